From an optimization exercise on the open Yosys and OpenROAD flow, aimed at small area; shortcuts taken in it are not production practice. Where RTL was checked, it was by simulation tests only, not by an equivalence proof against the original. The runs stand in the order in which they began. Some may have run side by side, so a run need not build on the results above it, and the first need not be the original design. Some runs may be left out. An edit can pass the tests and still lose a function that they never use. Function not checked in runs 3 to 5 and 8: the RTL went through the layout flow alone. The clock cells of runs 5 to 16 come from the design's own scripts or RTL, not from TritonCTS. The clock port is modelled as an ideal driver, which makes a skipped or thinned clock tree look cheaper than it is; a real chip needs a root buffer or a tree. Power figures rest on the tool's default switching activity, not on a simulated workload.

**run.sh**
```bash
#!/bin/bash
# synth_recipe.tcl (not shown) runs the flow's synth.tcl, then flattens the netlist and writes it again
# the make line also repeats each setting of config.mk as NAME=value (left out here)
make -C /OpenROAD-flow-scripts/flow DESIGN_CONFIG=/design/flow/config.mk WORK_HOME=/design/flow/orfs CLKGATE_MAP_FILE= SYNTH_SCRIPT=/design/flow/synth_recipe.tcl finish
```
**config.mk**
```make
export PLATFORM = sky130hd
export DESIGN_NAME = TopModule
export DESIGN_NICKNAME = TopModule
export VERILOG_FILES = /design/flow/design.v
export SDC_FILE = /design/flow/constraint.sdc
export NUM_CORES = 4
export LEC_CHECK = 0
export CAP_MARGIN = 20
export CORE_MARGIN = 2
export CORE_UTILIZATION = 40
export SLEW_MARGIN = 20
```
**constraint.sdc**
```tcl
create_clock -name core_clock -period 10.0 [get_ports {clk}]
set_input_delay 2.0000 -clock core_clock [delete_from_list [all_inputs] [get_ports {clk}]]
set_output_delay 2.0000 -clock core_clock [all_outputs]
set_load 0.01 [all_outputs]
```
**design.v**
```verilog
`timescale 1ns / 1ps
module debouncer(clk, rst, trigger, PB_down);
    input clk, rst, trigger;
    output PB_down;
     reg PB_state;
    reg PB_sync_0;  always @(posedge clk) PB_sync_0 <= rst ? 1'b0 : ~trigger;   
    reg PB_sync_1;  always @(posedge clk) PB_sync_1 <= rst ? 1'b0 : PB_sync_0;
    reg [15:0] PB_cnt;
    wire PB_idle = (PB_state==PB_sync_1);
    wire PB_cnt_max = &PB_cnt;   
    always @(posedge clk)
    if(rst) begin
         PB_cnt <= 0;
         PB_state <= 1'b0;
    end
    else if(PB_idle)
         PB_cnt <= 0;   
    else
    begin
         PB_cnt <= PB_cnt + 16'd1;   
         if(PB_cnt_max) PB_state <= ~PB_state;   
    end
    assign PB_down = ~PB_idle & PB_cnt_max & ~PB_state;
endmodule
`timescale 1ns / 1ps
module clkdiv(clk_100MHz,rst,clk_1kHz,tick_1kHz,clk_1Hz);
	input clk_100MHz;
	input rst;
	output reg clk_1kHz;
	output tick_1kHz;  
   output reg clk_1Hz;
reg [25:0]counter1;  
reg [25:0]counter2;  
assign tick_1kHz = (counter1==49999) & ~clk_1kHz;
always @(posedge clk_100MHz)
if (rst) begin
	counter1 <= 0;
	counter2 <= 0;
	clk_1kHz <= 1'b0;
	clk_1Hz <= 1'b0;
end
else begin
		counter1 <= counter1 + 1'd1;
	  counter2 <= counter2 + 1'd1;
if (counter1==49999)  
		begin
		counter1 <=0;
		clk_1kHz <= ~clk_1kHz;
		end
if(counter2 == 49999999) begin
			counter2 <=0;
			clk_1Hz <= ~clk_1Hz;
			end		
end
endmodule
`timescale 1ns / 1ps
module fsm(
	input [5:0] in,   
	input rst,
	input clk,  
	output reg [1:0] floor,  
	output reg [1:0] dir, output reg busy
    );
	 parameter F1 = 1, F2=2, F3=3,up=1,down=2,hold=3;
	 reg [1:0] dest_floor;
	 reg [1:0] next_floor;
	 reg [31:0]counter;
	reg reset;  
	 always @ (posedge clk) begin  
		if(rst) begin  
		dest_floor <= F1;
		next_floor <= F1;
		reset <= 1'b1;
		floor <= F1;
		dir <= hold;
		busy <= 1'b0;
		counter <= 0;
		end
		else if (reset) begin
			counter <= counter + 1'd1;
			dir <= down;
			if(counter ==  50000) begin  
				floor <= next_floor;  
				counter <= 0;
				reset<=0;
				dir <= hold;
			end
		end
		else begin
			if(floor == dest_floor) begin
				busy <= 1'b0;
			end
			if(busy==1'b0) begin
			case(in)
				1 : begin dest_floor <= F1; busy <= 1'b1; end  
				2 : begin dest_floor <= F2; busy <= 1'b1; end  
				4 : begin dest_floor <= F3; busy <= 1'b1; end  
				8 : begin dest_floor <= F1; busy <= 1'b1; end  
				16 : begin dest_floor <= F2; busy <= 1'b1; end  
				32 : begin dest_floor <= F3; busy <= 1'b1; end  
			endcase
			end
			else begin  
			case(dest_floor)  
			F1 : next_floor <= (floor==F3) ?  (F2) : (F1);  
			F2 : next_floor <= F2;
			F3 : next_floor <= (floor==F1) ? (F2) : (F3);  
			endcase
			case(next_floor)  
			F1 : dir <= (floor > F1) ? (down) : hold;
			F2 : dir <= (floor > F2) ? (down) : (floor < F2) ? (up) : hold;
			F3 : dir <= (floor < F3) ? (up) : hold;
			default : dir <= hold;
			endcase
			counter <= counter + 1'd1;
			if(counter ==  50000) begin  
				floor <= next_floor;  
				counter <= 0;
			end
			end
		end
	end
endmodule
module binary_to_segment(bin,seven);
input [3:0] bin;  
output reg [6:0] seven;  
always @ (*)
	case(bin)	 
		1:	 seven = 7'b1001111;	
		2:	 seven = 7'b0010010;
		3:	 seven = 7'b0000110;
		8:	 seven = 7'b0001001;  
		4:	 seven = 7'b1000001;  
		12:	 seven = 7'b1111110;  
		default: seven = 7'b0000000;	
	endcase
endmodule			
module seven_alternate (floor, dir, small_bin, AN, clk, rst, en);   
    input[1:0] floor;         
	 input[1:0] dir;				 
    output reg [3:0] small_bin;  
    output reg [3:0] AN;         
    input clk;                   
    input rst;
    input en;                    
    reg  count;             
	always @ (posedge clk) if (rst) begin
		AN = 0;
		small_bin = 0;
		count = 0;
	end
	else if (en) begin	
		count= count+ 1'b1;
		case (count)	
			0: begin  
				AN = 4'b1110;	
				small_bin = {2'b00, floor};
			end	
			1: begin  
				AN = 4'b0111;	
				small_bin = {dir, 2'b00};
			end	
			default:begin
				AN = 4'b1110;	
				small_bin = 4'b0000;
			end  
		endcase
	end
endmodule
`timescale 1ns / 1ps
module LED_display(floor,dir, hex, AN, clk, rst, en);
	input[1:0] dir;  
	input[1:0] floor;
	output[6:0] hex;  
	output[3:0] AN;  
	input clk;
	input rst;
	input en;  
	wire [3:0] small_bin;
	seven_alternate s1 (floor, dir, small_bin, AN, clk, rst, en);
	binary_to_segment b1 (small_bin, hex);
endmodule
`timescale 1ns / 1ps
module TopModule(
    input [5:0] in,
    input clk,
	 input reset,
    output [6:0] NUM,
    output [3:0] AN, output busy, output wire [5:0] in2
    );
	 wire clk_1kHz;
	 wire tick_1kHz;  
	 wire clk_1Hz;
	 wire [1:0] floor;
	 wire [1:0] dir;
	debouncer d1(.clk(clk),.rst(reset),.trigger(in[0]),.PB_down(in2[0]));  
	debouncer d2(.clk(clk),.rst(reset),.trigger(in[1]),.PB_down(in2[1])); 
	debouncer d3(.clk(clk),.rst(reset),.trigger(in[2]),.PB_down(in2[2])); 
	debouncer d4(.clk(clk),.rst(reset),.trigger(in[3]),.PB_down(in2[3])); 
	debouncer d5(.clk(clk),.rst(reset),.trigger(in[4]),.PB_down(in2[4])); 
	debouncer d6(.clk(clk),.rst(reset),.trigger(in[5]),.PB_down(in2[5])); 
	 clkdiv clgfat(.clk_100MHz(clk),.rst(reset),.clk_1kHz(clk_1kHz),.tick_1kHz(tick_1kHz),.clk_1Hz(clk_1Hz));
	 fsm f1(.in(in2),.rst(reset),.clk(clk),.floor(floor),.dir(dir),.busy(busy));  
	 LED_display randall(.dir(dir),.floor(floor),.hex(NUM),.AN(AN),.clk(clk),.rst(reset),.en(tick_1kHz));  
endmodule
```
==> summary.txt, run 1 <==
Status: no timing/DRC/antenna violations
Hold Fails Final Rpt: 0
Drt wl/cell: 11.4 um
Worst hold path class: reg2reg
Area added between synthesis and finish: 11.6%
CTS Hold Bufs: 0
Syn Area/Cell: 8.72 sq um
Worst Reg2Reg Path Length in Cells: 6
Port Buf Inserts: 25
CTS Buf Count: 17
CTS root buffer: clkbuf_16
Synth area leader: dfxtp_1
Via Count: 5847
Ports: 26
F_max: 216 MHz
Post-Syn Area: 8260 sq um
HPWL Detailed: 9.58 mm
Least-Margin Pin Slew: 0.806 ns
Initial Utilization: 0.408
WHS Endpoint: d1.PB_sync_1
Aggregate routed wire length: 14.1 mm
Routed vias/inst: 4.73
Post-CTS resize count: 0
Post-CTS Setup Inserts: 0
Critical path class: reg2out
Clk_skew: 0.0117 ns
Peak VDD IR: 0.000121 V
Count of different cell masters after synthesis: 54
WP data arrival: 2.62 ns
Synth warn: 5
Power Dens Cells: 157 nW/um^2
Nets: 970
Post-layout util: 0.455
Count of flip-flops with a built-in enable after synthesis: 0
H-tree lvl count: 4
Tcrit/Tclk final: 0.462
Clk latency of the worst-skew pair: 0.44 ns
Number of synthesized register bits: 190
Hold Crit Depth: 1
Reg-to-Reg Start: clgfat.counter1[5]
Worst r2r dst: randall.s1.small_bin[3]
Core Footprint: 20200 sq um
Pleak: 3.14 nW
CP max FO: 5
Final min period: 4.62 ns
Yosys top cell area share: 0.461
Startpoint Class: register
R2r setup slk: 7.44 ns
Total grt overflow: 0
Hold_sp: d1.PB_sync_0
Max_cap viols: 0
Asr flop ratio synth: 0
Setup Total Neg Slack: 0 ns
Syn Inst Count: 947
Final setup viols: 0
Die width: 148 um
Drt pass-1 iters: 4
Synth Flop Type: dfxtp_1
Number of global-route vias before repair: 5532
Max Slew Vio Count: 0
Syn_nets: 964
Initial antenna violation count: 0
Post-synthesis sequential area ratio: 0.461
Die ar.: 21800 sq um
Share of layout cells above drive strength 1: 0.0590
Post-detailed-route count of antenna-violating nets: 0
CTS Sinks: 190
# rows: 52
GPL Wtd Cong: 0.737
Gr usage total: 0.137
CP required: 8.00 ns
Slew Limit Headroom: 0.458
Clock Tree Buf Depth: 2
Drt initial violations: 256
CTS tree: built
Die height: 148 um
DRC violations left: 0
CP Capture Type: primary output
RSZ-0062 raised after global routing: false
Largest net degree at the start of global routing: 46
Top post-synthesis cells by area: dfxtp_1 46%, nor2_1 9.4%, xor2_1 8.6%
Clock-pin slew on the worst setup and hold paths: 0.07 ns
First-pass GRT wire length: 24.6 mm
ANT cells: 0
final cells by class:
| type | count | area, sq um |
|---|---|---|
| clock buffer | 17 | 425 |
| clock inverter | 15 | 153 |
| fill | 1950 | 11000 |
| inverter | 27 | 101 |
| multi-input combinational | 692 | 4150 |
| sequential | 190 | 3800 |
| tap | 270 | 338 |
| timing repair buffer | 25 | 245 |
layer usage:
layer | global-route usage | share of wire | up-vias
met5 | 0 | 0 | -
met4 | 0.0462 | 0.0096 | 0
met3 | 0.0355 | 0.023 | 13
met2 | 0.220 | 0.44 | 33
met1 | 0.179 | 0.53 | 2651
li1 | - | - | 3150
worst max-delay path by stage:
stage | from | to | depth (start not counted) | slack [ns]
5_1_grt | d1.PB_cnt[0] | in2[0] | 6 | 5.16
6_report | d2.PB_cnt[0] | in2[1] | 6 | 5.38
3_5_place_dp | d2.PB_cnt[0] | in2[1] | 6 | 5.83
2_1_floorplan | d2.PB_cnt[0] | in2[1] | 6 | 6.37
3_3_place_gp | d2.PB_cnt[0] | in2[1] | 6 | 5.84
4_1_cts | d2.PB_cnt[0] | in2[1] | 6 | 5.33
state kept, by name, summed over array words and instances, names as in the netlist, 2 cells and up:
signal / flops
randall.s1.AN: 3
f1.dir: 2
d4.PB_cnt: 16
f1.floor: 2
randall.s1.small_bin: 4
d6.PB_cnt: 16
clgfat.counter1: 26
f1.counter: 32
f1.next_floor: 2
d3.PB_cnt: 16
d2.PB_cnt: 16
d5.PB_cnt: 16
d1.PB_cnt: 16
f1.dest_floor: 2
cell families (layout without fill, tap and decap cells):
group	after synthesis	after routing	share of synthesized area
simple gates	481	481	0.287
flops	190	190	0.461
xor+xnor	147	147	0.156
buf+inv	65	84	0.0370
compound gates	46	46	0.0344
fa+ha+maj	9	9	0.0136
mux	9	9	0.0115
power breakdown:
group | internal [W] | switching [W] | total (W)
logic | 0.00000766 | 0.0000133 | 0.0000210
registers | 0.000761 | 0.00000398 | 0.000765
clock network | 0.000352 | 0.000310 | 0.000662
synthesized netlist by cell type (2+ instances only):
| master | count |
|---|---|
| buf_6 | 3 |
| xnor2_1 | 66 |
| nor4b_1 | 3 |
| or4_1 | 4 |
| a21oi_1 | 17 |
| and2_1 | 2 |
| nand2_1 | 66 |
| and3_2 | 3 |
| or3b_2 | 2 |
| dfxtp_1 | 190 |
| and4_4 | 2 |
| mux2i_1 | 8 |
| nor3_1 | 14 |
| clkbuf_1 | 22 |
| nand4_1 | 34 |
| buf_4 | 9 |
| or3_1 | 5 |
| nor3b_1 | 5 |
| a211oi_1 | 2 |
| ha_1 | 9 |
| or2_2 | 4 |
| nand2b_1 | 13 |
| buf_2 | 4 |
| and4_1 | 8 |
| a211o_1 | 3 |
| nor2b_1 | 13 |
| o211ai_1 | 2 |
| o21ai_0 | 13 |
| nor4_4 | 2 |
| nor2_1 | 207 |
| inv_1 | 27 |
| a31oi_1 | 2 |
| o2111ai_1 | 2 |
| nand3_1 | 55 |
| xor2_1 | 81 |
| nor4_1 | 10 |
| and3_1 | 18 |
layout by cell type, fill, tap and decap left out, drive strengths merged, types with 4 or more instances in the layout:
cell	count
nor3b	5
nor4	13
ha	9
a21oi	17
inv	34
or3	6
xor2	81
nand3	56
and4	10
nor3	14
clkbuf	17
nand2b	13
or2	4
xnor2	66
nor2b	13
nand4	35
o21ai	13
clkinv	6
and3	21
dfxtp	190
clkdlybuf4s50	24
nor2	208
or4	5
mux2i	8
nand2	66
worst max-delay path, cell delays in order (launching register included):
cell             delay (ns)
dfxtp_1                0.35
ha_1                   0.25
and3_1                 0.24
nand3_4                0.11
or4_4                  0.54
inv_1                  0.15
clkdlybuf4s50_1        0.56
stage by stage:
step,instances,worst slack [ns],hold slack (ns),cell area (sq um),total power [W]
6_report,1236,5.38,0.431,9220,0.00145
5_1_grt,1236,5.16,0.456,9220,0.00150
4_1_cts,1236,5.33,0.436,9220,0.00147
3_5_place_dp,1204,5.83,0.423,8640,0.000805
3_3_place_gp,1204,5.84,0.418,8640,0.000805
2_1_floorplan,947,6.37,0.413,8260,0.000799
==> run 2: changes to the inputs <==
==> design.v (replaced) <==
module debouncer(clk, rst, trigger, PB_down);
    input clk, rst, trigger;
    output PB_down;
    reg PB_sync_0, PB_sync_1, PB_state;
    reg [15:0] PB_cnt;
    wire PB_idle = (PB_state == PB_sync_1);
    wire low_zero = ~|PB_cnt[14:0];
    wire PB_cnt_max = PB_cnt[15] & low_zero;
    wire fb = PB_cnt[15] ^ PB_cnt[14] ^ PB_cnt[12] ^ PB_cnt[3] ^ low_zero;
    always @(posedge clk) begin
        PB_sync_0 <= ~rst & ~trigger;
        PB_sync_1 <= ~rst & PB_sync_0;
        if (rst | PB_idle) PB_cnt <= 16'd0;
        else PB_cnt <= {PB_cnt[14:0], fb};
        if (rst) PB_state <= 1'b0;
        else if (~PB_idle & PB_cnt_max) PB_state <= ~PB_state;
    end
    assign PB_down = ~PB_idle & PB_cnt_max & ~PB_state;
endmodule
module clkdiv(clk_100MHz, rst, tick_1kHz);
    input clk_100MHz;
    input rst;
    output tick_1kHz;
    reg [15:0] counter1;
    reg clk_1kHz;
    wire wrap = (counter1 == 16'h9487);
    wire fb = ~(counter1[15] ^ counter1[14] ^ counter1[12] ^ counter1[3]);
    assign tick_1kHz = wrap & ~clk_1kHz;
    always @(posedge clk_100MHz) begin
        if (rst | wrap) counter1 <= 16'd0;
        else counter1 <= {counter1[14:0], fb};
        clk_1kHz <= ~rst & (clk_1kHz ^ wrap);
    end
endmodule
module fsm(
    input [5:0] in,
    input rst,
    input clk,
    output reg [1:0] floor,
    output reg [1:0] dir,
    output reg busy
    );
    localparam F1 = 2'd1, F2 = 2'd2, F3 = 2'd3, up = 2'd1, down = 2'd2, hold = 2'd3;
    reg [1:0] dest_floor;
    reg [1:0] next_floor;
    reg [15:0] counter;
    reg reset;
    wire run = reset | busy;
    wire hit = (counter == 16'h290f);
    wire fb = ~(counter[15] ^ counter[14] ^ counter[12] ^ counter[3]);
    wire [2:0] lo = in[2:0], hi = in[5:3];
    wire lo_one = (lo == 3'b001) | (lo == 3'b010) | (lo == 3'b100);
    wire hi_one = (hi == 3'b001) | (hi == 3'b010) | (hi == 3'b100);
    wire lo_zero = ~|lo, hi_zero = ~|hi;
    wire req = (lo_one & hi_zero) | (hi_one & lo_zero);
    wire [2:0] sel = lo | hi;
    wire [1:0] req_floor = sel[0] ? F1 : sel[1] ? F2 : F3;
    reg [1:0] nf;
    reg [1:0] nd;
    always @(*) begin
        case (dest_floor)
            F1: nf = (floor == F3) ? F2 : F1;
            F2: nf = F2;
            default: nf = (floor == F1) ? F2 : F3;
        endcase
        case (next_floor)
            F1: nd = (floor > F1) ? down : hold;
            F2: nd = (floor > F2) ? down : (floor < F2) ? up : hold;
            F3: nd = (floor < F3) ? up : hold;
            default: nd = hold;
        endcase
    end
    always @(posedge clk) begin
        if (rst | (run & hit)) counter <= 16'd0;
        else if (run) counter <= {counter[14:0], fb};
        if (rst) begin
            next_floor <= F1;
            reset <= 1'b1;
            floor <= F1;
            dir <= hold;
            busy <= 1'b0;
        end else if (reset) begin
            dir <= hit ? hold : down;
            if (hit) reset <= 1'b0;
        end else if (!busy) begin
            if (req) begin
                dest_floor <= req_floor;
                busy <= 1'b1;
            end
        end else begin
            if (floor == dest_floor) busy <= 1'b0;
            next_floor <= nf;
            dir <= nd;
            if (hit) floor <= next_floor;
        end
    end
endmodule
module binary_to_segment(show_dir, show_floor, code, seven);
    input show_dir, show_floor;
    input [1:0] code;
    output reg [6:0] seven;
    always @(*)
        if (show_floor)
            case (code)
                2'd1: seven = 7'b1001111;
                2'd2: seven = 7'b0010010;
                2'd3: seven = 7'b0000110;
                default: seven = 7'b0000000;
            endcase
        else if (show_dir)
            case (code)
                2'd1: seven = 7'b1000001;  
                2'd2: seven = 7'b0001001;  
                2'd3: seven = 7'b1111110;  
                default: seven = 7'b0000000;
            endcase
        else
            seven = 7'b0000000;
endmodule
module seven_alternate (floor, dir, show_dir, show_floor, code, clk, rst, en);
    input [1:0] floor;
    input [1:0] dir;
    output reg show_dir;
    output reg show_floor;
    output reg [1:0] code;
    input clk;
    input rst;
    input en;
    always @(posedge clk)
        if (rst) begin
            show_dir <= 1'b0;
            show_floor <= 1'b0;
            code <= 2'd0;
        end else if (en) begin
            show_dir <= ~show_dir;
            show_floor <= show_dir;
            code <= show_dir ? floor : dir;
        end
endmodule
module LED_display(floor, dir, hex, AN, clk, rst, en);
    input [1:0] dir;
    input [1:0] floor;
    output [6:0] hex;
    output [3:0] AN;
    input clk;
    input rst;
    input en;
    wire show_dir, show_floor;
    wire [1:0] code;
    seven_alternate s1 (floor, dir, show_dir, show_floor, code, clk, rst, en);
    binary_to_segment b1 (show_dir, show_floor, code, hex);
    assign AN = {show_floor, show_dir | show_floor, show_dir | show_floor, show_dir};
endmodule
module TopModule(
    input [5:0] in,
    input clk,
    input reset,
    output [6:0] NUM,
    output [3:0] AN,
    output busy,
    output wire [5:0] in2
    );
    wire tick_1kHz;
    wire [1:0] floor;
    wire [1:0] dir;
    debouncer d1(.clk(clk), .rst(reset), .trigger(in[0]), .PB_down(in2[0]));
    debouncer d2(.clk(clk), .rst(reset), .trigger(in[1]), .PB_down(in2[1]));
    debouncer d3(.clk(clk), .rst(reset), .trigger(in[2]), .PB_down(in2[2]));
    debouncer d4(.clk(clk), .rst(reset), .trigger(in[3]), .PB_down(in2[3]));
    debouncer d5(.clk(clk), .rst(reset), .trigger(in[4]), .PB_down(in2[4]));
    debouncer d6(.clk(clk), .rst(reset), .trigger(in[5]), .PB_down(in2[5]));
    clkdiv clgfat(.clk_100MHz(clk), .rst(reset), .tick_1kHz(tick_1kHz));
    fsm f1(.in(in2), .rst(reset), .clk(clk), .floor(floor), .dir(dir), .busy(busy));
    LED_display randall(.dir(dir), .floor(floor), .hex(NUM), .AN(AN), .clk(clk), .rst(reset), .en(tick_1kHz));
endmodule
==> run 2 against run 1 <==
Net effect:
- first-iteration DRC count fell by 42%
- sequential cell count fell by 29
- critical path type unchanged
- register-to-register slack improved by 0.44 ns
==> summary.txt, run 2 <==
Status: no timing/DRC/antenna violations
CP required: 8.00 ns (about the same)
Worst hold path class: reg2reg
WHS: 0.438 ns (+0.00702 ns)
Clock-pin slew on the worst setup and hold paths: 0.06 ns (about the same)
Routed vias/inst: 4.74 (+0.12%)
Die width: 125 um (-16%)
Ports: 26 (unchanged)
Post-synthesis sequential area ratio: 0.558 (+0.0973)
Synth warn: 5 (unchanged)
CTS root buffer: clkbuf_16
Drt wl/cell: 11.8 um (+3.5%)
CP max stage delay: 0.62 ns (+0.06 ns)
Commonest non-fill, non-tap cell in the layout: dfxtp_1
H-tree lvl count: 4 (unchanged)
Share of layout cells above drive strength 1: 0.0801 (+0.0211)
CP Capture Type: primary output
Top delay family on crit path: simple AND/OR/NAND/NOR gates
CP max FO: 4 (-1)
Post-CTS resize count: 0 (unchanged)
CTS tree: built
HPWL Detailed: 6.44 mm (-33%)
GPL Wtd Cong: 0.743 (+0.79%)
Top post-synthesis cells by area: dfxtp_1 55%, and2_1 11%, xnor2_1 4.7%
Clk_skew: 0.00638 ns (-0.00536 ns)
Most frequent cell after synthesis: dfxtp_1
Peak VDD IR: 0.000143 V (+18%)
Aggregate routed wire length: 9.43 mm (-33%)
Least-Margin Pin Slew: 0.773 ns (-0.0335 ns)
Max_cap viols: 0 (unchanged)
Critical path class: reg2out
Core Footprint: 14400 sq um (-29%)
Post-Syn Area: 5810 sq um (-30%)
First-pass GRT wire length: 16.7 mm (-32%)
CTS Hold Bufs: 0 (unchanged)
Syn_nets: 598 (-38%)
Crit path buf inv count: 1 (-1)
Asr flop ratio synth: 0 (unchanged)
Initial Utilization: 0.405 (-0.00355)
Port Buf Inserts: 25 (unchanged)
Syn Inst Count: 581 (-39%)
Hold_sp: d5.PB_sync_0
Clock Tree Buf Depth: 2 (unchanged)
Via Count: 3770 (-36%)
Pleak: 2.57 nW (-18%)
Number of synthesized register bits: 161 (-15%)
Final min period: 4.37 ns (-0.251 ns)
Slew Limit Headroom: 0.484 (+0.0268)
Crit-path slowest cell: clkdlybuf4s50_1
DRC violations left: 0 (unchanged)
Hold Fails Final Rpt: 0 (unchanged)
Synth Flop Type: dfxtp_1
Yosys top cell area share: 0.548 (+0.0870)
Total grt overflow: 0 (unchanged)
Most frequent cells in the layout: 159 x dfxtp_1, 99 x and2_1, 52 x nand2_1
Startpoint Class: register
Tcrit/Tclk final: 0.437 (-0.0251)
Drt pass-1 iters: 4 (unchanged)
CTS Buf Count: 17 (unchanged)
Drt initial violations: 148 (-42%)
Synth area leader: dfxtp_1
Final setup viols: 0 (unchanged)
Critical path origin: d5.PB_cnt[5]
Nets: 616 (-36%)
Gr usage total: 0.131 (-0.00527)
Clk latency of the worst-skew pair: 0.41 ns (-0.03 ns)
Die ar.: 15500 sq um (-29%)
Number of global-route vias before repair: 3751 (-32%)
Cell chain of the critical path: nor4_1 -> nand4_1 -> nor3_1 -> clkdlybuf4s50_1
Count of flip-flops with a built-in enable after synthesis: 2 (+2)
Setup Total Neg Slack: 0 ns (unchanged)
# rows: 44 (-15%)
CTS Sinks: 161 (-15%)
F_max: 229 MHz (+5.7%)
Area added between synthesis and finish: 16.1%
Reg-to-Reg Start: d2.PB_cnt[8]
Max Slew Vio Count: 0 (unchanged)
Post-detailed-route count of antenna-violating nets: 0 (unchanged)
ANT cells: 0 (unchanged)
Post-CTS Setup Inserts: 0 (unchanged)
Count of different cell masters after synthesis: 51 (-5.6%)
WP data arrival: 2.37 ns (-0.25 ns)
RSZ-0062 raised after global routing: false
Top cells by count, synth: 159 x dfxtp_1, 99 x and2_1, 52 x nand2_1, 40 x nor2_1, 31 x xnor2_1
Power Dens Cells: 194 nW/um^2 (+23%)
Syn Area/Cell: 10.0 sq um (+15%)
Initial antenna violation count: 0 (unchanged)
Die height: 125 um (-16%)
Largest net degree at the start of global routing: 51 (+11%)
## run 2: cell types whose count changed in the layout (fill, tap and decap cells not counted), moves of 30 or more
cell / delta
nor2_1: -167
and2_1: +97
xor2_1: -77
nand3_1: -53
xnor2_1: -35
dfxtp_1: -31
nand4_1: -30
## run 2: per-stage QoR
| stage | total power, W | utilization | setup slack, ns | instances | instance area (sq um) |
|---|---|---|---|---|---|
| after floorplan | 0.000676 | - | 6.82 | 581 | 5810 |
| after global placement | 0.000682 | 0.429 | 6.12 | 764 | 6160 |
| after detailed placement | 0.000682 | 0.429 | 6.08 | 764 | 6160 |
| after CTS | 0.00133 | 0.470 | 5.60 | 796 | 6750 |
| after global routing | 0.00136 | 0.470 | 5.42 | 796 | 6750 |
| final | 0.00131 | 0.470 | 5.63 | 796 | 6750 |
## run 2: cells by family after synthesis
family / synth area share
mux: 0.0103
fa+ha+maj: 0.0194
simple gates: 0.265
xor+xnor: 0.0527
compound gates: 0.0618
buf+inv: 0.0331
flops: 0.558
## run 2: path summary, 6_finish.rpt
check             cells after the start               end  slack [ns]
hold / removal                        1      d5.PB_sync_1        0.44
setup reg to reg                      6  f1.dest_floor[1]        7.88
hold reg to reg                       1      d5.PB_sync_1        0.44
setup / recovery                      4            in2[4]        5.63
## run 2: layout make-up
cell class,count,area (sq um)
Sequential cell,161,3240
Fill cell,1337,7620
Multi-Input combinational cell,378,2380
Clock inverter,14,153
Clock buffer,18,439
Timing Repair Buffer,26,253
Inverter,15,56.3
Tap cell,184,230
## run 2: where the power goes
group          switching (W)  internal (W)
Sequential        0.00000278      0.000647
Clock               0.000263      0.000379
Combinational      0.0000101    0.00000702
## run 2: worst reg2reg max path, stage by stage, from the launching register on
cell and delay, ns:
dfxtp_1 0.32, nor4_2 0.34, nand4_2 0.24, nor3_4 0.35
and2b_1 0.19, o21ai_1 0.09, a211oi_2 0.28
## run 2: routing by layer
metal,global-route usage,share of wire
met1,0.164,0.49
met2,0.208,0.46
met3,0.0434,0.036
met4,0.0555,0.011
met5,0,0
==> run 3: changes to the inputs <==
--- a/design.v
+++ b/design.v
@@ -1,34 +1,36 @@
 module debouncer(clk, rst, trigger, PB_down);
     input clk, rst, trigger;
     output PB_down;
-    reg PB_sync_0, PB_sync_1, PB_state;
-    reg [15:0] PB_cnt;
+    localparam [15:0] INV = 16'hAAAA;
+    reg PB_sync_0, PB_sync_1_n, PB_state;
+    reg [15:0] PB_cnt_q;
+    wire [15:0] PB_cnt = PB_cnt_q ^ INV;
+    wire PB_sync_1 = ~PB_sync_1_n;
     wire PB_idle = (PB_state == PB_sync_1);
     wire low_zero = ~|PB_cnt[14:0];
     wire PB_cnt_max = PB_cnt[15] & low_zero;
     wire fb = PB_cnt[15] ^ PB_cnt[14] ^ PB_cnt[12] ^ PB_cnt[3] ^ low_zero;
     always @(posedge clk) begin
         PB_sync_0 <= ~rst & ~trigger;
-        PB_sync_1 <= ~rst & PB_sync_0;
-        if (rst | PB_idle) PB_cnt <= 16'd0;
-        else PB_cnt <= {PB_cnt[14:0], fb};
-        if (rst) PB_state <= 1'b0;
-        else if (~PB_idle & PB_cnt_max) PB_state <= ~PB_state;
+        PB_sync_1_n <= rst | ~PB_sync_0;
+        PB_cnt_q <= PB_idle ? INV : ({PB_cnt[14:0], fb} ^ INV);
+        PB_state <= ~rst & (PB_cnt_max ? PB_sync_1 : PB_state);
     end
-    assign PB_down = ~PB_idle & PB_cnt_max & ~PB_state;
+    assign PB_down = PB_cnt_max & PB_sync_1 & ~PB_state;
 endmodule
 module clkdiv(clk_100MHz, rst, tick_1kHz);
     input clk_100MHz;
     input rst;
     output tick_1kHz;
-    reg [15:0] counter1;
+    localparam [15:0] INV = 16'hAAAA;
+    reg [15:0] counter1_q;
+    wire [15:0] counter1 = counter1_q ^ INV;
     reg clk_1kHz;
     wire wrap = (counter1 == 16'h9487);
     wire fb = ~(counter1[15] ^ counter1[14] ^ counter1[12] ^ counter1[3]);
     assign tick_1kHz = wrap & ~clk_1kHz;
     always @(posedge clk_100MHz) begin
-        if (rst | wrap) counter1 <= 16'd0;
-        else counter1 <= {counter1[14:0], fb};
+        counter1_q <= (rst | wrap) ? INV : ({counter1[14:0], fb} ^ INV);
         clk_1kHz <= ~rst & (clk_1kHz ^ wrap);
     end
 endmodule
@@ -130,12 +132,12 @@
         if (rst) begin
             show_dir <= 1'b0;
             show_floor <= 1'b0;
-            code <= 2'd0;
         end else if (en) begin
             show_dir <= ~show_dir;
             show_floor <= show_dir;
-            code <= show_dir ? floor : dir;
         end
+    always @(posedge clk)
+        if (en) code <= show_dir ? floor : dir;
 endmodule
 module LED_display(floor, dir, hex, AN, clk, rst, en);
     input [1:0] dir;
--- a/config.mk
+++ b/config.mk
@@ -7,5 +7,8 @@
 export LEC_CHECK = 0
 export CAP_MARGIN = 20
 export CORE_MARGIN = 2
-export CORE_UTILIZATION = 40
+export CORE_UTILIZATION = 60
+export CTS_BUF_LIST = sky130_fd_sc_hd__clkbuf_8
+export CTS_CLUSTER_DIAMETER = 100
+export CTS_CLUSTER_SIZE = 40
 export SLEW_MARGIN = 20
==> run 3 against run 2 <==
Net effect:
- still clean
- synthesized cell count shrank 2.4%
- setup slack lost 0.12 ns
- fmax shrank 2.6%
- sequential power is essentially flat
- combinational power grew 32%
- clock skew grew 0.0042 ns
- clock power shrank 27%
- first-iteration DRC count shrank 26%
- area after synthesis shrank 3.2%
- critical path type unchanged
- largest power group unchanged
- highest routed layer unchanged
==> summary.txt, run 3 <==
Ports: 26 (unchanged)
Cell chain of the critical path: or4b_4 -> nor4_4 -> and2_2 -> clkdlybuf4s50_1
Syn_nets: 584 (-2.3%)
Die height: 101 um (-19%)
Post-CTS resize count: 0 (unchanged)
Worst hold path class: reg2reg
Pleak: 2.32 nW (-10%)
Status: no timing/DRC/antenna violations
Synth Flop Type: dfxtp_1
CP Capture Type: primary output
Post-CTS Setup Inserts: 0 (unchanged)
Initial antenna violation count: 0 (unchanged)
Most frequent cell after synthesis: dfxtp_1
Core Footprint: 9150 sq um (-36%)
Port Buf Inserts: 25 (unchanged)
H-tree lvl count: 4 (unchanged)
Post-synthesis sequential area ratio: 0.580 (+0.0222)
Syn Area/Cell: 9.92 sq um (-0.84%)
Final setup viols: 0 (unchanged)
Post-layout util: 0.690 (+0.220)
Syn Inst Count: 567 (-2.4%)
Routed vias/inst: 5.19 (+9.6%)
CP max stage delay: 0.56 ns (-0.06 ns)
Die width: 101 um (-19%)
Commonest non-fill, non-tap cell in the layout: dfxtp_1
RSZ-0062 raised after global routing: false
Max Slew Vio Count: 0 (unchanged)
Drt pass-1 iters: 4 (unchanged)
Largest net degree at the start of global routing: 39 (-24%)
WP data arrival: 2.49 ns (+0.12 ns)
Die ar.: 10200 sq um (-34%)
Count of different cell masters after synthesis: 56 (+9.8%)
# rows: 35 (-20%)
Most frequent cells in the layout: 157 x dfxtp_1, 99 x nand2_1, 81 x nor2_1
Peak VDD IR: 0.000135 V (-5.7%)
Drt wl/cell: 13.1 um (+11%)
Initial Utilization: 0.615 (+0.210)
Critical path class: reg2out
Tcrit/Tclk final: 0.449 (+0.0116)
CTS root buffer: clkbuf_8
Least-Margin Pin Slew: 0.661 ns (-0.112 ns)
Total grt overflow: 0 (unchanged)
HPWL Detailed: 6.62 mm (+2.8%)
Number of global-route vias before repair: 3573 (-4.7%)
Gr usage total: 0.200 (+0.0685)
Area added between synthesis and finish: 12.2%
Startpoint Class: register
Power Dens Cells: 181 nW/um^2 (-6.6%)
Clk_skew: 0.0105 ns (+0.00415 ns)
Clk latency of the worst-skew pair: 0.43 ns (+0.02 ns)
GPL Wtd Cong: 0.784 (+5.6%)
Drt initial violations: 109 (-26%)
Share of layout cells above drive strength 1: 0.0908 (+0.0107)
Yosys top cell area share: 0.559 (+0.0112)
Aggregate routed wire length: 9.40 mm (-0.27%)
Setup Total Neg Slack: 0 ns (unchanged)
CTS Hold Bufs: 0 (unchanged)
Hold Fails Final Rpt: 0 (unchanged)
Top post-synthesis cells by area: dfxtp_1 56%, nand2_1 6.6%, nor2_1 5.4%
Asr flop ratio synth: 0 (unchanged)
CTS Sinks: 161 (unchanged)
Via Count: 3721 (-1.3%)
CP required: 8.00 ns (about the same)
First-pass GRT wire length: 15.9 mm (-5.0%)
Crit-path slowest cell: clkdlybuf4s50_1
Nets: 610 (-0.97%)
ANT cells: 0 (unchanged)
Clock-pin slew on the worst setup and hold paths: 0.08 ns (+0.02 ns)
Max_cap viols: 0 (unchanged)
Synth area leader: dfxtp_1
Post-detailed-route count of antenna-violating nets: 0 (unchanged)
F_max: 223 MHz (-2.6%)
Clock Tree Buf Depth: 2 (unchanged)
Slew Limit Headroom: 0.556 (+0.0718)
CP max FO: 6 (+2)
CTS Buf Count: 17 (unchanged)
Number of synthesized register bits: 161 (unchanged)
Synth warn: 5 (unchanged)
Top cells by count, synth: 157 x dfxtp_1, 99 x nand2_1, 81 x nor2_1, 29 x xnor2_1, 24 x a21oi_1
Count of flip-flops with a built-in enable after synthesis: 4 (+2)
CTS tree: built
DRC violations left: 0 (unchanged)
Post-Syn Area: 5630 sq um (-3.2%)
Final min period: 4.49 ns (+0.116 ns)
==> run 3: changes by cell type in the layout (fill, tap and decap cells not counted), moves of 9 or more <==
cell | previous run | this run
and2_1 | 99 | 0
nand2_1 | 52 | 99
nor2_1 | 40 | 81
clkbuf_8 | 1 | 20
clkbuf_16 | 17 | 0
nor2b_1 | 15 | 3
nor4_1 | 13 | 2
nand2b_1 | 2 | 11
==> run 3: area by class of cell <==
class,count,area (sq um)
inverters,15,56.3
flip-flops and latches,161,3260
well taps,111,139
clock inverters,12,130
fillers,738,2840
repair buffers,27,265
clock buffers,20,275
multi-input cells,371,2180
==> run 3: report_power, final <==
part           switching (W)  internal [W]
sequential        0.00000373      0.000648
clock               0.000226      0.000242
combinational      0.0000135    0.00000912
==> run 3: critical path, delay by kind of cell (launching register included) <==
family / cells / cell delay, ns
AND/OR/NAND/NOR: 3 / 1.17
flip-flops: 1 / 0.32
buffers and inverters: 1 / 0.56
==> run 3: path summary, 6_finish.rpt <==
path             startpoint          endpoint  slack, ns  depth (start not counted)
max          d5.PB_cnt_q[4]            in2[4]       5.51                          4
min            d1.PB_sync_0    d1.PB_sync_1_n       0.38                          1
max reg2reg  d5.PB_cnt_q[4]  f1.dest_floor[1]       7.76                          6
min reg2reg    d1.PB_sync_0    d1.PB_sync_1_n       0.38                          1
==> run 3: logic make-up after synthesis <==
logic type | count (synthesis) | share of synthesized area
multiplexers | 3 | 0.00578
flip-flops | 161 | 0.580
XOR/XNOR | 40 | 0.0623
adder cells (fa/ha/maj) | 9 | 0.0200
buffers and inverters | 35 | 0.0327
AO/OA/AOI/OAI | 59 | 0.0650
AND/OR/NAND/NOR | 260 | 0.234
==> run 3: layer usage <==
layer	track usage	wire length [um]
met1	0.261	4730
met2	0.312	4260
met3	0.0749	361
met4	0.0537	52
met5	0	0
==> run 3: per-stage QoR <==
stage | power, W | cells | hold slack, ns | worst slack [ns] | instance area, sq um
floorplan | 0.000683 | 567 | 0.352 | 6.50 | 5630
global placement | 0.000690 | 685 | 0.362 | 6.01 | 5900
detailed placement | 0.000690 | 685 | 0.361 | 5.97 | 5900
CTS | 0.00116 | 717 | 0.382 | 5.48 | 6310
global route | 0.00119 | 717 | 0.392 | 5.42 | 6310
finish | 0.00114 | 717 | 0.379 | 5.51 | 6310
==> run 4: changes to the inputs <==
--- a/design.v
+++ b/design.v
@@ -42,7 +42,6 @@
     output reg [1:0] dir,
     output reg busy
     );
-    localparam F1 = 2'd1, F2 = 2'd2, F3 = 2'd3, up = 2'd1, down = 2'd2, hold = 2'd3;
     reg [1:0] dest_floor;
     reg [1:0] next_floor;
     reg [15:0] counter;
@@ -53,36 +52,23 @@
     wire [2:0] lo = in[2:0], hi = in[5:3];
     wire lo_one = (lo == 3'b001) | (lo == 3'b010) | (lo == 3'b100);
     wire hi_one = (hi == 3'b001) | (hi == 3'b010) | (hi == 3'b100);
-    wire lo_zero = ~|lo, hi_zero = ~|hi;
-    wire req = (lo_one & hi_zero) | (hi_one & lo_zero);
+    wire req = (lo_one & ~|hi) | (hi_one & ~|lo);
     wire [2:0] sel = lo | hi;
-    wire [1:0] req_floor = sel[0] ? F1 : sel[1] ? F2 : F3;
-    reg [1:0] nf;
-    reg [1:0] nd;
-    always @(*) begin
-        case (dest_floor)
-            F1: nf = (floor == F3) ? F2 : F1;
-            F2: nf = F2;
-            default: nf = (floor == F1) ? F2 : F3;
-        endcase
-        case (next_floor)
-            F1: nd = (floor > F1) ? down : hold;
-            F2: nd = (floor > F2) ? down : (floor < F2) ? up : hold;
-            F3: nd = (floor < F3) ? up : hold;
-            default: nd = hold;
-        endcase
-    end
+    wire [1:0] req_floor = {sel[1] | sel[2], sel[2]};
+    wire [1:0] nf = {floor[0] | dest_floor[1], floor[1] & dest_floor[0]};
+    wire nd_up = (next_floor[1] & ~floor[1]) | (next_floor[0] & ~floor[0]);
+    wire nd_down = (~next_floor[1] & floor[1]) | (~next_floor[0] & floor[0]);
     always @(posedge clk) begin
         if (rst | (run & hit)) counter <= 16'd0;
         else if (run) counter <= {counter[14:0], fb};
         if (rst) begin
-            next_floor <= F1;
+            next_floor <= 2'b00;
             reset <= 1'b1;
-            floor <= F1;
-            dir <= hold;
+            floor <= 2'b00;
+            dir <= 2'b00;
             busy <= 1'b0;
         end else if (reset) begin
-            dir <= hit ? hold : down;
+            dir <= {1'b0, ~hit};
             if (hit) reset <= 1'b0;
         end else if (!busy) begin
             if (req) begin
@@ -92,7 +78,7 @@
         end else begin
             if (floor == dest_floor) busy <= 1'b0;
             next_floor <= nf;
-            dir <= nd;
+            dir <= {nd_up, nd_down};
             if (hit) floor <= next_floor;
         end
     end
@@ -100,24 +86,16 @@
 module binary_to_segment(show_dir, show_floor, code, seven);
     input show_dir, show_floor;
     input [1:0] code;
-    output reg [6:0] seven;
-    always @(*)
-        if (show_floor)
-            case (code)
-                2'd1: seven = 7'b1001111;
-                2'd2: seven = 7'b0010010;
-                2'd3: seven = 7'b0000110;
-                default: seven = 7'b0000000;
-            endcase
-        else if (show_dir)
-            case (code)
-                2'd1: seven = 7'b1000001;  
-                2'd2: seven = 7'b0001001;  
-                2'd3: seven = 7'b1111110;  
-                default: seven = 7'b0000000;
-            endcase
-        else
-            seven = 7'b0000000;
+    output [6:0] seven;
+    wire a = code[1], b = code[0];
+    wire idle_dir = show_dir & ~a & ~b;
+    assign seven[6] = (show_floor & ~a) | (show_dir & ~b);
+    assign seven[5] = idle_dir;
+    assign seven[4] = (show_floor & a & ~b) | idle_dir;
+    assign seven[3] = (show_floor | show_dir) & ~a;
+    assign seven[2] = (show_floor & (~a | b)) | idle_dir;
+    assign seven[1] = show_floor | idle_dir;
+    assign seven[0] = (show_floor & ~a) | (show_dir & (a | b));
 endmodule
 module seven_alternate (floor, dir, show_dir, show_floor, code, clk, rst, en);
     input [1:0] floor;
==> flow/run.sh (new file) <==
#!/bin/bash
set -euo pipefail
bash standard.sh \
  "BUFFER_PORTS_ARGS=-buffer_cell sky130_fd_sc_hd__buf_1" \
  "CTS_ARGS=-sink_clustering_enable -repair_clock_nets -dont_use_dummy_load -buf_list sky130_fd_sc_hd__clkbuf_8" \
  finish > standard_make.log 2>&1
==> standard.sh (new file) <==
#!/bin/bash
# synth_recipe.tcl (not shown) runs the flow's synth.tcl, then flattens the netlist and writes it again
# the make line also repeats each setting of config.mk as NAME=value (left out here)
make -C /OpenROAD-flow-scripts/flow DESIGN_CONFIG=/design/flow/config.mk WORK_HOME=/design/flow/orfs CLKGATE_MAP_FILE= SYNTH_SCRIPT=/design/flow/synth_recipe.tcl "${@:-finish}"
--- a/config.mk
+++ b/config.mk
@@ -8,7 +8,4 @@
 export CAP_MARGIN = 20
 export CORE_MARGIN = 2
 export CORE_UTILIZATION = 60
-export CTS_BUF_LIST = sky130_fd_sc_hd__clkbuf_8
-export CTS_CLUSTER_DIAMETER = 100
-export CTS_CLUSTER_SIZE = 40
 export SLEW_MARGIN = 20
removed: run.sh
==> run 4 against run 3 <==
Net effect:
- via count shrank 0.56%
- area after synthesis fell by 2.9%
- combinational power shrank 12%
- largest cell class unchanged
- critical endpoint is now in2[5]
- global-route usage increased by 0.16 points
==> summary.txt, run 4 <==
Hold Fails Final Rpt: 0 (unchanged)
WHS Endpoint: d4.PB_cnt_q[5]
CTS Sinks: 161 (unchanged)
Initial antenna violation count: 0 (unchanged)
Fill count: 750 (+1.6%)
HPWL Detailed: 6.36 mm (-3.8%)
CP Capture Type: primary output
Routed wl met2: 4.25 mm (-0.16%)
Final setup viols: 0 (unchanged)
Clock Tree Buf Depth: 2 (unchanged)
Startpoint Class: register
Commonest non-fill, non-tap cell in the layout: dfxtp_1
Worst r2r dst: f1.dest_floor[1]
Hold_sp: d4.PB_cnt_q[4]
CTS Hold Bufs: 0 (unchanged)
Worst hold path class: reg2reg
# rows: 34 (-2.9%)
Status: no timing/DRC/antenna violations
Nets: 594 (-2.6%)
Gr usage total: 0.201 (+0.00164)
Reg-to-Reg Start: d6.PB_cnt_q[0]
Peak VDD IR: 0.0000958 V (-29%)
Post-detailed-route count of antenna-violating nets: 0 (unchanged)
Via Count: 3700 (-0.56%)
R2r setup slk: 7.57 ns (-0.19 ns)
Most frequent cell after synthesis: dfxtp_1
Cell count after placement: 672 (-1.9%)
Drt initial violations: 71 (-35%)
Most frequent cells in the layout: 157 x dfxtp_1, 95 x nand2_1, 83 x nor2_1
DRC violations left: 0 (unchanged)
Synth warn: 4 (-1)
Clk latency of the worst-skew pair: 0.44 ns (about the same)
Register area: 3260 sq um (unchanged)
Share of layout cells above drive strength 1: 0.0482 (-0.0426)
Post-Syn Area: 5460 sq um (-2.9%)
Aggregate routed wire length: 9.10 mm (-3.2%)
Met3 wire length: 318 um (-12%)
Slew Limit Headroom: 0.320 (-0.236)
Synth area leader: dfxtp_1
Post-CTS Setup Inserts: 0 (unchanged)
ANT cells: 0 (unchanged)
Highest routing layer actually used: met4
Least-Margin Pin Slew: 1.02 ns (+0.355 ns)
Tcrit/Tclk final: 0.408 (-0.0412)
GPL Wtd Cong: 0.832 (+6.0%)
Syn Inst Count: 560 (-1.2%)
Worst Reg2Reg Path Length in Cells: 6 (unchanged)
Initial Utilization: 0.623 (+0.00873)
Syn Area/Cell: 9.75 sq um (-1.7%)
Power Dens Cells: 174 nW/um^2 (-3.9%)
Area added between synthesis and finish: 6.44%
Fin cells: 689 (-3.9%)
CP max FO: 9 (+3)
CTS root buffer: clkbuf_8
Drt pass-1 iters: 4 (unchanged)
CTS tree: built
H-tree lvl count: 4 (unchanged)
Pleak: 2.07 nW (-11%)
Syn_nets: 571 (-2.2%)
Post-synthesis sequential area ratio: 0.597 (+0.0173)
Multi-input gate area: 2050 sq um (-5.9%)
First-pass GRT wire length: 16.2 mm (+2.1%)
Drt wl/cell: 13.2 um (+0.74%)
Max Slew Vio Count: 0 (unchanged)
Routed vias/inst: 5.37 (+3.5%)
Post-CTS resize count: 0 (unchanged)
Max_cap viols: 0 (unchanged)
Core Footprint: 8760 sq um (-4.3%)
Die width: 99.4 um (-1.4%)
Clock-pin slew on the worst setup and hold paths: 0.07 ns (about the same)
Largest net degree at the start of global routing: 39 (unchanged)
Final min period: 4.08 ns (-0.412 ns)
F_max: 245 MHz (+10%)
Ports: 26 (unchanged)
Die ar.: 9880 sq um (-2.8%)
Hold Crit Depth: 1 (unchanged)
RSZ-0062 raised after global routing: false
Total grt overflow: 0 (unchanged)
CP required: 8.00 ns (about the same)
WP data arrival: 2.08 ns (-0.41 ns)
Top cells by count, synth: 157 x dfxtp_1, 95 x nand2_1, 83 x nor2_1, 26 x xnor2_1, 24 x a21oi_1
Clk_skew: 0.0457 ns (+0.0352 ns)
Metal-1 WL: 4.43 mm (-6.3%)
Setup Total Neg Slack: 0 ns (unchanged)
Count of flip-flops with a built-in enable after synthesis: 4 (unchanged)
Critical path class: reg2out
Count of different cell masters after synthesis: 43 (-23%)
Yosys top cell area share: 0.575 (+0.0166)
Synth Flop Type: dfxtp_1
Port Buf Inserts: 25 (unchanged)
Number of global-route vias before repair: 3650 (+2.2%)
Top post-synthesis cells by area: dfxtp_1 58%, nand2_1 6.5%, nor2_1 5.7%
Number of synthesized register bits: 161 (unchanged)
Die height: 99.4 um (-1.4%)
Asr flop ratio synth: 0 (unchanged)
CTS Buf Count: 17 (unchanged)
[run 4: how the worst max path moves through the flow]
stage	cells past startpoint	start	to	slack, ns
floorplan	4	d6.PB_cnt_q[0]	in2[5]	6.64
global placement	4	d6.PB_cnt_q[0]	in2[5]	6.41
detailed placement	4	d6.PB_cnt_q[0]	in2[5]	6.38
CTS	4	d6.PB_cnt_q[0]	in2[5]	5.92
global route	4	d6.PB_cnt_q[0]	in2[5]	5.76
finish	4	d6.PB_cnt_q[0]	in2[5]	5.92
[run 4: metrics by stage]
stage,utilization,worst slack [ns],power [W],area [sq um],hold slack [ns]
2_1_floorplan,-,6.64,0.000681,5460,0.354
3_3_place_gp,0.636,6.41,0.000687,5580,0.358
3_5_place_dp,0.636,6.38,0.000687,5580,0.364
4_1_cts,0.663,5.92,0.00102,5810,0.376
5_1_grt,0.663,5.76,0.00105,5810,0.385
6_report,0.663,5.92,0.00101,5810,0.369
[run 4: report_power, final]
group | total [W] | internal [W] | switching [W]
registers | 0.000653 | 0.000649 | 0.00000372
clock network | 0.000340 | 0.000150 | 0.000190
logic | 0.0000198 | 0.00000705 | 0.0000128
total | 0.00101 | 0.000806 | 0.000206
[run 4: area by class of cell]
class                           instances  area share
Sequential cell                       161       0.561
Multi-Input combinational cell        369       0.353
Clock buffer                           17      0.0402
Tap cell                              108      0.0232
Timing Repair Buffer                   25      0.0164
Inverter                                9     0.00581
[run 4: cells by family after synthesis]
group / synth area share
mux: 0.00779
xor+xnor: 0.0609
simple gates: 0.240
fa+ha+maj: 0.00687
buf+inv: 0.0275
compound gates: 0.0596
flops: 0.597
[run 4: worst max-delay path: stages, from the launching register on]
cell	delay (ns)
dfxtp_1	0.33
nor4_1	0.28
nand3_1	0.12
nor4_2	0.70
buf_1	0.24
[run 4: layer usage]
metal | track usage | vias to the layer above
li1 | - | 1896
met1 | 0.260 | 1742
met2 | 0.330 | 52
met3 | 0.0611 | 10
met4 | 0.0569 | 0
met5 | 0 | -
==> run 5: changes to the inputs <==
==> flow/run.sh (replaced) <==
#!/bin/bash
# Own flow: the standard layout (standard.sh) with two changes: port
# buffers use the smallest buffer cell, and the clock tree is built by
# flow/cts_pre.tcl (a few large clock buffers) instead of TritonCTS.
set -euo pipefail
here=$(pwd)
bash standard.sh \
  "BUFFER_PORTS_ARGS=-buffer_cell sky130_fd_sc_hd__buf_1" \
  "PRE_CTS_TCL=$here/flow/cts_pre.tcl" \
  CTS_LEAVES=8 CTS_LEAF_CELL=sky130_fd_sc_hd__clkbuf_8 CTS_ROOT_CELL=sky130_fd_sc_hd__clkbuf_16 \
  finish > standard_make.log 2>&1
==> flow/cts_pre.tcl (new file) <==
set leaves $::env(CTS_LEAVES)
set leaf_cell $::env(CTS_LEAF_CELL)
set block [ord::get_db_block]
set db [ord::get_db]
set clk [$block findNet clk]

set pts {}
foreach it [$clk getITerms] {
  lassign [$it getAvgXY] ok x y
  lappend pts [list $it $x $y]
}

proc bisect {pts n} {
  if {$n <= 1} { return [list $pts] }
  set xs [lsort -integer [lmap p $pts {lindex $p 1}]]
  set ys [lsort -integer [lmap p $pts {lindex $p 2}]]
  set axis [expr {([lindex $xs end] - [lindex $xs 0]) >= ([lindex $ys end] - [lindex $ys 0]) ? 1 : 2}]
  set sorted [lsort -integer -index $axis $pts]
  set n1 [expr {$n / 2}]
  set k [expr {int(round([llength $sorted] * double($n1) / $n))}]
  set a [lrange $sorted 0 [expr {$k - 1}]]
  set b [lrange $sorted $k end]
  return [concat [bisect $a $n1] [bisect $b [expr {$n - $n1}]]]
}

proc centre {pts} {
  set sx 0; set sy 0
  foreach p $pts { set sx [expr {$sx + [lindex $p 1]}]; set sy [expr {$sy + [lindex $p 2]}] }
  set n [llength $pts]
  return [list [expr {$sx / $n}] [expr {$sy / $n}]]
}

proc add_buf {block db cell name in_net x y} {
  set master [$db findMaster $cell]
  set inst [odb::dbInst_create $block $master $name]
  set out [odb::dbNet_create $block "${name}_net"]
  $out setSigType CLOCK
  [$inst findITerm A] connect $in_net
  [$inst findITerm X] connect $out
  $inst setLocation [expr {int($x)}] [expr {int($y)}]
  $inst setPlacementStatus PLACED
  return $out
}

set groups [bisect $pts $leaves]
set drive $clk
if {$leaves > 4} {
  lassign [centre $pts] cx cy
  set drive [add_buf $block $db $::env(CTS_ROOT_CELL) clkroot $clk $cx $cy]
}
set i 0
foreach g $groups {
  lassign [centre $g] cx cy
  set out [add_buf $block $db $leaf_cell clkleaf_$i $drive $cx $cy]
  foreach p $g {
    set it [lindex $p 0]
    $it disconnect
    $it connect $out
  }
  puts "clock leaf $i: [llength $g] flip-flops"
  incr i
}

rename clock_tree_synthesis orfs_clock_tree_synthesis
proc clock_tree_synthesis {args} {
  puts "clock tree built by cts_pre.tcl"
  set_propagated_clock [all_clocks]
}
==> run 5 against run 4 <==
Net effect:
- highest routed layer unchanged
- routed wire length decreased by 2.3%
- worst hold slack improved by 0.015 ns
- cell count decreased by 1.0%
- via count fell by 1.1%
- fmax up 2.1%
- register-to-register slack better by 0.06 ns
- combinational power barely moved
- area after synthesis unchanged
==> summary.txt, run 5 <==
Port Buf Inserts: 25 (unchanged)
RSZ-0062 raised after global routing: false
Synth area leader: dfxtp_1
Count of different cell masters after synthesis: 43 (unchanged)
First-pass GRT wire length: 15.9 mm (-1.7%)
Die ar.: 9880 sq um (unchanged)
Synth Flop Type: dfxtp_1
Hold Crit Depth: 1 (unchanged)
CTS Hold Bufs: 0 (unchanged)
WHS Endpoint: d3.PB_sync_1_n
Final setup viols: 0 (unchanged)
Total grt overflow: 0 (unchanged)
Largest net degree at the start of global routing: 39 (unchanged)
Post-detailed-route count of antenna-violating nets: 0 (unchanged)
Hold_sp: d3.PB_sync_0
Aggregate routed wire length: 8.89 mm (-2.3%)
Post-CTS resize count: 0 (unchanged)
F_max: 250 MHz (+2.1%)
Critical path class: reg2out
Startpoint Class: register
Number of synthesized register bits: 161 (unchanged)
CP max FO: 9 (unchanged)
Slew Limit Headroom: 0.493 (+0.173)
Number of global-route vias before repair: 3599 (-1.4%)
Worst r2r dst: f1.dest_floor[0]
Crit-path slowest cell: nor4_2
Max_cap viols: 0 (unchanged)
Die width: 99.4 um (unchanged)
Share of layout cells above drive strength 1: 0.0366 (-0.0116)
Post-synthesis sequential area ratio: 0.597 (unchanged)
GPL Wtd Cong: 0.832 (unchanged)
Syn_nets: 571 (unchanged)
DRC violations left: 0 (unchanged)
Ports: 26 (unchanged)
Clk latency of the worst-skew pair: 0.35 ns (-0.09 ns)
Post-CTS Setup Inserts: 0 (unchanged)
HPWL Detailed: 6.36 mm (unchanged)
Worst Reg2Reg Path Length in Cells: 6 (unchanged)
Drt wl/cell: 13.0 um (-1.3%)
Final min period: 3.99 ns (-0.0827 ns)
Syn Area/Cell: 9.75 sq um (unchanged)
Pleak: 2.02 nW (-2.3%)
Via Count: 3658 (-1.1%)
PnR worst setup slack: 6.01 ns (+0.0827 ns)
CP max stage delay: 0.68 ns (-0.02 ns)
WP data arrival: 1.99 ns (-0.09 ns)
# rows: 34 (unchanged)
Max Slew Vio Count: 0 (unchanged)
Multi-input gate area: 2050 sq um (unchanged)
Post-Syn Area: 5460 sq um (unchanged)
ANT cells: 0 (unchanged)
Most frequent cell after synthesis: dfxtp_1
Worst hold path class: reg2reg
Setup Total Neg Slack: 0 ns (unchanged)
Power Dens Cells: 164 nW/um^2 (-6.0%)
Hold Fails Final Rpt: 0 (unchanged)
Drt pass-1 iters: 4 (unchanged)
Count of flip-flops with a built-in enable after synthesis: 4 (unchanged)
Least-Margin Pin Slew: 0.754 ns (-0.262 ns)
Asr flop ratio synth: 0 (unchanged)
Area added between synthesis and finish: 4.76%
Gr usage total: 0.185 (-0.0169)
Cell chain of the critical path: nor4_1 -> nand3_1 -> nor4_2 -> buf_1
Fill count: 756 (+0.80%)
Drt initial violations: 98 (+38%)
Most frequent cells in the layout: 157 x dfxtp_1, 95 x nand2_1, 83 x nor2_1
Commonest non-fill, non-tap cell in the layout: dfxtp_1
Die height: 99.4 um (unchanged)
Initial Utilization: 0.623 (unchanged)
Syn Inst Count: 560 (unchanged)
Register area: 3260 sq um (unchanged)
Top cells by count, synth: 157 x dfxtp_1, 95 x nand2_1, 83 x nor2_1, 26 x xnor2_1, 24 x a21oi_1
WHS: 0.384 ns (+0.0148 ns)
CP Capture Type: primary output
Yosys top cell area share: 0.575 (unchanged)
Clock-pin slew on the worst setup and hold paths: 0.11 ns (+0.04 ns)
Routed vias/inst: 5.36 (-0.12%)
Clk_skew: 0.00845 ns (-0.0372 ns)
Post-layout util: 0.653 (-0.0104)
Status: no timing/DRC/antenna violations
Peak VDD IR: 0.000112 V (+17%)
Core Footprint: 8760 sq um (unchanged)
Tcrit/Tclk final: 0.399 (-0.00827)
R2r setup slk: 7.63 ns (+0.06 ns)
Synth warn: 4 (unchanged)
Pre-CTS WS: 6.38 ns (unchanged)
Nets: 587 (-1.2%)
Reg-to-Reg Start: d6.PB_cnt_q[0]
Initial antenna violation count: 0 (unchanged)
CP required: 8.00 ns (about the same)
Top post-synthesis cells by area: dfxtp_1 58%, nand2_1 6.5%, nor2_1 5.7%
==> run 5: cell type report <==
| type | instances | share of cell area |
|---|---|---|
| inverter | 9 | 0.00590 |
| timing repair buffer | 26 | 0.0179 |
| buffer | 9 | 0.0236 |
| multi-input combinational | 369 | 0.359 |
| sequential | 161 | 0.570 |
| tap | 108 | 0.0236 |
==> run 5: stage by stage <==
step	power, W	cells	area, sq um
6_report	0.000937	682	5720
3_5_place_dp	0.000687	672	5580
5_1_grt	0.000975	682	5720
3_3_place_gp	0.000687	672	5580
2_1_floorplan	0.000681	560	5460
4_1_cts	0.000948	681	5710
==> run 5: routing by layer <==
layer / vias to the layer above / routed length [um] / track usage
li1: 1888 / - / -
met1: 1727 / 4370 / 0.257
met2: 32 / 4160 / 0.325
met3: 11 / 221 / 0.0148
met4: 0 / 138 / 0.0232
met5: - / 0 / 0
==> run 5: how the worst max path moves through the flow <==
stage	start	slack, ns	cells past startpoint	endpoint
2_1_floorplan	d6.PB_cnt_q[0]	6.64	4	in2[5]
3_3_place_gp	d6.PB_cnt_q[0]	6.41	4	in2[5]
3_5_place_dp	d6.PB_cnt_q[0]	6.38	4	in2[5]
4_1_cts	d6.PB_cnt_q[0]	5.97	4	in2[5]
5_1_grt	d6.PB_cnt_q[0]	5.82	4	in2[5]
6_report	d6.PB_cnt_q[0]	6.01	4	in2[5]
==> run 5: cells by family after synthesis <==
| family | synth area share |
|---|---|
| and+or+nand+nor | 0.240 |
| DFF | 0.597 |
| AOI/OAI and AO/OA | 0.0596 |
| xor gates and xnor gates | 0.0609 |
| buffers and inverters | 0.0275 |
| muxes | 0.00779 |
| adders and majority gates | 0.00687 |
==> run 5: critical path: cells and delay by family (launching register included) <==
family                 cells  cell delay [ns]
DFF                        1             0.34
buffers and inverters      1             0.23
and+or+nand+nor            3             1.07
==> run 5: power breakdown <==
group          switching [W]   total, W  leakage (nW)  internal [W]
registers         0.00000371   0.000653          1.31      0.000649
clock network       0.000173   0.000265        0.0698     0.0000917
logic              0.0000127  0.0000197         0.641    0.00000705
total               0.000189   0.000937          2.02      0.000748
==> run 6: changes to the inputs <==
--- a/design.v
+++ b/design.v
@@ -49,6 +49,8 @@
     wire run = reset | busy;
     wire hit = (counter == 16'h290f);
     wire fb = ~(counter[15] ^ counter[14] ^ counter[12] ^ counter[3]);
+    wire step = ~rst & run & ~hit;
+    wire keep = ~rst & ~run;
     wire [2:0] lo = in[2:0], hi = in[5:3];
     wire lo_one = (lo == 3'b001) | (lo == 3'b010) | (lo == 3'b100);
     wire hi_one = (hi == 3'b001) | (hi == 3'b010) | (hi == 3'b100);
@@ -59,8 +61,7 @@
     wire nd_up = (next_floor[1] & ~floor[1]) | (next_floor[0] & ~floor[0]);
     wire nd_down = (~next_floor[1] & floor[1]) | (~next_floor[0] & floor[0]);
     always @(posedge clk) begin
-        if (rst | (run & hit)) counter <= 16'd0;
-        else if (run) counter <= {counter[14:0], fb};
+        counter <= ({16{step}} & {counter[14:0], fb}) | ({16{keep}} & counter);
         if (rst) begin
             next_floor <= 2'b00;
             reset <= 1'b1;
==> run 6 against run 5 <==
Net effect:
- synthesized cell count decreased by 7.7%
- first-iteration DRC count up 23%
- clock power barely moved
- register-to-register slack improved by 0.04 ns
- critical path depth is the same
- setup slack lost 0.12 ns
- clock skew increased by 0.0012 ns
- sequential share of layout area up 0.44 points
- critical endpoint is now in2[1]
==> summary.txt, run 6 <==
Post-CTS Setup Inserts: 0 (unchanged)
Most frequent cell after synthesis: dfxtp_1
Top cells by count, synth: 157 x dfxtp_1, 77 x nor2_1, 73 x nand2_1, 24 x xnor2_1
Synth Flop Type: dfxtp_1
Final setup viols: 0 (unchanged)
Number of global-route vias before repair: 3185 (-12%)
ANT cells: 0 (unchanged)
Number of synthesized register bits: 161 (unchanged)
Die height: 99.2 um (-0.20%)
Core Footprint: 8760 sq um (unchanged)
HPWL Detailed: 6.34 mm (-0.41%)
Finished Cell Area: 5680 sq um (-0.77%)
Port Buf Inserts: 25 (unchanged)
Synth area leader: dfxtp_1
Post-CTS resize count: 0 (unchanged)
Commonest non-fill, non-tap cell in the layout: dfxtp_1
Pleak: 2.02 nW (+0.15%)
Tcrit/Tclk final: 0.412 (+0.0121)
Top post-synthesis cells by area: dfxtp_1 58%, nor2_1 5.3%, nand2_1 5.0%
Yosys top cell area share: 0.578 (+0.00238)
Routed vias/inst: 5.43 (+1.3%)
Crit-path slowest cell: or4b_4
Combinational share of power: 0.022 (about the same)
CP required: 8.00 ns (about the same)
Ports: 26 (unchanged)
Final min period: 4.12 ns (+0.121 ns)
Max Slew Vio Count: 0 (unchanged)
Slew Limit Headroom: 0.552 (+0.0588)
Startpoint Class: register
Post-detailed-route count of antenna-violating nets: 0 (unchanged)
Syn Inst Count: 517 (-7.7%)
CTS Hold Bufs: 0 (unchanged)
Largest net degree at the start of global routing: 29 (-26%)
CP max stage delay: 0.54 ns (-0.14 ns)
F_max: 243 MHz (-2.9%)
Clock-pin slew on the worst setup and hold paths: 0.11 ns (about the same)
Peak VDD IR: 0.000169 V (+51%)
Clock power share: 0.282 (about the same)
Via Count: 3476 (-5.0%)
# rows: 34 (unchanged)
Clk_skew: 0.00962 ns (+0.00117 ns)
Synth warn: 4 (unchanged)
First-pass GRT wire length: 15.1 mm (-5.1%)
Drt pass-1 iters: 4 (unchanged)
CP max FO: 6 (-3)
Sequential share of power: 0.696 (about the same)
CP Capture Type: primary output
Setup Total Neg Slack: 0 ns (unchanged)
Placed cell areas: 5540 sq um (-0.58%)
Count of flip-flops with a built-in enable after synthesis: 4 (unchanged)
DRC violations left: 0 (unchanged)
Asr flop ratio synth: 0 (unchanged)
Most frequent cells in the layout: 157 x dfxtp_1, 77 x nor2_1, 73 x nand2_1
Clk latency of the worst-skew pair: 0.35 ns (about the same)
Area added between synthesis and finish: 4.39%
Post-synthesis sequential area ratio: 0.600 (+0.00247)
Hold Fails Final Rpt: 0 (unchanged)
Worst hold path class: reg2reg
RSZ-0062 raised after global routing: false
Power Dens Cells: 165 nW/um^2 (+0.81%)
Sw Pwr: 0.000190 W (+0.16%)
Aggregate routed wire length: 8.86 mm (-0.30%)
Total grt overflow: 0 (unchanged)
Gr usage total: 0.179 (-0.00561)
Drt initial violations: 121 (+23%)
WP data arrival: 2.12 ns (+0.13 ns)
Initial antenna violation count: 0 (unchanged)
Share of layout cells above drive strength 1: 0.0602 (+0.0236)
Syn Area/Cell: 10.5 sq um (+7.9%)
Syn_nets: 528 (-7.5%)
Nets: 545 (-7.2%)
Status: no timing/DRC/antenna violations
Max_cap viols: 0 (unchanged)
Critical path class: reg2out
Post-Syn Area: 5440 sq um (-0.41%)
Switching share of power: 0.202 (+0.000245)
GPL Wtd Cong: 0.799 (-3.9%)
Die ar.: 9840 sq um (-0.39%)
Least-Margin Pin Slew: 0.667 ns (-0.0867 ns)
Initial Utilization: 0.621 (-0.00257)
Drt wl/cell: 13.8 um (+6.2%)
Count of different cell masters after synthesis: 58 (+35%)
Cell chain of the critical path: or4b_4 -> nor4_4 -> and2_1 -> buf_1
P_int: 0.000748 W (about the same)
Die width: 99.2 um (-0.20%)
-- run 6: changes by cell type after synthesis, moves of 4 or more --
| cell | previous run | this run |
|---|---|---|
| a211oi_1 | 8 | 4 |
| a21oi_1 | 24 | 9 |
| a22o_1 | 0 | 14 |
| and4_1 | 5 | 1 |
| clkbuf_1 | 10 | 4 |
| inv_1 | 9 | 13 |
| nand2_1 | 95 | 73 |
| nand2b_1 | 14 | 2 |
| nor2_1 | 83 | 77 |
| o21ai_0 | 12 | 8 |
| or2_2 | 5 | 1 |
-- run 6: power by group through the flow --
stage	Clock, W	Sequential [W]	Combinational (W)
2_1_floorplan	0	0.000666	0.0000156
3_3_place_gp	0	0.000667	0.0000205
3_5_place_dp	0	0.000667	0.0000207
4_1_cts	0.000275	0.000653	0.0000209
5_1_grt	0.000294	0.000654	0.0000231
6_report	0.000264	0.000653	0.0000206
-- run 6: cell type report --
type	instances	area [sq um]
buffer	9	135
timing repair buffer	27	109
tap	108	135
inverter	13	48.8
multi-input combinational	322	1990
fill	749	3080
sequential	161	3260
-- run 6: cell families after synthesis --
family	share of synthesized area
AO/OA/AOI/OAI	0.0672
XOR/XNOR	0.0612
adder cells (fa/ha/maj)	0.00690
buffers and inverters	0.0347
flip-flops	0.600
multiplexers	0.00782
AND/OR/NAND/NOR	0.222
-- run 6: routing by layer --
layer / share of wire / track usage
met5: 0 / 0
met1: 0.51 / 0.274
met2: 0.44 / 0.286
met3: 0.030 / 0.0155
met4: 0.017 / 0.0242
-- run 6: per-stage QoR --
stage / hold slack (ns) / worst slack (ns) / util / power [W] / cells
4_1_cts: 0.384 / 5.86 / 0.648 / 0.000948 / 640
3_3_place_gp: 0.359 / 6.30 / 0.633 / 0.000688 / 631
3_5_place_dp: 0.358 / 6.27 / 0.633 / 0.000688 / 631
6_report: 0.381 / 5.88 / 0.648 / 0.000937 / 640
2_1_floorplan: 0.352 / 6.45 / - / 0.000682 / 517
5_1_grt: 0.400 / 5.78 / 0.648 / 0.000971 / 640
-- run 6: final timing paths --
path                                startpoint          endpoint  slack, ns  cells past startpoint
worst max register to register  d1.PB_cnt_q[4]  f1.dest_floor[0]       7.67                      6
worst max-delay path            d2.PB_cnt_q[4]            in2[1]       5.88                      4
worst min-delay path              d3.PB_sync_0    d3.PB_sync_1_n       0.38                      1
worst min register to register    d3.PB_sync_0    d3.PB_sync_1_n       0.38                      1
-- run 6: worst max-delay path: cells and delay by family, from the launching register on --
kind	cells	cell delay, ns
and+or+nand+nor	3	1.24
buffers and inverters	1	0.20
DFF	1	0.33
==> run 7: changes to the inputs <==
==> flow/run.sh (replaced) <==
#!/bin/bash
# Own flow: the standard layout (standard.sh) with three changes:
#  - synthesis maps logic with flow/abc_area.script (area-oriented ABC mapping)
#    in place of ORFS's speed script; everything else in synthesis is ORFS's
#    own scripts, copied unchanged into scripts/ here;
#  - port buffers use the smallest buffer cell;
#  - the clock tree is built by flow/cts_pre.tcl (a few large clock buffers)
#    instead of TritonCTS.
# All tool output goes to standard_make.log and ORFS's own logs.
set -euo pipefail
here=$(pwd)
rm -rf "$here/scripts"
cp -r "$FLOW_HOME/scripts" "$here/scripts"
cp "$here/flow/abc_area.script" "$here/scripts/abc_speed.script"
bash standard.sh \
  "SCRIPTS_DIR=$here/scripts" \
  "BUFFER_PORTS_ARGS=-buffer_cell sky130_fd_sc_hd__buf_1" \
  "PRE_CTS_TCL=$here/flow/cts_pre.tcl" \
  CTS_LEAVES=8 CTS_LEAF_CELL=sky130_fd_sc_hd__clkbuf_8 CTS_ROOT_CELL=sky130_fd_sc_hd__clkbuf_16 \
  finish > standard_make.log 2>&1
==> flow/abc_area.script (new file) <==
&get -n
&st
&dch
&nf -a
&st
&dch
&nf -a
&st
&dch
&nf -a
&put
topo
stime -c
dnsize -c
==> run 7 against run 6 <==
Net effect:
- still clean
- combinational power shrank 13%
- global-route usage shrank 0.068 points
- sequential share of layout area grew 2.7 points
- core utilization grew 0.92 points
- fmax shrank 1.2%
- die area shrank 5.7%
- synthesized cell count shrank 5.8%
- sequential cell count is the same
- critical path depth is the same
- cell count shrank 3.3%
- clock skew shrank 0.0041 ns
==> summary.txt, run 7 <==
Pleak: 1.92 nW (-5.3%)
Port Buf Inserts: 25 (unchanged)
CP max stage delay: 0.82 ns (+0.28 ns)
Setup Total Neg Slack: 0 ns (unchanged)
Post-CTS Setup Inserts: 0 (unchanged)
Peak VDD IR: 0.000165 V (-2.9%)
Synth area leader: dfxtp_1
Aggregate routed wire length: 8.07 mm (-8.9%)
Placed cell areas: 5290 sq um (-4.5%)
Top post-synthesis cells by area: dfxtp_1 61%, nor2_1 6.0%, nand2_1 4.6%
Largest net degree at the start of global routing: 34 (+17%)
Critical path class: reg2out
Initial antenna violation count: 0 (unchanged)
Global-route met1 utilization: 0.245 (-0.0286)
Core Footprint: 8260 sq um (-5.8%)
CP max FO: 4 (-2)
Area added between synthesis and finish: 6.01%
F_max: 240 MHz (-1.2%)
Top delay family on crit path: simple AND/OR/NAND/NOR gates
P_int: 0.000747 W (-0.12%)
Max_cap viols: 0 (unchanged)
Count of different cell masters after synthesis: 35 (-40%)
Power Dens Cells: 171 nW/um^2 (+3.8%)
Post-Syn Area: 5120 sq um (-5.9%)
Clk latency of the worst-skew pair: 0.34 ns (about the same)
Clk_skew: 0.00557 ns (-0.00405 ns)
Yosys top cell area share: 0.614 (+0.0361)
HPWL Detailed: 5.68 mm (-10%)
# rows: 33 (-2.9%)
Most frequent cells in the layout: 157 x dfxtp_1, 82 x nor2_1, 63 x nand2_1
Die ar.: 9290 sq um (-5.7%)
Routed vias/inst: 5.36 (-1.3%)
Top cells by count, synth: 157 x dfxtp_1, 82 x nor2_1, 63 x nand2_1, 19 x xnor2_1, 16 x a22o_1
CP most frequent cell: nor4_1
Synth Flop Type: dfxtp_1
Final setup viols: 0 (unchanged)
Count of flip-flops with a built-in enable after synthesis: 4 (unchanged)
Post-layout util: 0.657 (+0.00921)
Most frequent cell after synthesis: dfxtp_1
Synth warn: 4 (unchanged)
Crit. path cell count: 4 (unchanged)
CTS Hold Bufs: 0 (unchanged)
Nets: 527 (-3.3%)
RSZ-0062 raised after global routing: false
GPL Wtd Cong: 0.779 (-2.5%)
Total grt overflow: 0 (unchanged)
Drt wl/cell: 13.0 um (-5.8%)
Crit path buf inv count: 1 (unchanged)
Clock-pin slew on the worst setup and hold paths: 0.11 ns (about the same)
Post-CTS resize count: 0 (unchanged)
Final min period: 4.16 ns (+0.0490 ns)
Number of synthesized register bits: 161 (unchanged)
Die width: 96.4 um (-2.9%)
CP Capture Type: primary output
Drt initial violations: 114 (-5.8%)
Slew Limit Headroom: 0.301 (-0.251)
Hold Crit Depth: 1 (unchanged)
Syn Area/Cell: 10.5 sq um (about the same)
Finished Cell Area: 5430 sq um (-4.4%)
Cell chain of the critical path: nor4_1 -> nand4_1 -> nor4_1 -> buf_1
Sequential share of power: 0.702 (+0.006)
Die height: 96.4 um (-2.9%)
Met2 Use GR: 0.316 (+0.0301)
Syn_nets: 498 (-5.7%)
Worst Reg2Reg Path Length in Cells: 7 (+1)
DRC violations left: 0 (unchanged)
Least-Margin Pin Slew: 1.04 ns (+0.371 ns)
Number of global-route vias before repair: 3085 (-3.1%)
Commonest non-fill, non-tap cell in the layout: dfxtp_1
Combinational share of power: 0.019 (-0.003)
Worst hold path class: reg2reg
Via Count: 3317 (-4.6%)
Ports: 26 (unchanged)
Tcrit/Tclk final: 0.416 (+0.00490)
First-pass GRT wire length: 13.7 mm (-9.1%)
Post-synthesis sequential area ratio: 0.637 (+0.0375)
Hold Fails Final Rpt: 0 (unchanged)
Drt pass-1 iters: 5 (+1)
Sw Pwr: 0.000183 W (-3.6%)
Max Slew Vio Count: 0 (unchanged)
Syn Inst Count: 487 (-5.8%)
GRT met3 Usage: 0.0194 (+0.00393)
Busiest grt layer: met2
ANT cells: 0 (unchanged)
Crit-path slowest cell: nor4_1
Switching share of power: 0.197 (-0.00571)
Post-detailed-route count of antenna-violating nets: 0 (unchanged)
Startpoint Class: register
Asr flop ratio synth: 0 (unchanged)
Status: no timing/DRC/antenna violations
Gr usage total: 0.178 (-0.000678)
CP required: 8.00 ns (about the same)
WP data arrival: 2.16 ns (+0.04 ns)
Share of layout cells above drive strength 1: 0.0233 (-0.0368)
Initial Utilization: 0.620 (-0.000788)
Clock power share: 0.279 (-0.003)
run 7: path summary, 6_finish.rpt:
path                                startpoint             end  slack (ns)
worst max-delay path            d5.PB_cnt_q[4]          in2[4]        5.84
worst min-delay path              d2.PB_sync_0  d2.PB_sync_1_n        0.38
worst max register to register  d5.PB_cnt_q[4]         f1.busy        7.49
worst min register to register    d2.PB_sync_0  d2.PB_sync_1_n        0.38
run 7: layout make-up:
cell class / instances / area (sq um)
Buffer: 9 / 135
Inverter: 8 / 30.0
Sequential cell: 161 / 3260
Multi-Input combinational cell: 308 / 1750
Timing Repair Buffer: 28 / 116
Tap cell: 105 / 131
Fill cell: 683 / 2830
run 7: layer usage:
layer / vias up / wire length, um
li1: 1698 / -
met1: 1592 / 3880
met2: 20 / 3900
met3: 7 / 217
met4: 0 / 75
met5: - / 0
run 7: power by group through the flow:
stage	clock network (W)	logic, W	registers, W
after CTS	0.000273	0.0000184	0.000653
after detailed placement	0	0.0000183	0.000667
after global routing	0.000297	0.0000203	0.000653
after floorplan	0	0.0000117	0.000666
after global placement	0	0.0000181	0.000667
final	0.000259	0.0000180	0.000652
run 7: metrics by stage:
step	std cells	total power (W)	hold slack, ns	setup WS, ns
detailed placement	610	0.000685	0.362	6.24
floorplan	487	0.000678	0.353	6.52
global placement	610	0.000685	0.358	6.32
CTS	619	0.000944	0.389	5.82
finish	619	0.000930	0.385	5.84
global route	619	0.000971	0.395	5.71
run 7: cell families (layout without fill, tap and decap cells):
family	count (synthesis)	in the layout	share of synthesized area
buffers and inverters	18	45	0.0205
XOR/XNOR	33	33	0.0565
AO/OA/AOI/OAI	50	50	0.0706
AND/OR/NAND/NOR	219	219	0.202
adder cells (fa/ha/maj)	5	5	0.0112
multiplexers	1	1	0.00196
flip-flops	161	161	0.637
run 7: worst reg2reg max path, stage by stage (launching register included):
cell and delay (ns):
dfxtp_1 0.33, nor4_1 0.27, nand4_1 0.19, nor4_1 0.82, maj3_1 0.36, nor3b_1 0.06
o21a_1 0.23, o21bai_1 0.16
==> run 8: changes to the inputs <==
--- a/design.v
+++ b/design.v
@@ -43,7 +43,7 @@
     output reg busy
     );
     reg [1:0] dest_floor;
-    reg [1:0] next_floor;
+    reg fresh;
     reg [15:0] counter;
     reg reset;
     wire run = reset | busy;
@@ -58,30 +58,18 @@
     wire [2:0] sel = lo | hi;
     wire [1:0] req_floor = {sel[1] | sel[2], sel[2]};
     wire [1:0] nf = {floor[0] | dest_floor[1], floor[1] & dest_floor[0]};
-    wire nd_up = (next_floor[1] & ~floor[1]) | (next_floor[0] & ~floor[0]);
-    wire nd_down = (~next_floor[1] & floor[1]) | (~next_floor[0] & floor[0]);
+    wire go_up = (dest_floor[1] & ~floor[1]) | (dest_floor[0] & ~floor[0]);
+    wire go_down = (~dest_floor[1] & floor[1]) | (~dest_floor[0] & floor[0]);
+    wire moving = busy & ~fresh;
     always @(posedge clk) begin
         counter <= ({16{step}} & {counter[14:0], fb}) | ({16{keep}} & counter);
-        if (rst) begin
-            next_floor <= 2'b00;
-            reset <= 1'b1;
-            floor <= 2'b00;
-            dir <= 2'b00;
-            busy <= 1'b0;
-        end else if (reset) begin
-            dir <= {1'b0, ~hit};
-            if (hit) reset <= 1'b0;
-        end else if (!busy) begin
-            if (req) begin
-                dest_floor <= req_floor;
-                busy <= 1'b1;
-            end
-        end else begin
-            if (floor == dest_floor) busy <= 1'b0;
-            next_floor <= nf;
-            dir <= {nd_up, nd_down};
-            if (hit) floor <= next_floor;
-        end
+        reset <= rst | (reset & ~hit);
+        busy <= ~rst & (busy ? (floor != dest_floor) : (req & ~reset));
+        fresh <= rst | ~busy | (hit & ~fresh);
+        dir <= {~rst & moving & go_up, ~rst & ((reset & ~hit) | (moving & go_down))};
+        if (rst) floor <= 2'b00;
+        else if (moving & hit) floor <= nf;
+        if (!busy) dest_floor <= req_floor;
     end
 endmodule
 module binary_to_segment(show_dir, show_floor, code, seven);
--- a/flow/run.sh
+++ b/flow/run.sh
@@ -16,5 +16,5 @@
   "SCRIPTS_DIR=$here/scripts" \
   "BUFFER_PORTS_ARGS=-buffer_cell sky130_fd_sc_hd__buf_1" \
   "PRE_CTS_TCL=$here/flow/cts_pre.tcl" \
-  CTS_LEAVES=8 CTS_LEAF_CELL=sky130_fd_sc_hd__clkbuf_8 CTS_ROOT_CELL=sky130_fd_sc_hd__clkbuf_16 \
+  CTS_LEAVES=8 CTS_LEAF_CELL=sky130_fd_sc_hd__clkbuf_8 CTS_ROOT_CELL=sky130_fd_sc_hd__clkbuf_8 \
   finish > standard_make.log 2>&1
--- a/config.mk
+++ b/config.mk
@@ -5,7 +5,7 @@
 export SDC_FILE = /design/flow/constraint.sdc
 export NUM_CORES = 4
 export LEC_CHECK = 0
-export CAP_MARGIN = 20
+export CAP_MARGIN = 0
 export CORE_MARGIN = 2
 export CORE_UTILIZATION = 60
-export SLEW_MARGIN = 20
+export SLEW_MARGIN = 0
==> run 8 against run 7 <==
Net effect:
- still clean on timing, DRC and antenna
- clock power is 3% lower
- clock skew is 0.0042 ns higher
- core utilization is 0.087 points higher
- sequential share of layout area is 0.15 points lower
- register-to-register slack better by 0.04 ns
- combinational power is 2% lower
- setup slack worse by 0.23 ns
- sequential cell count is 1 lower
- critical path depth is 1 higher
- first-iteration DRC count is 32% lower
- critical endpoint is now in2[2]
==> summary.txt, run 8 <==
Drt pass-1 iters: 4 (-1)
F_max: 228 MHz (-5.1%)
Peak VDD IR: 0.000157 V (-4.5%)
Share of layout cells above drive strength 1: 0.0233 (unchanged)
Fill count: 688 (+0.73%)
Crit path buf inv count: 1 (unchanged)
Reg-to-Reg Start: d3.PB_cnt_q[4]
CP most frequent cell: nor4_1
ANT cells: 0 (unchanged)
Gr usage total: 0.174 (-0.00441)
First-pass GRT wire length: 13.3 mm (-3.2%)
Clock power share: 0.274 (-0.005)
Aggregate routed wire length: 8.07 mm (about the same)
CTS Hold Bufs: 0 (unchanged)
Startpoint Class: register
Total grt overflow: 0 (unchanged)
Post-synthesis sequential area ratio: 0.635 (-0.00282)
Tcrit/Tclk final: 0.439 (+0.0225)
Commonest non-fill, non-tap cell in the layout: dfxtp_1
Setup Total Neg Slack: 0 ns (unchanged)
Largest net degree at the start of global routing: 31 (-8.8%)
Routed vias/inst: 5.28 (-1.4%)
Post-Syn Area: 5110 sq um (-0.17%)
Port Buf Inserts: 25 (unchanged)
Yosys top cell area share: 0.611 (-0.00286)
Crit-path slowest cell: nor3b_1
RSZ-0062 raised after global routing: false
Post-CTS resize count: 0 (unchanged)
Hold Fails Final Rpt: 0 (unchanged)
Die width: 96.3 um (about the same)
Pleak: 1.97 nW (+2.6%)
Synth area leader: dfxtp_1
Top post-synthesis cells by area: dfxtp_1 61%, nor2_1 6.2%, nand2_1 4.6%
Clk_skew: 0.00977 ns (+0.00420 ns)
Syn_nets: 502 (+0.80%)
Clock-pin slew on the worst setup and hold paths: 0.11 ns (about the same)
Most frequent cell after synthesis: dfxtp_1
Asr flop ratio synth: 0 (unchanged)
Count of different cell masters after synthesis: 36 (+2.9%)
CP max FO: 5 (+1)
Status: no timing/DRC/antenna violations
Syn Area/Cell: 10.5 sq um (-0.17%)
Post-layout util: 0.658 (+0.000866)
Die height: 96.3 um (about the same)
Die ar.: 9270 sq um (-0.17%)
Sw Pwr: 0.000184 W (+0.88%)
Initial antenna violation count: 0 (unchanged)
Via Count: 3269 (-1.4%)
Least-Margin Pin Slew: 0.823 ns (-0.215 ns)
Worst hold path class: reg2reg
DRC violations left: 0 (unchanged)
Post-detailed-route count of antenna-violating nets: 0 (unchanged)
Power Dens Cells: 170 nW/um^2 (-0.89%)
Worst r2r dst: f1.busy
Slew Limit Headroom: 0.446 (+0.144)
Critical path class: reg2out
Final min period: 4.39 ns (+0.225 ns)
Number of synthesized register bits: 160 (-0.62%)
Count of flip-flops with a built-in enable after synthesis: 4 (unchanged)
Synth warn: 4 (unchanged)
Crit. path cell count: 5 (+1)
GPL Wtd Cong: 0.776 (-0.37%)
Number of global-route vias before repair: 2944 (-4.6%)
Worst setup path endpoint: in2[2]
R2r setup slk: 7.53 ns (+0.04 ns)
Combinational share of power: 0.019 (about the same)
Max Slew Vio Count: 0 (unchanged)
HPWL Detailed: 5.76 mm (+1.4%)
P_int: 0.000734 W (-1.8%)
Drt initial violations: 77 (-32%)
Switching share of power: 0.201 (+0.00425)
Final setup viols: 0 (unchanged)
Top cells by count, synth: 156 x dfxtp_1, 85 x nor2_1, 63 x nand2_1, 17 x xnor2_1, 17 x xor2_1
CP max stage delay: 0.63 ns (-0.19 ns)
CP required: 8.00 ns (about the same)
Core Footprint: 8220 sq um (-0.50%)
Clk latency of the worst-skew pair: 0.38 ns (+0.04 ns)
Register area: 3240 sq um (-0.61%)
# rows: 33 (unchanged)
Synth Flop Type: dfxtp_1
CP Capture Type: primary output
Nets: 531 (+0.76%)
Area added between synthesis and finish: 5.80%
Max_cap viols: 0 (unchanged)
Initial Utilization: 0.622 (+0.00205)
WP data arrival: 2.39 ns (+0.23 ns)
Ports: 26 (unchanged)
Multi-input gate area: 1750 sq um (unchanged)
Most frequent cells in the layout: 156 x dfxtp_1, 85 x nor2_1, 63 x nand2_1
Top delay family on crit path: simple AND/OR/NAND/NOR gates
Post-CTS Setup Inserts: 0 (unchanged)
Syn Inst Count: 487 (unchanged)
Drt wl/cell: 13.0 um (about the same)
Sequential share of power: 0.706 (+0.004)
Critical path origin: d3.PB_cnt_q[4]
Worst Reg2Reg Path Length in Cells: 7 (unchanged)
Cell chain of the critical path: nor4_1 -> nand2_1 -> nor4_1 -> nor3b_1 -> buf_1
-- run 8: cell types whose count changed after synthesis, sizes merged, moves of 3 or more --
cell | before | now
nand4b | 1 | 5
and4 | 6 | 3
xor2 | 14 | 17
clkinv | 8 | 11
a21oi | 9 | 5
nor2 | 82 | 85
ha | 3 | 7
and4b | 6 | 2
-- run 8: worst min-delay path by stage --
stage / from / endpoint / slack (ns) / cells after the start
after floorplan: d1.PB_cnt_q[0] / d1.PB_cnt_q[1] / 0.35 / 1
after global placement: d4.PB_sync_0 / d4.PB_sync_1_n / 0.36 / 1
after detailed placement: d3.PB_sync_0 / d3.PB_sync_1_n / 0.36 / 1
after CTS: d1.PB_sync_0 / d1.PB_sync_1_n / 0.38 / 1
after global routing: d2.PB_sync_0 / d2.PB_sync_1_n / 0.40 / 1
final: d1.PB_sync_0 / d1.PB_sync_1_n / 0.38 / 1
-- run 8: layout make-up --
cell class,count,share of cell area
tap,105,0.0243
inverter,11,0.00764
sequential,160,0.600
timing repair buffer,28,0.0215
multi-input combinational,306,0.324
buffer,9,0.0229
-- run 8: kinds of logic after synthesis --
kind of cell	count (synthesis)	synth area share
AO/OA/AOI/OAI	42	0.0632
multiplexers	1	0.00196
AND/OR/NAND/NOR	221	0.200
buffers and inverters	21	0.0228
adder cells (fa/ha/maj)	8	0.0191
XOR/XNOR	34	0.0583
flip-flops	160	0.635
-- run 8: metal layers --
metal  track usage  part of all wire  wire length [um]
met1         0.244              0.50              4060
met2         0.299              0.45              3650
met3        0.0188             0.031               249
met4        0.0235             0.014               110
met5             0                 0                 0
-- run 8: per-stage QoR --
| stage | power, W | std cells | area, sq um | setup slack, ns | hold slack (ns) |
|---|---|---|---|---|---|
| final | 0.000918 | 619 | 5410 | 5.61 | 0.380 |
| after global routing | 0.000951 | 619 | 5410 | 5.34 | 0.401 |
| after CTS | 0.000927 | 619 | 5410 | 5.61 | 0.383 |
| after detailed placement | 0.000681 | 610 | 5280 | 6.06 | 0.361 |
| after global placement | 0.000680 | 610 | 5280 | 6.15 | 0.359 |
| after floorplan | 0.000674 | 487 | 5110 | 6.45 | 0.353 |
-- run 8: power by group through the flow --
stage / combinational [W] / sequential, W / clock [W]
3_5_place_dp: 0.0000177 / 0.000663 / 0
3_3_place_gp: 0.0000176 / 0.000663 / 0
2_1_floorplan: 0.0000116 / 0.000662 / 0
6_report: 0.0000176 / 0.000648 / 0.000252
5_1_grt: 0.0000200 / 0.000649 / 0.000282
4_1_cts: 0.0000178 / 0.000648 / 0.000261
==> run 9: changes to the inputs <==
--- a/design.v
+++ b/design.v
@@ -43,10 +43,11 @@
     output reg busy
     );
     reg [1:0] dest_floor;
-    reg fresh;
+    reg mode;
     reg [15:0] counter;
-    reg reset;
-    wire run = reset | busy;
+    wire reset = mode & ~busy;
+    wire moving = mode & busy;
+    wire run = mode | busy;
     wire hit = (counter == 16'h290f);
     wire fb = ~(counter[15] ^ counter[14] ^ counter[12] ^ counter[3]);
     wire step = ~rst & run & ~hit;
@@ -60,12 +61,10 @@
     wire [1:0] nf = {floor[0] | dest_floor[1], floor[1] & dest_floor[0]};
     wire go_up = (dest_floor[1] & ~floor[1]) | (dest_floor[0] & ~floor[0]);
     wire go_down = (~dest_floor[1] & floor[1]) | (~dest_floor[0] & floor[0]);
-    wire moving = busy & ~fresh;
     always @(posedge clk) begin
         counter <= ({16{step}} & {counter[14:0], fb}) | ({16{keep}} & counter);
-        reset <= rst | (reset & ~hit);
-        busy <= ~rst & (busy ? (floor != dest_floor) : (req & ~reset));
-        fresh <= rst | ~busy | (hit & ~fresh);
+        mode <= rst | (reset & ~hit) | (busy & (floor != dest_floor) & (~mode | ~hit));
+        busy <= ~rst & (busy ? (floor != dest_floor) : (req & ~mode));
         dir <= {~rst & moving & go_up, ~rst & ((reset & ~hit) | (moving & go_down))};
         if (rst) floor <= 2'b00;
         else if (moving & hit) floor <= nf;
==> flow/abc_area.script (replaced) <==
&get -n
&st
&dch
&nf -a -A 6 -F 8 -R 1000 -C 32 -p
&st
&dch
&nf -a -A 6 -F 8 -R 1000 -C 32 -p
&st
&dch
&nf -a -A 6 -F 8 -R 1000 -C 32 -p
&put
topo
stime -c
dnsize -c
==> run 9 against run 8 <==
Net effect:
- still clean
- routed wire length down 2.0%
- cell count unchanged
- critical path depth unchanged
- global-route usage down 0.10 points
- clock skew down 0.0034 ns
- critical endpoint is now in2[5]
==> summary.txt, run 9 <==
Status: no timing/DRC/antenna violations
CTS Hold Bufs: 0 (unchanged)
Drt initial violations: 84 (+9.1%)
Asr flop ratio synth: 0 (unchanged)
Synth warn: 4 (unchanged)
Sequential share of power: 0.707 (about the same)
Synth Flop Type: dfxtp_1
Least-Margin Pin Slew: 1.02 ns (+0.199 ns)
Port Buf Inserts: 25 (unchanged)
Clk latency of the worst-skew pair: 0.39 ns (about the same)
WP data arrival: 2.33 ns (-0.06 ns)
Cell count after placement: 610 (unchanged)
Switching share of power: 0.200 (-0.000435)
Worst setup path endpoint: in2[5]
F_max: 231 MHz (+1.3%)
Die height: 96.1 um (-0.21%)
Most frequent cells in the layout: 155 x dfxtp_1, 82 x nor2_1, 66 x nand2_1
Syn Area/Cell: 10.4 sq um (-0.85%)
DRC violations left: 0 (unchanged)
P_int: 0.000729 W (-0.62%)
Critical path origin: d6.PB_cnt_q[4]
Cell chain of the critical path: nor4_1 -> nand2_1 -> nor4_1 -> nor3b_1 -> buf_1
Syn_nets: 504 (+0.40%)
CP most frequent cell: nor4_1
Clk_skew: 0.00637 ns (-0.00340 ns)
Startpoint Class: register
Clock-pin slew on the worst setup and hold paths: 0.11 ns (about the same)
Worst r2r dst: f1.busy
Post-detailed-route count of antenna-violating nets: 0 (unchanged)
Max Slew Vio Count: 0 (unchanged)
Critical path class: reg2out
Top delay family on crit path: simple AND/OR/NAND/NOR gates
ANT cells: 0 (unchanged)
Initial antenna violation count: 0 (unchanged)
Count of different cell masters after synthesis: 36 (unchanged)
Met3 wire length: 229 um (-8.0%)
Reg-to-Reg Start: d6.PB_cnt_q[4]
Count of flip-flops with a built-in enable after synthesis: 4 (unchanged)
Drt wl/cell: 12.8 um (-2.0%)
CP max FO: 4 (-1)
Number of synthesized register bits: 159 (-0.63%)
Synth area leader: dfxtp_1
Total grt overflow: 0 (unchanged)
Pleak: 1.96 nW (-0.33%)
Crit-path slowest cell: nor3b_1
Drt pass-1 iters: 4 (unchanged)
GPL Wtd Cong: 0.771 (-0.68%)
Peak VDD IR: 0.000114 V (-27%)
Post-CTS resize count: 0 (unchanged)
Nets: 531 (unchanged)
Routed wl met2: 3.70 mm (+1.6%)
Hold Fails Final Rpt: 0 (unchanged)
Worst Reg2Reg Path Length in Cells: 8 (+1)
Ports: 26 (unchanged)
Metal-1 WL: 3.82 mm (-6.0%)
Worst hold path class: reg2reg
Routed vias/inst: 5.31 (+0.58%)
Number of global-route vias before repair: 3060 (+3.9%)
Via Count: 3288 (+0.58%)
Fin cells: 619 (unchanged)
CP Capture Type: primary output
Slew Limit Headroom: 0.316 (-0.130)
Die width: 96.1 um (-0.21%)
Highest routing layer actually used: met4
Initial Utilization: 0.619 (-0.00274)
Core Footprint: 8220 sq um (unchanged)
Die ar.: 9230 sq um (-0.43%)
Post-Syn Area: 5090 sq um (-0.44%)
Crit path buf inv count: 1 (unchanged)
Setup Total Neg Slack: 0 ns (unchanged)
Area added between synthesis and finish: 5.56%
Largest net degree at the start of global routing: 39 (+26%)
Syn Inst Count: 489 (+0.41%)
R2r setup slk: 7.53 ns (about the same)
Hold Crit Depth: 1 (unchanged)
Top post-synthesis cells by area: dfxtp_1 61%, nor2_1 6.0%, nand2_1 4.9%
Max_cap viols: 0 (unchanged)
Post-synthesis sequential area ratio: 0.633 (-0.00113)
Top cells by count, synth: 155 x dfxtp_1, 82 x nor2_1, 66 x nand2_1, 20 x xnor2_1, 17 x nor3_1
Clock power share: 0.274 (about the same)
Sw Pwr: 0.000183 W (-0.89%)
Gr usage total: 0.173 (-0.000996)
CP required: 8.00 ns (about the same)
Commonest non-fill, non-tap cell in the layout: dfxtp_1
Final min period: 4.33 ns (-0.0574 ns)
Tcrit/Tclk final: 0.433 (-0.00574)
Aggregate routed wire length: 7.91 mm (-2.0%)
Power Dens Cells: 170 nW/um^2 (about the same)
Post-CTS Setup Inserts: 0 (unchanged)
CP max stage delay: 0.51 ns (-0.12 ns)
HPWL Detailed: 5.67 mm (-1.5%)
Final setup viols: 0 (unchanged)
Yosys top cell area share: 0.610 (-0.00123)
Share of layout cells above drive strength 1: 0.0214 (-0.00195)
Crit. path cell count: 5 (unchanged)
# rows: 33 (unchanged)
First-pass GRT wire length: 13.3 mm (unchanged)
Combinational share of power: 0.019 (about the same)
Most frequent cell after synthesis: dfxtp_1
RSZ-0062 raised after global routing: false
==> run 9: cells by family (layout without fill, tap and decap cells) <==
kind of cell / after synthesis / in the layout / synth area share
adders and majority gates: 8 / 8 / 0.0192
xor gates and xnor gates: 31 / 31 / 0.0534
DFF: 159 / 159 / 0.633
and+or+nand+nor: 224 / 224 / 0.203
buffers and inverters: 20 / 45 / 0.0221
AOI/OAI and AO/OA: 46 / 46 / 0.0666
muxes: 1 / 1 / 0.00197
==> run 9: area by class of cell <==
| type | count | area [sq um] |
|---|---|---|
| buffer | 9 | 124 |
| fill | 665 | 2850 |
| inverter | 10 | 37.5 |
| multi-input combinational | 310 | 1750 |
| sequential | 159 | 3220 |
| tap | 105 | 131 |
| timing repair buffer | 26 | 103 |
==> run 9: power groups by stage <==
stage	logic, W	clock network, W	registers [W]
floorplan	0.0000114	0	0.000658
global placement	0.0000173	0	0.000659
detailed placement	0.0000174	0	0.000659
CTS	0.0000175	0.000262	0.000645
global route	0.0000195	0.000283	0.000646
finish	0.0000172	0.000250	0.000645
==> run 9: metrics by stage <==
stage	util	cell area, sq um	power (W)	hold WS (ns)	setup WS, ns
floorplan	-	5090	0.000670	0.353	6.48
global placement	0.639	5250	0.000676	0.358	6.15
detailed placement	0.639	5250	0.000677	0.362	6.07
CTS	0.654	5370	0.000924	0.389	5.57
global route	0.654	5370	0.000949	0.400	5.38
finish	0.654	5370	0.000912	0.387	5.67
==> run 9: worst min path at each step <==
stage,from,endpoint,slack (ns)
3_5_place_dp,d2.PB_sync_0,d2.PB_sync_1_n,0.36
5_1_grt,d2.PB_sync_0,d2.PB_sync_1_n,0.40
3_3_place_gp,d5.PB_sync_0,d5.PB_sync_1_n,0.36
4_1_cts,d2.PB_sync_0,d2.PB_sync_1_n,0.39
6_report,d2.PB_sync_0,d2.PB_sync_1_n,0.39
2_1_floorplan,d1.PB_cnt_q[0],d1.PB_cnt_q[1],0.35
==> run 9: layer usage <==
layer	global-route usage	vias up
li1	-	1701
met1	0.240	1534
met2	0.296	41
met3	0.0157	12
met4	0.0357	0
met5	0	-
==> run 10: changes to the inputs <==
--- a/flow/run.sh
+++ b/flow/run.sh
@@ -16,5 +16,5 @@
   "SCRIPTS_DIR=$here/scripts" \
   "BUFFER_PORTS_ARGS=-buffer_cell sky130_fd_sc_hd__buf_1" \
   "PRE_CTS_TCL=$here/flow/cts_pre.tcl" \
-  CTS_LEAVES=8 CTS_LEAF_CELL=sky130_fd_sc_hd__clkbuf_8 CTS_ROOT_CELL=sky130_fd_sc_hd__clkbuf_8 \
+  CTS_LEAVES=4 CTS_ROOT=1 CTS_LEAF_CELL=sky130_fd_sc_hd__inv_16 CTS_ROOT_CELL=sky130_fd_sc_hd__clkinv_8 \
   finish > standard_make.log 2>&1
--- a/flow/cts_pre.tcl
+++ b/flow/cts_pre.tcl
@@ -35,8 +35,10 @@
   set inst [odb::dbInst_create $block $master $name]
   set out [odb::dbNet_create $block "${name}_net"]
   $out setSigType CLOCK
-  [$inst findITerm A] connect $in_net
-  [$inst findITerm X] connect $out
+  foreach it [$inst getITerms] {
+    if {[$it isInputSignal]} { $it connect $in_net }
+    if {[$it isOutputSignal]} { $it connect $out }
+  }
   $inst setLocation [expr {int($x)}] [expr {int($y)}]
   $inst setPlacementStatus PLACED
   return $out
@@ -44,7 +46,7 @@
 
 set groups [bisect $pts $leaves]
 set drive $clk
-if {$leaves > 4} {
+if {$leaves > 4 || $::env(CTS_ROOT) == 1} {
   lassign [centre $pts] cx cy
   set drive [add_buf $block $db $::env(CTS_ROOT_CELL) clkroot $clk $cx $cy]
 }
@@ -61,6 +63,8 @@
   incr i
 }
 
+rename repair_clock_inverters orfs_repair_clock_inverters
+proc repair_clock_inverters {args} {}
 rename clock_tree_synthesis orfs_clock_tree_synthesis
 proc clock_tree_synthesis {args} {
   puts "clock tree built by cts_pre.tcl"
==> run 10 against run 9 <==
Net effect:
- still clean
- register-to-register slack about the same
- sequential share of layout area up 0.31 points
- sequential power about the same
- routed wire length down 0.76%
- first-iteration DRC count up 12%
- die area unchanged
- total power down 2.3%
- global-route usage down 0.21 points
- sequential cell count unchanged
- critical path depth unchanged
- fmax up 2.3%
- clock power down 8.8%
- largest cell class unchanged
==> summary.txt, run 10 <==
Number of global-route vias before repair: 3011 (-1.6%)
Asr flop ratio synth: 0 (unchanged)
Via Count: 3273 (-0.46%)
Peak VDD IR: 0.000121 V (+5.9%)
Yosys top cell area share: 0.610 (unchanged)
Port Buf Inserts: 25 (unchanged)
Count of flip-flops with a built-in enable after synthesis: 4 (unchanged)
Number of synthesized register bits: 159 (unchanged)
Max_cap viols: 0 (unchanged)
HPWL Detailed: 5.67 mm (unchanged)
First-pass GRT wire length: 13.2 mm (-0.88%)
Initial Utilization: 0.619 (unchanged)
Share of layout cells above drive strength 1: 0.0137 (-0.00768)
Pre-CTS WS: 6.07 ns (unchanged)
Syn Area/Cell: 10.4 sq um (unchanged)
Startpoint Class: register
Post-CTS resize count: 0 (unchanged)
CP max FO: 4 (unchanged)
Nets: 527 (-0.75%)
Tcrit/Tclk final: 0.423 (-0.00978)
PnR worst setup slack: 5.77 ns (+0.0978 ns)
Top cells by count, synth: 155 x dfxtp_1, 82 x nor2_1, 66 x nand2_1, 20 x xnor2_1, 17 x nor3_1
Post-Syn Area: 5090 sq um (unchanged)
Syn Inst Count: 489 (unchanged)
# rows: 33 (unchanged)
Status: no timing/DRC/antenna violations
Post-synthesis sequential area ratio: 0.633 (unchanged)
CTS Hold Bufs: 0 (unchanged)
Count of different cell masters after synthesis: 36 (unchanged)
Hold Fails Final Rpt: 0 (unchanged)
Gr usage total: 0.171 (-0.00206)
Clock-pin slew on the worst setup and hold paths: 0.12 ns (about the same)
Total grt overflow: 0 (unchanged)
Worst hold path class: reg2reg
Routed vias/inst: 5.32 (+0.19%)
Synth area leader: dfxtp_1
Clk_skew: 0.0130 ns (+0.00659 ns)
Post-CTS Setup Inserts: 0 (unchanged)
Least-Margin Pin Slew: 1.02 ns (+0.00118 ns)
Most frequent cells in the layout: 155 x dfxtp_1, 82 x nor2_1, 66 x nand2_1
F_max: 236 MHz (+2.3%)
Pleak: 1.94 nW (-0.95%)
CP Capture Type: primary output
WP data arrival: 2.23 ns (-0.10 ns)
ANT cells: 0 (unchanged)
Critical path class: reg2out
Sw Pwr: 0.000212 W (+16%)
Drt wl/cell: 12.8 um (-0.11%)
Clk latency of the worst-skew pair: 0.29 ns (-0.10 ns)
Commonest non-fill, non-tap cell in the layout: dfxtp_1
Setup Total Neg Slack: 0 ns (unchanged)
Top post-synthesis cells by area: dfxtp_1 61%, nor2_1 6.0%, nand2_1 4.9%
Core Footprint: 8220 sq um (unchanged)
Die height: 96.1 um (unchanged)
Clock power share: 0.257 (-0.017)
RSZ-0062 raised after global routing: false
Synth warn: 4 (unchanged)
Drt pass-1 iters: 6 (+2)
GPL Wtd Cong: 0.771 (unchanged)
CP required: 8.00 ns (about the same)
Combinational share of power: 0.019 (about the same)
Fin cells: 615 (-0.65%)
Sequential share of power: 0.724 (+0.017)
Area added between synthesis and finish: 5.02%
Final min period: 4.23 ns (-0.0978 ns)
Die width: 96.1 um (unchanged)
Synth Flop Type: dfxtp_1
Drt initial violations: 94 (+12%)
Max Slew Vio Count: 0 (unchanged)
Syn_nets: 504 (unchanged)
Ports: 26 (unchanged)
Final setup viols: 0 (unchanged)
Cell count after placement: 610 (unchanged)
Aggregate routed wire length: 7.85 mm (-0.76%)
Most frequent cell after synthesis: dfxtp_1
Initial antenna violation count: 0 (unchanged)
Switching share of power: 0.238 (+0.0380)
Power Dens Cells: 167 nW/um^2 (-1.8%)
DRC violations left: 0 (unchanged)
Largest net degree at the start of global routing: 41 (+5.1%)
Die ar.: 9230 sq um (unchanged)
Slew Limit Headroom: 0.315 (-0.000790)
Post-detailed-route count of antenna-violating nets: 0 (unchanged)
P_int: 0.000678 W (-7.0%)
## run 10: area by class of cell
type / instances / area [sq um]
multi-input cells: 310 / 1750
inverters: 15 / 134
well taps: 105 / 131
repair buffers: 26 / 103
flip-flops and latches: 159 / 3220
fillers: 675 / 2870
## run 10: critical path: stages, from the launching register on
cell and delay, ns:
dfxtp_1 0.33, nor4_1 0.30, nand2_1 0.11, nor4_1 0.49, nor3b_1 0.51, buf_1 0.21
## run 10: power groups by stage
stage / combinational, W / clock [W] / sequential [W]
6_report: 0.0000172 / 0.000228 / 0.000645
4_1_cts: 0.0000175 / 0.000237 / 0.000645
2_1_floorplan: 0.0000114 / 0 / 0.000658
3_5_place_dp: 0.0000174 / 0 / 0.000659
5_1_grt: 0.0000195 / 0.000258 / 0.000646
3_3_place_gp: 0.0000173 / 0 / 0.000659
## run 10: kinds of logic after synthesis
logic type      count (synthesis)  share of synthesized area
compound gates                 46                     0.0666
xor+xnor                       31                     0.0534
fa+ha+maj                       8                     0.0192
mux                             1                    0.00197
flops                         159                      0.633
buf+inv                        20                     0.0221
simple gates                  224                      0.203
## run 10: stage by stage
| stage | total power (W) | hold WS (ns) | utilization | cell area, sq um |
|---|---|---|---|---|
| after detailed placement | 0.000677 | 0.362 | 0.639 | 5250 |
| after CTS | 0.000900 | 0.389 | 0.650 | 5340 |
| final | 0.000890 | 0.388 | 0.650 | 5340 |
| after global placement | 0.000676 | 0.358 | 0.639 | 5250 |
| after global routing | 0.000923 | 0.400 | 0.650 | 5340 |
| after floorplan | 0.000670 | 0.353 | - | 5090 |
## run 10: final timing paths
path / cells after the start / endpoint / from / slack [ns]
min reg2reg: 1 / d2.PB_sync_1_n / d2.PB_sync_0 / 0.39
max: 5 / in2[5] / d6.PB_cnt_q[4] / 5.77
max reg2reg: 8 / f1.busy / d6.PB_cnt_q[4] / 7.54
min: 1 / d2.PB_sync_1_n / d2.PB_sync_0 / 0.39
## run 10: layer usage
metal / vias up / global-route usage / wire, um
met5: - / 0 / 0
met4: 0 / 0.0262 / 144
met3: 13 / 0.0102 / 185
met2: 42 / 0.296 / 3650
met1: 1522 / 0.241 / 3870
li1: 1696 / - / -
==> run 11: changes to the inputs <==
--- a/flow/run.sh
+++ b/flow/run.sh
@@ -16,5 +16,5 @@
   "SCRIPTS_DIR=$here/scripts" \
   "BUFFER_PORTS_ARGS=-buffer_cell sky130_fd_sc_hd__buf_1" \
   "PRE_CTS_TCL=$here/flow/cts_pre.tcl" \
-  CTS_LEAVES=4 CTS_ROOT=1 CTS_LEAF_CELL=sky130_fd_sc_hd__inv_16 CTS_ROOT_CELL=sky130_fd_sc_hd__clkinv_8 \
+  CTS_LEAVES=4 CTS_ROOT=1 CTS_LEAF_CELL=sky130_fd_sc_hd__inv_16 CTS_ROOT_CELL=sky130_fd_sc_hd__inv_8 \
   finish > standard_make.log 2>&1
==> run 11 against run 10 <==
Net effect:
- largest power group unchanged
- cell count is the same
- largest cell class unchanged
- sequential power about the same
- still clean
- clock power about the same
- synthesized cell count is the same
- die area is the same
- critical path type unchanged
- via count is the same
- routed wire length hardly changed
- register-to-register slack about the same
- sequential share of layout area increased by 0.057 points
- first-iteration DRC count is the same
==> summary.txt, run 11 <==
Max_cap viols: 0 (unchanged)
Critical path class: reg2out
Post-detailed-route count of antenna-violating nets: 0 (unchanged)
DRC violations left: 0 (unchanged)
Highest routing layer actually used: met4
Ports: 26 (unchanged)
Commonest non-fill, non-tap cell in the layout: dfxtp_1
Count of different cell masters after synthesis: 36 (unchanged)
Drt initial violations: 94 (unchanged)
ANT cells: 0 (unchanged)
Crit-path slowest cell: nor3b_1
Synth Flop Type: dfxtp_1
CP most frequent cell: nor4_1
Metal-1 WL: 3.86 mm (about the same)
Fill count: 676 (+0.15%)
Via Count: 3273 (unchanged)
Finished Cell Area: 5340 sq um (about the same)
WHS: 0.387 ns (-0.00166 ns)
Routed vias/inst: 5.32 (unchanged)
Count of flip-flops with a built-in enable after synthesis: 4 (unchanged)
Met3 wire length: 185 um (unchanged)
Number of synthesized register bits: 159 (unchanged)
Drt wl/cell: 12.8 um (about the same)
Multi-input gate area: 1750 sq um (unchanged)
HPWL Detailed: 5.67 mm (unchanged)
Initial antenna violation count: 0 (unchanged)
Die height: 96.1 um (unchanged)
Post-Syn Area: 5090 sq um (unchanged)
First-pass GRT wire length: 13.2 mm (unchanged)
Core Footprint: 8220 sq um (unchanged)
Max Slew Vio Count: 0 (unchanged)
Area added between synthesis and finish: 4.92% (about the same)
Pre-CTS WS: 6.07 ns (unchanged)
Post-layout util: 0.650 (about the same)
Clock-pin slew on the worst setup and hold paths: 0.11 ns (about the same)
Port Buf Inserts: 25 (unchanged)
Total grt overflow: 0 (unchanged)
Post-CTS resize count: 0 (unchanged)
Pleak: 1.94 nW (about the same)
Largest net degree at the start of global routing: 41 (unchanged)
Peak VDD IR: 0.000121 V (+0.20%)
Power Dens Cells: 167 nW/um^2 (+0.11%)
Post-CTS Setup Inserts: 0 (unchanged)
Cell chain of the critical path: nor4_1 -> nand2_1 -> nor4_1 -> nor3b_1 -> buf_1
Setup Total Neg Slack: 0 ns (unchanged)
F_max: 241 MHz (+2.0%)
Top post-synthesis cells by area: dfxtp_1 61%, nor2_1 6.0%, nand2_1 4.9%
Die width: 96.1 um (unchanged)
# rows: 33 (unchanged)
Least-Margin Pin Slew: 1.02 ns (unchanged)
Routed wl met2: 3.65 mm (unchanged)
Post-synthesis sequential area ratio: 0.633 (unchanged)
CP max stage delay: 0.51 ns (about the same)
Top delay family on crit path: simple AND/OR/NAND/NOR gates
Gr usage total: 0.171 (unchanged)
WP data arrival: 2.15 ns (-0.08 ns)
CP Capture Type: primary output
GPL Wtd Cong: 0.771 (unchanged)
Number of global-route vias before repair: 3011 (unchanged)
Placed cell areas: 5250 sq um (unchanged)
Die ar.: 9230 sq um (unchanged)
Tcrit/Tclk final: 0.415 (-0.00844)
Most frequent cells in the layout: 155 x dfxtp_1, 82 x nor2_1, 66 x nand2_1
CP max FO: 4 (unchanged)
Status: no timing/DRC/antenna violations
Syn Inst Count: 489 (unchanged)
CTS Hold Bufs: 0 (unchanged)
Crit path buf inv count: 1 (unchanged)
CP required: 8.00 ns (about the same)
Slew Limit Headroom: 0.315 (unchanged)
Worst hold path class: reg2reg
Share of layout cells above drive strength 1: 0.0137 (unchanged)
Syn_nets: 504 (unchanged)
Nets: 527 (unchanged)
Final setup viols: 0 (unchanged)
Aggregate routed wire length: 7.85 mm (about the same)
RSZ-0062 raised after global routing: false
Clk_skew: 0.0124 ns (-0.000594 ns)
PnR worst setup slack: 5.85 ns (+0.0844 ns)
Startpoint Class: register
Most frequent cell after synthesis: dfxtp_1
Synth warn: 4 (unchanged)
Clk latency of the worst-skew pair: 0.21 ns (-0.08 ns)
Synth area leader: dfxtp_1
Final min period: 4.15 ns (-0.0844 ns)
Hold Fails Final Rpt: 0 (unchanged)
R2r setup slk: 7.54 ns (about the same)
Drt pass-1 iters: 6 (unchanged)
Top cells by count, synth: 155 x dfxtp_1, 82 x nor2_1, 66 x nand2_1, 20 x xnor2_1, 17 x nor3_1
Asr flop ratio synth: 0 (unchanged)
Yosys top cell area share: 0.610 (unchanged)
Register area: 3220 sq um (unchanged)
Syn Area/Cell: 10.4 sq um (unchanged)
Initial Utilization: 0.619 (unchanged)
run 11: cell types whose count changed in the layout (fill, tap and decap cells not counted):
cell      change
clkinv_8      -1
inv_8         +1
run 11: worst reg2reg max path: stages, from the launching register on:
cell	delay [ns]
dfxtp_1	0.33
nor4_1	0.30
nand2_1	0.11
nor4_1	0.49
nor3b_1	0.51
nor3_1	0.13
o31ai_1	0.31
nand2_1	0.09
a21oi_1	0.13
run 11: cell families after synthesis:
group | synth area share
simple gates | 0.203
flops | 0.633
compound gates | 0.0666
xor+xnor | 0.0534
buf+inv | 0.0221
fa+ha+maj | 0.0192
mux | 0.00197
run 11: metrics by stage:
step | std cells | total power [W]
floorplan | 489 | 0.000670
detailed placement | 610 | 0.000677
global route | 615 | 0.000923
global placement | 610 | 0.000676
CTS | 615 | 0.000900
finish | 615 | 0.000891
run 11: report_power, final:
part,internal (W),switching (W)
Sequential,0.000641,0.00000372
Combinational,0.00000588,0.0000114
Clock,0.0000312,0.000197
Total,0.000678,0.000212
run 11: layout make-up:
cell class              count  area share
repair buffers             26      0.0192
multi-input cells         310       0.328
well taps                 105      0.0246
flip-flops and latches    159       0.604
inverters                  15      0.0241
run 11: worst paths after layout:
check / from / endpoint / depth (start not counted)
setup / recovery: d6.PB_cnt_q[4] / in2[5] / 5
hold / removal: d2.PB_sync_0 / d2.PB_sync_1_n / 1
setup reg to reg: d6.PB_cnt_q[4] / f1.busy / 8
hold reg to reg: d2.PB_sync_0 / d2.PB_sync_1_n / 1
run 11: per-layer routing:
layer	global-route usage	vias up
met2	0.296	42
met3	0.0102	13
met1	0.241	1522
met5	0	-
met4	0.0262	0
li1	-	1696
==> run 12: changes to the inputs <==
--- a/design.v
+++ b/design.v
@@ -26,11 +26,12 @@
     reg [15:0] counter1_q;
     wire [15:0] counter1 = counter1_q ^ INV;
     reg clk_1kHz;
-    wire wrap = (counter1 == 16'h9487);
+    localparam [15:0] START = 16'h1fd4;
+    wire wrap = ((counter1 & 16'hfbde) == (16'h8897 & 16'hfbde));
     wire fb = ~(counter1[15] ^ counter1[14] ^ counter1[12] ^ counter1[3]);
     assign tick_1kHz = wrap & ~clk_1kHz;
     always @(posedge clk_100MHz) begin
-        counter1_q <= (rst | wrap) ? INV : ({counter1[14:0], fb} ^ INV);
+        counter1_q <= (rst | wrap) ? (START ^ INV) : ({counter1[14:0], fb} ^ INV);
         clk_1kHz <= ~rst & (clk_1kHz ^ wrap);
     end
 endmodule
@@ -48,8 +49,8 @@
     wire reset = mode & ~busy;
     wire moving = mode & busy;
     wire run = mode | busy;
-    wire hit = (counter == 16'h290f);
-    wire fb = ~(counter[15] ^ counter[14] ^ counter[12] ^ counter[3]);
+    wire hit = ((counter & 16'hf8ff) == (16'hcbda & 16'hf8ff));
+    wire fb = ~(counter[15] ^ counter[14] ^ counter[11] ^ counter[0]);
     wire step = ~rst & run & ~hit;
     wire keep = ~rst & ~run;
     wire [2:0] lo = in[2:0], hi = in[5:3];
--- a/config.mk
+++ b/config.mk
@@ -8,4 +8,5 @@
 export CAP_MARGIN = 0
 export CORE_MARGIN = 2
 export CORE_UTILIZATION = 60
+export GPL_TIMING_DRIVEN = 0
 export SLEW_MARGIN = 0
==> run 12 against run 11 <==
Net effect:
- total power up 0.83%
- still clean on timing, DRC and antenna
- clock skew decreased by 0.0028 ns
- sequential cell count unchanged
- sequential share of layout area decreased by 0.70 points
==> summary.txt, run 12 <==
Status: no timing/DRC/antenna violations
Hold Crit Depth: 1 (unchanged)
Slew Limit Headroom: 0.322 (+0.00714)
Multi-input gate area: 1760 sq um (+0.57%)
Crit-path slowest cell: nor3b_1
Aggregate routed wire length: 7.80 mm (-0.57%)
Most frequent cells in the layout: 155 x dfxtp_1, 78 x nor2_1, 72 x nand2_1
Overall power: 0.000898 W (+0.83%)
Drt initial violations: 77 (-18%)
Share of layout cells above drive strength 1: 0.0328 (+0.0191)
Post-detailed-route count of antenna-violating nets: 0 (unchanged)
Die ar.: 9220 sq um (-0.19%)
Syn Inst Count: 488 (-0.20%)
Initial antenna violation count: 0 (unchanged)
Final setup viols: 0 (unchanged)
Top delay family on crit path: simple AND/OR/NAND/NOR gates
Final min period: 4.23 ns (+0.0780 ns)
Routed vias/inst: 5.26 (-1.1%)
Syn Area/Cell: 10.4 sq um (about the same)
Power Dens Cells: 166 nW/um^2 (-0.34%)
Clock-pin slew on the worst setup and hold paths: 0.11 ns (about the same)
Drt pass-1 iters: 4 (-2)
Total grt overflow: 0 (unchanged)
Clk latency of the worst-skew pair: 0.21 ns (about the same)
Most frequent cell after synthesis: dfxtp_1
Port Buf Inserts: 25 (unchanged)
Die height: 96 um (about the same)
Pre-CTS WS: 5.99 ns (-0.0745 ns)
Top post-synthesis cells by area: dfxtp_1 61%, nor2_1 5.8%, nand2_1 5.3%
Fill count: 700 (+3.6%)
Gr usage total: 0.173 (+0.00177)
Top cells by count, synth: 155 x dfxtp_1, 78 x nor2_1, 72 x nand2_1, 19 x xnor2_1, 18 x nor3_1
CTS Hold Bufs: 0 (unchanged)
Synth warn: 4 (unchanged)
CP max FO: 4 (unchanged)
Syn_nets: 501 (-0.60%)
Max_cap viols: 0 (unchanged)
Post-Syn Area: 5080 sq um (-0.20%)
Core Footprint: 8220 sq um (unchanged)
# rows: 33 (unchanged)
Post-synthesis sequential area ratio: 0.635 (+0.00125)
Cell chain of the critical path: nor4_1 -> nand2_1 -> nor4_1 -> nor3b_1 -> buf_4 -> buf_1
CP most frequent cell: nor4_1
F_max: 237 MHz (-1.8%)
Post-CTS resize count: 0 (unchanged)
Largest net degree at the start of global routing: 41 (unchanged)
CP Capture Type: primary output
Via Count: 3280 (+0.21%)
Hold Fails Final Rpt: 0 (unchanged)
WP data arrival: 2.23 ns (+0.08 ns)
Initial Utilization: 0.618 (-0.00122)
Post-CTS Setup Inserts: 0 (unchanged)
Area added between synthesis and finish: 6.36%
Crit. path cell count: 6 (+1)
Number of global-route vias before repair: 3025 (+0.46%)
First-pass GRT wire length: 13.3 mm (+1.1%)
Count of flip-flops with a built-in enable after synthesis: 4 (unchanged)
Yosys top cell area share: 0.611 (+0.00120)
Register area: 3220 sq um (unchanged)
Ports: 26 (unchanged)
ANT cells: 0 (unchanged)
Asr flop ratio synth: 0 (unchanged)
RSZ-0062 raised after global routing: false
Synth Flop Type: dfxtp_1
Least-Margin Pin Slew: 1.01 ns (-0.0107 ns)
GPL Wtd Cong: 0.797 (+3.4%)
Max Slew Vio Count: 0 (unchanged)
Drt wl/cell: 12.5 um (-1.9%)
Worst Reg2Reg Path Length in Cells: 9 (+1)
Die width: 96 um (about the same)
Nets: 533 (+1.1%)
Count of different cell masters after synthesis: 34 (-5.6%)
Peak VDD IR: 0.0000996 V (-18%)
Critical path class: reg2out
Clk_skew: 0.00956 ns (-0.00281 ns)
CP max stage delay: 0.59 ns (+0.08 ns)
Synth area leader: dfxtp_1
Setup Total Neg Slack: 0 ns (unchanged)
WHS: 0.378 ns (-0.00879 ns)
Crit path buf inv count: 2 (+1)
Number of synthesized register bits: 159 (unchanged)
Worst hold path class: reg2reg
HPWL Detailed: 5.50 mm (-3.1%)
PnR worst setup slack: 5.77 ns (-0.0780 ns)
DRC violations left: 0 (unchanged)
Startpoint Class: register
Commonest non-fill, non-tap cell in the layout: dfxtp_1
Pleak: 2.00 nW (+3.2%)
Tcrit/Tclk final: 0.423 (+0.00780)
CP required: 8.00 ns (about the same)
-- run 12: per-layer routing --
layer  routed length [um]  vias up  GRT usage
li1                     -     1710          -
met1                 3810     1530      0.241
met2                 3670       34      0.299
met3                  235        6     0.0196
met4                   87        0     0.0190
met5                    0        -          0
-- run 12: where the power goes --
group | switching (W) | internal [W]
clock | 0.000198 | 0.0000311
sequential | 0.00000488 | 0.000644
combinational | 0.0000126 | 0.00000759
-- run 12: cell families after synthesis --
group | synth area share
adder cells (fa/ha/maj) | 0.0143
AND/OR/NAND/NOR | 0.206
multiplexers | 0.00197
flip-flops | 0.635
buffers and inverters | 0.0192
AO/OA/AOI/OAI | 0.0648
XOR/XNOR | 0.0586
-- run 12: per-stage QoR --
| stage | instances | utilization | instance area, sq um |
|---|---|---|---|
| after global placement | 618 | 0.646 | 5300 |
| after CTS | 623 | 0.657 | 5400 |
| after detailed placement | 618 | 0.646 | 5310 |
| after global routing | 623 | 0.657 | 5400 |
| final | 623 | 0.657 | 5400 |
| after floorplan | 488 | - | 5080 |
-- run 12: path summary, 6_finish.rpt --
check / start / end / slack [ns]
setup / recovery: d3.PB_cnt_q[4] / in2[2] / 5.77
hold / removal: clgfat.counter1_q[5] / clgfat.counter1_q[6] / 0.38
setup reg to reg: d3.PB_cnt_q[4] / f1.busy / 7.60
hold reg to reg: clgfat.counter1_q[5] / clgfat.counter1_q[6] / 0.38
-- run 12: cell type report --
type                    instances  share of cell area
repair buffers                 25              0.0176
plain buffers                  10              0.0139
flip-flops and latches        159               0.597
well taps                     105              0.0243
inverters                      11              0.0211
multi-input cells             313               0.326
==> run 13: changes to the inputs <==
==> flow/abc_area.script (replaced) <==
&get -n
&st
&dch
&nf -a -p -R 1000 -E 50 -A 6 -F 8
&st
&dch
&nf -a -p -R 1000 -E 50 -A 6 -F 8
&put
topo
stime -c
dnsize -c
--- a/config.mk
+++ b/config.mk
@@ -8,5 +8,4 @@
 export CAP_MARGIN = 0
 export CORE_MARGIN = 2
 export CORE_UTILIZATION = 60
-export GPL_TIMING_DRIVEN = 0
 export SLEW_MARGIN = 0
==> run 13 against run 12 <==
Net effect:
- first-iteration DRC count increased by 36%
- clock skew is 0.0027 ns higher
- sequential share of layout area up 0.97 points
- cell area down 1.6%
- die area decreased by 0.66%
- total power about the same
- area after synthesis decreased by 0.69%
- routed wire length increased by 2.2%
- largest cell class unchanged
- largest power group unchanged
==> summary.txt, run 13 <==
Nets: 523 (-1.9%)
Aggregate routed wire length: 7.97 mm (+2.2%)
HPWL Detailed: 5.67 mm (+3.2%)
Hold Fails Final Rpt: 0 (unchanged)
Startpoint Class: register
Gr usage total: 0.173 (+0.000342)
Die height: 95.7 um (-0.33%)
Final setup viols: 0 (unchanged)
CP Capture Type: primary output
Least-Margin Pin Slew: 0.946 ns (-0.0668 ns)
Core Footprint: 8180 sq um (-0.50%)
Routed vias/inst: 5.27 (about the same)
Largest net degree at the start of global routing: 41 (unchanged)
Max Slew Vio Count: 0 (unchanged)
Port Buf Inserts: 25 (unchanged)
Asr flop ratio synth: 0 (unchanged)
Synth area leader: dfxtp_1
Commonest non-fill, non-tap cell in the layout: dfxtp_1
Cell count after placement: 608 (-1.6%)
Max_cap viols: 0 (unchanged)
Power Dens Cells: 169 nW/um^2 (+1.6%)
Critical path class: reg2out
Setup Total Neg Slack: 0 ns (unchanged)
WP data arrival: 2.10 ns (-0.13 ns)
Crit-path slowest cell: nor3b_1
Most frequent cells in the layout: 155 x dfxtp_1, 77 x nor2_1, 77 x nand2_1
Clk_skew: 0.0123 ns (+0.00271 ns)
CTS Hold Bufs: 0 (unchanged)
First-pass GRT wire length: 13.2 mm (-0.72%)
Die width: 95.7 um (-0.33%)
Post-Syn Area: 5040 sq um (-0.69%)
Tcrit/Tclk final: 0.410 (-0.0125)
Post-synthesis sequential area ratio: 0.639 (+0.00441)
Count of flip-flops with a built-in enable after synthesis: 4 (unchanged)
Syn Area/Cell: 10.4 sq um (+0.13%)
Cell chain of the critical path: nor4_1 -> nand2_1 -> nor4_1 -> nor3b_1 -> buf_1
Syn Inst Count: 484 (-0.82%)
Via Count: 3229 (-1.6%)
Number of synthesized register bits: 159 (unchanged)
Ports: 26 (unchanged)
CP max stage delay: 0.54 ns (-0.05 ns)
Count of different cell masters after synthesis: 34 (unchanged)
Drt initial violations: 105 (+36%)
R2r setup slk: 7.55 ns (-0.05 ns)
CP most frequent cell: nor4_1
Area added between synthesis and finish: 5.38%
Final min period: 4.10 ns (-0.125 ns)
Top cells by count, synth: 155 x dfxtp_1, 77 x nand2_1, 77 x nor2_1
Total grt overflow: 0 (unchanged)
Synth Flop Type: dfxtp_1
Syn_nets: 497 (-0.80%)
CP max FO: 4 (unchanged)
CP required: 8.00 ns (about the same)
Top post-synthesis cells by area: dfxtp_1 62%, nand2_1 5.7%, nor2_1 5.7%
Peak VDD IR: 0.000108 V (+8.8%)
Worst hold path class: reg2reg
# rows: 33 (unchanged)
Pleak: 1.97 nW (-1.8%)
Fin cells: 613 (-1.6%)
ANT cells: 0 (unchanged)
Drt wl/cell: 13.0 um (+3.8%)
Synth warn: 4 (unchanged)
Yosys top cell area share: 0.615 (+0.00424)
Post-detailed-route count of antenna-violating nets: 0 (unchanged)
Number of global-route vias before repair: 2920 (-3.5%)
DRC violations left: 0 (unchanged)
Drt pass-1 iters: 4 (unchanged)
WHS: 0.378 ns (-0.000200 ns)
RSZ-0062 raised after global routing: false
GPL Wtd Cong: 0.796 (-0.13%)
Most frequent cell after synthesis: dfxtp_1
Share of layout cells above drive strength 1: 0.0177 (-0.0151)
Initial antenna violation count: 0 (unchanged)
Slew Limit Headroom: 0.364 (+0.0412)
Post-CTS Setup Inserts: 0 (unchanged)
Die ar.: 9160 sq um (-0.66%)
Clk latency of the worst-skew pair: 0.22 ns (about the same)
F_max: 244 MHz (+3.1%)
Initial Utilization: 0.617 (-0.00116)
Status: no timing/DRC/antenna violations
Clock-pin slew on the worst setup and hold paths: 0.11 ns (about the same)
Post-CTS resize count: 0 (unchanged)
[run 13: layer usage]
layer	wire length, um	global-route usage	up-vias
met5	0	0	-
met4	135	0.0333	0
met3	205	0.0150	8
met2	3530	0.274	37
met1	4100	0.261	1497
li1	-	-	1687
[run 13: kinds of logic (layout without fill, tap and decap cells)]
kind of cell    Yosys count  count (layout)  share of synthesized area
compound gates           45              45                     0.0652
flops                   159             159                      0.639
simple gates            219             219                      0.196
fa+ha+maj                 6               6                     0.0144
buf+inv                  18              42                     0.0208
mux                       1               1                    0.00198
xor+xnor                 36              36                     0.0625
[run 13: final timing paths]
path | startpoint | to | cells after the start
hold / removal | d1.PB_sync_0 | d1.PB_sync_1_n | 1
hold reg to reg | d1.PB_sync_0 | d1.PB_sync_1_n | 1
setup / recovery | d6.PB_cnt_q[4] | in2[5] | 5
setup reg to reg | d6.PB_cnt_q[4] | f1.busy | 8
[run 13: worst max-delay path, delay by kind of cell, from the launching register on]
family	cells	cell delay, ns
buf+inv	1	0.22
simple gates	4	1.35
flops	1	0.33
[run 13: metrics by stage]
stage | area [sq um] | util | worst slack (ns) | power (W)
after floorplan | 5040 | - | 6.50 | 0.000675
after global placement | 5220 | 0.639 | 6.23 | 0.000683
after detailed placement | 5220 | 0.639 | 6.20 | 0.000683
after CTS | 5320 | 0.650 | 5.94 | 0.000909
after global routing | 5320 | 0.650 | 5.66 | 0.000932
final | 5320 | 0.650 | 5.90 | 0.000898
[run 13: power by group]
part / leakage [nW] / switching, W / total, W / internal, W
Combinational: 0.620 / 0.0000131 / 0.0000206 / 0.00000751
Sequential: 1.30 / 0.00000481 / 0.000648 / 0.000644
Clock: 0.0452 / 0.000198 / 0.000229 / 0.0000311
[run 13: cell type report]
type,count,area [sq um]
Fill cell,696,2860
Tap cell,105,131
Multi-Input combinational cell,307,1720
Timing Repair Buffer,29,124
Sequential cell,159,3220
Inverter,13,121
==> run 14: changes to the inputs <==
--- a/config.mk
+++ b/config.mk
@@ -7,5 +7,5 @@
 export LEC_CHECK = 0
 export CAP_MARGIN = 0
 export CORE_MARGIN = 2
-export CORE_UTILIZATION = 60
+export CORE_UTILIZATION = 75
 export SLEW_MARGIN = 0
==> run 14 against run 13 <==
Net effect:
- still clean on timing, DRC and antenna
- core utilization grew 17 points
- routed wire length up 9.9%
- cell area decreased by 0.80%
- sequential cell count is the same
- cell count is 4.7% lower
- synthesized cell count is the same
==> summary.txt, run 14 <==
Least-Margin Pin Slew: 0.927 ns (-0.0191 ns)
Via Count: 3381 (+4.7%)
Max Slew Vio Count: 0 (unchanged)
Final setup viols: 0 (unchanged)
Core Footprint: 6420 sq um (-21%)
First-pass GRT wire length: 14.9 mm (+12%)
Pre-CTS WS: 6.24 ns (+0.0341 ns)
Status: no timing/DRC/antenna violations
Commonest non-fill, non-tap cell in the layout: dfxtp_1
WHS: 0.385 ns (+0.00713 ns)
Startpoint Class: register
Post-detailed-route count of antenna-violating nets: 0 (unchanged)
Peak VDD IR: 0.000135 V (+24%)
Gr usage total: 0.240 (+0.0671)
Syn Area/Cell: 10.4 sq um (unchanged)
Yosys top cell area share: 0.615 (unchanged)
CTS Hold Bufs: 0 (unchanged)
Number of global-route vias before repair: 3282 (+12%)
DRC violations left: 0 (unchanged)
Asr flop ratio synth: 0 (unchanged)
Port Buf Inserts: 25 (unchanged)
Pleak: 1.96 nW (-0.28%)
CP Capture Type: primary output
Slew Limit Headroom: 0.373 (+0.00985)
PnR worst setup slack: 5.81 ns (-0.0918 ns)
GPL Wtd Cong: 0.824 (+3.6%)
Worst hold path class: reg2reg
Initial Utilization: 0.785 (+0.168)
CP max FO: 4 (unchanged)
Area added between synthesis and finish: 4.54%
Register area: 3220 sq um (unchanged)
Die width: 86.0 um (-10%)
Drt wl/cell: 15.0 um (+15%)
Synth area leader: dfxtp_1
ANT cells: 0 (unchanged)
Aggregate routed wire length: 8.76 mm (+9.9%)
Overall power: 0.000899 W (+0.12%)
Clk latency of the worst-skew pair: 0.21 ns (about the same)
Fill count: 395 (-43%)
Initial antenna violation count: 0 (unchanged)
F_max: 238 MHz (-2.2%)
Nets: 522 (-0.19%)
Routed vias/inst: 5.79 (+9.9%)
Post-synthesis sequential area ratio: 0.639 (unchanged)
Largest net degree at the start of global routing: 41 (unchanged)
CP most frequent cell: nor4_1
Syn Inst Count: 484 (unchanged)
Share of layout cells above drive strength 1: 0.0158 (-0.00194)
Post-Syn Area: 5040 sq um (unchanged)
Clock-pin slew on the worst setup and hold paths: 0.11 ns (about the same)
Crit-path slowest cell: nor3b_1
Setup Total Neg Slack: 0 ns (unchanged)
Syn_nets: 497 (unchanged)
Most frequent cell after synthesis: dfxtp_1
Synth Flop Type: dfxtp_1
Number of synthesized register bits: 159 (unchanged)
RSZ-0062 raised after global routing: false
Most frequent cells in the layout: 155 x dfxtp_1, 77 x nor2_1, 77 x nand2_1
HPWL Detailed: 6.13 mm (+8.1%)
WP data arrival: 2.19 ns (+0.09 ns)
Critical path class: reg2out
Die height: 86.0 um (-10%)
Top post-synthesis cells by area: dfxtp_1 62%, nand2_1 5.7%, nor2_1 5.7%
Max_cap viols: 0 (unchanged)
Die ar.: 7400 sq um (-19%)
Clk_skew: 0.00633 ns (-0.00594 ns)
CP required: 8.00 ns (about the same)
Cell chain of the critical path: nor4_1 -> nand2_1 -> nor4_1 -> nor3b_1 -> buf_1
Final min period: 4.19 ns (+0.0918 ns)
Post-CTS Setup Inserts: 0 (unchanged)
Drt initial violations: 181 (+72%)
Tcrit/Tclk final: 0.419 (+0.00917)
# rows: 29 (-12%)
Ports: 26 (unchanged)
Synth warn: 4 (unchanged)
Multi-input gate area: 1720 sq um (unchanged)
Drt pass-1 iters: 4 (unchanged)
Count of flip-flops with a built-in enable after synthesis: 4 (unchanged)
Hold Fails Final Rpt: 0 (unchanged)
Post-CTS resize count: 0 (unchanged)
CP max stage delay: 0.61 ns (+0.07 ns)
Total grt overflow: 0 (unchanged)
Top cells by count, synth: 155 x dfxtp_1, 77 x nand2_1, 77 x nor2_1
Count of different cell masters after synthesis: 34 (unchanged)
Power Dens Cells: 171 nW/um^2 (+0.93%)
[run 14: kinds of logic (layout without fill, tap and decap cells)]
group / Yosys count / in the layout / synth area share
buf+inv: 18 / 41 / 0.0208
simple gates: 219 / 219 / 0.196
fa+ha+maj: 6 / 6 / 0.0144
compound gates: 45 / 45 / 0.0652
mux: 1 / 1 / 0.00198
xor+xnor: 36 / 36 / 0.0625
flops: 159 / 159 / 0.639
[run 14: layout make-up]
| type | instances | share of cell area |
|---|---|---|
| inverters | 13 | 0.0230 |
| flip-flops and latches | 159 | 0.611 |
| repair buffers | 28 | 0.0221 |
| multi-input cells | 307 | 0.325 |
| well taps | 77 | 0.0183 |
[run 14: layer usage]
layer | global-route usage | vias up | wire length, um
met5 | 0 | - | 0
met2 | 0.429 | 66 | 4440
met4 | 0.0418 | 0 | 137
met1 | 0.322 | 1625 | 3940
li1 | - | 1677 | -
met3 | 0.0221 | 13 | 246
[run 14: through the flow]
stage                     cell area, sq um   util  cells
after floorplan                       5040      -    484
after global placement                5180  0.807    579
after detailed placement              5180  0.807    579
after CTS                             5270  0.821    584
after global routing                  5270  0.821    584
final                                 5270  0.821    584
[run 14: worst paths after layout]
path,endpoint,from,depth (start not counted),slack (ns)
min reg2reg,d2.PB_sync_1_n,d2.PB_sync_0,1,0.38
max,in2[5],d6.PB_cnt_q[4],5,5.81
min,d2.PB_sync_1_n,d2.PB_sync_0,1,0.38
max reg2reg,f1.busy,d6.PB_cnt_q[4],9,7.39
[run 14: critical path: cells and delay by family (launching register included)]
family / cells / cell delay [ns]
simple gates: 4 / 1.45
flops: 1 / 0.33
buf+inv: 1 / 0.21
[run 14: power by group]
group | switching (W) | internal, W | total, W
sequential | 0.00000506 | 0.000644 | 0.000649
combinational | 0.0000138 | 0.00000751 | 0.0000213
clock | 0.000198 | 0.0000311 | 0.000229
==> run 15: changes to the inputs <==
--- a/config.mk
+++ b/config.mk
@@ -7,5 +7,5 @@
 export LEC_CHECK = 0
 export CAP_MARGIN = 0
 export CORE_MARGIN = 2
-export CORE_UTILIZATION = 75
+export CORE_UTILIZATION = 85
 export SLEW_MARGIN = 0
==> run 15 against run 14 <==
Net effect:
- critical path depth did not move
- clock skew rose by 0.0054 ns
- cell area about the same
- total power increased by 0.39%
- highest routed layer unchanged
==> summary.txt, run 15 <==
Syn Inst Count: 484 (unchanged)
Global-route met1 utilization: 0.386 (+0.0634)
Max Slew Vio Count: 0 (unchanged)
Power Dens Cells: 171 nW/um^2 (+0.29%)
Final setup viols: 0 (unchanged)
Tcrit/Tclk final: 0.420 (about the same)
Initial antenna violation count: 0 (unchanged)
GPL Wtd Cong: 0.836 (+1.5%)
Post-CTS resize count: 0 (unchanged)
Final min period: 4.20 ns (+0.00161 ns)
Nets: 523 (+0.19%)
Most frequent cell after synthesis: dfxtp_1
F_max: 238 MHz (about the same)
Hold Fails Final Rpt: 0 (unchanged)
Yosys top cell area share: 0.615 (unchanged)
Worst Reg2Reg Path Length in Cells: 9 (unchanged)
ANT cells: 0 (unchanged)
Post-Syn Area: 5040 sq um (unchanged)
Cell count after placement: 578 (-0.17%)
Post-synthesis xor/xnor area fraction: 0.0625 (unchanged)
Initial Utilization: 0.867 (+0.0819)
Startpoint Class: register
Busiest grt layer: met2
Syn_nets: 497 (unchanged)
Status: no timing/DRC/antenna violations
Simple-gate portion of the synthesized area: 0.196 (unchanged)
Clk_skew: 0.0118 ns (+0.00543 ns)
RSZ-0062 raised after global routing: false
Drt pass-1 iters: 5 (+1)
Max_cap viols: 0 (unchanged)
Core Footprint: 5820 sq um (-9.4%)
Area added between synthesis and finish: 4.64% (about the same)
Post-detailed-route count of antenna-violating nets: 0 (unchanged)
Pre-CTS WS: 6.20 ns (-0.0343 ns)
Commonest non-fill, non-tap cell in the layout: dfxtp_1
Slew Limit Headroom: 0.320 (-0.0534)
Gr usage total: 0.334 (+0.0938)
Number of synthesized register bits: 159 (unchanged)
Clock-pin slew on the worst setup and hold paths: 0.11 ns (about the same)
WP data arrival: 2.20 ns (about the same)
Synth area leader: dfxtp_1
Port Buf Inserts: 25 (unchanged)
Worst hold path class: reg2reg
Top cells by count, synth: 155 x dfxtp_1, 77 x nand2_1, 77 x nor2_1
Post-CTS Setup Inserts: 0 (unchanged)
Fin cells: 583 (-0.17%)
# rows: 28 (-3.4%)
Worst r2r dst: f1.busy
First-pass GRT wire length: 17.2 mm (+16%)
Number of global-route vias before repair: 3624 (+10%)
CP max FO: 4 (unchanged)
Post-synthesis sequential area ratio: 0.639 (unchanged)
PnR worst setup slack: 5.80 ns (-0.00161 ns)
Asr flop ratio synth: 0 (unchanged)
Die height: 81.0 um (-5.8%)
Ports: 26 (unchanged)
Post-synthesis compound-gate area fraction: 0.0652 (unchanged)
CP required: 8.00 ns (about the same)
DRC violations left: 0 (unchanged)
Least-Margin Pin Slew: 1.01 ns (+0.0839 ns)
Critical path class: reg2out
R2r setup slk: 7.37 ns (-0.02 ns)
Synth Area in Adders: 0.0144 (unchanged)
Largest family of logic cells by synthesized area: simple AND/OR/NAND/NOR gates
Overall power: 0.000902 W (+0.39%)
GRT met3 Usage: 0.0411 (+0.0190)
Die ar.: 6570 sq um (-11%)
Synth warn: 4 (unchanged)
Routed vias/inst: 6.16 (+6.3%)
Top post-synthesis cells by area: dfxtp_1 62%, nand2_1 5.7%, nor2_1 5.7%
Die width: 81.0 um (-5.8%)
Setup Total Neg Slack: 0 ns (unchanged)
Count of flip-flops with a built-in enable after synthesis: 4 (unchanged)
Synth Flop Type: dfxtp_1
CP Capture Type: primary output
Count of different cell masters after synthesis: 34 (unchanged)
Via Count: 3589 (+6.2%)
Clk latency of the worst-skew pair: 0.21 ns (about the same)
Reg-to-Reg Start: d6.PB_cnt_q[4]
Worst setup path endpoint: in2[5]
Drt initial violations: 234 (+29%)
Aggregate routed wire length: 10.6 mm (+21%)
Finished Cell Area: 5280 sq um (about the same)
Met2 Use GR: 0.637 (+0.208)
CTS Hold Bufs: 0 (unchanged)
Placed cell areas: 5190 sq um (about the same)
Total grt overflow: 0 (unchanged)
Syn Area/Cell: 10.4 sq um (unchanged)
Critical path origin: d6.PB_cnt_q[4]
Share of layout cells above drive strength 1: 0.0177 (+0.00194)
Largest net degree at the start of global routing: 41 (unchanged)
HPWL Detailed: 7.07 mm (+15%)
Pleak: 1.97 nW (+0.28%)
Post-synthesis mux area share: 0.00198 (unchanged)
Drt wl/cell: 18.2 um (+22%)
Peak VDD IR: 0.000186 V (+38%)
Most frequent cells in the layout: 155 x dfxtp_1, 77 x nor2_1, 77 x nand2_1
## run 15: changes by cell type in the layout (fill, tap and decap cells not counted), sizes merged
cell,change
buf,+1
## run 15: worst min-delay path by stage
stage | from | slack (ns) | to | depth (start not counted)
2_1_floorplan | clgfat.counter1_q[0] | 0.34 | clgfat.counter1_q[1] | 1
3_3_place_gp | clgfat.counter1_q[5] | 0.35 | clgfat.counter1_q[6] | 1
3_5_place_dp | clgfat.counter1_q[0] | 0.35 | clgfat.counter1_q[1] | 1
4_1_cts | d5.PB_sync_0 | 0.39 | d5.PB_sync_1_n | 1
5_1_grt | d2.PB_sync_0 | 0.40 | d2.PB_sync_1_n | 1
6_report | d5.PB_sync_0 | 0.38 | d5.PB_sync_1_n | 1
## run 15: cell families (layout without fill, tap and decap cells)
kind of cell | Yosys count | count (layout)
fa+ha+maj | 6 | 6
xor+xnor | 36 | 36
flops | 159 | 159
simple gates | 219 | 219
compound gates | 45 | 45
mux | 1 | 1
buf+inv | 18 | 42
## run 15: final cells by class
| class | instances | area (sq um) |
|---|---|---|
| multi-input cells | 307 | 1720 |
| flip-flops and latches | 159 | 3220 |
| repair buffers | 29 | 124 |
| inverters | 13 | 121 |
| well taps | 75 | 93.8 |
| fillers | 220 | 538 |
## run 15: worst max-delay path, stage by stage, from the launching register on
cell,delay (ns)
dfxtp_1,0.33
nor4_1,0.28
nand2_1,0.11
nor4_1,0.45
nor3b_1,0.61
buf_1,0.21
## run 15: power by group
part | internal [W] | total, W | switching [W]
combinational | 0.00000751 | 0.0000222 | 0.0000147
sequential | 0.000644 | 0.000649 | 0.00000577
clock | 0.0000312 | 0.000231 | 0.000200
total | 0.000682 | 0.000902 | 0.000220
## run 15: stage by stage
step                      hold slack (ns)  utilization
after CTS                           0.385        0.907
final                               0.384        0.907
after floorplan                     0.343            -
after detailed placement            0.353        0.892
after global routing                0.396        0.907
after global placement              0.348        0.892
## run 15: layer usage
layer | up-vias | share of wire
met5 | - | 0
met4 | 0 | 0.034
met3 | 37 | 0.046
met2 | 120 | 0.53
met1 | 1748 | 0.40
li1 | 1684 | -
==> run 16: changes to the inputs <==
--- a/flow/run.sh
+++ b/flow/run.sh
@@ -4,8 +4,9 @@
 #    in place of ORFS's speed script; everything else in synthesis is ORFS's
 #    own scripts, copied unchanged into scripts/ here;
 #  - port buffers use the smallest buffer cell;
-#  - the clock tree is built by flow/cts_pre.tcl (a few large clock buffers)
-#    instead of TritonCTS.
+#  - the clock tree is built by flow/cts_pre.tcl instead of TritonCTS: the
+#    clock port drives one inv_8, which drives four inv_16, each of which
+#    drives a quarter of the flip-flops.
 # All tool output goes to standard_make.log and ORFS's own logs.
 set -euo pipefail
 here=$(pwd)
--- a/config.mk
+++ b/config.mk
@@ -7,5 +7,5 @@
 export LEC_CHECK = 0
 export CAP_MARGIN = 0
 export CORE_MARGIN = 2
-export CORE_UTILIZATION = 85
+export CORE_UTILIZATION = 75
 export SLEW_MARGIN = 0
==> run 16 against run 15 <==
Net effect:
- core utilization decreased by 8.7 points
- clock skew down 0.0054 ns
- die area is 13% higher
- sequential share of layout area rose by 0.058 points
- total power down 0.38%
- worst hold slack better by 0.00085 ns
- sequential power hardly changed
==> summary.txt, run 16 <==
Status: no timing/DRC/antenna violations
Sw Pwr: 0.000217 W (-1.5%)
CTS Hold Bufs: 0 (unchanged)
CP Capture Type: primary output
Nets: 522 (-0.19%)
Post-synthesis xor/xnor area fraction: 0.0625 (unchanged)
CP max stage delay: 0.61 ns (about the same)
Max_cap viols: 0 (unchanged)
Core Footprint: 6420 sq um (+10%)
Power Dens Cells: 171 nW/um^2 (-0.29%)
WP data arrival: 2.19 ns (about the same)
Synth Area in Adders: 0.0144 (unchanged)
Area added between synthesis and finish: 4.54% (about the same)
Synth Flop Type: dfxtp_1
Yosys top cell area share: 0.615 (unchanged)
Simple-gate portion of the synthesized area: 0.196 (unchanged)
Top delay family on crit path: simple AND/OR/NAND/NOR gates
Die ar.: 7400 sq um (+13%)
Peak VDD IR: 0.000135 V (-27%)
Post-synthesis mux area share: 0.00198 (unchanged)
Largest family of logic cells by synthesized area: simple AND/OR/NAND/NOR gates
Number of global-route vias before repair: 3282 (-9.4%)
Drt initial violations: 181 (-23%)
Port Buf Inserts: 25 (unchanged)
DRC violations left: 0 (unchanged)
Hold Crit Depth: 1 (unchanged)
# rows: 29 (+3.6%)
CP most frequent cell: nor4_1
P_int: 0.000682 W (about the same)
Post-CTS resize count: 0 (unchanged)
Crit. path cell count: 5 (unchanged)
GPL Wtd Cong: 0.824 (-1.5%)
Routed vias/inst: 5.79 (-6.0%)
Post-CTS Setup Inserts: 0 (unchanged)
Aggregate routed wire length: 8.76 mm (-18%)
Initial Utilization: 0.785 (-0.0819)
Cell chain of the critical path: nor4_1 -> nand2_1 -> nor4_1 -> nor3b_1 -> buf_1
Pleak: 1.96 nW (-0.28%)
Least-Margin Pin Slew: 0.927 ns (-0.0839 ns)
Worst hold path class: reg2reg
Clock power share: 0.255 (about the same)
Post-synthesis sequential area ratio: 0.639 (unchanged)
Drt wl/cell: 15.0 um (-18%)
Syn_nets: 497 (unchanged)
Die width: 86.0 um (+6.1%)
Final setup viols: 0 (unchanged)
Worst Reg2Reg Path Length in Cells: 9 (unchanged)
Top post-synthesis cells by area: dfxtp_1 62%, nand2_1 5.7%, nor2_1 5.7%
Initial antenna violation count: 0 (unchanged)
ANT cells: 0 (unchanged)
Fin cells: 584 (+0.17%)
Largest net degree at the start of global routing: 41 (unchanged)
Share of layout cells above drive strength 1: 0.0158 (-0.00194)
First-pass GRT wire length: 14.9 mm (-13%)
Sequential share of power: 0.721 (about the same)
Syn Area/Cell: 10.4 sq um (unchanged)
Crit-path slowest cell: nor3b_1
Tcrit/Tclk final: 0.419 (about the same)
Count of flip-flops with a built-in enable after synthesis: 4 (unchanged)
Max Slew Vio Count: 0 (unchanged)
Top cells by count, synth: 155 x dfxtp_1, 77 x nand2_1, 77 x nor2_1
Ports: 26 (unchanged)
Syn Inst Count: 484 (unchanged)
Clk_skew: 0.00633 ns (-0.00543 ns)
Slew Limit Headroom: 0.373 (+0.0534)
F_max: 238 MHz (about the same)
CP max FO: 4 (unchanged)
Count of different cell masters after synthesis: 34 (unchanged)
Hold Fails Final Rpt: 0 (unchanged)
HPWL Detailed: 6.13 mm (-13%)
Most frequent cells in the layout: 155 x dfxtp_1, 77 x nor2_1, 77 x nand2_1
Clk latency of the worst-skew pair: 0.21 ns (about the same)
Gr usage total: 0.240 (-0.0938)
Die height: 86.0 um (+6.1%)
Post-detailed-route count of antenna-violating nets: 0 (unchanged)
Synth area leader: dfxtp_1
Switching share of power: 0.241 (-0.00285)
Synth warn: 4 (unchanged)
Startpoint Class: register
Post-Syn Area: 5040 sq um (unchanged)
Post-synthesis compound-gate area fraction: 0.0652 (unchanged)
Drt pass-1 iters: 4 (-1)
Crit path buf inv count: 1 (unchanged)
Clock-pin slew on the worst setup and hold paths: 0.11 ns (about the same)
Most frequent cell after synthesis: dfxtp_1
Combinational share of power: 0.024 (about the same)
RSZ-0062 raised after global routing: false
Critical path class: reg2out
Commonest non-fill, non-tap cell in the layout: dfxtp_1
CP required: 8.00 ns (about the same)
Via Count: 3381 (-5.8%)
Asr flop ratio synth: 0 (unchanged)
Number of synthesized register bits: 159 (unchanged)
Setup Total Neg Slack: 0 ns (unchanged)
Cell count after placement: 579 (+0.17%)
Total grt overflow: 0 (unchanged)
Final min period: 4.19 ns (-0.00161 ns)
Overall power: 0.000899 W (-0.38%)
==> run 16: worst paths after layout <==
check	start	end	slack (ns)
worst max register to register	d6.PB_cnt_q[4]	f1.busy	7.39
worst max-delay path	d6.PB_cnt_q[4]	in2[5]	5.81
worst min register to register	d2.PB_sync_0	d2.PB_sync_1_n	0.38
worst min-delay path	d2.PB_sync_0	d2.PB_sync_1_n	0.38
==> run 16: area by class of cell <==
cell class	instances	area, sq um
sequential	159	3220
multi-input combinational	307	1720
timing repair buffer	28	116
fill	395	1150
tap	77	96.3
inverter	13	121
==> run 16: metal layers <==
layer  GRT usage  share of wire  vias to the layer above
li1            -              -                     1677
met3      0.0221          0.028                       13
met4      0.0418          0.016                        0
met2       0.429           0.51                       66
met1       0.322           0.45                     1625
met5           0              0                        -
==> run 16: cell families (layout without fill, tap and decap cells) <==
family          after synthesis  in the layout
fa+ha+maj                     6              6
mux                           1              1
flops                       159            159
simple gates                219            219
compound gates               45             45
xor+xnor                     36             36
buf+inv                      18             41
==> run 16: power groups by stage <==
| stage | clock, W | sequential, W | combinational, W |
|---|---|---|---|
| after floorplan | 0 | 0.000661 | 0.0000137 |
| after global placement | 0 | 0.000662 | 0.0000203 |
| after detailed placement | 0 | 0.000663 | 0.0000211 |
| after CTS | 0.000234 | 0.000649 | 0.0000213 |
| after global routing | 0.000258 | 0.000650 | 0.0000239 |
| final | 0.000229 | 0.000649 | 0.0000213 |
==> run 16: stage by stage <==
| step | cell area (sq um) | setup slack (ns) | util | hold slack, ns |
|---|---|---|---|---|
| 3_5_place_dp | 5180 | 6.24 | 0.807 | 0.357 |
| 4_1_cts | 5270 | 5.87 | 0.821 | 0.388 |
| 2_1_floorplan | 5040 | 6.50 | - | 0.343 |
| 3_3_place_gp | 5180 | 6.31 | 0.807 | 0.348 |
| 6_report | 5270 | 5.81 | 0.821 | 0.385 |
| 5_1_grt | 5270 | 5.60 | 0.821 | 0.406 |

[port drivers added, routing unchanged]
The results above use ideal ports. As a check the final layouts listed here were re-extracted and re-timed, cells and wires unchanged.
Step 1 (the two cells are an assumption about what drives the block):
set clk [get_ports {clk}]
set_driving_cell -lib_cell sky130_fd_sc_hd__clkbuf_16 $clk
set_driving_cell -lib_cell sky130_fd_sc_hd__buf_2 [delete_from_list [all_inputs] $clk]
Step 2 adds t to the input delays and takes it off the output delays; t is the mean of the earliest and latest rising clock arrival at the registers after step 1. Input paths then give back, and output paths get back, about the clock's delay inside the block.
Three values: no drivers, after step 1, after step 2; two values: the first two.
| run | t, ns | setup WS [ns] | slew at the worst register clock pin (ns) |
|---|---|---|---|
| run 1 | 0.473 | 5.377 / 5.334 / 5.807 | 0.08 / 0.08 |
| run 2 | 0.451 | 5.628 / 5.588 / 6.039 | 0.06 / 0.06 |
| run 3 | 0.459 | 5.512 / 5.479 / 5.938 | 0.08 / 0.08 |
| run 4 | 0.449 | 5.923 / 5.891 / 6.339 | 0.10 / 0.10 |
| run 5 | 0.377 | 6.006 / 5.972 / 6.349 | 0.12 / 0.12 |
| run 6 | 0.379 | 5.885 / 5.848 / 6.227 | 0.11 / 0.11 |
| run 7 | 0.372 | 5.836 / 5.802 / 6.174 | 0.11 / 0.11 |
| run 8 | 0.404 | 5.611 / 5.585 / 5.989 | 0.11 / 0.11 |
| run 9 | 0.409 | 5.668 / 5.640 / 6.050 | 0.11 / 0.11 |
| run 10 | 0.338 | 5.766 / 5.716 / 6.053 | 0.12 / 0.12 |
| run 11 | 0.252 | 5.850 / 5.803 / 6.055 | 0.11 / 0.11 |
| run 12 | 0.256 | 5.772 / 5.725 / 5.981 | 0.11 / 0.11 |
| run 13 | 0.256 | 5.897 / 5.850 / 6.105 | 0.11 / 0.11 |
| run 14 | 0.254 | 5.806 / 5.759 / 6.013 | 0.11 / 0.11 |
| run 15 | 0.255 | 5.804 / 5.756 / 6.011 | 0.12 / 0.12 |
| run 16 | 0.254 | 5.806 / 5.759 / 6.013 | 0.11 / 0.11 |
After both steps setup and hold are still met in every run listed.
